Source: an optimization exercise on an open RTL-to-GDS flow (aim: small area, a short achievable clock period and few clock cycles per item). Production flows keep margins and buffers that such runs may drop. Where RTL was checked, it was by simulation tests only, not by an equivalence proof against the original. Order is by start time. A run may have started before the one above it ended, and the first run may already hold edits. The series may have gaps, and a smaller design here may also do less where the tests do not look. No functional check of the RTL was part of runs 2 to 4. Power and IR drop assume default switching activity.

$ cat flow/design.v
`timescale 1ns/100ps
typedef logic [31:0] ADDR;
typedef logic [31:0] DATA;
typedef logic [4:0] REG_IDX;
typedef logic [$clog2(32)-1:0] ROB_IDX;
typedef logic [3:0] MEM_TAG;
typedef union packed {
    logic [7:0][7:0]  byte_level;
    logic [3:0][15:0] half_level;
    logic [1:0][31:0] word_level;
    logic      [63:0] dbbl_level;
} MEM_BLOCK;
typedef enum logic [1:0] {
    BYTE   = 2'h0,
    HALF   = 2'h1,
    WORD   = 2'h2,
    DOUBLE = 2'h3
} MEM_SIZE;
typedef enum logic [1:0] {
    MEM_NONE   = 2'h0,
    MEM_LOAD   = 2'h1,
    MEM_STORE  = 2'h2
} MEM_COMMAND;
typedef struct packed {
    logic [12-$clog2(32):0] tags;
    logic                          valid;
} ICACHE_TAG;
typedef enum logic [3:0] {
    INST_ADDR_MISALIGN  = 4'h0,
    INST_ACCESS_FAULT   = 4'h1,
    ILLEGAL_INST        = 4'h2,
    BREAKPOINT          = 4'h3,
    LOAD_ADDR_MISALIGN  = 4'h4,
    LOAD_ACCESS_FAULT   = 4'h5,
    STORE_ADDR_MISALIGN = 4'h6,
    STORE_ACCESS_FAULT  = 4'h7,
    ECALL_U_MODE        = 4'h8,
    ECALL_S_MODE        = 4'h9,
    NO_ERROR            = 4'ha,  
    ECALL_M_MODE        = 4'hb,
    INST_PAGE_FAULT     = 4'hc,
    LOAD_PAGE_FAULT     = 4'hd,
    HALTED_ON_WFI       = 4'he,  
    STORE_PAGE_FAULT    = 4'hf
} EXCEPTION_CODE;
typedef union packed {
    logic [31:0] inst;
    struct packed {
        logic [6:0] funct7;
        logic [4:0] rs2;  
        logic [4:0] rs1;  
        logic [2:0] funct3;
        logic [4:0] rd;  
        logic [6:0] opcode;
    } r;  
    struct packed {
        logic [11:0] imm;  
        logic [4:0]  rs1;  
        logic [2:0]  funct3;
        logic [4:0]  rd;   
        logic [6:0]  opcode;
    } i;  
    struct packed {
        logic [6:0] off;  
        logic [4:0] rs2;  
        logic [4:0] rs1;  
        logic [2:0] funct3;
        logic [4:0] set;  
        logic [6:0] opcode;
    } s;  
    struct packed {
        logic       of;   
        logic [5:0] s;    
        logic [4:0] rs2;  
        logic [4:0] rs1;  
        logic [2:0] funct3;
        logic [3:0] et;   
        logic       f;    
        logic [6:0] opcode;
    } b;  
    struct packed {
        logic [19:0] imm;  
        logic [4:0]  rd;  
        logic [6:0]  opcode;
    } u;  
    struct packed {
        logic       of;  
        logic [9:0] et;  
        logic       s;   
        logic [7:0] f;   
        logic [4:0] rd;  
        logic [6:0] opcode;
    } j;   
} INST;  
typedef enum logic [1:0] {
    OPA_IS_RS1  = 2'h0,
    OPA_IS_NPC  = 2'h1,
    OPA_IS_PC   = 2'h2,
    OPA_IS_ZERO = 2'h3
} ALU_OPA_SELECT;
typedef enum logic [2:0] {
    OPB_IS_RS2    = 3'h0,
    OPB_IS_I_IMM  = 3'h1,
    OPB_IS_S_IMM  = 3'h2,
    OPB_IS_B_IMM  = 3'h3,
    OPB_IS_U_IMM  = 3'h4,
    OPB_IS_J_IMM  = 3'h5
} ALU_OPB_SELECT;
typedef enum logic [3:0] {
    ALU_ADD     = 4'h0,
    ALU_SUB     = 4'h1,
    ALU_SLT     = 4'h2,
    ALU_SLTU    = 4'h3,
    ALU_AND     = 4'h4,
    ALU_OR      = 4'h5,
    ALU_XOR     = 4'h6,
    ALU_SLL     = 4'h7,
    ALU_SRL     = 4'h8,
    ALU_SRA     = 4'h9
} ALU_FUNC;
typedef enum logic [2:0] {
    M_MUL,
    M_MULH,
    M_MULHSU,
    M_MULHU
} MULT_FUNC;
function automatic logic is_older(ROB_IDX a, ROB_IDX b, ROB_IDX head);
    int dist_a, dist_b;
    if (a >= head) dist_a = a - head;
    else           dist_a = (a + 32) - head;
    if (b >= head) dist_b = b - head;
    else           dist_b = (b + 32) - head;
    return (dist_a < dist_b);
endfunction
typedef struct packed {
    INST  inst;
    ADDR  PC;
    ADDR  NPC;  
    logic valid;
} IF_ID_PACKET;
typedef struct packed {
    INST inst;
    ADDR PC;
    ADDR NPC;  
    DATA rs1_value;  
    DATA rs2_value;  
    ALU_OPA_SELECT opa_select;  
    ALU_OPB_SELECT opb_select;  
    REG_IDX  dest_reg_idx;   
    ALU_FUNC alu_func;       
    logic    mult;           
    logic    rd_mem;         
    logic    wr_mem;         
    logic    cond_branch;    
    logic    uncond_branch;  
    logic    halt;           
    logic    illegal;        
    logic    csr_op;         
    logic    valid;
} ID_EX_PACKET;
typedef struct packed {
    DATA alu_result;
    ADDR NPC;
    logic    take_branch;  
    DATA     rs2_value;
    logic    rd_mem;
    logic    wr_mem;
    REG_IDX  dest_reg_idx;
    logic    halt;
    logic    illegal;
    logic    csr_op;
    logic    rd_unsigned;  
    MEM_SIZE mem_size;
    logic    valid;
} EX_MEM_PACKET;
typedef struct packed {
    DATA    result;
    ADDR    NPC;
    REG_IDX dest_reg_idx;  
    logic   take_branch;
    logic   halt;     
    logic   illegal;  
    logic   valid;
} MEM_WB_PACKET;
typedef struct packed {
    ADDR    NPC;
    DATA    data;
    REG_IDX reg_idx;
    logic   halt;
    logic   illegal;
    logic   valid;
} COMMIT_PACKET;
typedef struct packed {
    INST inst;  
    ADDR PC;
    ADDR NPC;  
    ALU_OPA_SELECT opa_select;  
    ALU_OPB_SELECT opb_select;  
    REG_IDX  dest_reg_idx;   
    ALU_FUNC alu_func;       
    logic    mult;           
    logic    rd_mem;         
    logic    wr_mem;         
    logic    cond_branch;    
    logic    uncond_branch;  
    logic    halt;           
    logic    illegal;        
    logic    csr_op;         
    logic    [1:0]fu_type;
    logic    valid;
} DISP_PACKET;
typedef struct packed {
    logic                           valid;      
    logic [$clog2(32)-1:0]  rob_idx;
    logic [1:0]                     fu_type; 
    logic [$clog2(32)-1:0]  dest_arch_reg;  
    logic [$clog2(64)-1:0]  dest_tag;   
    logic [$clog2(64)-1:0]  src1_tag;   
    logic [$clog2(64)-1:0]  src2_tag;   
    logic                          src1_ready;  
    logic                          src2_ready;  
    DISP_PACKET                   disp_packet;  
} rs_entry_t;
typedef enum logic [1:0] {
    FU_ALU = 2'b00,
    FU_MUL = 2'b01,
    FU_LOAD = 2'b10,
    FU_BRANCH = 2'b11
} fu_type_e;
typedef struct packed {
    logic                          valid;
    logic [32-1:0]              value;
    logic [$clog2(64)-1:0] dest_prf;
    logic [32-1:0] sw_data;
    logic                          is_lw;
    logic                          is_sw;
    logic [$clog2(32)-1:0] rob_idx;
    logic                          exception;
    logic                          mispred;
    ADDR                           j_type_value;
    logic                          is_jtype;
    logic [2:0]                    funct3;
} fu_resp_t;
typedef struct packed {
    logic                         valid;       
    logic [$clog2(32)-1:0] dest_arch;   
    logic [$clog2(64)-1:0] phys_tag;    
    logic [32-1:0]              value;       
} cdb_entry_t;
typedef struct packed {
    logic [$clog2(64)-1:0] phys;   
    logic                         valid;  
} map_entry_t;
typedef struct packed {
    logic     valid;
    ADDR      addr;
    logic     addr_valid;  
    MEM_SIZE  size;
    ROB_IDX   rob_idx;
    logic     data_valid;
    MEM_BLOCK data;
    logic     issued;   
    logic [$clog2(64)-1:0]disp_rd_new_prf;
    logic [2:0] funct3;
} lq_entry_t;
typedef struct packed {
    logic     valid;
    ADDR      addr;
    logic     addr_valid;
    MEM_SIZE  size;
    ROB_IDX   rob_idx;
    logic     data_valid;
    MEM_BLOCK data;
    logic     commited; 
} sq_entry_t;  
typedef struct packed {
    logic                          valid;    
    fu_type_e                      fu_type;        
    logic [3:0]                    opcode;         
    logic [$clog2(64)-1:0] dest_tag;       
    logic [32-1:0]               src1_mux;
    logic [32-1:0]               src2_mux;
    logic                          src1_valid;       
    logic [32-1:0]               src1_val;       
    logic [32-1:0]               src2_val;       
    logic                           src2_valid;       
    logic [32-1:0]               imm;
    logic [$clog2(32)-1:0] rob_idx;        
    DISP_PACKET                    disp_packet;  
} issue_packet_t;
module mult (
    input clock, reset, start,
    input DATA rs1, rs2,
    input MULT_FUNC func,
    output DATA result,
    output done
);
    MULT_FUNC [2-2:0] internal_funcs;
    MULT_FUNC func_out;
    logic [(64*(2-1))-1:0] internal_sums, internal_mcands, internal_mpliers;
    logic [2-2:0] internal_dones;
    logic [63:0] mcand, mplier, product;
    logic [63:0] mcand_out, mplier_out;  
    mult_stage mstage [2-1:0] (
        .clock (clock),
        .reset (reset),
        .func        ({internal_funcs,   func}),
        .start       ({internal_dones,   start}),  
        .prev_sum    ({internal_sums,    64'h0}),  
        .mplier      ({internal_mpliers, mplier}),
        .mcand       ({internal_mcands,  mcand}),
        .product_sum ({product,    internal_sums}),
        .next_mplier ({mplier_out, internal_mpliers}),
        .next_mcand  ({mcand_out,  internal_mcands}),
        .next_func   ({func_out,   internal_funcs}),
        .done        ({done,       internal_dones})  
    );
    always_comb begin
        case (func)
            M_MUL, M_MULH, M_MULHSU: mcand = {{(32){rs1[31]}}, rs1};
            default:                 mcand = {32'b0, rs1};
        endcase
        case (func)
            M_MUL, M_MULH: mplier = {{(32){rs2[31]}}, rs2};
            default:       mplier = {32'b0, rs2};
        endcase
    end
    assign result = (func_out == M_MUL) ? product[31:0] : product[63:32];
endmodule  
module mult_stage (
    input clock, reset, start,
    input [63:0] prev_sum, mplier, mcand,
    input MULT_FUNC func,
    output logic [63:0] product_sum, next_mplier, next_mcand,
    output MULT_FUNC next_func,
    output logic done
);
    parameter SHIFT = 64/2;
    logic [63:0] partial_product, shifted_mplier, shifted_mcand;
    assign partial_product = mplier[SHIFT-1:0] * mcand;
    assign shifted_mplier = {SHIFT'('b0), mplier[63:SHIFT]};
    assign shifted_mcand = {mcand[63-SHIFT:0], SHIFT'('b0)};
    always_ff @(posedge clock) begin
        product_sum <= prev_sum + partial_product;
        next_mplier <= shifted_mplier;
        next_mcand  <= shifted_mcand;
        next_func   <= func;
    end
    always_ff @(posedge clock) begin
        if (reset) begin
            done <= 1'b0;
        end else begin
            done <= start;
        end
    end
endmodule  
$ cat flow/run.sh
#!/bin/bash
# synth_recipe.tcl (not shown) runs the flow's synth.tcl, then flattens the netlist and writes it again
# the make line also repeats each setting of config.mk as NAME=value (left out here)
make -C /OpenROAD-flow-scripts/flow DESIGN_CONFIG=/design/flow/config.mk WORK_HOME=/design/flow/orfs CLKGATE_MAP_FILE= SYNTH_SCRIPT=/design/flow/synth_recipe.tcl finish
$ cat flow/config.mk
export PLATFORM = sky130hd
export DESIGN_NAME = mult
export DESIGN_NICKNAME = mult
export VERILOG_FILES = /design/flow/design.v
export SDC_FILE = /design/flow/constraint.sdc
export NUM_CORES = 4
export LEC_CHECK = 0
export CAP_MARGIN = 20
export CORE_MARGIN = 2
export CORE_UTILIZATION = 40
export SLEW_MARGIN = 20
$ cat flow/constraint.sdc
create_clock -name core_clock -period 9.0 [get_ports {clock}]
set_input_delay 1.8000 -clock core_clock [delete_from_list [all_inputs] [get_ports {clock}]]
set_output_delay 1.8000 -clock core_clock [all_outputs]
set_load 0.01 [all_outputs]
==> impl_metrics.yaml, run 1 <==
route:
  drt-met1-wl_um: 50400
  drt_drc_violations_left: 0
  detailedRoute.firstIterationViolations: 1738
  drt.antenna.violating_nets: 0
  met3RoutedLength_um: 5340
  route.vias.total: 31592
  top_layer: "met5"
  routed_via_density: 4.90
  drt-wirelength-per-cell_um: 18.3
  drtPass1Iterations: 5
  wl_um: 118000
  met2WireLength_um: 58400
synthesis:
  netlist-cell-type-count: 67
  netlist_instances: 4583
  synth_area_leaders: "sky130_fd_sc_hd__fa_1, sky130_fd_sc_hd__inv_1, sky130_fd_sc_hd__dfxtp_1"
  synth_top_cell_area_share: 0.506
  synth_enable_flop_cells: 0
  ys_async_sr_fraction: 0
  postSynthRegisterBits: 169
  yosysTopAreaCell: "sky130_fd_sc_hd__fa_1"
  syn_area_per_cell_um2: 9.27
  synthesis.area_mm2: 0.0425
  post_synthesis_sequential_area_ratio: 0.0796
  synth_top_flop_cell: "sky130_fd_sc_hd__dfxtp_1"
  yosys_warnings: 2
worst_setup_path:
  cp-startpoint: "func[1]"
  r2r_start: "mstage[0].next_mplier[0]"
  reg2reg_to: "mstage[1].product_sum[62]"
  r2r_cells: 19
  worstPathRequired_ns: 9.34
  timing.reg2reg.setup_slack_ns: 3.62
  arrival_worst_endpoint_ns: 9.13
  crit_path_top_cell_by_count: "sky130_fd_sc_hd__fa_1"
  critical_path.startpoint_type: "primary input"
  cp-end-kind: "flip-flop"
  critPathSlowestCell: "sky130_fd_sc_hd__fa_2"
  cp-endpoint: "mstage[0].product_sum[63]"
  worst-path-max-fanout: 5
  max_stage_delay_on_crit_path_ns: 0.60
  critPathKind: "in2reg"
place:
  detailed_place_hpwl_um: 103000
  routabilityCongestion: 0.905
  portBuffers: 102
cts:
  clock_path_buffers: 2
  cts_tree: "done"
  root_buffer: "sky130_fd_sc_hd__clkbuf_16"
  postCtsHoldBufs: 0
  cts_buffers: 17
  clk-insertion-delay-late_ns: 0.45
  clock_sinks: 169
  cts-htree-levels: 4
  cts.reportedPaths.clkPinSlew_ns: 0.07
die:
  die_width_um: 330
  boundaryPins: 103
  placeableCoreArea_mm2: 0.105
  placement_rows: 119
  start_util: 0.404
  chipHeight_um: 330
  die-area_mm2: 0.109
global_route:
  grt_use_total: 0.223
  pin_count_of_the_biggest_net_entering_global_routing: 41
  vias_in_the_first_global_route: 34470
  number_of_antenna_violations_at_the_first_check_in_global_routing: 6
  grt_first_pass_wirelength_um: 189000
  grt_overflow_total: 0
timing:
  max_freq_ghz: 0.114
  max_slew_margin: 0.654
  timing.final.max_slew_violations: 0
  worst_clock_skew_ns: 0.0273
  finalCritPeriodShare: 0.977
  setup_viol: 0
  final_period_minus_worst_setup_slack_ns: 8.79
  hold_viol_final: 0
  worst-slew-pin-transition_ns: 0.511
min_path:
  worst_hold_path.num_cells: 0
  timing.hold.worst.class: "reg2reg"
cells_and_area:
  drive_gt1_frac: 0.150
  finish.utilization: 0.484
  syn_to_final_growth_pct: 19.9
  final_nets: 6396
  fillerInstances: 9932
run_status:
  run_status: "finished clean"
run:
  maxCapViolations: 0
-- through the flow --
| step | setup slack, ns | instance area [µm²] | TNS [ns] | hold slack (ns) | cells |
|---|---|---|---|---|---|
| global placement | -0.813 | 49300 | -16.24 | 0.311 | 6377 |
| detailed placement | -0.824 | 49300 | -15.93 | 0.312 | 6377 |
| floorplan | 0.00191 | 42500 | 0 | 0.310 | 4583 |
| finish | 0.206 | 50900 | 0 | 0.317 | 6447 |
| global route | -0.0310 | 50900 | -0.0570 | 0.330 | 6446 |
| CTS | 0.000391 | 50200 | 0 | 0.323 | 6419 |
-- synthesized netlist by cell type, drive strengths merged (3+ instances only) --
master / n
dfxtp: 169
o21ai: 54
nand2b: 14
o21bai: 14
a31oi: 11
nor2: 62
inv: 1085
o31a: 3
o41ai: 3
o211ai: 9
xor2: 67
o21a: 14
nand3b: 3
nand4: 9
a41oi: 3
xnor2: 108
nor3b: 5
a211oi: 11
mux2: 32
or4: 3
a211o: 3
nor2b: 10
nor3: 16
a21o: 46
and2: 395
a21boi: 4
nand2: 754
fa: 1074
or3: 5
and3: 8
o22ai: 5
nor4: 8
nand3: 16
clkbuf: 218
a22oi: 4
a21oi: 96
ha: 210
o31ai: 4
-- repair_timing --
item,4_1_cts,5_1_grt
gates cloned,0,6
pin swaps,39,97
setup endpoints to repair,19,24
resized for setup,77,151
buffers inserted,10,22
-- worst min path at each step --
| stage | from | endpoint | slack, ns |
|---|---|---|---|
| 6_report | mstage[0].product_sum[14] | mstage[1].product_sum[14] | 0.32 |
| 3_3_place_gp | mstage[0].product_sum[26] | mstage[1].product_sum[26] | 0.31 |
| 5_1_grt | mstage[0].product_sum[3] | mstage[1].product_sum[3] | 0.33 |
| 4_1_cts | mstage[0].product_sum[14] | mstage[1].product_sum[14] | 0.32 |
| 2_1_floorplan | mstage[0].next_func[0] | mstage[1].next_func[0] | 0.31 |
| 3_5_place_dp | mstage[0].product_sum[13] | mstage[1].product_sum[13] | 0.31 |
-- area by class of cell --
| class | instances | area (µm²) | share of cell area |
|---|---|---|---|
| clock inverter | 14 | 173 | 0.00339 |
| timing repair buffer | 660 | 6390 | 0.125 |
| sequential | 169 | 3380 | 0.0664 |
| inverter | 1085 | 4070 | 0.0800 |
| multi-input combinational | 3109 | 34700 | 0.682 |
| clock buffer | 18 | 429 | 0.00843 |
| tap | 1391 | 1740 | 0.0342 |
| antenna | 1 | 2.50 | 0.0000491 |
-- flip-flops by register name (all words and copies together) (netlist names) --
signal / cells
mstage.product_sum: 128
mstage.next_mplier: 1
mstage.done: 2
mstage.next_func: 6
mstage.next_mcand: 32
-- cell usage in the layout, fill, tap and decap left out, types with 28 or more instances in the layout --
master	netlist	routed
sky130_fd_sc_hd__mux2_2	32	32
sky130_fd_sc_hd__fa_2	0	28
sky130_fd_sc_hd__o21ai_0	54	42
sky130_fd_sc_hd__buf_12	0	75
sky130_fd_sc_hd__dfxtp_1	169	169
sky130_fd_sc_hd__xor2_1	66	64
sky130_fd_sc_hd__and2_1	395	384
sky130_fd_sc_hd__a21oi_1	96	85
sky130_fd_sc_hd__fa_1	1074	1046
sky130_fd_sc_hd__inv_1	1085	1073
sky130_fd_sc_hd__ha_1	210	192
sky130_fd_sc_hd__buf_4	0	447
sky130_fd_sc_hd__xnor2_1	108	104
sky130_fd_sc_hd__clkdlybuf4s50_1	0	58
sky130_fd_sc_hd__nand2_1	754	752
sky130_fd_sc_hd__a21o_1	46	46
sky130_fd_sc_hd__nor2_1	62	61
-- worst max-delay path: cells and delay by family --
family          cells  cell delay, ns
buf+inv             7            0.95
simple gates        6            0.77
compound gates      6            1.41
fa+ha+maj           9            4.16
-- kinds of logic after synthesis --
group / after synthesis / synth area share
AO/OA/AOI/OAI: 304 / 0.0457
XOR/XNOR: 175 / 0.0363
adder cells (fa/ha/maj): 1284 / 0.568
buffers and inverters: 1305 / 0.115
flip-flops: 169 / 0.0796
multiplexers: 32 / 0.00848
AND/OR/NAND/NOR: 1314 / 0.146
-- per-layer routing --
| metal | track usage | vias to the layer above |
|---|---|---|
| met1 | 0.298 | 16456 |
| li1 | - | 14174 |
| met2 | 0.390 | 783 |
| met3 | 0.0188 | 177 |
| met5 | 0 | - |
| met4 | 0.0620 | 2 |
Testbench counts, summed over its fixed seeds: cycles 31,457, ops 24,000.
Power of run 1 is left out: the tool's default activity adds up to more than one toggle a clock period on the data nets, which glitch-free logic cannot reach.
## Run 2: large edit since run 1, in outline
flow/design.v: 356 -> 2836 lines; modules unchanged: 0
  mult: edited, 39 -> 2546 lines, shown in part
  removed: mult_stage
==> module mult, changes in run 2, first 62 of 2572 lines <==
@@ -7,33 +7,2540 @@
 );
-    MULT_FUNC [2-2:0] internal_funcs;
-    MULT_FUNC func_out;
-    logic [(64*(2-1))-1:0] internal_sums, internal_mcands, internal_mpliers;
-    logic [2-2:0] internal_dones;
-    logic [63:0] mcand, mplier, product;
-    logic [63:0] mcand_out, mplier_out;  
-    mult_stage mstage [2-1:0] (
-        .clock (clock),
-        .reset (reset),
-        .func        ({internal_funcs,   func}),
-        .start       ({internal_dones,   start}),  
-        .prev_sum    ({internal_sums,    64'h0}),  
-        .mplier      ({internal_mpliers, mplier}),
-        .mcand       ({internal_mcands,  mcand}),
-        .product_sum ({product,    internal_sums}),
-        .next_mplier ({mplier_out, internal_mpliers}),
-        .next_mcand  ({mcand_out,  internal_mcands}),
-        .next_func   ({func_out,   internal_funcs}),
-        .done        ({done,       internal_dones})  
-    );
-    always_comb begin
-        case (func)
-            M_MUL, M_MULH, M_MULHSU: mcand = {{(32){rs1[31]}}, rs1};
-            default:                 mcand = {32'b0, rs1};
-        endcase
-        case (func)
-            M_MUL, M_MULH: mplier = {{(32){rs2[31]}}, rs2};
-            default:       mplier = {32'b0, rs2};
-        endcase
+    wire a_sign = rs1[31] & (func[1:0] != 2'd3);
+    wire b_sign = rs2[31] & ~func[1];
+    wire [33:0] aa = {a_sign, a_sign, rs1};
+    wire s1;
+    wire c2;
+    wire s3;
+    wire c4;
+    wire s5;
+    wire c6;
+    wire s7;
+    wire c8;
+    wire s9;
+    wire c10;
+    wire s11;
+    wire c12;
+    wire s13;
+    wire c14;
+    wire s15;
+    wire c16;
+    wire s17;
+    wire c18;
+    wire s19;
+    wire c20;
+    wire s21;
+    wire c22;
+    wire s23;
+    wire c24;
+    wire s25;
+    wire c26;
+    wire s27;
+    wire c28;
==> run 2 against run 1 <==
- still clean
- global-route usage rose by 9.1 points
- cell area down 20%
- synthesized area is 7.6% lower
- via count is 30% higher
- critical endpoint is now q1_43
- highest routed layer unchanged
==> impl_metrics.yaml, run 2 <==
die:
  die-area_mm2: 0.101
  chipHeight_um: 317
  boundaryPins: 103
  start_util: 0.405
  die_width_um: 317
  placeableCoreArea_mm2: 0.0970
  placement_rows: 114
route:
  drt.antenna.violating_nets: 0
  drt_drc_violations_left: 0
  route.vias.total: 41038
  routed_via_density: 6.46
  drt-wirelength-per-cell_um: 25.5
  detailedRoute.firstIterationViolations: 5473
  drtPass1Iterations: 6
  wl_um: 162000
min_path:
  worst_hold_path.num_cells: 1
  hold_path_end: "q0_0"
  timing.hold.worst.class: "in2reg"
  worst_hold_startpoint: "rs2[1]"
worst_setup_path:
  cpLargestDelayFamily: "adder cells"
  max_stage_delay_on_crit_path_ns: 0.94
  critical_path.n_buffers_inverters: 5
  critical_path_cell_sequence: "clkdlybuf4s50_1, xor2_1, and2_1, buf_4, a22oi_1, o21ai_0, fa_1, inv_1, fa_1, inv_1, fa_1, fa_1, fa_1, fa_1, inv_1, ha_1"
  critPathSlowestCell: "sky130_fd_sc_hd__and2_1"
  cp-end-kind: "flip-flop"
  worst-path-max-fanout: 17
  critPathKind: "in2reg"
  critical_path.startpoint_type: "primary input"
  worstPathRequired_ns: 9.29
  arrival_worst_endpoint_ns: 7.68
  crit_path_top_cell_by_count: "sky130_fd_sc_hd__fa_1"
synthesis:
  synth_top_cell_area_share: 0.240
  synth_area_leaders: "sky130_fd_sc_hd__fa_1, sky130_fd_sc_hd__a21oi_1, sky130_fd_sc_hd__dfxtp_1"
  ys_async_sr_fraction: 0
  synth_enable_flop_cells: 0
  yosys_warnings: 1
  synth_commonest_cells: "sky130_fd_sc_hd__a21oi_1, sky130_fd_sc_hd__clkbuf_1, sky130_fd_sc_hd__inv_1, sky130_fd_sc_hd__nand2_1, sky130_fd_sc_hd__nor2_1"
  synthesis.area_mm2: 0.0393
  netlist-cell-type-count: 82
  synth_top_flop_cell: "sky130_fd_sc_hd__dfxtp_1"
  postSynthRegisterBits: 129
  syn_area_per_cell_um2: 7.14
  post_synthesis_sequential_area_ratio: 0.0658
  synth_most_common_cell: "sky130_fd_sc_hd__a21oi_1"
  yosysTopAreaCell: "sky130_fd_sc_hd__fa_1"
  netlist_instances: 5496
power_and_ir_drop:
  vdd_drop_max_mv: 0.291
  pwr_density_cell_mw_per_mm2: 359
  leakagePower_nw: 16.2
  total_power_w: 0.0146
cts:
  cts-htree-levels: 4
  postcts_setup_bufs: 0
  clock_path_buffers: 2
  cts_tree: "done"
  cts-resized-gates: 0
  cts_buffers: 17
  clock_sinks: 129
  cts.reportedPaths.clkPinSlew_ns: 0.06
  postCtsHoldBufs: 0
  root_buffer: "sky130_fd_sc_hd__clkbuf_16"
place:
  portBuffers: 101
  placed_cell_area_mm2: 0.0402
  routabilityCongestion: 0.967
  detailed_place_hpwl_um: 118000
timing:
  finalCritPeriodShare: 0.821
  max_freq_ghz: 0.135
  timing.final.max_slew_violations: 0
  holdWs_ns: 1.80
  final_period_minus_worst_setup_slack_ns: 7.39
  hold_viol_final: 0
  worst-slew-pin-transition_ns: 1.18
  rsz_0062_raised_after_global_routing: "false"
  setup_viol: 0
  max_slew_margin: 0.209
  final_sum_of_negative_setup_slack_ns: 0
global_route:
  grt_overflow_total: 0
  vias_in_the_first_global_route: 36971
  pin_count_of_the_biggest_net_entering_global_routing: 93
  grt_use_total: 0.314
  grt_first_pass_wirelength_um: 242000
  grt_busiest_layer: "met2"
  grtUsageMet1: 0.441
  number_of_antenna_violations_at_the_first_check_in_global_routing: 8
  groute.layer.met2.usage: 0.458
  grt.met3_usage: 0.0785
run:
  maxCapViolations: 0
cells_and_area:
  syn_to_final_growth_pct: 4.00
  commonest_non_fill_non_tap_cell_in_the_layout: "sky130_fd_sc_hd__a21oi_1"
  drive_gt1_frac: 0.0552
  layout.cells.most_common_list: "sky130_fd_sc_hd__a21oi_1, sky130_fd_sc_hd__inv_1, sky130_fd_sc_hd__nand2_1"
  finish.instance_area_mm2: 0.0408
  final_nets: 5735
  finish.utilization: 0.421
run_status:
  run_status: "finished clean"
-- run 2: area by class of cell --
| cell class | instances | area (µm²) |
|---|---|---|
| Fill cell | 10028 | 56200 |
| Multi-Input combinational cell | 4156 | 32200 |
| Sequential cell | 129 | 2580 |
| Timing Repair Buffer | 256 | 1960 |
| Inverter | 504 | 1890 |
| Tap cell | 1276 | 1600 |
| Clock buffer | 18 | 429 |
| Clock inverter | 14 | 169 |
| Antenna cell | 3 | 7.51 |
-- run 2: through the flow --
stage | std cells | worst slack, ns
6_report | 6356 | 1.61
2_1_floorplan | 5496 | 2.41
3_3_place_gp | 6321 | 1.34
3_5_place_dp | 6321 | 1.33
4_1_cts | 6353 | 1.77
5_1_grt | 6354 | 1.41
-- run 2: cell families (layout without fill, tap and decap cells) --
kind of cell	after synthesis	count (layout)	synth area share
XOR/XNOR	125	125	0.0279
other	0	3	0
buffers and inverters	1211	792	0.116
AND/OR/NAND/NOR	1236	1236	0.135
multiplexers	2	2	0.000510
flip-flops	129	129	0.0658
AO/OA/AOI/OAI	2058	2058	0.339
adder cells (fa/ha/maj)	735	735	0.316
-- run 2: routing by layer --
| metal | vias to the layer above | share of wire |
|---|---|---|
| met5 | - | 0.00035 |
| li1 | 18311 | - |
| met1 | 19703 | 0.41 |
| met4 | 8 | 0.048 |
| met2 | 2599 | 0.41 |
| met3 | 417 | 0.13 |
-- run 2: how the worst max path moves through the flow --
stage               cells past startpoint    end     from  slack [ns]
global placement                       16  q1_37  rs2[20]        1.34
detailed placement                     13  q1_40  rs2[30]        1.33
finish                                 16  q1_43  rs2[24]        1.61
global route                           16  q1_37  rs2[20]        1.41
floorplan                              15  q1_33  rs2[21]        2.41
CTS                                    13  q1_40  rs2[30]        1.77
-- run 2: where the power goes --
group	switching [W]	total [W]	internal, W	leakage, nW
Clock	0.000266	0.000683	0.000417	0.291
Combinational	0.00786	0.0128	0.00493	14.8
Sequential	0.0000922	0.00117	0.00108	1.08
--- run 3: outline of the changes from run 2 ---
flow/design.v: 2836 -> 2943 lines; modules unchanged: 0
  mult: edited, 2546 -> 2653 lines, shown in part
==> module mult, changes in run 3, first 111 of 3793 lines <==
@@ -400,30 +400,30 @@
     wire c390;
-    wire s391;
-    wire c392;
-    wire s393;
-    wire c394;
-    wire s395;
-    wire c396;
-    wire s397;
-    wire c398;
-    wire s399;
-    wire c400;
-    wire s401;
-    wire c402;
-    wire s403;
-    wire c404;
-    wire s405;
-    wire c406;
-    wire s407;
-    wire c408;
-    wire s409;
-    wire c410;
-    wire s411;
-    wire c412;
-    wire s413;
-    wire c414;
-    wire s415;
-    wire c416;
-    wire s417;
-    wire c418;
+    wire k391;
+    wire s392;
+    wire c393;
+    wire s394;
+    wire c395;
+    wire s396;
+    wire c397;
+    wire s398;
+    wire c399;
+    wire s400;
+    wire c401;
+    wire s402;
+    wire c403;
+    wire s404;
+    wire c405;
+    wire s406;
+    wire c407;
+    wire s408;
+    wire c409;
+    wire s410;
+    wire c411;
+    wire s412;
+    wire c413;
+    wire s414;
+    wire c415;
+    wire s416;
+    wire c417;
+    wire k418;
     wire s419;
@@ -480,45 +480,45 @@
     wire c470;
-    wire s471;
-    wire c472;
-    wire s473;
-    wire c474;
-    wire s475;
-    wire c476;
-    wire s477;
-    wire c478;
-    wire s479;
-    wire c480;
-    wire s481;
-    wire c482;
-    wire s483;
-    wire c484;
-    wire s485;
-    wire c486;
-    wire s487;
-    wire c488;
-    wire s489;
-    wire c490;
-    wire s491;
-    wire c492;
-    wire s493;
-    wire c494;
-    wire s495;
-    wire c496;
-    wire s497;
-    wire c498;
-    wire s499;
-    wire c500;
-    wire s501;
-    wire c502;
-    wire s503;
-    wire c504;
-    wire s505;
-    wire c506;
-    wire s507;
-    wire c508;
-    wire s509;
-    wire c510;
-    wire s511;
-    wire c512;
-    wire k513;
+    wire k471;
+    wire s472;
+    wire c473;
+    wire s474;
+    wire c475;
+    wire s476;
+    wire c477;
--- a/flow/config.mk
+++ b/flow/config.mk
@@ -7,2 +7,3 @@
 export LEC_CHECK = 0
+export ABC_AREA = 1
 export CAP_MARGIN = 20
@@ -10,2 +11,3 @@
 export CORE_UTILIZATION = 40
+export SETUP_SLACK_MARGIN = 4.0
 export SLEW_MARGIN = 20
==> run 3 against run 2 <==
- still clean on timing, DRC and antenna
- first-iteration DRC count shrank 38%
- synthesized area decreased by 19%
- final cell count down 21%
- core utilization up 6.2 points
- setup slack better by 1.7 ns
- sequential share of layout area up 6.7 points
- maximum frequency rose by 31%
- critical path type is now reg2out
- highest routed layer unchanged
==> impl_metrics.yaml, run 3 <==
run_status:
  run_status: "finished clean"
timing:
  setup_viol: 0
  timing.final.max_slew_violations: 0
  hold_viol_final: 0
  worst-slew-pin-transition_ns: 1.07
  max_slew_margin: 0.286
  finalCritPeriodShare: 0.627
  rsz_0062_raised_after_global_routing: "true"
  max_freq_ghz: 0.177
  final_period_minus_worst_setup_slack_ns: 5.64
  final_sum_of_negative_setup_slack_ns: 0
synthesis:
  synthesis.area_mm2: 0.0317
  synth_top_cell_area_share: 0.305
  synth_top_flop_cell: "sky130_fd_sc_hd__dfxtp_1"
  post_synthesis_sequential_area_ratio: 0.156
  synth_most_common_cell: "sky130_fd_sc_hd__inv_1"
  synth_area_leaders: "sky130_fd_sc_hd__fa_1, sky130_fd_sc_hd__dfxtp_1, sky130_fd_sc_hd__xor2_1"
  synth_enable_flop_cells: 0
  ys_async_sr_fraction: 0
  yosys_warnings: 1
  syn_area_per_cell_um2: 8.22
  netlist-cell-type-count: 35
  postSynthRegisterBits: 246
  yosysTopAreaCell: "sky130_fd_sc_hd__fa_1"
  synth_commonest_cells: "sky130_fd_sc_hd__inv_1, sky130_fd_sc_hd__nand2_1, sky130_fd_sc_hd__xor2_1, sky130_fd_sc_hd__o22ai_1, sky130_fd_sc_hd__fa_1"
  netlist_instances: 3851
global_route:
  grt_use_total: 0.315
  number_of_antenna_violations_at_the_first_check_in_global_routing: 0
  pin_count_of_the_biggest_net_entering_global_routing: 54
  grt_first_pass_wirelength_um: 190000
  grt_overflow_total: 0
  vias_in_the_first_global_route: 29607
die:
  start_util: 0.403
  die_width_um: 285
  placeableCoreArea_mm2: 0.0786
  die-area_mm2: 0.0814
  boundaryPins: 103
  placement_rows: 103
  chipHeight_um: 285
min_path:
  timing.hold.worst.class: "in2reg"
  worst_hold_path.num_cells: 2
  hold_path_end: "q3_61"
  worst_hold_startpoint: "rs2[29]"
worst_setup_path:
  worst-path-max-fanout: 4
  arrival_worst_endpoint_ns: 3.84
  critical_path.startpoint_type: "flip-flop"
  critical_path.n_buffers_inverters: 4
  crit_path_top_cell_by_count: "sky130_fd_sc_hd__nand2_1"
  cpLargestDelayFamily: "adder cells"
  critPathSlowestCell: "sky130_fd_sc_hd__fa_2"
  timing.critical_path.depth: 20
  critical_path_cell_sequence: "fa_2, inv_2, fa_2, inv_2, fa_2, fa_2, ha_4, nand2_4, nor2_1, nand2_1, nand2_2, nand3_1, nand3_2, buf_4, nand2_1, nand2_1, nand2_1, nand2_1, o21ai_2, buf_2"
  cp-end-kind: "output port"
  max_stage_delay_on_crit_path_ns: 0.38
  worstPathRequired_ns: 7.20
  critPathKind: "reg2out"
cells_and_area:
  finish.utilization: 0.483
  commonest_non_fill_non_tap_cell_in_the_layout: "sky130_fd_sc_hd__inv_1"
  layout.cells.most_common_list: "sky130_fd_sc_hd__inv_1, sky130_fd_sc_hd__nand2_1, sky130_fd_sc_hd__xor2_1"
  regArea_mm2: 0.00493
  fillerInstances: 7450
  final_nets: 4572
  multi_input_logic_area_mm2: 0.0247
  drive_gt1_frac: 0.158
  syn_to_final_growth_pct: 19.9
cts:
  root_buffer: "sky130_fd_sc_hd__clkbuf_16"
  cts-htree-levels: 1
  cts.reportedPaths.clkPinSlew_ns: 0.07
  cts_tree: "done"
  clock_path_buffers: 3
  clock_sinks: 246
  cts_buffers: 27
  postCtsHoldBufs: 0
place:
  detailed_place_hpwl_um: 85100
  portBuffers: 101
  routabilityCongestion: 0.985
route:
  route.vias.total: 29383
  drtPass1Iterations: 12
  drt.antenna.violating_nets: 0
  wl_um: 132000
  routed_via_density: 5.87
  detailedRoute.firstIterationViolations: 3399
  drt-wirelength-per-cell_um: 26.4
  drt_drc_violations_left: 0
run:
  maxCapViolations: 0
## run 3: changes by cell type after synthesis, sizes merged, moves of 108 or more
cell,change
clkbuf,-457
inv,+154
dfxtp,+117
xor2,+475
nor2,-317
o22ai,+275
o21ai,-321
maj3,-134
a22oi,-215
a21oi,-506
a221oi,-108
a211oi,-212
nand2,+150
## run 3: worst max path at each step
stage                 endpoint  slack, ns    start
finish               result[8]       3.36     q2_2
global route         result[0]       3.22     q2_2
CTS                 result[30]       3.37     q2_2
detailed placement       q3_32       2.08  rs2[25]
global placement         q3_34       2.03  rs2[25]
floorplan                q3_32       4.00  rs2[29]
## run 3: kinds of logic after synthesis
| kind of cell | count (synthesis) | synth area share |
|---|---|---|
| xor+xnor | 538 | 0.149 |
| fa+ha+maj | 567 | 0.338 |
| buf+inv | 911 | 0.113 |
| flops | 246 | 0.156 |
| simple gates | 931 | 0.119 |
| compound gates | 658 | 0.126 |
## run 3: layout make-up
cell class              count  share of cell area
repair buffers            313              0.0899
diodes                      1           0.0000659
multi-input cells        2697               0.651
well taps                1050              0.0346
clock buffers              33              0.0194
flip-flops and latches    246               0.130
repair inverters            2            0.000429
clock inverters            15             0.00745
inverters                 648              0.0668
## run 3: metal layers
layer  vias up  part of all wire  track usage
met5         -           0.00041            0
met4         2             0.077        0.177
met3       679              0.14        0.106
met2      2263              0.42        0.477
met1     14097              0.36        0.394
li1      12342                 -            -
## run 3: through the flow
stage	setup slack (ns)	hold slack [ns]	cells	cell area (µm²)
global route	3.22	1.69	5004	38000
floorplan	4.00	1.83	3851	31700
CTS	3.37	1.75	4960	36800
finish	3.36	1.68	5005	38000
global placement	2.03	2.33	4837	33700
detailed placement	2.08	2.33	4838	33700
## run 3: repair_timing
item / 4_1_cts / 5_1_grt
setup buffers: 61 / 38
pin swaps: 86 / 62
gates resized for setup: 503 / 207
endpoints found under the setup margin: 193 / 81
cloned: 13 / 6
Power of run 3 is left out: the tool's default activity adds up to more than one toggle a clock period on the data nets, which glitch-free logic cannot reach.
## Run 4: large edit since run 3, in outline
flow/design.v: 2943 -> 2808 lines; modules unchanged: 0
  mult: edited, 2653 -> 2510 lines, shown in part
  mult_fa: new, 4 lines
  mult_ha: new, 4 lines
==> module mult, changes in run 4, first 111 of 3253 lines <==
@@ -400,30 +400,30 @@
     wire c390;
-    wire k391;
-    wire s392;
-    wire c393;
-    wire s394;
-    wire c395;
-    wire s396;
-    wire c397;
-    wire s398;
-    wire c399;
-    wire s400;
-    wire c401;
-    wire s402;
-    wire c403;
-    wire s404;
-    wire c405;
-    wire s406;
-    wire c407;
-    wire s408;
-    wire c409;
-    wire s410;
-    wire c411;
-    wire s412;
-    wire c413;
-    wire s414;
-    wire c415;
-    wire s416;
-    wire c417;
-    wire k418;
+    wire s391;
+    wire c392;
+    wire s393;
+    wire c394;
+    wire s395;
+    wire c396;
+    wire s397;
+    wire c398;
+    wire s399;
+    wire c400;
+    wire s401;
+    wire c402;
+    wire s403;
+    wire c404;
+    wire s405;
+    wire c406;
+    wire s407;
+    wire c408;
+    wire s409;
+    wire c410;
+    wire s411;
+    wire c412;
+    wire s413;
+    wire c414;
+    wire s415;
+    wire c416;
+    wire s417;
+    wire c418;
     wire s419;
@@ -480,52 +480,52 @@
     wire c470;
-    wire k471;
-    wire s472;
-    wire c473;
-    wire s474;
-    wire c475;
-    wire s476;
-    wire c477;
-    wire s478;
-    wire c479;
-    wire s480;
-    wire c481;
-    wire s482;
-    wire c483;
-    wire s484;
-    wire c485;
-    wire s486;
-    wire c487;
-    wire s488;
-    wire c489;
-    wire s490;
-    wire c491;
-    wire s492;
-    wire c493;
-    wire s494;
-    wire c495;
-    wire s496;
-    wire c497;
-    wire s498;
-    wire c499;
-    wire s500;
-    wire c501;
-    wire s502;
-    wire c503;
-    wire s504;
-    wire c505;
-    wire s506;
-    wire c507;
-    wire s508;
-    wire c509;
-    wire s510;
-    wire c511;
-    wire s512;
-    wire c513;
-    wire s514;
-    wire c515;
-    wire s516;
-    wire c517;
-    wire s518;
-    wire c519;
-    wire k520;
==> module mult_fa as of run 4 <==
module mult_fa (input a, b, c, output s, co);
    assign s = a ^ b ^ c;
    assign co = (a & b) | (a & c) | (b & c);
endmodule
==> module mult_ha as of run 4 <==
module mult_ha (input a, b, output s, co);
    assign s = a ^ b;
    assign co = a & b;
endmodule
--- a/flow/config.mk
+++ b/flow/config.mk
@@ -10,4 +10,7 @@
 export CORE_MARGIN = 2
-export CORE_UTILIZATION = 40
+export CORE_UTILIZATION = 60
+export PLACE_DENSITY = 0.7
 export SETUP_SLACK_MARGIN = 4.0
 export SLEW_MARGIN = 20
+export SYNTH_HIERARCHICAL = 1
+export TNS_END_PERCENT = 0
==> run 4 against run 3 <==
- via count decreased by 9.3%
- synthesized area decreased by 12%
- first-iteration DRC count increased by 20%
- setup slack improved by 0.37 ns
- flip-flop and latch count decreased by 57
- critical endpoint is now q2_29
==> impl_metrics.yaml, run 4 <==
run_status:
  run_status: "finished clean"
synthesis:
  syn_area_per_cell_um2: 8.95
  synthesis.area_mm2: 0.0279
  synth_enable_flop_cells: 0
  netlist_instances: 3113
  yosysTopAreaCell: "sky130_fd_sc_hd__fa_1"
  yosys_warnings: 7
  synth_most_common_cell: "sky130_fd_sc_hd__xor2_1"
  synth_commonest_cells: "sky130_fd_sc_hd__xor2_1, sky130_fd_sc_hd__o22ai_1, sky130_fd_sc_hd__fa_1, sky130_fd_sc_hd__nand2_1, sky130_fd_sc_hd__inv_1"
  post_synthesis_sequential_area_ratio: 0.136
  netlist-cell-type-count: 36
  postSynthRegisterBits: 189
  synth_top_flop_cell: "sky130_fd_sc_hd__dfxtp_1"
  synth_top_cell_area_share: 0.337
  synth_area_leaders: "sky130_fd_sc_hd__fa_1, sky130_fd_sc_hd__xor2_1, sky130_fd_sc_hd__dfxtp_1"
  ys_async_sr_fraction: 0
die:
  placeableCoreArea_mm2: 0.0456
  boundaryPins: 103
  chipHeight_um: 220
  start_util: 0.611
  placement_rows: 78
  die-area_mm2: 0.0482
  die_width_um: 220
cts:
  clock_sinks: 189
  clock_path_buffers: 2
  cts_buffers: 17
  cts_tree: "done"
  root_buffer: "sky130_fd_sc_hd__clkbuf_16"
  postCtsHoldBufs: 0
  cts-htree-levels: 4
  cts.reportedPaths.clkPinSlew_ns: 0.08
timing:
  final_period_minus_worst_setup_slack_ns: 5.27
  timing.final.ws_setup_ns: 3.73
  max_freq_ghz: 0.190
  finalCritPeriodShare: 0.586
  timing.final.max_slew_violations: 0
  final_sum_of_negative_setup_slack_ns: 0
  hold_viol_final: 0
  rsz_0062_raised_after_global_routing: "true"
  setup_viol: 0
  max_slew_margin: 0.344
  worst-slew-pin-transition_ns: 0.978
global_route:
  grt_use_total: 0.462
  grt_overflow_total: 0
  vias_in_the_first_global_route: 27447
  pin_count_of_the_biggest_net_entering_global_routing: 38
  grt_first_pass_wirelength_um: 163000
  number_of_antenna_violations_at_the_first_check_in_global_routing: 0
worst_setup_path:
  worstPathRequired_ns: 9.38
  arrival_worst_endpoint_ns: 5.66
  critPathKind: "in2reg"
  worst-path-max-fanout: 5
  critical_path.startpoint_type: "primary input"
  cp-end-kind: "flip-flop"
route:
  routed_via_density: 6.99
  drt-wirelength-per-cell_um: 28.9
  drt_drc_violations_left: 0
  drt.antenna.violating_nets: 0
  wl_um: 110000
  detailedRoute.firstIterationViolations: 4078
  drtPass1Iterations: 14
  route.vias.total: 26652
cells_and_area:
  final_nets: 3861
  syn_to_final_growth_pct: 19.8
  finish.utilization: 0.733
  layout.cells.most_common_list: "sky130_fd_sc_hd__xor2_1, sky130_fd_sc_hd__o22ai_1, sky130_fd_sc_hd__fa_1"
  commonest_non_fill_non_tap_cell_in_the_layout: "sky130_fd_sc_hd__xor2_1"
  drive_gt1_frac: 0.201
  finish.instance_area_mm2: 0.0334
place:
  portBuffers: 101
  detailed_place_hpwl_um: 68900
  placed_cell_area_mm2: 0.0294
  dp_slack_ns: 2.38
  routabilityCongestion: 0.971
min_path:
  timing.hold.worst.class: "in2reg"
run:
  maxCapViolations: 0
[run 4: cell type report]
cell class                 instances  area (µm²)
multi-input combinational       2433       23800
fill                            3242       12200
sequential                       189        3790
timing repair buffer             329        3400
inverter                         222         960
tap                              600         751
clock buffer                      19         453
clock inverter                    13         150
timing repair inverter             5        32.5
antenna                            2        5.00
[run 4: final timing paths]
kind	from	to	cells past startpoint
setup / recovery	rs2[18]	q2_29	14
hold / removal	rs2[3]	q0_2	1
[run 4: stage by stage]
| step | std cells | hold slack, ns |
|---|---|---|
| after floorplan | 3113 | 1.83 |
| after global placement | 3623 | 2.22 |
| after detailed placement | 3623 | 2.23 |
| after CTS | 3796 | 1.51 |
| after global routing | 3810 | 1.51 |
| final | 3812 | 1.54 |
[run 4: per-module statistics from Yosys (local to each module, per instance)]
module | copies in the design | cells inside
mult | 1 | 2603
mult_fa | 464 | 1
mult_ha | 46 | 1
[run 4: cells by family (layout without fill, tap and decap cells)]
| group | after synthesis | in the layout | share of synthesized area |
|---|---|---|---|
| AOI/OAI and AO/OA | 692 | 695 | 0.150 |
| DFF | 189 | 189 | 0.136 |
| buffers and inverters | 499 | 588 | 0.0695 |
| other | 0 | 2 | 0 |
| and+or+nand+nor | 639 | 644 | 0.0947 |
| xor gates and xnor gates | 500 | 500 | 0.157 |
| adders and majority gates | 594 | 594 | 0.393 |
[run 4: metal layers]
| metal | vias to the layer above | wire length [µm] | track usage |
|---|---|---|---|
| li1 | 10575 | - | - |
| met1 | 12736 | 37200 | 0.551 |
| met2 | 2507 | 45900 | 0.676 |
| met3 | 832 | 17400 | 0.209 |
| met4 | 2 | 9590 | 0.294 |
| met5 | - | 135 | 0 |
[run 4: repair_timing]
item | CTS | global route
pin swaps | 80 | 34
setup buffers | 125 | 9
resized for setup | 446 | 92
cloned | 16 | 5
endpoints found under the setup margin | 157 | 100
[run 4: worst max-delay path: stages]
cell and delay (ns):
sky130_fd_sc_hd__dlygate4sd2_1 0.30, sky130_fd_sc_hd__nand2_2 0.10, sky130_fd_sc_hd__inv_1 0.07, sky130_fd_sc_hd__nor2_4 0.13
sky130_fd_sc_hd__clkinvlp_4 0.29, sky130_fd_sc_hd__buf_6 0.23, sky130_fd_sc_hd__o22ai_1 0.16, sky130_fd_sc_hd__xor2_1 0.33
sky130_fd_sc_hd__fa_1 0.50, sky130_fd_sc_hd__fa_1 0.48, sky130_fd_sc_hd__fa_2 0.38, sky130_fd_sc_hd__fa_1 0.42
sky130_fd_sc_hd__ha_1 0.20, sky130_fd_sc_hd__ha_1 0.27
Power of run 4 is not shown: the default activity estimate is doubtful for this run.
## Run 5: large edit since run 4, in outline
flow/design.v: 2808 -> 2760 lines; modules unchanged: 2
  mult: edited, 2510 -> 2462 lines, shown in part
==> module mult, changes in run 5, first 92 of 1842 lines <==
@@ -938,547 +938,686 @@
     wire c928;
+    wire s929;
+    wire c930;
+    wire s931;
+    wire c932;
+    wire s933;
+    wire c934;
+    wire s935;
+    wire c936;
+    wire s937;
+    wire c938;
+    wire s939;
+    wire c940;
+    wire s941;
+    wire c942;
+    wire s943;
+    wire c944;
+    wire s945;
+    wire c946;
+    wire s947;
+    wire c948;
+    wire s949;
+    wire c950;
+    wire s951;
+    wire c952;
+    wire s953;
+    wire c954;
+    wire s955;
+    wire c956;
+    wire s957;
+    wire c958;
+    wire s959;
+    wire c960;
+    wire s961;
+    wire c962;
+    wire s963;
+    wire c964;
+    wire s965;
+    wire c966;
+    wire s967;
+    wire c968;
+    wire s969;
+    wire c970;
+    wire s971;
+    wire c972;
+    wire s973;
+    wire c974;
+    wire s975;
+    wire c976;
+    wire s977;
+    wire c978;
+    wire s979;
+    wire c980;
+    wire s981;
+    wire c982;
+    wire s983;
+    wire c984;
+    wire s985;
+    wire c986;
+    wire s987;
+    wire c988;
+    wire s989;
+    wire c990;
+    wire s991;
+    wire c992;
+    wire s993;
+    wire c994;
+    wire s995;
+    wire c996;
+    wire s997;
+    wire c998;
+    wire s999;
+    wire c1000;
+    wire s1001;
+    wire c1002;
+    wire s1003;
+    wire c1004;
+    wire s1005;
+    wire c1006;
+    wire s1007;
+    wire c1008;
+    wire s1009;
+    wire c1010;
     wire bo0 = rs2[0] ^ 1'b0;
     wire bt0 = (rs2[1] & ~rs2[0] & ~1'b0) | (~rs2[1] & rs2[0] & 1'b0);
-    wire bn0 = rs2[1];
-    wire [33:0] pp0 = (({34{bo0}} & aa) | ({34{bt0}} & {aa[32:0], 1'b0})) ^ {34{bn0}};
+    wire [34:0] ax0 = {aa, 1'b0} ^ {35{rs2[1]}};
+    wire [33:0] pp0 = ({34{bo0}} & ax0[34:1]) | ({34{bt0}} & ax0[33:0]);
+    wire bn0 = rs2[1] & ~(rs2[0] & 1'b0);
     wire bo1 = rs2[2] ^ rs2[1];
==> run 5 against run 4 <==
- routed wire length is 8.4% lower
- clock-buffer cell count is 2 higher
- global-route usage is 2.8 points lower
- core utilization is 3.3 points lower
- die area is 3.6% lower
- setup slack worse by 0.099 ns
- maximum frequency is 1.8% lower
- final cell count is 7.3% lower
- sequential share of layout area is 2.5 points lower
- non-clock buffer count is 95 lower
- synthesized area is 3.6% lower
- via count is 8.7% lower
==> impl_metrics.yaml, run 5 <==
cells_and_area:
  commonest_non_fill_non_tap_cell_in_the_layout: "sky130_fd_sc_hd__xnor2_1"
  layout.cells.most_common_list: "sky130_fd_sc_hd__xnor2_1, sky130_fd_sc_hd__fa_1, sky130_fd_sc_hd__o22ai_1"
  antenna_cell_count: 0
  final_nets: 3606
  finish.utilization: 0.699
  layout.cells.non_filler: 3532
  syn_to_final_growth_pct: 15.2
  drive_gt1_frac: 0.165
synthesis:
  synthesis.area_mm2: 0.0268
  post_synthesis_sequential_area_ratio: 0.101
  netlist-cell-type-count: 42
  synth_enable_flop_cells: 0
  synth_top_cell_area_share: 0.357
  postSynthRegisterBits: 136
  ys_async_sr_fraction: 0
  yosys_warnings: 7
  syn_area_per_cell_um2: 9.25
  synth_top_flop_cell: "sky130_fd_sc_hd__dfxtp_1"
  netlist_instances: 2903
  synth_most_common_cell: "sky130_fd_sc_hd__xnor2_1"
  yosysTopAreaCell: "sky130_fd_sc_hd__fa_1"
  synth_area_leaders: "sky130_fd_sc_hd__fa_1, sky130_fd_sc_hd__xnor2_1, sky130_fd_sc_hd__o22ai_1"
  synth_commonest_cells: "sky130_fd_sc_hd__xnor2_1, sky130_fd_sc_hd__fa_1, sky130_fd_sc_hd__o22ai_1, sky130_fd_sc_hd__nand2_1, sky130_fd_sc_hd__inv_1"
place:
  detailed_place_hpwl_um: 71100
  routabilityCongestion: 0.996
  dp.cells: 3410
  portBuffers: 101
timing:
  final_period_minus_worst_setup_slack_ns: 5.37
  rsz_0062_raised_after_global_routing: "true"
  final_sum_of_negative_setup_slack_ns: 0
  max_freq_ghz: 0.186
  finalCritPeriodShare: 0.597
  hold_viol_final: 0
  holdWs_ns: 1.84
  setup_viol: 0
  timing.final.max_slew_violations: 0
  worst-slew-pin-transition_ns: 0.966
  max_slew_margin: 0.356
global_route:
  grt_busiest_layer: "met2"
  grt_use_total: 0.433
  grt.met3_usage: 0.128
  grt_first_pass_wirelength_um: 149000
  grtUsageMet1: 0.536
  number_of_antenna_violations_at_the_first_check_in_global_routing: 1
  vias_in_the_first_global_route: 25042
  groute.layer.met2.usage: 0.657
  pin_count_of_the_biggest_net_entering_global_routing: 39
  grt_overflow_total: 0
route:
  drtPass1Iterations: 7
  drt_drc_violations_left: 0
  wl_um: 101000
  routed_via_density: 6.89
  drt-wirelength-per-cell_um: 28.6
  route.vias.total: 24331
  drt.antenna.violating_nets: 0
  detailedRoute.firstIterationViolations: 3209
worst_setup_path:
  critical_path_cell_sequence: "clkdlybuf4s50_1, ha_1, inv_8, o21ai_0, fa_1, fa_1, fa_1, fa_1, fa_1, ha_1"
  critPathSlowestCell: "sky130_fd_sc_hd__clkdlybuf4s50_1"
  max_stage_delay_on_crit_path_ns: 0.52
  cp-end-kind: "flip-flop"
  worstPathRequired_ns: 9.36
  cpLargestDelayFamily: "adder cells"
  worst-path-max-fanout: 33
  crit_path_top_cell_by_count: "sky130_fd_sc_hd__fa_1"
  critPathKind: "in2reg"
  critical_path.n_buffers_inverters: 2
  critical_path.startpoint_type: "primary input"
  arrival_worst_endpoint_ns: 5.74
die:
  placeableCoreArea_mm2: 0.0442
  start_util: 0.607
  chipHeight_um: 216
  die-area_mm2: 0.0465
  placement_rows: 77
  boundaryPins: 103
  die_width_um: 216
cts:
  clock_path_buffers: 2
  postCtsHoldBufs: 0
  root_buffer: "sky130_fd_sc_hd__clkbuf_16"
  clock_sinks: 136
  cts-htree-levels: 4
  cts.reportedPaths.clkPinSlew_ns: 0.06
  cts_tree: "done"
  cts_buffers: 17
min_path:
  timing.hold.worst.class: "in2reg"
  hold_path_end: "done_q"
  worst_hold_path.num_cells: 3
  worst_hold_startpoint: "start"
run_status:
  run_status: "finished clean"
run:
  maxCapViolations: 0
power_and_ir_drop:
  leakagePower_nw: 12.4
  vdd_drop_max_mv: 0.305
  pwr_density_cell_mw_per_mm2: 403
[run 5: report_power, final]
group	switching [W]	internal (W)	total, W	leakage (nW)
Sequential	0.000155	0.00106	0.00121	1.14
Clock	0.000315	0.000400	0.000715	0.268
Combinational	0.00611	0.00441	0.0105	10.9
Total	0.00658	0.00587	0.0124	12.4
[run 5: metal layers]
metal | vias to the layer above | part of all wire
met3 | 553 | 0.13
met5 | - | 0.00070
met4 | 2 | 0.078
li1 | 9867 | -
met1 | 11919 | 0.35
met2 | 1990 | 0.44
[run 5: layout make-up]
cell class	count	area, µm²
multi-input cells	2326	23400
flip-flops and latches	136	2720
repair inverters	11	83.8
inverters	202	1030
fillers	3337	13300
clock inverters	10	96.3
repair buffers	234	2350
well taps	592	741
clock buffers	21	470
[run 5: worst max-delay path by stage]
stage | from | endpoint | cells past startpoint
floorplan | rs1[9] | q2_35 | 9
global placement | rs2[0] | q0_24 | 11
detailed placement | rs2[0] | q0_24 | 11
CTS | rs2[26] | q0_27 | 9
global route | q1_30 | result[6] | 14
finish | rs2[26] | q2_31 | 10
[run 5: per-stage QoR]
step	setup WS (ns)	total power (W)	area (µm²)
2_1_floorplan	3.97	0.00736	27800
3_3_place_gp	2.22	0.0102	28100
3_5_place_dp	2.12	0.0104	28100
4_1_cts	3.74	0.0120	30400
5_1_grt	3.56	0.0134	30900
6_report	3.63	0.0124	30900
[run 5: worst min-delay path, stage by stage]
cell                              delay, ns
sky130_fd_sc_hd__clkdlybuf4s50_1       0.40
sky130_fd_sc_hd__inv_1                 0.05
sky130_fd_sc_hd__nor2_1                0.03
[run 5: timing repair]
action | CTS | global route
endpoints found under the setup margin | 154 | 116
buffers inserted | 61 | 14
gates cloned | 13 | 3
pin swaps | 27 | 13
gates resized for setup | 312 | 93
[run 5: kinds of logic after synthesis]
| family | Yosys count | share of synthesized area |
|---|---|---|
| AOI/OAI and AO/OA | 659 | 0.153 |
| xor gates and xnor gates | 518 | 0.169 |
| adders and majority gates | 608 | 0.417 |
| buffers and inverters | 443 | 0.0706 |
| DFF | 136 | 0.101 |
| and+or+nand+nor | 539 | 0.0884 |
[run 5: per-module statistics from Yosys, one instance, submodules excluded]
| module | times used | area [µm²] | cells |
|---|---|---|---|
| mult | 1 | 16700 | 2379 |
| mult_ha | 48 | 12.5 | 1 |
| mult_fa | 476 | 20.0 | 1 |
Testbench counts for the RTL of run 5, summed over its fixed seeds: cycles 24,000, ops 24,000.
==> run 6: changes to the inputs <==
==> flow/flow/run.sh (new file) <==
#!/bin/bash
# The standard layout (standard.sh: ORFS synthesis through finish), except
# that the port buffers buffer_ports inserts are plain buf_2 cells rather than the
# delay cells it picks by default. Make's full output goes to flow_make.log.
set -euo pipefail
bash standard.sh BUFFER_PORTS_ARGS="-buffer_cell sky130_fd_sc_hd__buf_2" finish > flow_make.log 2>&1
==> flow/standard.sh (new file) <==
#!/bin/bash
# synth_recipe.tcl (not shown) runs the flow's synth.tcl, then flattens the netlist and writes it again
# the make line also repeats each setting of config.mk as NAME=value (left out here)
make -C /OpenROAD-flow-scripts/flow DESIGN_CONFIG=/design/flow/config.mk WORK_HOME=/design/flow/orfs CLKGATE_MAP_FILE= SYNTH_SCRIPT=/design/flow/synth_recipe.tcl "${@:-finish}"
removed: flow/run.sh
==> run 6 against run 5 <==
- still clean
- flip-flop and latch count did not move
- sequential share of layout area barely moved
- final cell count down 0.31%
- core utilization decreased by 0.057 points
- die area stayed put
- hold slack got worse by 0.37 ns
- maximum frequency grew 3.3%
- combinational power hardly changed
- critical endpoint is now q1_32
==> impl_metrics.yaml, run 6 <==
run_status:
  run_status: "finished clean"
worst_setup_path:
  cp-end-kind: "flip-flop"
  worst-path-max-fanout: 18
  critical_path.startpoint_type: "primary input"
  cp-startpoint: "rs1[11]"
  worstPathRequired_ns: 9.35
  arrival_worst_endpoint_ns: 5.55
  critPathKind: "in2reg"
route:
  routed_via_density: 6.99
  drtPass1Iterations: 8
  detailedRoute.firstIterationViolations: 3030
  drt_drc_violations_left: 0
  drt-wirelength-per-cell_um: 30.0
  drt.antenna.violating_nets: 0
  route.vias.total: 24606
  wl_um: 106000
cts:
  cts_tree: "done"
  clock_sinks: 136
  cts.reportedPaths.clkPinSlew_ns: 0.07
  postCtsHoldBufs: 0
  clock_path_buffers: 2
  cts-htree-levels: 4
  cts_buffers: 17
  root_buffer: "sky130_fd_sc_hd__clkbuf_16"
timing:
  hold_viol_final: 0
  final_sum_of_negative_setup_slack_ns: 0
  max_freq_ghz: 0.192
  setup_viol: 0
  timing.final.max_slew_violations: 0
  finalCritPeriodShare: 0.578
  max_slew_margin: 0.343
  holdWs_ns: 1.47
  final_period_minus_worst_setup_slack_ns: 5.20
  rsz_0062_raised_after_global_routing: "true"
  worst-slew-pin-transition_ns: 0.986
die:
  boundaryPins: 103
  placement_rows: 77
  start_util: 0.607
  die-area_mm2: 0.0465
  chipHeight_um: 216
  die_width_um: 216
  placeableCoreArea_mm2: 0.0442
synthesis:
  netlist_instances: 2903
  synth_enable_flop_cells: 0
  synth_top_cell_area_share: 0.357
  ys_async_sr_fraction: 0
  synth_area_leaders: "sky130_fd_sc_hd__fa_1, sky130_fd_sc_hd__xnor2_1, sky130_fd_sc_hd__o22ai_1"
  netlist-cell-type-count: 42
  yosysTopAreaCell: "sky130_fd_sc_hd__fa_1"
  synth_commonest_cells: "sky130_fd_sc_hd__xnor2_1, sky130_fd_sc_hd__fa_1, sky130_fd_sc_hd__o22ai_1, sky130_fd_sc_hd__nand2_1, sky130_fd_sc_hd__inv_1"
  yosys_warnings: 7
  postSynthRegisterBits: 136
  syn_area_per_cell_um2: 9.25
  post_synthesis_sequential_area_ratio: 0.101
  synth_top_flop_cell: "sky130_fd_sc_hd__dfxtp_1"
  synth_most_common_cell: "sky130_fd_sc_hd__xnor2_1"
  synthesis.area_mm2: 0.0268
min_path:
  worst_hold_startpoint: "reset"
  timing.hold.worst.class: "in2reg"
place:
  placed_cell_area_mm2: 0.0275
  routabilityCongestion: 0.986
  dp.cells: 3385
  portBuffers: 101
  detailed_place_hpwl_um: 71700
cells_and_area:
  final_nets: 3594
  layout.cells.most_common_list: "sky130_fd_sc_hd__xnor2_1, sky130_fd_sc_hd__fa_1, sky130_fd_sc_hd__o22ai_1"
  antenna_cell_count: 0
  commonest_non_fill_non_tap_cell_in_the_layout: "sky130_fd_sc_hd__xnor2_1"
  finish.instance_area_mm2: 0.0309
  layout.cells.non_filler: 3521
  finish.utilization: 0.699
  syn_to_final_growth_pct: 15.1
  drive_gt1_frac: 0.194
global_route:
  number_of_antenna_violations_at_the_first_check_in_global_routing: 0
  grt_use_total: 0.440
  vias_in_the_first_global_route: 25162
  grt_overflow_total: 0
  grt_first_pass_wirelength_um: 151000
  pin_count_of_the_biggest_net_entering_global_routing: 37
power_and_ir_drop:
  total_switching_power_w: 0.00669
  netSwitchingFraction: 0.537
  vdd_drop_max_mv: 0.290
  internal_power_w: 0.00577
  pwr-share-clk: 0.058
  comb_power_share: 0.845
  seq_power_share: 0.097
  leakagePower_nw: 12.4
  pwr_density_cell_mw_per_mm2: 403
run:
  maxCapViolations: 0
==> run 6: cell counts after synthesis <==
Identical to the previous run, type by type.
==> run 6: critical path, stage by stage <==
cell                      delay, ns
sky130_fd_sc_hd__buf_2         0.71
sky130_fd_sc_hd__xnor2_1       0.25
sky130_fd_sc_hd__o22ai_1       0.28
sky130_fd_sc_hd__fa_2          0.51
sky130_fd_sc_hd__fa_1          0.45
sky130_fd_sc_hd__fa_1          0.48
sky130_fd_sc_hd__fa_1          0.63
sky130_fd_sc_hd__fa_1          0.43
==> run 6: path summary, 6_finish.rpt <==
check	to	slack, ns	cells past startpoint
min	done_q	1.47	2
max	q1_32	3.80	8
==> run 6: Yosys stat by module, one instance, submodules excluded <==
module	copies in the design	cells inside	cell area, µm²	flops+latches
mult_ha	48	1	12.5	0
mult	1	2379	16700	136
mult_fa	476	1	20.0	0
==> run 6: logic make-up (layout without fill, tap and decap cells) <==
family | Yosys count | in the layout | share of synthesized area
and+or+nand+nor | 539 | 541 | 0.0884
adders and majority gates | 608 | 608 | 0.417
DFF | 136 | 136 | 0.101
AOI/OAI and AO/OA | 659 | 659 | 0.153
xor gates and xnor gates | 518 | 518 | 0.169
buffers and inverters | 443 | 467 | 0.0706
==> run 6: cell type report <==
class / count / area (µm²)
sequential: 136 / 2730
multi-input combinational: 2326 / 23500
timing repair inverter: 14 / 123
inverter: 202 / 1100
tap: 592 / 741
clock inverter: 13 / 120
timing repair buffer: 219 / 2120
fill: 3318 / 13300
clock buffer: 19 / 453
==> run 6: per-stage QoR <==
stage          setup WS [ns]  power [W]
3_5_place_dp            2.38     0.0102
2_1_floorplan           3.97    0.00736
4_1_cts                 3.93     0.0116
5_1_grt                 3.80     0.0134
3_3_place_gp            2.42    0.00995
6_report                3.80     0.0125
==> run 6: timing repair <==
| action | in CTS | in global routing |
|---|---|---|
| pin swaps | 17 | 36 |
| resized for setup | 255 | 141 |
| setup endpoints to repair | 149 | 92 |
| gates cloned | 17 | 11 |
| setup buffers | 48 | 28 |
==> run 6: power by group through the flow <==
stage          sequential (W)  combinational (W)  clock, W
3_5_place_dp          0.00122            0.00897         0
4_1_cts               0.00121            0.00965  0.000720
5_1_grt               0.00123             0.0114  0.000741
6_report              0.00121             0.0105  0.000717
3_3_place_gp          0.00121            0.00874         0
2_1_floorplan         0.00117            0.00619         0
==> run 6: routing by layer <==
metal | vias up | part of all wire | GRT usage
li1 | 9868 | - | -
met3 | 648 | 0.14 | 0.149
met2 | 2186 | 0.43 | 0.668
met4 | 0 | 0.081 | 0.276
met1 | 11904 | 0.35 | 0.540
met5 | - | 0 | 0
==> run 7: changes to the inputs <==
--- a/flow/design.v
+++ b/flow/design.v
@@ -1310,81 +1310,81 @@
     wire c1010;
-    wire bo0 = rs2[0] ^ 1'b0;
-    wire bt0 = (rs2[1] & ~rs2[0] & ~1'b0) | (~rs2[1] & rs2[0] & 1'b0);
-    wire [34:0] ax0 = {aa, 1'b0} ^ {35{rs2[1]}};
-    wire [33:0] pp0 = ({34{bo0}} & ax0[34:1]) | ({34{bt0}} & ax0[33:0]);
+    wire bo0_n, bt0_n;
+    mult_benc u_benc0 (.x2(rs2[1]), .x1(rs2[0]), .x0(1'b0), .one_n(bo0_n), .two_n(bt0_n));
+    wire [34:0] ax0_n = ~({aa, 1'b0} ^ {35{rs2[1]}});
+    wire [33:0] pp0 = ~(({34{bo0_n}} | ax0_n[34:1]) & ({34{bt0_n}} | ax0_n[33:0]));
     wire bn0 = rs2[1] & ~(rs2[0] & 1'b0);
-    wire bo1 = rs2[2] ^ rs2[1];
-    wire bt1 = (rs2[3] & ~rs2[2] & ~rs2[1]) | (~rs2[3] & rs2[2] & rs2[1]);
-    wire [34:0] ax1 = {aa, 1'b0} ^ {35{rs2[3]}};
-    wire [33:0] pp1 = ({34{bo1}} & ax1[34:1]) | ({34{bt1}} & ax1[33:0]);
+    wire bo1_n, bt1_n;
+    mult_benc u_benc1 (.x2(rs2[3]), .x1(rs2[2]), .x0(rs2[1]), .one_n(bo1_n), .two_n(bt1_n));
+    wire [34:0] ax1_n = ~({aa, 1'b0} ^ {35{rs2[3]}});
+    wire [33:0] pp1 = ~(({34{bo1_n}} | ax1_n[34:1]) & ({34{bt1_n}} | ax1_n[33:0]));
     wire bn1 = rs2[3] & ~(rs2[2] & rs2[1]);
-    wire bo2 = rs2[4] ^ rs2[3];
-    wire bt2 = (rs2[5] & ~rs2[4] & ~rs2[3]) | (~rs2[5] & rs2[4] & rs2[3]);
-    wire [34:0] ax2 = {aa, 1'b0} ^ {35{rs2[5]}};
-    wire [33:0] pp2 = ({34{bo2}} & ax2[34:1]) | ({34{bt2}} & ax2[33:0]);
+    wire bo2_n, bt2_n;
+    mult_benc u_benc2 (.x2(rs2[5]), .x1(rs2[4]), .x0(rs2[3]), .one_n(bo2_n), .two_n(bt2_n));
+    wire [34:0] ax2_n = ~({aa, 1'b0} ^ {35{rs2[5]}});
+    wire [33:0] pp2 = ~(({34{bo2_n}} | ax2_n[34:1]) & ({34{bt2_n}} | ax2_n[33:0]));
     wire bn2 = rs2[5] & ~(rs2[4] & rs2[3]);
-    wire bo3 = rs2[6] ^ rs2[5];
-    wire bt3 = (rs2[7] & ~rs2[6] & ~rs2[5]) | (~rs2[7] & rs2[6] & rs2[5]);
-    wire [34:0] ax3 = {aa, 1'b0} ^ {35{rs2[7]}};
-    wire [33:0] pp3 = ({34{bo3}} & ax3[34:1]) | ({34{bt3}} & ax3[33:0]);
+    wire bo3_n, bt3_n;
+    mult_benc u_benc3 (.x2(rs2[7]), .x1(rs2[6]), .x0(rs2[5]), .one_n(bo3_n), .two_n(bt3_n));
+    wire [34:0] ax3_n = ~({aa, 1'b0} ^ {35{rs2[7]}});
+    wire [33:0] pp3 = ~(({34{bo3_n}} | ax3_n[34:1]) & ({34{bt3_n}} | ax3_n[33:0]));
     wire bn3 = rs2[7] & ~(rs2[6] & rs2[5]);
-    wire bo4 = rs2[8] ^ rs2[7];
-    wire bt4 = (rs2[9] & ~rs2[8] & ~rs2[7]) | (~rs2[9] & rs2[8] & rs2[7]);
-    wire [34:0] ax4 = {aa, 1'b0} ^ {35{rs2[9]}};
-    wire [33:0] pp4 = ({34{bo4}} & ax4[34:1]) | ({34{bt4}} & ax4[33:0]);
+    wire bo4_n, bt4_n;
+    mult_benc u_benc4 (.x2(rs2[9]), .x1(rs2[8]), .x0(rs2[7]), .one_n(bo4_n), .two_n(bt4_n));
+    wire [34:0] ax4_n = ~({aa, 1'b0} ^ {35{rs2[9]}});
+    wire [33:0] pp4 = ~(({34{bo4_n}} | ax4_n[34:1]) & ({34{bt4_n}} | ax4_n[33:0]));
     wire bn4 = rs2[9] & ~(rs2[8] & rs2[7]);
-    wire bo5 = rs2[10] ^ rs2[9];
-    wire bt5 = (rs2[11] & ~rs2[10] & ~rs2[9]) | (~rs2[11] & rs2[10] & rs2[9]);
-    wire [34:0] ax5 = {aa, 1'b0} ^ {35{rs2[11]}};
-    wire [33:0] pp5 = ({34{bo5}} & ax5[34:1]) | ({34{bt5}} & ax5[33:0]);
+    wire bo5_n, bt5_n;
+    mult_benc u_benc5 (.x2(rs2[11]), .x1(rs2[10]), .x0(rs2[9]), .one_n(bo5_n), .two_n(bt5_n));
+    wire [34:0] ax5_n = ~({aa, 1'b0} ^ {35{rs2[11]}});
+    wire [33:0] pp5 = ~(({34{bo5_n}} | ax5_n[34:1]) & ({34{bt5_n}} | ax5_n[33:0]));
     wire bn5 = rs2[11] & ~(rs2[10] & rs2[9]);
-    wire bo6 = rs2[12] ^ rs2[11];
-    wire bt6 = (rs2[13] & ~rs2[12] & ~rs2[11]) | (~rs2[13] & rs2[12] & rs2[11]);
-    wire [34:0] ax6 = {aa, 1'b0} ^ {35{rs2[13]}};
-    wire [33:0] pp6 = ({34{bo6}} & ax6[34:1]) | ({34{bt6}} & ax6[33:0]);
+    wire bo6_n, bt6_n;
+    mult_benc u_benc6 (.x2(rs2[13]), .x1(rs2[12]), .x0(rs2[11]), .one_n(bo6_n), .two_n(bt6_n));
+    wire [34:0] ax6_n = ~({aa, 1'b0} ^ {35{rs2[13]}});
+    wire [33:0] pp6 = ~(({34{bo6_n}} | ax6_n[34:1]) & ({34{bt6_n}} | ax6_n[33:0]));
     wire bn6 = rs2[13] & ~(rs2[12] & rs2[11]);
-    wire bo7 = rs2[14] ^ rs2[13];
-    wire bt7 = (rs2[15] & ~rs2[14] & ~rs2[13]) | (~rs2[15] & rs2[14] & rs2[13]);
-    wire [34:0] ax7 = {aa, 1'b0} ^ {35{rs2[15]}};
-    wire [33:0] pp7 = ({34{bo7}} & ax7[34:1]) | ({34{bt7}} & ax7[33:0]);
+    wire bo7_n, bt7_n;
+    mult_benc u_benc7 (.x2(rs2[15]), .x1(rs2[14]), .x0(rs2[13]), .one_n(bo7_n), .two_n(bt7_n));
+    wire [34:0] ax7_n = ~({aa, 1'b0} ^ {35{rs2[15]}});
+    wire [33:0] pp7 = ~(({34{bo7_n}} | ax7_n[34:1]) & ({34{bt7_n}} | ax7_n[33:0]));
     wire bn7 = rs2[15] & ~(rs2[14] & rs2[13]);
-    wire bo8 = rs2[16] ^ rs2[15];
-    wire bt8 = (rs2[17] & ~rs2[16] & ~rs2[15]) | (~rs2[17] & rs2[16] & rs2[15]);
-    wire [34:0] ax8 = {aa, 1'b0} ^ {35{rs2[17]}};
-    wire [33:0] pp8 = ({34{bo8}} & ax8[34:1]) | ({34{bt8}} & ax8[33:0]);
+    wire bo8_n, bt8_n;
+    mult_benc u_benc8 (.x2(rs2[17]), .x1(rs2[16]), .x0(rs2[15]), .one_n(bo8_n), .two_n(bt8_n));
+    wire [34:0] ax8_n = ~({aa, 1'b0} ^ {35{rs2[17]}});
+    wire [33:0] pp8 = ~(({34{bo8_n}} | ax8_n[34:1]) & ({34{bt8_n}} | ax8_n[33:0]));
     wire bn8 = rs2[17] & ~(rs2[16] & rs2[15]);
-    wire bo9 = rs2[18] ^ rs2[17];
-    wire bt9 = (rs2[19] & ~rs2[18] & ~rs2[17]) | (~rs2[19] & rs2[18] & rs2[17]);
-    wire [34:0] ax9 = {aa, 1'b0} ^ {35{rs2[19]}};
-    wire [33:0] pp9 = ({34{bo9}} & ax9[34:1]) | ({34{bt9}} & ax9[33:0]);
+    wire bo9_n, bt9_n;
+    mult_benc u_benc9 (.x2(rs2[19]), .x1(rs2[18]), .x0(rs2[17]), .one_n(bo9_n), .two_n(bt9_n));
+    wire [34:0] ax9_n = ~({aa, 1'b0} ^ {35{rs2[19]}});
+    wire [33:0] pp9 = ~(({34{bo9_n}} | ax9_n[34:1]) & ({34{bt9_n}} | ax9_n[33:0]));
     wire bn9 = rs2[19] & ~(rs2[18] & rs2[17]);
-    wire bo10 = rs2[20] ^ rs2[19];
-    wire bt10 = (rs2[21] & ~rs2[20] & ~rs2[19]) | (~rs2[21] & rs2[20] & rs2[19]);
-    wire [34:0] ax10 = {aa, 1'b0} ^ {35{rs2[21]}};
-    wire [33:0] pp10 = ({34{bo10}} & ax10[34:1]) | ({34{bt10}} & ax10[33:0]);
+    wire bo10_n, bt10_n;
+    mult_benc u_benc10 (.x2(rs2[21]), .x1(rs2[20]), .x0(rs2[19]), .one_n(bo10_n), .two_n(bt10_n));
+    wire [34:0] ax10_n = ~({aa, 1'b0} ^ {35{rs2[21]}});
+    wire [33:0] pp10 = ~(({34{bo10_n}} | ax10_n[34:1]) & ({34{bt10_n}} | ax10_n[33:0]));
     wire bn10 = rs2[21] & ~(rs2[20] & rs2[19]);
-    wire bo11 = rs2[22] ^ rs2[21];
-    wire bt11 = (rs2[23] & ~rs2[22] & ~rs2[21]) | (~rs2[23] & rs2[22] & rs2[21]);
-    wire [34:0] ax11 = {aa, 1'b0} ^ {35{rs2[23]}};
-    wire [33:0] pp11 = ({34{bo11}} & ax11[34:1]) | ({34{bt11}} & ax11[33:0]);
+    wire bo11_n, bt11_n;
+    mult_benc u_benc11 (.x2(rs2[23]), .x1(rs2[22]), .x0(rs2[21]), .one_n(bo11_n), .two_n(bt11_n));
+    wire [34:0] ax11_n = ~({aa, 1'b0} ^ {35{rs2[23]}});
+    wire [33:0] pp11 = ~(({34{bo11_n}} | ax11_n[34:1]) & ({34{bt11_n}} | ax11_n[33:0]));
     wire bn11 = rs2[23] & ~(rs2[22] & rs2[21]);
-    wire bo12 = rs2[24] ^ rs2[23];
-    wire bt12 = (rs2[25] & ~rs2[24] & ~rs2[23]) | (~rs2[25] & rs2[24] & rs2[23]);
-    wire [34:0] ax12 = {aa, 1'b0} ^ {35{rs2[25]}};
-    wire [33:0] pp12 = ({34{bo12}} & ax12[34:1]) | ({34{bt12}} & ax12[33:0]);
+    wire bo12_n, bt12_n;
+    mult_benc u_benc12 (.x2(rs2[25]), .x1(rs2[24]), .x0(rs2[23]), .one_n(bo12_n), .two_n(bt12_n));
+    wire [34:0] ax12_n = ~({aa, 1'b0} ^ {35{rs2[25]}});
+    wire [33:0] pp12 = ~(({34{bo12_n}} | ax12_n[34:1]) & ({34{bt12_n}} | ax12_n[33:0]));
     wire bn12 = rs2[25] & ~(rs2[24] & rs2[23]);
-    wire bo13 = rs2[26] ^ rs2[25];
-    wire bt13 = (rs2[27] & ~rs2[26] & ~rs2[25]) | (~rs2[27] & rs2[26] & rs2[25]);
-    wire [34:0] ax13 = {aa, 1'b0} ^ {35{rs2[27]}};
-    wire [33:0] pp13 = ({34{bo13}} & ax13[34:1]) | ({34{bt13}} & ax13[33:0]);
+    wire bo13_n, bt13_n;
+    mult_benc u_benc13 (.x2(rs2[27]), .x1(rs2[26]), .x0(rs2[25]), .one_n(bo13_n), .two_n(bt13_n));
+    wire [34:0] ax13_n = ~({aa, 1'b0} ^ {35{rs2[27]}});
+    wire [33:0] pp13 = ~(({34{bo13_n}} | ax13_n[34:1]) & ({34{bt13_n}} | ax13_n[33:0]));
     wire bn13 = rs2[27] & ~(rs2[26] & rs2[25]);
-    wire bo14 = rs2[28] ^ rs2[27];
-    wire bt14 = (rs2[29] & ~rs2[28] & ~rs2[27]) | (~rs2[29] & rs2[28] & rs2[27]);
-    wire [34:0] ax14 = {aa, 1'b0} ^ {35{rs2[29]}};
-    wire [33:0] pp14 = ({34{bo14}} & ax14[34:1]) | ({34{bt14}} & ax14[33:0]);
+    wire bo14_n, bt14_n;
+    mult_benc u_benc14 (.x2(rs2[29]), .x1(rs2[28]), .x0(rs2[27]), .one_n(bo14_n), .two_n(bt14_n));
+    wire [34:0] ax14_n = ~({aa, 1'b0} ^ {35{rs2[29]}});
+    wire [33:0] pp14 = ~(({34{bo14_n}} | ax14_n[34:1]) & ({34{bt14_n}} | ax14_n[33:0]));
     wire bn14 = rs2[29] & ~(rs2[28] & rs2[27]);
-    wire bo15 = rs2[30] ^ rs2[29];
-    wire bt15 = (rs2[31] & ~rs2[30] & ~rs2[29]) | (~rs2[31] & rs2[30] & rs2[29]);
-    wire [34:0] ax15 = {aa, 1'b0} ^ {35{rs2[31]}};
-    wire [33:0] pp15 = ({34{bo15}} & ax15[34:1]) | ({34{bt15}} & ax15[33:0]);
+    wire bo15_n, bt15_n;
+    mult_benc u_benc15 (.x2(rs2[31]), .x1(rs2[30]), .x0(rs2[29]), .one_n(bo15_n), .two_n(bt15_n));
+    wire [34:0] ax15_n = ~({aa, 1'b0} ^ {35{rs2[31]}});
+    wire [33:0] pp15 = ~(({34{bo15_n}} | ax15_n[34:1]) & ({34{bt15_n}} | ax15_n[33:0]));
     wire bn15 = rs2[31] & ~(rs2[30] & rs2[29]);
@@ -2756,2 +2756,6 @@
 endmodule
+module mult_benc (input x2, x1, x0, output one_n, two_n);
+    assign one_n = ~(x1 ^ x0);
+    assign two_n = ~((x2 ^ x1) & ~(x1 ^ x0));
+endmodule
 module mult_ha (input a, b, output s, co);
==> run 7 against run 6 <==
- still clean
- sequential share of layout area is 0.065 points lower
- first-iteration DRC count is 34% higher
- routed wire length is 1.2% higher
- maximum frequency is 2.5% higher
- via count is 0.50% higher
- die area is 0.42% lower
- final cell count is 0.74% higher
- setup slack better by 0.13 ns
- critical path type unchanged
==> impl_metrics.yaml, run 7 <==
place:
  routabilityCongestion: 1.02
  detailed_place_hpwl_um: 69300
  portBuffers: 101
synthesis:
  syn_area_per_cell_um2: 9.13
  synth_area_leaders: "sky130_fd_sc_hd__fa_1, sky130_fd_sc_hd__xnor2_1, sky130_fd_sc_hd__o22ai_1"
  synth_commonest_cells: "sky130_fd_sc_hd__xnor2_1, sky130_fd_sc_hd__o22ai_1, sky130_fd_sc_hd__fa_1, sky130_fd_sc_hd__nand2_1, sky130_fd_sc_hd__inv_1"
  yosysTopAreaCell: "sky130_fd_sc_hd__fa_1"
  synth_top_cell_area_share: 0.359
  ys_async_sr_fraction: 0
  post_synthesis_sequential_area_ratio: 0.102
  postSynthRegisterBits: 136
  yosys_warnings: 7
  synthesis.area_mm2: 0.0267
  synth_top_flop_cell: "sky130_fd_sc_hd__dfxtp_1"
  synth_enable_flop_cells: 0
  netlist-cell-type-count: 40
  synth_most_common_cell: "sky130_fd_sc_hd__xnor2_1"
  netlist_instances: 2928
route:
  route.vias.total: 24730
  drt_drc_violations_left: 0
  drt-wirelength-per-cell_um: 30.1
  wl_um: 107000
  detailedRoute.firstIterationViolations: 4070
  drtPass1Iterations: 8
  drt.antenna.violating_nets: 0
  routed_via_density: 6.97
worst_setup_path:
  critical_path.startpoint_type: "primary input"
  arrival_worst_endpoint_ns: 5.36
  cp-end-kind: "flip-flop"
  worstPathRequired_ns: 9.28
  worst-path-max-fanout: 18
  critPathKind: "in2reg"
min_path:
  worst_hold_path.num_cells: 2
  worst_hold_startpoint: "func[0]"
  timing.hold.worst.class: "in2reg"
  hold_path_end: "is_mul_q"
global_route:
  number_of_antenna_violations_at_the_first_check_in_global_routing: 1
  grt_first_pass_wirelength_um: 148000
  grt_overflow_total: 0
  pin_count_of_the_biggest_net_entering_global_routing: 39
  vias_in_the_first_global_route: 23807
  grt_use_total: 0.433
timing:
  worst-slew-pin-transition_ns: 0.807
  final_sum_of_negative_setup_slack_ns: 0
  setup_viol: 0
  max_slew_margin: 0.456
  rsz_0062_raised_after_global_routing: "true"
  timing.final.max_slew_violations: 0
  final_period_minus_worst_setup_slack_ns: 5.07
  finalCritPeriodShare: 0.564
  max_freq_ghz: 0.197
  hold_viol_final: 0
cts:
  cts_buffers: 17
  cts.reportedPaths.clkPinSlew_ns: 0.09
  postCtsHoldBufs: 0
  cts-htree-levels: 4
  clock_sinks: 136
  cts_tree: "done"
  clock_path_buffers: 2
  root_buffer: "sky130_fd_sc_hd__clkbuf_16"
cells_and_area:
  multi_input_logic_area_mm2: 0.0235
  regArea_mm2: 0.00273
  fillerInstances: 3375
  syn_to_final_growth_pct: 16.4
  commonest_non_fill_non_tap_cell_in_the_layout: "sky130_fd_sc_hd__xnor2_1"
  layout.cells.most_common_list: "sky130_fd_sc_hd__xnor2_1, sky130_fd_sc_hd__o22ai_1, sky130_fd_sc_hd__fa_1"
  final_nets: 3606
  drive_gt1_frac: 0.176
die:
  placement_rows: 77
  boundaryPins: 103
  chipHeight_um: 215
  start_util: 0.606
  die-area_mm2: 0.0463
  placeableCoreArea_mm2: 0.0441
  die_width_um: 215
run:
  maxCapViolations: 0
run_status:
  run_status: "finished clean"
==> run 7: kinds of logic after synthesis <==
family,after synthesis,share of synthesized area
xor gates and xnor gates,547,0.179
buffers and inverters,484,0.0737
other,1,0.000140
DFF,136,0.102
AOI/OAI and AO/OA,665,0.153
adders and majority gates,593,0.412
and+or+nand+nor,502,0.0800
==> run 7: repair_timing <==
item,4_1_cts,5_1_grt
cloned,13,20
pin swaps,13,52
gates resized for setup,149,262
endpoints found under the hold margin,0,0
setup buffers,16,60
endpoints found under the setup margin,145,89
==> run 7: worst max path at each step <==
stage,slack [ns],start,to
final,3.93,rs2[29],q0_49
after global routing,3.87,q2_29,result[1]
after global placement,2.53,rs2[25],q0_49
after detailed placement,2.44,rs2[29],q0_46
after floorplan,3.99,rs2[29],q0_49
after CTS,3.86,q0_29,result[3]
==> run 7: per-module statistics from Yosys, one instance, submodules excluded <==
module	flops+latches	times used	cells inside
mult	136	1	2308
mult_fa	0	476	1
mult_benc	0	16	6
mult_ha	0	48	1
==> run 7: cell type report <==
cell class / instances / share of cell area
antenna: 1 / 0.0000804
clock buffer: 20 / 0.0147
clock inverter: 10 / 0.00466
inverter: 214 / 0.0259
multi-input combinational: 2324 / 0.755
sequential: 136 / 0.0876
tap: 592 / 0.0238
timing repair buffer: 250 / 0.0887
==> run 7: metrics by stage <==
| step | setup WS (ns) | hold slack [ns] | utilization | instances | cell area (µm²) |
|---|---|---|---|---|---|
| 6_report | 3.93 | 1.51 | 0.705 | 3547 | 31100 |
| 5_1_grt | 3.87 | 1.51 | 0.705 | 3546 | 31100 |
| 4_1_cts | 3.86 | 1.50 | 0.659 | 3466 | 29100 |
| 3_5_place_dp | 2.44 | 1.96 | 0.623 | 3407 | 27500 |
| 3_3_place_gp | 2.53 | 1.96 | 0.623 | 3407 | 27500 |
| 2_1_floorplan | 3.99 | 1.87 | - | 2930 | 27500 |
==> run 7: worst max-delay path, cell delays in order <==
cell	delay [ns]
sky130_fd_sc_hd__clkbuf_4	0.17
sky130_fd_sc_hd__buf_12	0.17
sky130_fd_sc_hd__o21ai_4	0.27
sky130_fd_sc_hd__nand2_4	0.18
sky130_fd_sc_hd__buf_8	0.21
sky130_fd_sc_hd__o22ai_1	0.20
sky130_fd_sc_hd__fa_1	0.47
sky130_fd_sc_hd__fa_1	0.39
sky130_fd_sc_hd__fa_1	0.43
sky130_fd_sc_hd__fa_1	0.55
sky130_fd_sc_hd__fa_2	0.50
==> run 7: layer usage <==
| metal | track usage | share of wire | vias up |
|---|---|---|---|
| met4 | 0.210 | 0.069 | 4 |
| li1 | - | - | 9964 |
| met1 | 0.586 | 0.36 | 11900 |
| met2 | 0.601 | 0.39 | 2375 |
| met5 | 0.0115 | 0.00088 | - |
| met3 | 0.174 | 0.17 | 487 |
Testbench counts for the RTL of run 7, summed over its fixed seeds: cycles 24,000, ops 24,000.
Power of run 7 is not shown: the default activity estimate is doubtful for this run.
==> run 8: changes to the inputs <==
--- a/flow/design.v
+++ b/flow/design.v
@@ -1310,80 +1310,80 @@
     wire c1010;
+    wire [34:0] ax0_n = ~({aa, 1'b0} ^ {35{rs2[1]}});
     wire bo0_n, bt0_n;
     mult_benc u_benc0 (.x2(rs2[1]), .x1(rs2[0]), .x0(1'b0), .one_n(bo0_n), .two_n(bt0_n));
-    wire [34:0] ax0_n = ~({aa, 1'b0} ^ {35{rs2[1]}});
     wire [33:0] pp0 = ~(({34{bo0_n}} | ax0_n[34:1]) & ({34{bt0_n}} | ax0_n[33:0]));
     wire bn0 = rs2[1] & ~(rs2[0] & 1'b0);
+    wire [34:0] ax1_n = ~({aa, 1'b0} ^ {35{rs2[3]}});
     wire bo1_n, bt1_n;
     mult_benc u_benc1 (.x2(rs2[3]), .x1(rs2[2]), .x0(rs2[1]), .one_n(bo1_n), .two_n(bt1_n));
-    wire [34:0] ax1_n = ~({aa, 1'b0} ^ {35{rs2[3]}});
     wire [33:0] pp1 = ~(({34{bo1_n}} | ax1_n[34:1]) & ({34{bt1_n}} | ax1_n[33:0]));
     wire bn1 = rs2[3] & ~(rs2[2] & rs2[1]);
+    wire [34:0] ax2_n = ~({aa, 1'b0} ^ {35{rs2[5]}});
     wire bo2_n, bt2_n;
     mult_benc u_benc2 (.x2(rs2[5]), .x1(rs2[4]), .x0(rs2[3]), .one_n(bo2_n), .two_n(bt2_n));
-    wire [34:0] ax2_n = ~({aa, 1'b0} ^ {35{rs2[5]}});
     wire [33:0] pp2 = ~(({34{bo2_n}} | ax2_n[34:1]) & ({34{bt2_n}} | ax2_n[33:0]));
     wire bn2 = rs2[5] & ~(rs2[4] & rs2[3]);
+    wire [34:0] ax3_n = ~({aa, 1'b0} ^ {35{rs2[7]}});
     wire bo3_n, bt3_n;
     mult_benc u_benc3 (.x2(rs2[7]), .x1(rs2[6]), .x0(rs2[5]), .one_n(bo3_n), .two_n(bt3_n));
-    wire [34:0] ax3_n = ~({aa, 1'b0} ^ {35{rs2[7]}});
     wire [33:0] pp3 = ~(({34{bo3_n}} | ax3_n[34:1]) & ({34{bt3_n}} | ax3_n[33:0]));
     wire bn3 = rs2[7] & ~(rs2[6] & rs2[5]);
+    wire [34:0] ax4_n = ~({aa, 1'b0} ^ {35{rs2[9]}});
     wire bo4_n, bt4_n;
     mult_benc u_benc4 (.x2(rs2[9]), .x1(rs2[8]), .x0(rs2[7]), .one_n(bo4_n), .two_n(bt4_n));
-    wire [34:0] ax4_n = ~({aa, 1'b0} ^ {35{rs2[9]}});
     wire [33:0] pp4 = ~(({34{bo4_n}} | ax4_n[34:1]) & ({34{bt4_n}} | ax4_n[33:0]));
     wire bn4 = rs2[9] & ~(rs2[8] & rs2[7]);
+    wire [34:0] ax5_n = ~({aa, 1'b0} ^ {35{rs2[11]}});
     wire bo5_n, bt5_n;
     mult_benc u_benc5 (.x2(rs2[11]), .x1(rs2[10]), .x0(rs2[9]), .one_n(bo5_n), .two_n(bt5_n));
-    wire [34:0] ax5_n = ~({aa, 1'b0} ^ {35{rs2[11]}});
     wire [33:0] pp5 = ~(({34{bo5_n}} | ax5_n[34:1]) & ({34{bt5_n}} | ax5_n[33:0]));
     wire bn5 = rs2[11] & ~(rs2[10] & rs2[9]);
+    wire [34:0] ax6_n = ~({aa, 1'b0} ^ {35{rs2[13]}});
     wire bo6_n, bt6_n;
     mult_benc u_benc6 (.x2(rs2[13]), .x1(rs2[12]), .x0(rs2[11]), .one_n(bo6_n), .two_n(bt6_n));
-    wire [34:0] ax6_n = ~({aa, 1'b0} ^ {35{rs2[13]}});
     wire [33:0] pp6 = ~(({34{bo6_n}} | ax6_n[34:1]) & ({34{bt6_n}} | ax6_n[33:0]));
     wire bn6 = rs2[13] & ~(rs2[12] & rs2[11]);
+    wire [34:0] ax7_n = ~({aa, 1'b0} ^ {35{rs2[15]}});
     wire bo7_n, bt7_n;
     mult_benc u_benc7 (.x2(rs2[15]), .x1(rs2[14]), .x0(rs2[13]), .one_n(bo7_n), .two_n(bt7_n));
-    wire [34:0] ax7_n = ~({aa, 1'b0} ^ {35{rs2[15]}});
     wire [33:0] pp7 = ~(({34{bo7_n}} | ax7_n[34:1]) & ({34{bt7_n}} | ax7_n[33:0]));
     wire bn7 = rs2[15] & ~(rs2[14] & rs2[13]);
+    wire [34:0] ax8_n = ~({aa, 1'b0} ^ {35{rs2[17]}});
     wire bo8_n, bt8_n;
     mult_benc u_benc8 (.x2(rs2[17]), .x1(rs2[16]), .x0(rs2[15]), .one_n(bo8_n), .two_n(bt8_n));
-    wire [34:0] ax8_n = ~({aa, 1'b0} ^ {35{rs2[17]}});
     wire [33:0] pp8 = ~(({34{bo8_n}} | ax8_n[34:1]) & ({34{bt8_n}} | ax8_n[33:0]));
     wire bn8 = rs2[17] & ~(rs2[16] & rs2[15]);
+    wire [34:0] ax9_n = ~({aa, 1'b0} ^ {35{rs2[19]}});
     wire bo9_n, bt9_n;
     mult_benc u_benc9 (.x2(rs2[19]), .x1(rs2[18]), .x0(rs2[17]), .one_n(bo9_n), .two_n(bt9_n));
-    wire [34:0] ax9_n = ~({aa, 1'b0} ^ {35{rs2[19]}});
     wire [33:0] pp9 = ~(({34{bo9_n}} | ax9_n[34:1]) & ({34{bt9_n}} | ax9_n[33:0]));
     wire bn9 = rs2[19] & ~(rs2[18] & rs2[17]);
+    wire [34:0] ax10_n = ~({aa, 1'b0} ^ {35{rs2[21]}});
     wire bo10_n, bt10_n;
     mult_benc u_benc10 (.x2(rs2[21]), .x1(rs2[20]), .x0(rs2[19]), .one_n(bo10_n), .two_n(bt10_n));
-    wire [34:0] ax10_n = ~({aa, 1'b0} ^ {35{rs2[21]}});
     wire [33:0] pp10 = ~(({34{bo10_n}} | ax10_n[34:1]) & ({34{bt10_n}} | ax10_n[33:0]));
     wire bn10 = rs2[21] & ~(rs2[20] & rs2[19]);
+    wire [34:0] ax11_n = ~({aa, 1'b0} ^ {35{rs2[23]}});
     wire bo11_n, bt11_n;
     mult_benc u_benc11 (.x2(rs2[23]), .x1(rs2[22]), .x0(rs2[21]), .one_n(bo11_n), .two_n(bt11_n));
-    wire [34:0] ax11_n = ~({aa, 1'b0} ^ {35{rs2[23]}});
     wire [33:0] pp11 = ~(({34{bo11_n}} | ax11_n[34:1]) & ({34{bt11_n}} | ax11_n[33:0]));
     wire bn11 = rs2[23] & ~(rs2[22] & rs2[21]);
+    wire [34:0] ax12_n = ~({aa, 1'b0} ^ {35{rs2[25]}});
     wire bo12_n, bt12_n;
     mult_benc u_benc12 (.x2(rs2[25]), .x1(rs2[24]), .x0(rs2[23]), .one_n(bo12_n), .two_n(bt12_n));
-    wire [34:0] ax12_n = ~({aa, 1'b0} ^ {35{rs2[25]}});
     wire [33:0] pp12 = ~(({34{bo12_n}} | ax12_n[34:1]) & ({34{bt12_n}} | ax12_n[33:0]));
     wire bn12 = rs2[25] & ~(rs2[24] & rs2[23]);
+    wire [34:0] ax13_n = ~({aa, 1'b0} ^ {35{rs2[27]}});
     wire bo13_n, bt13_n;
     mult_benc u_benc13 (.x2(rs2[27]), .x1(rs2[26]), .x0(rs2[25]), .one_n(bo13_n), .two_n(bt13_n));
-    wire [34:0] ax13_n = ~({aa, 1'b0} ^ {35{rs2[27]}});
     wire [33:0] pp13 = ~(({34{bo13_n}} | ax13_n[34:1]) & ({34{bt13_n}} | ax13_n[33:0]));
     wire bn13 = rs2[27] & ~(rs2[26] & rs2[25]);
+    wire [34:0] ax14_n = ~({aa, 1'b0} ^ {35{rs2[29]}});
     wire bo14_n, bt14_n;
     mult_benc u_benc14 (.x2(rs2[29]), .x1(rs2[28]), .x0(rs2[27]), .one_n(bo14_n), .two_n(bt14_n));
-    wire [34:0] ax14_n = ~({aa, 1'b0} ^ {35{rs2[29]}});
     wire [33:0] pp14 = ~(({34{bo14_n}} | ax14_n[34:1]) & ({34{bt14_n}} | ax14_n[33:0]));
     wire bn14 = rs2[29] & ~(rs2[28] & rs2[27]);
+    wire [34:0] ax15_n = ~({aa, 1'b0} ^ {35{rs2[31]}});
     wire bo15_n, bt15_n;
     mult_benc u_benc15 (.x2(rs2[31]), .x1(rs2[30]), .x0(rs2[29]), .one_n(bo15_n), .two_n(bt15_n));
-    wire [34:0] ax15_n = ~({aa, 1'b0} ^ {35{rs2[31]}});
     wire [33:0] pp15 = ~(({34{bo15_n}} | ax15_n[34:1]) & ({34{bt15_n}} | ax15_n[33:0]));
@@ -1455,3 +1455,3 @@
     mult_fa u_fa64 (.a(pp8[0]), .b(c108), .c(c110), .s(s127), .co(c128));
-    mult_fa u_fa65 (.a(s121), .b(s123), .c(s125), .s(s129), .co(c130));
+    mult_fa u_fa65 (.a(s123), .b(s121), .c(s125), .s(s129), .co(c130));
     mult_fa u_fa66 (.a(c112), .b(c114), .c(s127), .s(s131), .co(c132));
@@ -1461,3 +1461,3 @@
     mult_fa u_fa70 (.a(pp6[5]), .b(pp7[3]), .c(pp8[1]), .s(s139), .co(c140));
-    mult_fa u_fa71 (.a(c122), .b(c124), .c(c126), .s(s141), .co(c142));
+    mult_fa u_fa71 (.a(c124), .b(c122), .c(c126), .s(s141), .co(c142));
     mult_fa u_fa72 (.a(s135), .b(s137), .c(s139), .s(s143), .co(c144));
@@ -1470,6 +1470,6 @@
     mult_fa u_fa79 (.a(pp8[2]), .b(pp9[0]), .c(c136), .s(s157), .co(c158));
-    mult_fa u_fa80 (.a(c138), .b(c140), .c(s151), .s(s159), .co(c160));
-    mult_fa u_fa81 (.a(s153), .b(s155), .c(c142), .s(s161), .co(c162));
+    mult_fa u_fa80 (.a(c138), .b(c140), .c(s153), .s(s159), .co(c160));
+    mult_fa u_fa81 (.a(s151), .b(s155), .c(c142), .s(s161), .co(c162));
     mult_fa u_fa82 (.a(c144), .b(s157), .c(s159), .s(s163), .co(c164));
-    mult_fa u_fa83 (.a(s161), .b(c146), .c(s163), .s(s165), .co(c166));
+    mult_fa u_fa83 (.a(c146), .b(s161), .c(s163), .s(s165), .co(c166));
     mult_fa u_fa84 (.a(pp0[19]), .b(pp1[17]), .c(pp2[15]), .s(s167), .co(c168));
@@ -1477,3 +1477,3 @@
     mult_fa u_fa86 (.a(pp6[7]), .b(pp7[5]), .c(pp8[3]), .s(s171), .co(c172));
-    mult_fa u_fa87 (.a(pp9[1]), .b(c152), .c(c154), .s(s173), .co(c174));
+    mult_fa u_fa87 (.a(pp9[1]), .b(c154), .c(c152), .s(s173), .co(c174));
     mult_fa u_fa88 (.a(c156), .b(s167), .c(s169), .s(s175), .co(c176));
@@ -1483,8 +1483,8 @@
     mult_fa u_fa92 (.a(s181), .b(s179), .c(c166), .s(s183), .co(c184));
-    mult_fa u_fa93 (.a(bn10), .b(pp0[20]), .c(pp10[0]), .s(s185), .co(c186));
-    mult_fa u_fa94 (.a(pp1[18]), .b(pp2[16]), .c(pp3[14]), .s(s187), .co(c188));
-    mult_fa u_fa95 (.a(pp4[12]), .b(pp5[10]), .c(pp6[8]), .s(s189), .co(c190));
-    mult_fa u_fa96 (.a(pp7[6]), .b(pp8[4]), .c(pp9[2]), .s(s191), .co(c192));
+    mult_fa u_fa93 (.a(bn10), .b(pp0[20]), .c(pp1[18]), .s(s185), .co(c186));
+    mult_fa u_fa94 (.a(pp2[16]), .b(pp3[14]), .c(pp4[12]), .s(s187), .co(c188));
+    mult_fa u_fa95 (.a(pp5[10]), .b(pp6[8]), .c(pp7[6]), .s(s189), .co(c190));
+    mult_fa u_fa96 (.a(pp8[4]), .b(pp9[2]), .c(pp10[0]), .s(s191), .co(c192));
     mult_fa u_fa97 (.a(c168), .b(c170), .c(c172), .s(s193), .co(c194));
-    mult_fa u_fa98 (.a(s185), .b(s187), .c(s189), .s(s195), .co(c196));
+    mult_fa u_fa98 (.a(s187), .b(s185), .c(s189), .s(s195), .co(c196));
     mult_fa u_fa99 (.a(s191), .b(c174), .c(c176), .s(s197), .co(c198));
@@ -1492,41 +1492,41 @@
     mult_fa u_fa101 (.a(s197), .b(c182), .c(c180), .s(s201), .co(c202));
-    mult_fa u_fa102 (.a(pp0[21]), .b(pp10[1]), .c(pp1[19]), .s(s203), .co(c204));
-    mult_fa u_fa103 (.a(pp2[17]), .b(pp3[15]), .c(pp4[13]), .s(s205), .co(c206));
-    mult_fa u_fa104 (.a(pp5[11]), .b(pp6[9]), .c(pp7[7]), .s(s207), .co(c208));
-    mult_fa u_fa105 (.a(pp8[5]), .b(pp9[3]), .c(c186), .s(s209), .co(c210));
-    mult_fa u_fa106 (.a(c188), .b(c190), .c(c192), .s(s211), .co(c212));
+    mult_fa u_fa102 (.a(pp0[21]), .b(pp1[19]), .c(pp2[17]), .s(s203), .co(c204));
+    mult_fa u_fa103 (.a(pp3[15]), .b(pp4[13]), .c(pp5[11]), .s(s205), .co(c206));
+    mult_fa u_fa104 (.a(pp6[9]), .b(pp7[7]), .c(pp8[5]), .s(s207), .co(c208));
+    mult_fa u_fa105 (.a(pp9[3]), .b(pp10[1]), .c(c188), .s(s209), .co(c210));
+    mult_fa u_fa106 (.a(c186), .b(c190), .c(c192), .s(s211), .co(c212));
     mult_fa u_fa107 (.a(s203), .b(s205), .c(s207), .s(s213), .co(c214));
-    mult_fa u_fa108 (.a(c194), .b(c196), .c(s209), .s(s215), .co(c216));
-    mult_fa u_fa109 (.a(s211), .b(s213), .c(c198), .s(s217), .co(c218));
+    mult_fa u_fa108 (.a(c194), .b(c196), .c(s211), .s(s215), .co(c216));
+    mult_fa u_fa109 (.a(s209), .b(s213), .c(c198), .s(s217), .co(c218));
     mult_ha u_ha110 (.a(s215), .b(c200), .s(s219), .co(c220));
     mult_fa u_fa111 (.a(s217), .b(s219), .c(c202), .s(s221), .co(c222));
-    mult_fa u_fa112 (.a(bn11), .b(pp0[22]), .c(pp10[2]), .s(s223), .co(c224));
-    mult_fa u_fa113 (.a(pp11[0]), .b(pp1[20]), .c(pp2[18]), .s(s225), .co(c226));
-    mult_fa u_fa114 (.a(pp3[16]), .b(pp4[14]), .c(pp5[12]), .s(s227), .co(c228));
-    mult_fa u_fa115 (.a(pp6[10]), .b(pp7[8]), .c(pp8[6]), .s(s229), .co(c230));
-    mult_fa u_fa116 (.a(pp9[4]), .b(c204), .c(c206), .s(s231), .co(c232));
-    mult_fa u_fa117 (.a(c208), .b(s223), .c(s225), .s(s233), .co(c234));
-    mult_fa u_fa118 (.a(s227), .b(s229), .c(c210), .s(s235), .co(c236));
-    mult_fa u_fa119 (.a(c212), .b(c214), .c(s231), .s(s237), .co(c238));
-    mult_fa u_fa120 (.a(s233), .b(s235), .c(c216), .s(s239), .co(c240));
+    mult_fa u_fa112 (.a(bn11), .b(pp0[22]), .c(pp1[20]), .s(s223), .co(c224));
+    mult_fa u_fa113 (.a(pp2[18]), .b(pp3[16]), .c(pp4[14]), .s(s225), .co(c226));
+    mult_fa u_fa114 (.a(pp5[12]), .b(pp6[10]), .c(pp7[8]), .s(s227), .co(c228));
+    mult_fa u_fa115 (.a(pp8[6]), .b(pp9[4]), .c(pp10[2]), .s(s229), .co(c230));
+    mult_fa u_fa116 (.a(pp11[0]), .b(c204), .c(c206), .s(s231), .co(c232));
+    mult_fa u_fa117 (.a(c208), .b(s225), .c(s223), .s(s233), .co(c234));
+    mult_fa u_fa118 (.a(s227), .b(s229), .c(c212), .s(s235), .co(c236));
+    mult_fa u_fa119 (.a(c210), .b(c214), .c(s231), .s(s237), .co(c238));
+    mult_fa u_fa120 (.a(s233), .b(c216), .c(s235), .s(s239), .co(c240));
     mult_fa u_fa121 (.a(s237), .b(c218), .c(s239), .s(s241), .co(c242));
-    mult_fa u_fa122 (.a(pp0[23]), .b(pp10[3]), .c(pp11[1]), .s(s243), .co(c244));
-    mult_fa u_fa123 (.a(pp1[21]), .b(pp2[19]), .c(pp3[17]), .s(s245), .co(c246));
-    mult_fa u_fa124 (.a(pp4[15]), .b(pp5[13]), .c(pp6[11]), .s(s247), .co(c248));
-    mult_fa u_fa125 (.a(pp7[9]), .b(pp8[7]), .c(pp9[5]), .s(s249), .co(c250));
-    mult_fa u_fa126 (.a(c224), .b(c226), .c(c228), .s(s251), .co(c252));
+    mult_fa u_fa122 (.a(pp0[23]), .b(pp1[21]), .c(pp2[19]), .s(s243), .co(c244));
+    mult_fa u_fa123 (.a(pp3[17]), .b(pp4[15]), .c(pp5[13]), .s(s245), .co(c246));
+    mult_fa u_fa124 (.a(pp6[11]), .b(pp7[9]), .c(pp8[7]), .s(s247), .co(c248));
+    mult_fa u_fa125 (.a(pp9[5]), .b(pp10[3]), .c(pp11[1]), .s(s249), .co(c250));
+    mult_fa u_fa126 (.a(c226), .b(c224), .c(c228), .s(s251), .co(c252));
     mult_fa u_fa127 (.a(c230), .b(s243), .c(s245), .s(s253), .co(c254));
     mult_fa u_fa128 (.a(s247), .b(s249), .c(c232), .s(s255), .co(c256));
-    mult_fa u_fa129 (.a(c234), .b(s251), .c(s253), .s(s257), .co(c258));
-    mult_fa u_fa130 (.a(c236), .b(s255), .c(c238), .s(s259), .co(c260));
+    mult_fa u_fa129 (.a(s251), .b(c234), .c(s253), .s(s257), .co(c258));
+    mult_fa u_fa130 (.a(c236), .b(c238), .c(s255), .s(s259), .co(c260));
     mult_ha u_ha131 (.a(s257), .b(c240), .s(s261), .co(c262));
-    mult_fa u_fa132 (.a(bn12), .b(pp0[24]), .c(pp10[4]), .s(s263), .co(c264));
-    mult_fa u_fa133 (.a(pp11[2]), .b(pp12[0]), .c(pp1[22]), .s(s265), .co(c266));
-    mult_fa u_fa134 (.a(pp2[20]), .b(pp3[18]), .c(pp4[16]), .s(s267), .co(c268));
-    mult_fa u_fa135 (.a(pp5[14]), .b(pp6[12]), .c(pp7[10]), .s(s269), .co(c270));
-    mult_fa u_fa136 (.a(pp8[8]), .b(pp9[6]), .c(c244), .s(s271), .co(c272));
+    mult_fa u_fa132 (.a(bn12), .b(pp0[24]), .c(pp1[22]), .s(s263), .co(c264));
+    mult_fa u_fa133 (.a(pp2[20]), .b(pp3[18]), .c(pp4[16]), .s(s265), .co(c266));
+    mult_fa u_fa134 (.a(pp5[14]), .b(pp6[12]), .c(pp7[10]), .s(s267), .co(c268));
+    mult_fa u_fa135 (.a(pp8[8]), .b(pp9[6]), .c(pp10[4]), .s(s269), .co(c270));
+    mult_fa u_fa136 (.a(pp11[2]), .b(pp12[0]), .c(c244), .s(s271), .co(c272));
     mult_fa u_fa137 (.a(c246), .b(c248), .c(c250), .s(s273), .co(c274));
-    mult_fa u_fa138 (.a(s263), .b(s265), .c(s267), .s(s275), .co(c276));
+    mult_fa u_fa138 (.a(s265), .b(s263), .c(s267), .s(s275), .co(c276));
     mult_fa u_fa139 (.a(s269), .b(c252), .c(c254), .s(s277), .co(c278));
-    mult_fa u_fa140 (.a(s271), .b(s273), .c(s275), .s(s279), .co(c280));
+    mult_fa u_fa140 (.a(s273), .b(s271), .c(s275), .s(s279), .co(c280));
     mult_fa u_fa141 (.a(c256), .b(c258), .c(s277), .s(s281), .co(c282));
@@ -1534,10 +1534,10 @@
     mult_fa u_fa143 (.a(s281), .b(c262), .c(s283), .s(s285), .co(c286));
-    mult_fa u_fa144 (.a(pp0[25]), .b(pp10[5]), .c(pp11[3]), .s(s287), .co(c288));
-    mult_fa u_fa145 (.a(pp12[1]), .b(pp1[23]), .c(pp2[21]), .s(s289), .co(c290));
-    mult_fa u_fa146 (.a(pp3[19]), .b(pp4[17]), .c(pp5[15]), .s(s291), .co(c292));
-    mult_fa u_fa147 (.a(pp6[13]), .b(pp7[11]), .c(pp8[9]), .s(s293), .co(c294));
-    mult_fa u_fa148 (.a(pp9[7]), .b(c264), .c(c266), .s(s295), .co(c296));
+    mult_fa u_fa144 (.a(pp0[25]), .b(pp1[23]), .c(pp2[21]), .s(s287), .co(c288));
+    mult_fa u_fa145 (.a(pp3[19]), .b(pp4[17]), .c(pp5[15]), .s(s289), .co(c290));
+    mult_fa u_fa146 (.a(pp6[13]), .b(pp7[11]), .c(pp8[9]), .s(s291), .co(c292));
+    mult_fa u_fa147 (.a(pp9[7]), .b(pp10[5]), .c(pp11[3]), .s(s293), .co(c294));
+    mult_fa u_fa148 (.a(pp12[1]), .b(c266), .c(c264), .s(s295), .co(c296));
     mult_fa u_fa149 (.a(c268), .b(c270), .c(s287), .s(s297), .co(c298));
     mult_fa u_fa150 (.a(s289), .b(s291), .c(s293), .s(s299), .co(c300));
-    mult_fa u_fa151 (.a(c272), .b(c274), .c(c276), .s(s301), .co(c302));
+    mult_fa u_fa151 (.a(c274), .b(c272), .c(c276), .s(s301), .co(c302));
     mult_fa u_fa152 (.a(s295), .b(s297), .c(s299), .s(s303), .co(c304));
@@ -1545,87 +1545,87 @@
     mult_fa u_fa154 (.a(s303), .b(c282), .c(s305), .s(s307), .co(c308));
-    mult_fa u_fa155 (.a(bn13), .b(pp0[26]), .c(pp10[6]), .s(s309), .co(c310));
-    mult_fa u_fa156 (.a(pp11[4]), .b(pp12[2]), .c(pp13[0]), .s(s311), .co(c312));
-    mult_fa u_fa157 (.a(pp1[24]), .b(pp2[22]), .c(pp3[20]), .s(s313), .co(c314));
-    mult_fa u_fa158 (.a(pp4[18]), .b(pp5[16]), .c(pp6[14]), .s(s315), .co(c316));
-    mult_fa u_fa159 (.a(pp7[12]), .b(pp8[10]), .c(pp9[8]), .s(s317), .co(c318));
+    mult_fa u_fa155 (.a(bn13), .b(pp0[26]), .c(pp1[24]), .s(s309), .co(c310));
+    mult_fa u_fa156 (.a(pp2[22]), .b(pp3[20]), .c(pp4[18]), .s(s311), .co(c312));
+    mult_fa u_fa157 (.a(pp5[16]), .b(pp6[14]), .c(pp7[12]), .s(s313), .co(c314));
+    mult_fa u_fa158 (.a(pp8[10]), .b(pp9[8]), .c(pp10[6]), .s(s315), .co(c316));
+    mult_fa u_fa159 (.a(pp11[4]), .b(pp12[2]), .c(pp13[0]), .s(s317), .co(c318));
     mult_fa u_fa160 (.a(c288), .b(c290), .c(c292), .s(s319), .co(c320));
-    mult_fa u_fa161 (.a(c294), .b(s309), .c(s311), .s(s321), .co(c322));
+    mult_fa u_fa161 (.a(c294), .b(s311), .c(s309), .s(s321), .co(c322));
     mult_fa u_fa162 (.a(s313), .b(s315), .c(s317), .s(s323), .co(c324));
-    mult_fa u_fa163 (.a(c296), .b(c298), .c(c300), .s(s325), .co(c326));
-    mult_fa u_fa164 (.a(s319), .b(s321), .c(s323), .s(s327), .co(c328));
-    mult_fa u_fa165 (.a(c302), .b(c304), .c(s325), .s(s329), .co(c330));
+    mult_fa u_fa163 (.a(c296), .b(s319), .c(c298), .s(s325), .co(c326));
+    mult_fa u_fa164 (.a(c300), .b(s321), .c(s323), .s(s327), .co(c328));
+    mult_fa u_fa165 (.a(c302), .b(s325), .c(c304), .s(s329), .co(c330));
     mult_ha u_ha166 (.a(s327), .b(c306), .s(s331), .co(c332));
-    mult_fa u_fa167 (.a(pp0[27]), .b(pp10[7]), .c(pp11[5]), .s(s333), .co(c334));
-    mult_fa u_fa168 (.a(pp12[3]), .b(pp13[1]), .c(pp1[25]), .s(s335), .co(c336));
-    mult_fa u_fa169 (.a(pp2[23]), .b(pp3[21]), .c(pp4[19]), .s(s337), .co(c338));
-    mult_fa u_fa170 (.a(pp5[17]), .b(pp6[15]), .c(pp7[13]), .s(s339), .co(c340));
-    mult_fa u_fa171 (.a(pp8[11]), .b(pp9[9]), .c(c310), .s(s341), .co(c342));
-    mult_fa u_fa172 (.a(c312), .b(c314), .c(c316), .s(s343), .co(c344));
+    mult_fa u_fa167 (.a(pp0[27]), .b(pp1[25]), .c(pp2[23]), .s(s333), .co(c334));
+    mult_fa u_fa168 (.a(pp3[21]), .b(pp4[19]), .c(pp5[17]), .s(s335), .co(c336));
+    mult_fa u_fa169 (.a(pp6[15]), .b(pp7[13]), .c(pp8[11]), .s(s337), .co(c338));
+    mult_fa u_fa170 (.a(pp9[9]), .b(pp10[7]), .c(pp11[5]), .s(s339), .co(c340));
+    mult_fa u_fa171 (.a(pp12[3]), .b(pp13[1]), .c(c312), .s(s341), .co(c342));
+    mult_fa u_fa172 (.a(c310), .b(c314), .c(c316), .s(s343), .co(c344));
     mult_fa u_fa173 (.a(c318), .b(s333), .c(s335), .s(s345), .co(c346));
     mult_fa u_fa174 (.a(s337), .b(s339), .c(c320), .s(s347), .co(c348));
-    mult_fa u_fa175 (.a(c322), .b(c324), .c(s341), .s(s349), .co(c350));
-    mult_fa u_fa176 (.a(s343), .b(s345), .c(s347), .s(s351), .co(c352));
-    mult_fa u_fa177 (.a(c326), .b(c328), .c(s349), .s(s353), .co(c354));
-    mult_ha u_ha178 (.a(s351), .b(c330), .s(s355), .co(c356));
+    mult_fa u_fa175 (.a(c322), .b(s343), .c(c324), .s(s349), .co(c350));
+    mult_fa u_fa176 (.a(s341), .b(s345), .c(c326), .s(s351), .co(c352));
+    mult_fa u_fa177 (.a(s347), .b(s349), .c(c328), .s(s353), .co(c354));
+    mult_ha u_ha178 (.a(c330), .b(s351), .s(s355), .co(c356));
     mult_fa u_fa179 (.a(s353), .b(c332), .c(s355), .s(s357), .co(c358));
-    mult_fa u_fa180 (.a(bn14), .b(pp0[28]), .c(pp10[8]), .s(s359), .co(c360));
-    mult_fa u_fa181 (.a(pp11[6]), .b(pp12[4]), .c(pp13[2]), .s(s361), .co(c362));
-    mult_fa u_fa182 (.a(pp14[0]), .b(pp1[26]), .c(pp2[24]), .s(s363), .co(c364));
-    mult_fa u_fa183 (.a(pp3[22]), .b(pp4[20]), .c(pp5[18]), .s(s365), .co(c366));
-    mult_fa u_fa184 (.a(pp6[16]), .b(pp7[14]), .c(pp8[12]), .s(s367), .co(c368));
-    mult_fa u_fa185 (.a(pp9[10]), .b(c334), .c(c336), .s(s369), .co(c370));
-    mult_fa u_fa186 (.a(c338), .b(c340), .c(s359), .s(s371), .co(c372));
-    mult_fa u_fa187 (.a(s361), .b(s363), .c(s365), .s(s373), .co(c374));
-    mult_fa u_fa188 (.a(s367), .b(c342), .c(c344), .s(s375), .co(c376));
+    mult_fa u_fa180 (.a(bn14), .b(pp0[28]), .c(pp1[26]), .s(s359), .co(c360));
+    mult_fa u_fa181 (.a(pp2[24]), .b(pp3[22]), .c(pp4[20]), .s(s361), .co(c362));
+    mult_fa u_fa182 (.a(pp5[18]), .b(pp6[16]), .c(pp7[14]), .s(s363), .co(c364));
+    mult_fa u_fa183 (.a(pp8[12]), .b(pp9[10]), .c(pp10[8]), .s(s365), .co(c366));
+    mult_fa u_fa184 (.a(pp11[6]), .b(pp12[4]), .c(pp13[2]), .s(s367), .co(c368));
+    mult_fa u_fa185 (.a(pp14[0]), .b(c334), .c(c336), .s(s369), .co(c370));
+    mult_fa u_fa186 (.a(c338), .b(c340), .c(s361), .s(s371), .co(c372));
+    mult_fa u_fa187 (.a(s359), .b(s363), .c(s365), .s(s373), .co(c374));
+    mult_fa u_fa188 (.a(s367), .b(c344), .c(c342), .s(s375), .co(c376));
     mult_fa u_fa189 (.a(c346), .b(s369), .c(s371), .s(s377), .co(c378));
-    mult_fa u_fa190 (.a(s373), .b(c348), .c(s375), .s(s379), .co(c380));
-    mult_fa u_fa191 (.a(c350), .b(s377), .c(c352), .s(s381), .co(c382));
+    mult_fa u_fa190 (.a(s373), .b(c348), .c(c350), .s(s379), .co(c380));
+    mult_fa u_fa191 (.a(s375), .b(s377), .c(c352), .s(s381), .co(c382));
     mult_fa u_fa192 (.a(s379), .b(c354), .c(c356), .s(s383), .co(c384));
-    mult_fa u_fa193 (.a(pp0[29]), .b(pp10[9]), .c(pp11[7]), .s(s385), .co(c386));
-    mult_fa u_fa194 (.a(pp12[5]), .b(pp13[3]), .c(pp14[1]), .s(s387), .co(c388));
-    mult_fa u_fa195 (.a(pp1[27]), .b(pp2[25]), .c(pp3[23]), .s(s389), .co(c390));
-    mult_fa u_fa196 (.a(pp4[21]), .b(pp5[19]), .c(pp6[17]), .s(s391), .co(c392));
-    mult_fa u_fa197 (.a(pp7[15]), .b(pp8[13]), .c(pp9[11]), .s(s393), .co(c394));
-    mult_fa u_fa198 (.a(c360), .b(c362), .c(c364), .s(s395), .co(c396));
+    mult_fa u_fa193 (.a(pp0[29]), .b(pp1[27]), .c(pp2[25]), .s(s385), .co(c386));
+    mult_fa u_fa194 (.a(pp3[23]), .b(pp4[21]), .c(pp5[19]), .s(s387), .co(c388));
+    mult_fa u_fa195 (.a(pp6[17]), .b(pp7[15]), .c(pp8[13]), .s(s389), .co(c390));
+    mult_fa u_fa196 (.a(pp9[11]), .b(pp10[9]), .c(pp11[7]), .s(s391), .co(c392));
+    mult_fa u_fa197 (.a(pp12[5]), .b(pp13[3]), .c(pp14[1]), .s(s393), .co(c394));
+    mult_fa u_fa198 (.a(c362), .b(c360), .c(c364), .s(s395), .co(c396));
     mult_fa u_fa199 (.a(c366), .b(c368), .c(s385), .s(s397), .co(c398));
     mult_fa u_fa200 (.a(s387), .b(s389), .c(s391), .s(s399), .co(c400));
-    mult_fa u_fa201 (.a(s393), .b(c370), .c(c372), .s(s401), .co(c402));
-    mult_fa u_fa202 (.a(c374), .b(s395), .c(s397), .s(s403), .co(c404));
-    mult_fa u_fa203 (.a(s399), .b(c376), .c(c378), .s(s405), .co(c406));
+    mult_fa u_fa201 (.a(s393), .b(c370), .c(s395), .s(s401), .co(c402));
+    mult_fa u_fa202 (.a(c372), .b(c374), .c(s399), .s(s403), .co(c404));
+    mult_fa u_fa203 (.a(s397), .b(c376), .c(c378), .s(s405), .co(c406));
     mult_fa u_fa204 (.a(s401), .b(s403), .c(c380), .s(s407), .co(c408));
     mult_ha u_ha205 (.a(s405), .b(c382), .s(s409), .co(c410));
-    mult_fa u_fa206 (.a(bn15), .b(pp0[30]), .c(pp10[10]), .s(s411), .co(c412));
-    mult_fa u_fa207 (.a(pp11[8]), .b(pp12[6]), .c(pp13[4]), .s(s413), .co(c414));
-    mult_fa u_fa208 (.a(pp14[2]), .b(pp15[0]), .c(pp1[28]), .s(s415), .co(c416));
-    mult_fa u_fa209 (.a(pp2[26]), .b(pp3[24]), .c(pp4[22]), .s(s417), .co(c418));
-    mult_fa u_fa210 (.a(pp5[20]), .b(pp6[18]), .c(pp7[16]), .s(s419), .co(c420));
-    mult_fa u_fa211 (.a(pp8[14]), .b(pp9[12]), .c(c386), .s(s421), .co(c422));
+    mult_fa u_fa206 (.a(bn15), .b(pp0[30]), .c(pp1[28]), .s(s411), .co(c412));
+    mult_fa u_fa207 (.a(pp2[26]), .b(pp3[24]), .c(pp4[22]), .s(s413), .co(c414));
+    mult_fa u_fa208 (.a(pp5[20]), .b(pp6[18]), .c(pp7[16]), .s(s415), .co(c416));
+    mult_fa u_fa209 (.a(pp8[14]), .b(pp9[12]), .c(pp10[10]), .s(s417), .co(c418));
+    mult_fa u_fa210 (.a(pp11[8]), .b(pp12[6]), .c(pp13[4]), .s(s419), .co(c420));
+    mult_fa u_fa211 (.a(pp14[2]), .b(pp15[0]), .c(c386), .s(s421), .co(c422));
     mult_fa u_fa212 (.a(c388), .b(c390), .c(c392), .s(s423), .co(c424));
-    mult_fa u_fa213 (.a(c394), .b(s411), .c(s413), .s(s425), .co(c426));
+    mult_fa u_fa213 (.a(c394), .b(s413), .c(s411), .s(s425), .co(c426));
     mult_fa u_fa214 (.a(s415), .b(s417), .c(s419), .s(s427), .co(c428));
-    mult_fa u_fa215 (.a(c396), .b(c398), .c(c400), .s(s429), .co(c430));
-    mult_fa u_fa216 (.a(s421), .b(s423), .c(s425), .s(s431), .co(c432));
-    mult_fa u_fa217 (.a(s427), .b(c402), .c(c404), .s(s433), .co(c434));
-    mult_fa u_fa218 (.a(s429), .b(s431), .c(c406), .s(s435), .co(c436));
+    mult_fa u_fa215 (.a(c396), .b(c400), .c(s423), .s(s429), .co(c430));
+    mult_fa u_fa216 (.a(c398), .b(s421), .c(s425), .s(s431), .co(c432));
+    mult_fa u_fa217 (.a(s427), .b(c402), .c(s429), .s(s433), .co(c434));
+    mult_fa u_fa218 (.a(c404), .b(s431), .c(c406), .s(s435), .co(c436));
     mult_ha u_ha219 (.a(s433), .b(c408), .s(s437), .co(c438));
-    mult_fa u_fa220 (.a(pp0[31]), .b(pp10[11]), .c(pp11[9]), .s(s439), .co(c440));
-    mult_fa u_fa221 (.a(pp12[7]), .b(pp13[5]), .c(pp14[3]), .s(s441), .co(c442));
-    mult_fa u_fa222 (.a(pp15[1]), .b(pp1[29]), .c(pp2[27]), .s(s443), .co(c444));
-    mult_fa u_fa223 (.a(pp3[25]), .b(pp4[23]), .c(pp5[21]), .s(s445), .co(c446));
-    mult_fa u_fa224 (.a(pp6[19]), .b(pp7[17]), .c(pp8[15]), .s(s447), .co(c448));
-    mult_fa u_fa225 (.a(pp9[13]), .b(c412), .c(c414), .s(s449), .co(c450));
+    mult_fa u_fa220 (.a(pp0[31]), .b(pp1[29]), .c(pp2[27]), .s(s439), .co(c440));
+    mult_fa u_fa221 (.a(pp3[25]), .b(pp4[23]), .c(pp5[21]), .s(s441), .co(c442));
+    mult_fa u_fa222 (.a(pp6[19]), .b(pp7[17]), .c(pp8[15]), .s(s443), .co(c444));
+    mult_fa u_fa223 (.a(pp9[13]), .b(pp10[11]), .c(pp11[9]), .s(s445), .co(c446));
+    mult_fa u_fa224 (.a(pp12[7]), .b(pp13[5]), .c(pp14[3]), .s(s447), .co(c448));
+    mult_fa u_fa225 (.a(pp15[1]), .b(c414), .c(c412), .s(s449), .co(c450));
     mult_fa u_fa226 (.a(c416), .b(c418), .c(c420), .s(s451), .co(c452));
     mult_fa u_fa227 (.a(s439), .b(s441), .c(s443), .s(s453), .co(c454));
-    mult_fa u_fa228 (.a(s445), .b(s447), .c(c422), .s(s455), .co(c456));
-    mult_fa u_fa229 (.a(c424), .b(c426), .c(c428), .s(s457), .co(c458));
-    mult_fa u_fa230 (.a(s449), .b(s451), .c(s453), .s(s459), .co(c460));
-    mult_fa u_fa231 (.a(s455), .b(c430), .c(c432), .s(s461), .co(c462));
+    mult_fa u_fa228 (.a(s445), .b(s447), .c(c424), .s(s455), .co(c456));
+    mult_fa u_fa229 (.a(c422), .b(c426), .c(s449), .s(s457), .co(c458));
+    mult_fa u_fa230 (.a(c428), .b(s451), .c(s453), .s(s459), .co(c460));
+    mult_fa u_fa231 (.a(c430), .b(s455), .c(c432), .s(s461), .co(c462));
     mult_fa u_fa232 (.a(s457), .b(s459), .c(c434), .s(s463), .co(c464));
     mult_ha u_ha233 (.a(s461), .b(c436), .s(s465), .co(c466));
-    mult_fa u_fa234 (.a(pp0[32]), .b(pp10[12]), .c(pp11[10]), .s(s467), .co(c468));
-    mult_fa u_fa235 (.a(pp12[8]), .b(pp13[6]), .c(pp14[4]), .s(s469), .co(c470));
-    mult_fa u_fa236 (.a(pp15[2]), .b(pp16[0]), .c(pp1[30]), .s(s471), .co(c472));
-    mult_fa u_fa237 (.a(pp2[28]), .b(pp3[26]), .c(pp4[24]), .s(s473), .co(c474));
-    mult_fa u_fa238 (.a(pp5[22]), .b(pp6[20]), .c(pp7[18]), .s(s475), .co(c476));
-    mult_fa u_fa239 (.a(pp8[16]), .b(pp9[14]), .c(c440), .s(s477), .co(c478));
+    mult_fa u_fa234 (.a(pp0[32]), .b(pp1[30]), .c(pp2[28]), .s(s467), .co(c468));
+    mult_fa u_fa235 (.a(pp3[26]), .b(pp4[24]), .c(pp5[22]), .s(s469), .co(c470));
+    mult_fa u_fa236 (.a(pp6[20]), .b(pp7[18]), .c(pp8[16]), .s(s471), .co(c472));
+    mult_fa u_fa237 (.a(pp9[14]), .b(pp10[12]), .c(pp11[10]), .s(s473), .co(c474));
+    mult_fa u_fa238 (.a(pp12[8]), .b(pp13[6]), .c(pp14[4]), .s(s475), .co(c476));
+    mult_fa u_fa239 (.a(pp15[2]), .b(pp16[0]), .c(c440), .s(s477), .co(c478));
     mult_fa u_fa240 (.a(c442), .b(c444), .c(c446), .s(s479), .co(c480));
@@ -1634,13 +1634,13 @@
     mult_fa u_fa243 (.a(c450), .b(c452), .c(c454), .s(s485), .co(c486));
-    mult_fa u_fa244 (.a(s477), .b(s479), .c(s481), .s(s487), .co(c488));
+    mult_fa u_fa244 (.a(s479), .b(s477), .c(s481), .s(s487), .co(c488));
     mult_fa u_fa245 (.a(s483), .b(c456), .c(c458), .s(s489), .co(c490));
-    mult_fa u_fa246 (.a(c460), .b(s485), .c(s487), .s(s491), .co(c492));
+    mult_fa u_fa246 (.a(s485), .b(c460), .c(s487), .s(s491), .co(c492));
     mult_fa u_fa247 (.a(c462), .b(s489), .c(s491), .s(s493), .co(c494));
-    assign s495 = ~(pp10[13] ^ pp11[11]);
-    assign c496 = pp10[13] | pp11[11];
-    mult_fa u_fa248 (.a(pp12[9]), .b(pp13[7]), .c(pp14[5]), .s(s497), .co(c498));
-    mult_fa u_fa249 (.a(pp15[3]), .b(pp16[1]), .c(pp1[31]), .s(s499), .co(c500));
-    mult_fa u_fa250 (.a(pp2[29]), .b(pp3[27]), .c(pp4[25]), .s(s501), .co(c502));
-    mult_fa u_fa251 (.a(pp5[23]), .b(pp6[21]), .c(pp7[19]), .s(s503), .co(c504));
-    mult_fa u_fa252 (.a(pp8[17]), .b(pp9[15]), .c(~pp0[33]), .s(s505), .co(c506));
+    assign s495 = ~(~pp0[33] ^ pp1[31]);
+    assign c496 = ~pp0[33] | pp1[31];
+    mult_fa u_fa248 (.a(pp2[29]), .b(pp3[27]), .c(pp4[25]), .s(s497), .co(c498));
+    mult_fa u_fa249 (.a(pp5[23]), .b(pp6[21]), .c(pp7[19]), .s(s499), .co(c500));
+    mult_fa u_fa250 (.a(pp8[17]), .b(pp9[15]), .c(pp10[13]), .s(s501), .co(c502));
+    mult_fa u_fa251 (.a(pp11[11]), .b(pp12[9]), .c(pp13[7]), .s(s503), .co(c504));
+    mult_fa u_fa252 (.a(pp14[5]), .b(pp15[3]), .c(pp16[1]), .s(s505), .co(c506));
     mult_fa u_fa253 (.a(s495), .b(c468), .c(c470), .s(s507), .co(c508));
@@ -1648,15 +1648,15 @@
     mult_fa u_fa255 (.a(s497), .b(s499), .c(s501), .s(s511), .co(c512));
-    mult_fa u_fa256 (.a(s503), .b(s505), .c(c478), .s(s513), .co(c514));
-    mult_fa u_fa257 (.a(c480), .b(c482), .c(c484), .s(s515), .co(c516));
-    mult_fa u_fa258 (.a(s507), .b(s509), .c(s511), .s(s517), .co(c518));
-    mult_fa u_fa259 (.a(s513), .b(c486), .c(c488), .s(s519), .co(c520));
-    mult_fa u_fa260 (.a(s515), .b(s517), .c(c490), .s(s521), .co(c522));
+    mult_fa u_fa256 (.a(s503), .b(s505), .c(c480), .s(s513), .co(c514));
+    mult_fa u_fa257 (.a(c478), .b(s507), .c(c482), .s(s515), .co(c516));
+    mult_fa u_fa258 (.a(c484), .b(s509), .c(s511), .s(s517), .co(c518));
+    mult_fa u_fa259 (.a(c486), .b(s513), .c(s515), .s(s519), .co(c520));
+    mult_fa u_fa260 (.a(c488), .b(s517), .c(c490), .s(s521), .co(c522));
     mult_ha u_ha261 (.a(c492), .b(s519), .s(s523), .co(c524));
-    assign s525 = ~(pp10[14] ^ pp11[12]);
-    assign c526 = pp10[14] | pp11[12];
-    mult_fa u_fa262 (.a(pp12[10]), .b(pp13[8]), .c(pp14[6]), .s(s527), .co(c528));
-    mult_fa u_fa263 (.a(pp15[4]), .b(pp16[2]), .c(pp1[32]), .s(s529), .co(c530));
-    mult_fa u_fa264 (.a(pp2[30]), .b(pp3[28]), .c(pp4[26]), .s(s531), .co(c532));
-    mult_fa u_fa265 (.a(pp5[24]), .b(pp6[22]), .c(pp7[20]), .s(s533), .co(c534));
-    mult_fa u_fa266 (.a(pp8[18]), .b(pp9[16]), .c(c496), .s(s535), .co(c536));
+    assign s525 = ~(pp1[32] ^ pp2[30]);
+    assign c526 = pp1[32] | pp2[30];
+    mult_fa u_fa262 (.a(pp3[28]), .b(pp4[26]), .c(pp5[24]), .s(s527), .co(c528));
+    mult_fa u_fa263 (.a(pp6[22]), .b(pp7[20]), .c(pp8[18]), .s(s529), .co(c530));
+    mult_fa u_fa264 (.a(pp9[16]), .b(pp10[14]), .c(pp11[12]), .s(s531), .co(c532));
+    mult_fa u_fa265 (.a(pp12[10]), .b(pp13[8]), .c(pp14[6]), .s(s533), .co(c534));
+    mult_fa u_fa266 (.a(pp15[4]), .b(pp16[2]), .c(c496), .s(s535), .co(c536));
     mult_fa u_fa267 (.a(s525), .b(c498), .c(c500), .s(s537), .co(c538));
@@ -1665,13 +1665,13 @@
     mult_fa u_fa270 (.a(s533), .b(s535), .c(c508), .s(s543), .co(c544));
-    mult_fa u_fa271 (.a(c510), .b(c512), .c(s537), .s(s545), .co(c546));
+    mult_fa u_fa271 (.a(c510), .b(s537), .c(c512), .s(s545), .co(c546));
     mult_fa u_fa272 (.a(s539), .b(s541), .c(c514), .s(s547), .co(c548));
-    mult_fa u_fa273 (.a(s543), .b(c516), .c(c518), .s(s549), .co(c550));
-    mult_fa u_fa274 (.a(s545), .b(s547), .c(c520), .s(s551), .co(c552));
+    mult_fa u_fa273 (.a(c516), .b(s543), .c(s545), .s(s549), .co(c550));
+    mult_fa u_fa274 (.a(c518), .b(s547), .c(c520), .s(s551), .co(c552));
     mult_ha u_ha275 (.a(s549), .b(c524), .s(s553), .co(c554));
-    mult_fa u_fa276 (.a(pp10[15]), .b(pp11[13]), .c(pp12[11]), .s(s555), .co(c556));
-    mult_fa u_fa277 (.a(pp13[9]), .b(pp14[7]), .c(pp15[5]), .s(s557), .co(c558));
-    mult_fa u_fa278 (.a(pp16[3]), .b(pp2[31]), .c(pp3[29]), .s(s559), .co(c560));
-    mult_fa u_fa279 (.a(pp4[27]), .b(pp5[25]), .c(pp6[23]), .s(s561), .co(c562));
-    mult_fa u_fa280 (.a(pp7[21]), .b(pp8[19]), .c(pp9[17]), .s(s563), .co(c564));
-    mult_fa u_fa281 (.a(~pp1[33]), .b(c526), .c(c528), .s(s565), .co(c566));
+    mult_fa u_fa276 (.a(~pp1[33]), .b(pp2[31]), .c(pp3[29]), .s(s555), .co(c556));
+    mult_fa u_fa277 (.a(pp4[27]), .b(pp5[25]), .c(pp6[23]), .s(s557), .co(c558));
+    mult_fa u_fa278 (.a(pp7[21]), .b(pp8[19]), .c(pp9[17]), .s(s559), .co(c560));
+    mult_fa u_fa279 (.a(pp10[15]), .b(pp11[13]), .c(pp12[11]), .s(s561), .co(c562));
+    mult_fa u_fa280 (.a(pp13[9]), .b(pp14[7]), .c(pp15[5]), .s(s563), .co(c564));
+    mult_fa u_fa281 (.a(pp16[3]), .b(c526), .c(c528), .s(s565), .co(c566));
     mult_fa u_fa282 (.a(c530), .b(c532), .c(c534), .s(s567), .co(c568));
@@ -1684,9 +1684,9 @@
     mult_fa u_fa289 (.a(c550), .b(s577), .c(s579), .s(s581), .co(c582));
-    assign s583 = ~(pp10[16] ^ pp11[14]);
-    assign c584 = pp10[16] | pp11[14];
-    mult_fa u_fa290 (.a(pp12[12]), .b(pp13[10]), .c(pp14[8]), .s(s585), .co(c586));
-    mult_fa u_fa291 (.a(pp15[6]), .b(pp16[4]), .c(pp2[32]), .s(s587), .co(c588));
-    mult_fa u_fa292 (.a(pp3[30]), .b(pp4[28]), .c(pp5[26]), .s(s589), .co(c590));
-    mult_fa u_fa293 (.a(pp6[24]), .b(pp7[22]), .c(pp8[20]), .s(s591), .co(c592));
-    mult_fa u_fa294 (.a(pp9[18]), .b(s583), .c(c556), .s(s593), .co(c594));
+    assign s583 = ~(pp2[32] ^ pp3[30]);
+    assign c584 = pp2[32] | pp3[30];
+    mult_fa u_fa290 (.a(pp4[28]), .b(pp5[26]), .c(pp6[24]), .s(s585), .co(c586));
+    mult_fa u_fa291 (.a(pp7[22]), .b(pp8[20]), .c(pp9[18]), .s(s587), .co(c588));
+    mult_fa u_fa292 (.a(pp10[16]), .b(pp11[14]), .c(pp12[12]), .s(s589), .co(c590));
+    mult_fa u_fa293 (.a(pp13[10]), .b(pp14[8]), .c(pp15[6]), .s(s591), .co(c592));
+    mult_fa u_fa294 (.a(pp16[4]), .b(s583), .c(c556), .s(s593), .co(c594));
     mult_fa u_fa295 (.a(c558), .b(c560), .c(c562), .s(s595), .co(c596));
@@ -1694,12 +1694,12 @@
     mult_fa u_fa297 (.a(s589), .b(s591), .c(c566), .s(s599), .co(c600));
-    mult_fa u_fa298 (.a(c568), .b(c570), .c(s593), .s(s601), .co(c602));
-    mult_fa u_fa299 (.a(s595), .b(s597), .c(c572), .s(s603), .co(c604));
-    mult_fa u_fa300 (.a(s599), .b(c574), .c(c576), .s(s605), .co(c606));
-    mult_fa u_fa301 (.a(s601), .b(s603), .c(c578), .s(s607), .co(c608));
+    mult_fa u_fa298 (.a(c568), .b(c570), .c(s595), .s(s601), .co(c602));
+    mult_fa u_fa299 (.a(s593), .b(s597), .c(c572), .s(s603), .co(c604));
+    mult_fa u_fa300 (.a(c574), .b(s599), .c(s601), .s(s605), .co(c606));
+    mult_fa u_fa301 (.a(c576), .b(s603), .c(c578), .s(s607), .co(c608));
     mult_ha u_ha302 (.a(s605), .b(c580), .s(s609), .co(c610));
-    mult_fa u_fa303 (.a(pp10[17]), .b(pp11[15]), .c(pp12[13]), .s(s611), .co(c612));
-    mult_fa u_fa304 (.a(pp13[11]), .b(pp14[9]), .c(pp15[7]), .s(s613), .co(c614));
-    mult_fa u_fa305 (.a(pp16[5]), .b(pp3[31]), .c(pp4[29]), .s(s615), .co(c616));
-    mult_fa u_fa306 (.a(pp5[27]), .b(pp6[25]), .c(pp7[23]), .s(s617), .co(c618));
-    mult_fa u_fa307 (.a(pp8[21]), .b(pp9[19]), .c(~pp2[33]), .s(s619), .co(c620));
+    mult_fa u_fa303 (.a(~pp2[33]), .b(pp3[31]), .c(pp4[29]), .s(s611), .co(c612));
+    mult_fa u_fa304 (.a(pp5[27]), .b(pp6[25]), .c(pp7[23]), .s(s613), .co(c614));
+    mult_fa u_fa305 (.a(pp8[21]), .b(pp9[19]), .c(pp10[17]), .s(s615), .co(c616));
+    mult_fa u_fa306 (.a(pp11[15]), .b(pp12[13]), .c(pp13[11]), .s(s617), .co(c618));
+    mult_fa u_fa307 (.a(pp14[9]), .b(pp15[7]), .c(pp16[5]), .s(s619), .co(c620));
     mult_fa u_fa308 (.a(c584), .b(c586), .c(c588), .s(s621), .co(c622));
@@ -1707,13 +1707,13 @@
     mult_fa u_fa310 (.a(s613), .b(s615), .c(s617), .s(s625), .co(c626));
-    mult_fa u_fa311 (.a(s619), .b(c594), .c(c596), .s(s627), .co(c628));
-    mult_fa u_fa312 (.a(c598), .b(s621), .c(s623), .s(s629), .co(c630));
-    mult_fa u_fa313 (.a(s625), .b(c600), .c(s627), .s(s631), .co(c632));
-    mult_fa u_fa314 (.a(c602), .b(s629), .c(c604), .s(s633), .co(c634));
-    mult_fa u_fa315 (.a(s631), .b(c606), .c(s633), .s(s635), .co(c636));
-    assign s637 = ~(pp10[18] ^ pp11[16]);
-    assign c638 = pp10[18] | pp11[16];
-    mult_fa u_fa316 (.a(pp12[14]), .b(pp13[12]), .c(pp14[10]), .s(s639), .co(c640));
-    mult_fa u_fa317 (.a(pp15[8]), .b(pp16[6]), .c(pp3[32]), .s(s641), .co(c642));
-    mult_fa u_fa318 (.a(pp4[30]), .b(pp5[28]), .c(pp6[26]), .s(s643), .co(c644));
-    mult_fa u_fa319 (.a(pp7[24]), .b(pp8[22]), .c(pp9[20]), .s(s645), .co(c646));
+    mult_fa u_fa311 (.a(s619), .b(c596), .c(c594), .s(s627), .co(c628));
+    mult_fa u_fa312 (.a(s621), .b(c598), .c(s625), .s(s629), .co(c630));
+    mult_fa u_fa313 (.a(s623), .b(c600), .c(c602), .s(s631), .co(c632));
+    mult_fa u_fa314 (.a(s627), .b(s629), .c(c604), .s(s633), .co(c634));
+    mult_fa u_fa315 (.a(c606), .b(s631), .c(s633), .s(s635), .co(c636));
+    assign s637 = ~(pp3[32] ^ pp4[30]);
+    assign c638 = pp3[32] | pp4[30];
+    mult_fa u_fa316 (.a(pp5[28]), .b(pp6[26]), .c(pp7[24]), .s(s639), .co(c640));
+    mult_fa u_fa317 (.a(pp8[22]), .b(pp9[20]), .c(pp10[18]), .s(s641), .co(c642));
+    mult_fa u_fa318 (.a(pp11[16]), .b(pp12[14]), .c(pp13[12]), .s(s643), .co(c644));
+    mult_fa u_fa319 (.a(pp14[10]), .b(pp15[8]), .c(pp16[6]), .s(s645), .co(c646));
     mult_fa u_fa320 (.a(s637), .b(c612), .c(c614), .s(s647), .co(c648));
@@ -1721,4 +1721,4 @@
     mult_fa u_fa322 (.a(s639), .b(s641), .c(s643), .s(s651), .co(c652));
-    mult_fa u_fa323 (.a(s645), .b(c622), .c(c624), .s(s653), .co(c654));
-    mult_fa u_fa324 (.a(c626), .b(s647), .c(s649), .s(s655), .co(c656));
+    mult_fa u_fa323 (.a(s645), .b(c622), .c(s647), .s(s653), .co(c654));
+    mult_fa u_fa324 (.a(c626), .b(c624), .c(s649), .s(s655), .co(c656));
     mult_fa u_fa325 (.a(s651), .b(c628), .c(c630), .s(s657), .co(c658));
@@ -1726,7 +1726,7 @@
     mult_ha u_ha327 (.a(s657), .b(c634), .s(s661), .co(c662));
-    mult_fa u_fa328 (.a(pp10[19]), .b(pp11[17]), .c(pp12[15]), .s(s663), .co(c664));
-    mult_fa u_fa329 (.a(pp13[13]), .b(pp14[11]), .c(pp15[9]), .s(s665), .co(c666));
-    mult_fa u_fa330 (.a(pp16[7]), .b(pp4[31]), .c(pp5[29]), .s(s667), .co(c668));
-    mult_fa u_fa331 (.a(pp6[27]), .b(pp7[25]), .c(pp8[23]), .s(s669), .co(c670));
-    mult_fa u_fa332 (.a(pp9[21]), .b(~pp3[33]), .c(c638), .s(s671), .co(c672));
+    mult_fa u_fa328 (.a(~pp3[33]), .b(pp4[31]), .c(pp5[29]), .s(s663), .co(c664));
+    mult_fa u_fa329 (.a(pp6[27]), .b(pp7[25]), .c(pp8[23]), .s(s665), .co(c666));
+    mult_fa u_fa330 (.a(pp9[21]), .b(pp10[19]), .c(pp11[17]), .s(s667), .co(c668));
+    mult_fa u_fa331 (.a(pp12[15]), .b(pp13[13]), .c(pp14[11]), .s(s669), .co(c670));
+    mult_fa u_fa332 (.a(pp15[9]), .b(pp16[7]), .c(c638), .s(s671), .co(c672));
     mult_fa u_fa333 (.a(c640), .b(c642), .c(c644), .s(s673), .co(c674));
@@ -1738,8 +1738,8 @@
     mult_fa u_fa339 (.a(s681), .b(c658), .c(s683), .s(s685), .co(c686));
-    assign s687 = ~(pp10[20] ^ pp11[18]);
-    assign c688 = pp10[20] | pp11[18];
-    mult_fa u_fa340 (.a(pp12[16]), .b(pp13[14]), .c(pp14[12]), .s(s689), .co(c690));
-    mult_fa u_fa341 (.a(pp15[10]), .b(pp16[8]), .c(pp4[32]), .s(s691), .co(c692));
-    mult_fa u_fa342 (.a(pp5[30]), .b(pp6[28]), .c(pp7[26]), .s(s693), .co(c694));
-    mult_fa u_fa343 (.a(pp8[24]), .b(pp9[22]), .c(s687), .s(s695), .co(c696));
+    assign s687 = ~(pp4[32] ^ pp5[30]);
+    assign c688 = pp4[32] | pp5[30];
+    mult_fa u_fa340 (.a(pp6[28]), .b(pp7[26]), .c(pp8[24]), .s(s689), .co(c690));
+    mult_fa u_fa341 (.a(pp9[22]), .b(pp10[20]), .c(pp11[18]), .s(s691), .co(c692));
+    mult_fa u_fa342 (.a(pp12[16]), .b(pp13[14]), .c(pp14[12]), .s(s693), .co(c694));
+    mult_fa u_fa343 (.a(pp15[10]), .b(pp16[8]), .c(s687), .s(s695), .co(c696));
     mult_fa u_fa344 (.a(c664), .b(c666), .c(c668), .s(s697), .co(c698));
@@ -1747,3 +1747,3 @@
     mult_fa u_fa346 (.a(s693), .b(c672), .c(s695), .s(s701), .co(c702));
-    mult_fa u_fa347 (.a(c674), .b(c676), .c(s697), .s(s703), .co(c704));
+    mult_fa u_fa347 (.a(c674), .b(s697), .c(c676), .s(s703), .co(c704));
     mult_fa u_fa348 (.a(s699), .b(c678), .c(s701), .s(s705), .co(c706));
@@ -1751,7 +1751,7 @@
     mult_ha u_ha350 (.a(s705), .b(c684), .s(s709), .co(c710));
-    mult_fa u_fa351 (.a(pp10[21]), .b(pp11[19]), .c(pp12[17]), .s(s711), .co(c712));
-    mult_fa u_fa352 (.a(pp13[15]), .b(pp14[13]), .c(pp15[11]), .s(s713), .co(c714));
-    mult_fa u_fa353 (.a(pp16[9]), .b(pp5[31]), .c(pp6[29]), .s(s715), .co(c716));
-    mult_fa u_fa354 (.a(pp7[27]), .b(pp8[25]), .c(pp9[23]), .s(s717), .co(c718));
-    mult_fa u_fa355 (.a(~pp4[33]), .b(c688), .c(c690), .s(s719), .co(c720));
+    mult_fa u_fa351 (.a(~pp4[33]), .b(pp5[31]), .c(pp6[29]), .s(s711), .co(c712));
+    mult_fa u_fa352 (.a(pp7[27]), .b(pp8[25]), .c(pp9[23]), .s(s713), .co(c714));
+    mult_fa u_fa353 (.a(pp10[21]), .b(pp11[19]), .c(pp12[17]), .s(s715), .co(c716));
+    mult_fa u_fa354 (.a(pp13[15]), .b(pp14[13]), .c(pp15[11]), .s(s717), .co(c718));
+    mult_fa u_fa355 (.a(pp16[9]), .b(c688), .c(c690), .s(s719), .co(c720));
     mult_fa u_fa356 (.a(c692), .b(c694), .c(s711), .s(s721), .co(c722));
@@ -1762,18 +1762,18 @@
     mult_fa u_fa361 (.a(s727), .b(c706), .c(s729), .s(s731), .co(c732));
-    assign s733 = ~(pp10[22] ^ pp11[20]);
-    assign c734 = pp10[22] | pp11[20];
-    mult_fa u_fa362 (.a(pp12[18]), .b(pp13[16]), .c(pp14[14]), .s(s735), .co(c736));
-    mult_fa u_fa363 (.a(pp15[12]), .b(pp16[10]), .c(pp5[32]), .s(s737), .co(c738));
-    mult_fa u_fa364 (.a(pp6[30]), .b(pp7[28]), .c(pp8[26]), .s(s739), .co(c740));
-    mult_fa u_fa365 (.a(pp9[24]), .b(s733), .c(c712), .s(s741), .co(c742));
+    assign s733 = ~(pp5[32] ^ pp6[30]);
+    assign c734 = pp5[32] | pp6[30];
+    mult_fa u_fa362 (.a(pp7[28]), .b(pp8[26]), .c(pp9[24]), .s(s735), .co(c736));
+    mult_fa u_fa363 (.a(pp10[22]), .b(pp11[20]), .c(pp12[18]), .s(s737), .co(c738));
+    mult_fa u_fa364 (.a(pp13[16]), .b(pp14[14]), .c(pp15[12]), .s(s739), .co(c740));
+    mult_fa u_fa365 (.a(pp16[10]), .b(s733), .c(c712), .s(s741), .co(c742));
     mult_fa u_fa366 (.a(c714), .b(c716), .c(c718), .s(s743), .co(c744));
     mult_fa u_fa367 (.a(s735), .b(s737), .c(s739), .s(s745), .co(c746));
-    mult_fa u_fa368 (.a(c720), .b(c722), .c(c724), .s(s747), .co(c748));
-    mult_fa u_fa369 (.a(s741), .b(s743), .c(s745), .s(s749), .co(c750));
-    mult_fa u_fa370 (.a(c726), .b(c728), .c(s747), .s(s751), .co(c752));
+    mult_fa u_fa368 (.a(c720), .b(c722), .c(s741), .s(s747), .co(c748));
+    mult_fa u_fa369 (.a(c724), .b(s743), .c(s745), .s(s749), .co(c750));
+    mult_fa u_fa370 (.a(c726), .b(s747), .c(c728), .s(s751), .co(c752));
     mult_ha u_ha371 (.a(s749), .b(c730), .s(s753), .co(c754));
-    mult_fa u_fa372 (.a(pp10[23]), .b(pp11[21]), .c(pp12[19]), .s(s755), .co(c756));
-    mult_fa u_fa373 (.a(pp13[17]), .b(pp14[15]), .c(pp15[13]), .s(s757), .co(c758));
-    mult_fa u_fa374 (.a(pp16[11]), .b(pp6[31]), .c(pp7[29]), .s(s759), .co(c760));
-    mult_fa u_fa375 (.a(pp8[27]), .b(pp9[25]), .c(~pp5[33]), .s(s761), .co(c762));
+    mult_fa u_fa372 (.a(~pp5[33]), .b(pp6[31]), .c(pp7[29]), .s(s755), .co(c756));
+    mult_fa u_fa373 (.a(pp8[27]), .b(pp9[25]), .c(pp10[23]), .s(s757), .co(c758));
+    mult_fa u_fa374 (.a(pp11[21]), .b(pp12[19]), .c(pp13[17]), .s(s759), .co(c760));
+    mult_fa u_fa375 (.a(pp14[15]), .b(pp15[13]), .c(pp16[11]), .s(s761), .co(c762));
     mult_fa u_fa376 (.a(c734), .b(c736), .c(c738), .s(s763), .co(c764));
@@ -1781,10 +1781,10 @@
     mult_fa u_fa378 (.a(s759), .b(s761), .c(c742), .s(s767), .co(c768));
-    mult_fa u_fa379 (.a(c744), .b(c746), .c(s763), .s(s769), .co(c770));
-    mult_fa u_fa380 (.a(s765), .b(s767), .c(c748), .s(s771), .co(c772));
-    mult_fa u_fa381 (.a(c750), .b(s769), .c(c752), .s(s773), .co(c774));
-    assign s775 = ~(pp10[24] ^ pp11[22]);
-    assign c776 = pp10[24] | pp11[22];
-    mult_fa u_fa382 (.a(pp12[20]), .b(pp13[18]), .c(pp14[16]), .s(s777), .co(c778));
-    mult_fa u_fa383 (.a(pp15[14]), .b(pp16[12]), .c(pp6[32]), .s(s779), .co(c780));
-    mult_fa u_fa384 (.a(pp7[30]), .b(pp8[28]), .c(pp9[26]), .s(s781), .co(c782));
+    mult_fa u_fa379 (.a(c744), .b(s763), .c(c746), .s(s769), .co(c770));
+    mult_fa u_fa380 (.a(s765), .b(c748), .c(s767), .s(s771), .co(c772));
+    mult_fa u_fa381 (.a(s769), .b(c750), .c(c752), .s(s773), .co(c774));
+    assign s775 = ~(pp6[32] ^ pp7[30]);
+    assign c776 = pp6[32] | pp7[30];
+    mult_fa u_fa382 (.a(pp8[28]), .b(pp9[26]), .c(pp10[24]), .s(s777), .co(c778));
+    mult_fa u_fa383 (.a(pp11[22]), .b(pp12[20]), .c(pp13[18]), .s(s779), .co(c780));
+    mult_fa u_fa384 (.a(pp14[16]), .b(pp15[14]), .c(pp16[12]), .s(s781), .co(c782));
     mult_fa u_fa385 (.a(s775), .b(c756), .c(c758), .s(s783), .co(c784));
@@ -1792,9 +1792,9 @@
     mult_fa u_fa387 (.a(s779), .b(s781), .c(c764), .s(s787), .co(c788));
-    mult_fa u_fa388 (.a(c766), .b(s783), .c(s785), .s(s789), .co(c790));
-    mult_fa u_fa389 (.a(c768), .b(s787), .c(c770), .s(s791), .co(c792));
+    mult_fa u_fa388 (.a(s783), .b(c766), .c(s785), .s(s789), .co(c790));
+    mult_fa u_fa389 (.a(c768), .b(c770), .c(s787), .s(s791), .co(c792));
     mult_ha u_ha390 (.a(s789), .b(c772), .s(s793), .co(c794));
-    mult_fa u_fa391 (.a(pp10[25]), .b(pp11[23]), .c(pp12[21]), .s(s795), .co(c796));
-    mult_fa u_fa392 (.a(pp13[19]), .b(pp14[17]), .c(pp15[15]), .s(s797), .co(c798));
-    mult_fa u_fa393 (.a(pp16[13]), .b(pp7[31]), .c(pp8[29]), .s(s799), .co(c800));
-    mult_fa u_fa394 (.a(pp9[27]), .b(~pp6[33]), .c(c776), .s(s801), .co(c802));
+    mult_fa u_fa391 (.a(~pp6[33]), .b(pp7[31]), .c(pp8[29]), .s(s795), .co(c796));
+    mult_fa u_fa392 (.a(pp9[27]), .b(pp10[25]), .c(pp11[23]), .s(s797), .co(c798));
+    mult_fa u_fa393 (.a(pp12[21]), .b(pp13[19]), .c(pp14[17]), .s(s799), .co(c800));
+    mult_fa u_fa394 (.a(pp15[15]), .b(pp16[13]), .c(c776), .s(s801), .co(c802));
     mult_fa u_fa395 (.a(c778), .b(c780), .c(c782), .s(s803), .co(c804));
@@ -1804,7 +1804,7 @@
     mult_fa u_fa399 (.a(c790), .b(s807), .c(s809), .s(s811), .co(c812));
-    assign s813 = ~(pp10[26] ^ pp11[24]);
-    assign c814 = pp10[26] | pp11[24];
-    mult_fa u_fa400 (.a(pp12[22]), .b(pp13[20]), .c(pp14[18]), .s(s815), .co(c816));
-    mult_fa u_fa401 (.a(pp15[16]), .b(pp16[14]), .c(pp7[32]), .s(s817), .co(c818));
-    mult_fa u_fa402 (.a(pp8[30]), .b(pp9[28]), .c(s813), .s(s819), .co(c820));
+    assign s813 = ~(pp7[32] ^ pp8[30]);
+    assign c814 = pp7[32] | pp8[30];
+    mult_fa u_fa400 (.a(pp9[28]), .b(pp10[26]), .c(pp11[24]), .s(s815), .co(c816));
+    mult_fa u_fa401 (.a(pp12[22]), .b(pp13[20]), .c(pp14[18]), .s(s817), .co(c818));
+    mult_fa u_fa402 (.a(pp15[16]), .b(pp16[14]), .c(s813), .s(s819), .co(c820));
     mult_fa u_fa403 (.a(c796), .b(c798), .c(c800), .s(s821), .co(c822));
@@ -1815,6 +1815,6 @@
     mult_fa u_fa408 (.a(s827), .b(s829), .c(c812), .s(s831), .co(c832));
-    mult_fa u_fa409 (.a(pp10[27]), .b(pp11[25]), .c(pp12[23]), .s(s833), .co(c834));
-    mult_fa u_fa410 (.a(pp13[21]), .b(pp14[19]), .c(pp15[17]), .s(s835), .co(c836));
-    mult_fa u_fa411 (.a(pp16[15]), .b(pp8[31]), .c(pp9[29]), .s(s837), .co(c838));
-    mult_fa u_fa412 (.a(~pp7[33]), .b(c814), .c(c816), .s(s839), .co(c840));
+    mult_fa u_fa409 (.a(~pp7[33]), .b(pp8[31]), .c(pp9[29]), .s(s833), .co(c834));
+    mult_fa u_fa410 (.a(pp10[27]), .b(pp11[25]), .c(pp12[23]), .s(s835), .co(c836));
+    mult_fa u_fa411 (.a(pp13[21]), .b(pp14[19]), .c(pp15[17]), .s(s837), .co(c838));
+    mult_fa u_fa412 (.a(pp16[15]), .b(c814), .c(c816), .s(s839), .co(c840));
     mult_fa u_fa413 (.a(c818), .b(s833), .c(s835), .s(s841), .co(c842));
@@ -1822,9 +1822,9 @@
     mult_fa u_fa415 (.a(s839), .b(s841), .c(c824), .s(s845), .co(c846));
-    mult_fa u_fa416 (.a(s843), .b(c826), .c(s845), .s(s847), .co(c848));
+    mult_fa u_fa416 (.a(c826), .b(s843), .c(s845), .s(s847), .co(c848));
     mult_ha u_ha417 (.a(c828), .b(c830), .s(s849), .co(c850));
-    assign s851 = ~(pp10[28] ^ pp11[26]);
-    assign c852 = pp10[28] | pp11[26];
-    mult_fa u_fa418 (.a(pp12[24]), .b(pp13[22]), .c(pp14[20]), .s(s853), .co(c854));
-    mult_fa u_fa419 (.a(pp15[18]), .b(pp16[16]), .c(pp8[32]), .s(s855), .co(c856));
-    mult_fa u_fa420 (.a(pp9[30]), .b(s851), .c(c834), .s(s857), .co(c858));
+    assign s851 = ~(pp8[32] ^ pp9[30]);
+    assign c852 = pp8[32] | pp9[30];
+    mult_fa u_fa418 (.a(pp10[28]), .b(pp11[26]), .c(pp12[24]), .s(s853), .co(c854));
+    mult_fa u_fa419 (.a(pp13[22]), .b(pp14[20]), .c(pp15[18]), .s(s855), .co(c856));
+    mult_fa u_fa420 (.a(pp16[16]), .b(s851), .c(c834), .s(s857), .co(c858));
     mult_fa u_fa421 (.a(c836), .b(c838), .c(s853), .s(s859), .co(c860));
@@ -1833,25 +1833,25 @@
     mult_fa u_fa424 (.a(s861), .b(c846), .c(s863), .s(s865), .co(c866));
-    mult_fa u_fa425 (.a(pp10[29]), .b(pp11[27]), .c(pp12[25]), .s(s867), .co(c868));
-    mult_fa u_fa426 (.a(pp13[23]), .b(pp14[21]), .c(pp15[19]), .s(s869), .co(c870));
-    mult_fa u_fa427 (.a(pp16[17]), .b(pp9[31]), .c(~pp8[33]), .s(s871), .co(c872));
+    mult_fa u_fa425 (.a(~pp8[33]), .b(pp9[31]), .c(pp10[29]), .s(s867), .co(c868));
+    mult_fa u_fa426 (.a(pp11[27]), .b(pp12[25]), .c(pp13[23]), .s(s869), .co(c870));
+    mult_fa u_fa427 (.a(pp14[21]), .b(pp15[19]), .c(pp16[17]), .s(s871), .co(c872));
     mult_fa u_fa428 (.a(c852), .b(c854), .c(c856), .s(s873), .co(c874));
     mult_fa u_fa429 (.a(s867), .b(s869), .c(s871), .s(s875), .co(c876));
-    mult_fa u_fa430 (.a(c858), .b(c860), .c(s873), .s(s877), .co(c878));
+    mult_fa u_fa430 (.a(c858), .b(s873), .c(c860), .s(s877), .co(c878));
     mult_fa u_fa431 (.a(s875), .b(c862), .c(s877), .s(s879), .co(c880));
     mult_fa u_fa432 (.a(c864), .b(s879), .c(c866), .s(s881), .co(c882));
-    assign s883 = ~(pp10[30] ^ pp11[28]);
-    assign c884 = pp10[30] | pp11[28];
-    mult_fa u_fa433 (.a(pp12[26]), .b(pp13[24]), .c(pp14[22]), .s(s885), .co(c886));
-    mult_fa u_fa434 (.a(pp15[20]), .b(pp16[18]), .c(pp9[32]), .s(s887), .co(c888));
+    assign s883 = ~(pp9[32] ^ pp10[30]);
+    assign c884 = pp9[32] | pp10[30];
+    mult_fa u_fa433 (.a(pp11[28]), .b(pp12[26]), .c(pp13[24]), .s(s885), .co(c886));
+    mult_fa u_fa434 (.a(pp14[22]), .b(pp15[20]), .c(pp16[18]), .s(s887), .co(c888));
     mult_fa u_fa435 (.a(s883), .b(c868), .c(c870), .s(s889), .co(c890));
     mult_fa u_fa436 (.a(c872), .b(s885), .c(s887), .s(s891), .co(c892));
-    mult_fa u_fa437 (.a(c874), .b(c876), .c(s889), .s(s893), .co(c894));
+    mult_fa u_fa437 (.a(c874), .b(s889), .c(c876), .s(s893), .co(c894));
     mult_fa u_fa438 (.a(s891), .b(c878), .c(s893), .s(s895), .co(c896));
-    mult_fa u_fa439 (.a(pp10[31]), .b(pp11[29]), .c(pp12[27]), .s(s897), .co(c898));
-    mult_fa u_fa440 (.a(pp13[25]), .b(pp14[23]), .c(pp15[21]), .s(s899), .co(c900));
-    mult_fa u_fa441 (.a(pp16[19]), .b(~pp9[33]), .c(c884), .s(s901), .co(c902));
+    mult_fa u_fa439 (.a(~pp9[33]), .b(pp10[31]), .c(pp11[29]), .s(s897), .co(c898));
+    mult_fa u_fa440 (.a(pp12[27]), .b(pp13[25]), .c(pp14[23]), .s(s899), .co(c900));
+    mult_fa u_fa441 (.a(pp15[21]), .b(pp16[19]), .c(c884), .s(s901), .co(c902));
     mult_fa u_fa442 (.a(c886), .b(c888), .c(s897), .s(s903), .co(c904));
     mult_fa u_fa443 (.a(s899), .b(s901), .c(c890), .s(s905), .co(c906));
-    mult_fa u_fa444 (.a(c892), .b(s903), .c(s905), .s(s907), .co(c908));
-    mult_fa u_fa445 (.a(c894), .b(s907), .c(c896), .s(s909), .co(c910));
+    mult_fa u_fa444 (.a(c892), .b(s903), .c(c894), .s(s907), .co(c908));
+    mult_fa u_fa445 (.a(s905), .b(c896), .c(s907), .s(s909), .co(c910));
     assign s911 = ~(pp10[32] ^ pp11[30]);
@@ -1863,5 +1863,5 @@
     mult_fa u_fa450 (.a(s917), .b(c906), .c(s919), .s(s921), .co(c922));
-    mult_fa u_fa451 (.a(pp11[31]), .b(pp12[29]), .c(pp13[27]), .s(s923), .co(c924));
-    mult_fa u_fa452 (.a(pp14[25]), .b(pp15[23]), .c(pp16[21]), .s(s925), .co(c926));
-    mult_fa u_fa453 (.a(~pp10[33]), .b(c912), .c(c914), .s(s927), .co(c928));
+    mult_fa u_fa451 (.a(~pp10[33]), .b(pp11[31]), .c(pp12[29]), .s(s923), .co(c924));
+    mult_fa u_fa452 (.a(pp13[27]), .b(pp14[25]), .c(pp15[23]), .s(s925), .co(c926));
+    mult_fa u_fa453 (.a(pp16[21]), .b(c912), .c(c914), .s(s927), .co(c928));
     mult_fa u_fa454 (.a(s923), .b(s925), .c(c916), .s(s929), .co(c930));
@@ -1875,4 +1875,4 @@
     mult_fa u_fa460 (.a(s939), .b(c930), .c(s941), .s(s943), .co(c944));
-    mult_fa u_fa461 (.a(pp12[31]), .b(pp13[29]), .c(pp14[27]), .s(s945), .co(c946));
-    mult_fa u_fa462 (.a(pp15[25]), .b(pp16[23]), .c(~pp11[33]), .s(s947), .co(c948));
+    mult_fa u_fa461 (.a(~pp11[33]), .b(pp12[31]), .c(pp13[29]), .s(s945), .co(c946));
+    mult_fa u_fa462 (.a(pp14[27]), .b(pp15[25]), .c(pp16[23]), .s(s947), .co(c948));
     mult_fa u_fa463 (.a(c936), .b(c938), .c(s945), .s(s949), .co(c950));
@@ -1886,4 +1886,4 @@
     mult_fa u_fa469 (.a(c952), .b(s961), .c(c954), .s(s963), .co(c964));
-    mult_fa u_fa470 (.a(pp13[31]), .b(pp14[29]), .c(pp15[27]), .s(s965), .co(c966));
-    mult_fa u_fa471 (.a(pp16[25]), .b(~pp12[33]), .c(c956), .s(s967), .co(c968));
+    mult_fa u_fa470 (.a(~pp12[33]), .b(pp13[31]), .c(pp14[29]), .s(s965), .co(c966));
+    mult_fa u_fa471 (.a(pp15[27]), .b(pp16[25]), .c(c956), .s(s967), .co(c968));
     mult_fa u_fa472 (.a(c958), .b(s965), .c(s967), .s(s969), .co(c970));
@@ -1895,4 +1895,4 @@
     mult_fa u_fa476 (.a(c970), .b(s977), .c(c972), .s(s979), .co(c980));
-    mult_fa u_fa477 (.a(pp14[31]), .b(pp15[29]), .c(pp16[27]), .s(s981), .co(c982));
-    mult_fa u_fa478 (.a(~pp13[33]), .b(c974), .c(s981), .s(s983), .co(c984));
+    mult_fa u_fa477 (.a(~pp13[33]), .b(pp14[31]), .c(pp15[29]), .s(s981), .co(c982));
+    mult_fa u_fa478 (.a(pp16[27]), .b(c974), .c(s981), .s(s983), .co(c984));
     mult_ha u_ha479 (.a(c976), .b(s983), .s(s985), .co(c986));
@@ -1903,3 +1903,3 @@
     mult_ha u_ha482 (.a(c984), .b(s991), .s(s993), .co(c994));
-    mult_fa u_fa483 (.a(pp15[31]), .b(pp16[29]), .c(~pp14[33]), .s(s995), .co(c996));
+    mult_fa u_fa483 (.a(~pp14[33]), .b(pp15[31]), .c(pp16[29]), .s(s995), .co(c996));
     mult_ha u_ha484 (.a(c990), .b(s995), .s(s997), .co(c998));
@@ -1910,3 +1910,3 @@
     mult_fa u_fa487 (.a(s1003), .b(c998), .c(c1000), .s(s1005), .co(c1006));
-    mult_fa u_fa488 (.a(pp16[31]), .b(~pp15[33]), .c(c1002), .s(s1007), .co(c1008));
+    mult_fa u_fa488 (.a(~pp15[33]), .b(pp16[31]), .c(c1002), .s(s1007), .co(c1008));
     mult_fa u_fa489 (.a(c1004), .b(s1007), .c(c1006), .s(s1009), .co(c1010));
==> run 8 against run 7 <==
- critical path type unchanged
- maximum frequency shrank 0.95%
- still clean on timing, DRC and antenna
- critical path depth is the same
- largest cell class unchanged
- synthesized cell count barely moved
- cell area down 4.2%
- sequential share of layout area increased by 0.37 points
- first-iteration DRC count is 27% lower
- hold slack got worse by 0.035 ns
- synthesized area increased by 0.34%
- non-clock buffer count is 50 lower
- global-route usage down 2.9 points
==> impl_metrics.yaml, run 8 <==
run_status:
  run_status: "finished clean"
synthesis:
  synth_enable_flop_cells: 0
  synth_area_leaders: "sky130_fd_sc_hd__fa_1, sky130_fd_sc_hd__xnor2_1, sky130_fd_sc_hd__o22ai_1"
  post_synthesis_sequential_area_ratio: 0.101
  syn_area_per_cell_um2: 9.16
  yosysTopAreaCell: "sky130_fd_sc_hd__fa_1"
  postSynthRegisterBits: 136
  ys_async_sr_fraction: 0
  synth_most_common_cell: "sky130_fd_sc_hd__xnor2_1"
  synthesis.area_mm2: 0.0268
  synth_top_flop_cell: "sky130_fd_sc_hd__dfxtp_1"
  netlist_instances: 2930
  netlist-cell-type-count: 43
  synth_commonest_cells: "sky130_fd_sc_hd__xnor2_1, sky130_fd_sc_hd__o22ai_1, sky130_fd_sc_hd__fa_1, sky130_fd_sc_hd__nand2_1, sky130_fd_sc_hd__inv_1"
  yosys_warnings: 7
  synth_top_cell_area_share: 0.357
die:
  die_width_um: 215
  boundaryPins: 103
  placeableCoreArea_mm2: 0.0442
  start_util: 0.607
  placement_rows: 77
  chipHeight_um: 215
  die-area_mm2: 0.0464
global_route:
  grt_use_total: 0.404
  grt_first_pass_wirelength_um: 141000
  pin_count_of_the_biggest_net_entering_global_routing: 41
  number_of_antenna_violations_at_the_first_check_in_global_routing: 3
  grt_overflow_total: 0
  vias_in_the_first_global_route: 23809
worst_setup_path:
  worstPathRequired_ns: 9.34
  worst-path-max-fanout: 10
  critPathKind: "in2reg"
  critical_path.startpoint_type: "primary input"
  cp-end-kind: "flip-flop"
  arrival_worst_endpoint_ns: 5.46
min_path:
  timing.hold.worst.class: "in2reg"
  worst_hold_path.num_cells: 2
  worst_hold_startpoint: "reset"
  hold_path_end: "done_q"
route:
  drt.antenna.violating_nets: 0
  drt-wirelength-per-cell_um: 27.7
  routed_via_density: 6.71
  detailedRoute.firstIterationViolations: 2960
  drtPass1Iterations: 8
  wl_um: 96800
  route.vias.total: 23468
  drt_drc_violations_left: 0
cts:
  clock_sinks: 136
  cts_buffers: 17
  cts-htree-levels: 4
  cts_tree: "done"
  root_buffer: "sky130_fd_sc_hd__clkbuf_16"
  cts.reportedPaths.clkPinSlew_ns: 0.07
  clock_path_buffers: 2
timing:
  final_period_minus_worst_setup_slack_ns: 5.12
  setup_viol: 0
  rsz_0062_raised_after_global_routing: "true"
  hold_viol_final: 0
  max_freq_ghz: 0.195
  max_slew_margin: 0.431
  final_sum_of_negative_setup_slack_ns: 0
  timing.final.max_slew_violations: 0
  finalCritPeriodShare: 0.569
  timing.final.ws_setup_ns: 3.88
  worst-slew-pin-transition_ns: 0.854
cells_and_area:
  final_nets: 3552
  syn_to_final_growth_pct: 11.2
  drive_gt1_frac: 0.137
  finish.instance_area_mm2: 0.0298
  commonest_non_fill_non_tap_cell_in_the_layout: "sky130_fd_sc_hd__o22ai_1"
  layout.cells.most_common_list: "sky130_fd_sc_hd__o22ai_1, sky130_fd_sc_hd__xnor2_1, sky130_fd_sc_hd__fa_1"
  fillerInstances: 3478
place:
  portBuffers: 101
  placed_cell_area_mm2: 0.0276
  detailed_place_hpwl_um: 70500
  dp_slack_ns: 2.35
  routabilityCongestion: 0.992
run:
  maxCapViolations: 0
==> run 8: area by class of cell <==
type	count	area (µm²)	share of cell area
Multi-Input combinational cell	2318	23000	0.771
Inverter	216	816	0.0274
Tap cell	592	741	0.0248
Clock inverter	13	108	0.00361
Clock buffer	19	453	0.0152
Sequential cell	136	2720	0.0913
Timing Repair Buffer	200	1990	0.0666
Antenna cell	2	5.00	0.000168
==> run 8: per-layer routing <==
layer / routed length, µm / track usage / share of wire
met1: 35500 / 0.505 / 0.37
met2: 42900 / 0.636 / 0.44
met3: 11900 / 0.111 / 0.12
met4: 6530 / 0.226 / 0.067
met5: 40 / 0.00625 / 0.00041
==> run 8: through the flow <==
stage,hold WS (ns),std cells,utilization
final,1.47,3496,0.674
after CTS,1.46,3462,0.651
after detailed placement,1.96,3409,0.623
after global placement,1.96,3408,0.623
after global routing,1.47,3496,0.674
after floorplan,1.87,2932,-
==> run 8: repair_timing <==
action | CTS | global route
resized for setup | 113 | 128
hold buffers | 0 | 0
cloned | 3 | 14
endpoints found under the setup margin | 153 | 93
pin swaps | 16 | 17
setup buffers | 18 | 18
==> run 8: logic make-up after synthesis <==
group           synth area share
xor+xnor                   0.179
compound gates             0.152
buf+inv                   0.0743
simple gates              0.0830
flops                      0.101
fa+ha+maj                  0.411
other cells             0.000140
==> run 8: worst max-delay path, cell delays in order <==
cell and delay [ns]:
sky130_fd_sc_hd__clkbuf_4 0.21, sky130_fd_sc_hd__buf_12 0.21, sky130_fd_sc_hd__nand2_1 0.11, sky130_fd_sc_hd__nand2_4 0.21, sky130_fd_sc_hd__nand2_4 0.19, sky130_fd_sc_hd__o22ai_1 0.28, sky130_fd_sc_hd__fa_1 0.51, sky130_fd_sc_hd__fa_1 0.53
sky130_fd_sc_hd__fa_1 0.44, sky130_fd_sc_hd__fa_1 0.55, sky130_fd_sc_hd__fa_1 0.41
==> run 8: worst max path at each step <==
stage | from | to
floorplan | rs2[1] | q0_15
global placement | rs2[23] | q0_56
detailed placement | rs2[23] | q0_49
CTS | q2_31 | result[5]
global route | q0_34 | result[19]
finish | rs2[17] | q2_35
==> run 8: per-module statistics from Yosys (local to each module, per instance) <==
module,copies in the design,cells inside,flip-flops and latches,cell area [µm²]
mult,1,2310,136,16200
mult_benc,16,6,0,28.8
mult_fa,476,1,0,20.0
mult_ha,48,1,0,12.5
Testbench counts for the RTL of run 8, summed over its fixed seeds: cycles 24,000, ops 24,000.
Power of run 8 is not shown: the default activity estimate is doubtful for this run.
==> run 9: too many edits to list; what changed since run 8 <==
flow/design.v: 2764 -> 2779 lines; modules unchanged: 3
  mult: edited, 2462 -> 2477 lines, shown in part
==> module mult, changes in run 9, first 41 of 1352 lines <==
@@ -1002,20 +1002,2 @@
     wire c992;
-    wire s993;
-    wire c994;
-    wire s995;
-    wire c996;
-    wire s997;
-    wire c998;
-    wire s999;
-    wire c1000;
-    wire s1001;
-    wire c1002;
-    wire s1003;
-    wire c1004;
-    wire s1005;
-    wire c1006;
-    wire s1007;
-    wire c1008;
-    wire s1009;
-    wire c1010;
     wire [34:0] ax0_n = ~({aa, 1'b0} ^ {35{rs2[1]}});
@@ -1160,10 +1142,10 @@
     mult_fa u_fa59 (.a(s113), .b(c102), .c(s115), .s(s117), .co(c118));
-    mult_fa u_fa60 (.a(c104), .b(s117), .c(c106), .s(s119), .co(c120));
-    mult_fa u_fa61 (.a(bn8), .b(pp0[16]), .c(pp1[14]), .s(s121), .co(c122));
-    mult_fa u_fa62 (.a(pp2[12]), .b(pp3[10]), .c(pp4[8]), .s(s123), .co(c124));
-    mult_fa u_fa63 (.a(pp5[6]), .b(pp6[4]), .c(pp7[2]), .s(s125), .co(c126));
-    mult_fa u_fa64 (.a(pp8[0]), .b(c108), .c(c110), .s(s127), .co(c128));
-    mult_fa u_fa65 (.a(s123), .b(s121), .c(s125), .s(s129), .co(c130));
-    mult_fa u_fa66 (.a(c112), .b(c114), .c(s127), .s(s131), .co(c132));
-    mult_fa u_fa67 (.a(s129), .b(c116), .c(s131), .s(s133), .co(c134));
+    mult_fa u_fa60 (.a(bn8), .b(pp0[16]), .c(pp1[14]), .s(s119), .co(c120));
+    mult_fa u_fa61 (.a(pp2[12]), .b(pp3[10]), .c(pp4[8]), .s(s121), .co(c122));
+    mult_fa u_fa62 (.a(pp5[6]), .b(pp6[4]), .c(pp7[2]), .s(s123), .co(c124));
+    mult_fa u_fa63 (.a(pp8[0]), .b(c108), .c(c110), .s(s125), .co(c126));
+    mult_fa u_fa64 (.a(s119), .b(s121), .c(s123), .s(s127), .co(c128));
+    mult_fa u_fa65 (.a(c112), .b(c114), .c(s125), .s(s129), .co(c130));
+    mult_ha u_ha66 (.a(s127), .b(c116), .s(s131), .co(c132));
+    mult_fa u_fa67 (.a(s129), .b(s131), .c(c118), .s(s133), .co(c134));
     mult_fa u_fa68 (.a(pp0[17]), .b(pp1[15]), .c(pp2[13]), .s(s135), .co(c136));
@@ -1171,15 +1153,15 @@
==> run 9 against run 8 <==
- clock-buffer cell count is 5 higher
- critical endpoint is now result[14]
- sequential share of layout area increased by 0.89 points
- first-iteration DRC count rose by 1.7%
- still clean
- synthesized cell count is 0.72% higher
- critical path type is now reg2out
- synthesized area up 0.47%
- non-clock buffer count decreased by 11
- final cell count is 0.11% higher
- routed wire length increased by 0.24%
- core utilization is 0.55 points lower
- global-route usage rose by 1.3 points
- maximum frequency shrank 1.5%
- flip-flop and latch count rose by 12
==> impl_metrics.yaml, run 9 <==
run_status:
  run_status: "finished clean"
cts:
  cts_tree: "done"
  clock_sinks: 148
  root_buffer: "sky130_fd_sc_hd__clkbuf_16"
  cts.reportedPaths.clkPinSlew_ns: 0.06
  clock_path_buffers: 2
  cts_buffers: 17
  cts-htree-levels: 4
cells_and_area:
  drive_gt1_frac: 0.128
  syn_to_final_growth_pct: 10.0
  final_nets: 3557
  fillerInstances: 3494
  commonest_non_fill_non_tap_cell_in_the_layout: "sky130_fd_sc_hd__o22ai_1"
  antenna_cell_count: 0
  layout.cells.most_common_list: "sky130_fd_sc_hd__o22ai_1, sky130_fd_sc_hd__xnor2_1, sky130_fd_sc_hd__fa_1"
die:
  placeableCoreArea_mm2: 0.0443
  placement_rows: 77
  die-area_mm2: 0.0466
  die_width_um: 216
  start_util: 0.608
  boundaryPins: 103
  chipHeight_um: 216
timing:
  setup_viol: 0
  worst-slew-pin-transition_ns: 0.944
  max_slew_margin: 0.371
  holdWs_ns: 1.48
  max_freq_ghz: 0.192
  final_sum_of_negative_setup_slack_ns: 0
  timing.final.max_slew_violations: 0
  hold_viol_final: 0
  finalCritPeriodShare: 0.578
  rsz_0062_raised_after_global_routing: "true"
  final_period_minus_worst_setup_slack_ns: 5.20
route:
  detailedRoute.firstIterationViolations: 3009
  routed_via_density: 6.83
  drt_drc_violations_left: 0
  wl_um: 97100
  route.vias.total: 23904
  drt-wirelength-per-cell_um: 27.7
  drt.antenna.violating_nets: 0
  drtPass1Iterations: 7
min_path:
  timing.hold.worst.class: "in2reg"
  worst_hold_path.num_cells: 2
worst_setup_path:
  arrival_worst_endpoint_ns: 3.40
  cp-end-kind: "output port"
  worst-path-max-fanout: 6
  worstPathRequired_ns: 7.20
  critical_path.startpoint_type: "flip-flop"
  critPathKind: "reg2out"
global_route:
  grt_first_pass_wirelength_um: 145000
  grt_use_total: 0.417
  pin_count_of_the_biggest_net_entering_global_routing: 41
  vias_in_the_first_global_route: 25209
  grt_overflow_total: 0
  number_of_antenna_violations_at_the_first_check_in_global_routing: 0
place:
  portBuffers: 101
  routabilityCongestion: 0.948
  detailed_place_hpwl_um: 66400
synthesis:
  synth_area_leaders: "sky130_fd_sc_hd__fa_1, sky130_fd_sc_hd__xnor2_1, sky130_fd_sc_hd__o22ai_1"
  synth_most_common_cell: "sky130_fd_sc_hd__xnor2_1"
  synthesis.area_mm2: 0.0270
  netlist_instances: 2951
  yosysTopAreaCell: "sky130_fd_sc_hd__fa_1"
  yosys_warnings: 7
  ys_async_sr_fraction: 0
  netlist-cell-type-count: 41
  synth_enable_flop_cells: 0
  synth_top_cell_area_share: 0.354
  synth_commonest_cells: "sky130_fd_sc_hd__xnor2_1, sky130_fd_sc_hd__o22ai_1, sky130_fd_sc_hd__fa_1, sky130_fd_sc_hd__nand2_1, sky130_fd_sc_hd__inv_1"
  postSynthRegisterBits: 148
  syn_area_per_cell_um2: 9.13
  post_synthesis_sequential_area_ratio: 0.110
  synth_top_flop_cell: "sky130_fd_sc_hd__dfxtp_1"
run:
  maxCapViolations: 0
## run 9: cell types whose count changed in the layout (fill, tap and decap cells not counted), sizes merged, moves of 3 or more
cell / before / now
buf: 177 / 180
o21bai: 5 / 1
fa: 479 / 476
dfxtp: 136 / 148
a21oi: 70 / 77
clkbuf: 42 / 32
nand3: 77 / 71
nand4: 6 / 9
## run 9: path summary, 6_finish.rpt
path | from | to
setup / recovery | q1_31 | result[14]
hold / removal | reset | done_q
## run 9: layout make-up
type	instances	area, µm²	area share
clock buffer	24	492	0.0166
multi-input combinational	2316	22800	0.771
clock inverter	8	98.8	0.00333
sequential	148	2970	0.100
tap	592	741	0.0250
inverter	223	840	0.0283
timing repair buffer	189	1660	0.0559
## run 9: critical path: stages (launching register included)
cell,delay [ns]
sky130_fd_sc_hd__dfxtp_2,0.33
sky130_fd_sc_hd__fa_2,0.68
sky130_fd_sc_hd__ha_4,0.25
sky130_fd_sc_hd__nand2_4,0.09
sky130_fd_sc_hd__nor2_4,0.04
sky130_fd_sc_hd__buf_6,0.11
sky130_fd_sc_hd__a21oi_4,0.17
sky130_fd_sc_hd__nand3_4,0.28
sky130_fd_sc_hd__buf_4,0.25
sky130_fd_sc_hd__nand2_2,0.07
sky130_fd_sc_hd__nand3_1,0.26
sky130_fd_sc_hd__o21ai_2,0.21
sky130_fd_sc_hd__buf_2,0.18
## run 9: Yosys stat by module, one instance, submodules excluded
module | cells | flops+latches | cell area (µm²) | copies in the design
mult | 2334 | 148 | 16400 | 1
mult_benc | 6 | 0 | 28.8 | 16
mult_fa | 1 | 0 | 20.0 | 473
mult_ha | 1 | 0 | 12.5 | 48
## run 9: cell families after synthesis
family,share of synthesized area
AO/OA/AOI/OAI,0.151
adder cells (fa/ha/maj),0.407
XOR/XNOR,0.178
AND/OR/NAND/NOR,0.0787
buffers and inverters,0.0742
flip-flops,0.110
other,0.000139
## run 9: what timing repair did
action                     CTS  global route
pin swaps                   38            26
setup endpoints to repair  148            77
cloned                       6             3
hold buffers                 0             0
buffers inserted            29             6
gates resized for setup    188            62
## run 9: metrics by stage
stage	std cells	setup WS [ns]	util	instance area (µm²)
after global placement	3424	2.72	0.621	27500
after global routing	3500	3.80	0.669	29600
after detailed placement	3424	2.68	0.621	27500
after CTS	3491	3.90	0.660	29200
final	3500	3.80	0.669	29600
after floorplan	2953	3.96	-	27200
## run 9: layer usage
| metal | part of all wire | track usage | wire, µm |
|---|---|---|---|
| met5 | 0 | 0 | 0 |
| met4 | 0.079 | 0.284 | 7660 |
| met3 | 0.13 | 0.134 | 12800 |
| met2 | 0.44 | 0.636 | 42300 |
| met1 | 0.35 | 0.505 | 34400 |
Testbench counts for the RTL of run 9, summed over its fixed seeds: cycles 24,000, ops 24,000.
Power of run 9 is not shown: the default activity estimate is doubtful for this run.
## Run 10: large edit since run 9, in outline
flow/design.v: 2779 -> 2764 lines; modules unchanged: 3
  mult: edited, 2477 -> 2462 lines, shown in part
==> module mult, changes in run 10, first 41 of 1352 lines <==
@@ -1002,2 +1002,20 @@
     wire c992;
+    wire s993;
+    wire c994;
+    wire s995;
+    wire c996;
+    wire s997;
+    wire c998;
+    wire s999;
+    wire c1000;
+    wire s1001;
+    wire c1002;
+    wire s1003;
+    wire c1004;
+    wire s1005;
+    wire c1006;
+    wire s1007;
+    wire c1008;
+    wire s1009;
+    wire c1010;
     wire [34:0] ax0_n = ~({aa, 1'b0} ^ {35{rs2[1]}});
@@ -1142,10 +1160,10 @@
     mult_fa u_fa59 (.a(s113), .b(c102), .c(s115), .s(s117), .co(c118));
-    mult_fa u_fa60 (.a(bn8), .b(pp0[16]), .c(pp1[14]), .s(s119), .co(c120));
-    mult_fa u_fa61 (.a(pp2[12]), .b(pp3[10]), .c(pp4[8]), .s(s121), .co(c122));
-    mult_fa u_fa62 (.a(pp5[6]), .b(pp6[4]), .c(pp7[2]), .s(s123), .co(c124));
-    mult_fa u_fa63 (.a(pp8[0]), .b(c108), .c(c110), .s(s125), .co(c126));
-    mult_fa u_fa64 (.a(s119), .b(s121), .c(s123), .s(s127), .co(c128));
-    mult_fa u_fa65 (.a(c112), .b(c114), .c(s125), .s(s129), .co(c130));
-    mult_ha u_ha66 (.a(s127), .b(c116), .s(s131), .co(c132));
-    mult_fa u_fa67 (.a(s129), .b(s131), .c(c118), .s(s133), .co(c134));
+    mult_fa u_fa60 (.a(c104), .b(s117), .c(c106), .s(s119), .co(c120));
+    mult_fa u_fa61 (.a(bn8), .b(pp0[16]), .c(pp1[14]), .s(s121), .co(c122));
+    mult_fa u_fa62 (.a(pp2[12]), .b(pp3[10]), .c(pp4[8]), .s(s123), .co(c124));
+    mult_fa u_fa63 (.a(pp5[6]), .b(pp6[4]), .c(pp7[2]), .s(s125), .co(c126));
+    mult_fa u_fa64 (.a(pp8[0]), .b(c108), .c(c110), .s(s127), .co(c128));
+    mult_fa u_fa65 (.a(s123), .b(s121), .c(s125), .s(s129), .co(c130));
+    mult_fa u_fa66 (.a(c112), .b(c114), .c(s127), .s(s131), .co(c132));
+    mult_fa u_fa67 (.a(s129), .b(c116), .c(s131), .s(s133), .co(c134));
     mult_fa u_fa68 (.a(pp0[17]), .b(pp1[15]), .c(pp2[13]), .s(s135), .co(c136));
@@ -1153,15 +1171,15 @@
==> run 10 against run 9 <==
- still clean
- non-clock buffer count increased by 34
- die area shrank 0.55%
- first-iteration DRC count grew 8.1%
- core utilization increased by 3.5 points
- critical endpoint is now q2_35
- highest routed layer unchanged
==> impl_metrics.yaml, run 10 <==
run_status:
  run_status: "finished clean"
timing:
  worst-slew-pin-transition_ns: 1.13
  timing.final.max_slew_violations: 0
  setup_viol: 0
  max_slew_margin: 0.245
  final_period_minus_worst_setup_slack_ns: 5.06
  max_freq_ghz: 0.198
  final_sum_of_negative_setup_slack_ns: 0
  hold_viol_final: 0
  finalCritPeriodShare: 0.562
  rsz_0062_raised_after_global_routing: "true"
place:
  routabilityCongestion: 1.01
  detailed_place_hpwl_um: 70700
  portBuffers: 101
global_route:
  vias_in_the_first_global_route: 25078
  number_of_antenna_violations_at_the_first_check_in_global_routing: 0
  grt_overflow_total: 0
  pin_count_of_the_biggest_net_entering_global_routing: 41
  grt_use_total: 0.455
  grt_first_pass_wirelength_um: 154000
die:
  placeableCoreArea_mm2: 0.0441
  die-area_mm2: 0.0464
  start_util: 0.607
  chipHeight_um: 215
  die_width_um: 215
  placement_rows: 77
  boundaryPins: 103
cts:
  clock_path_buffers: 2
  cts.reportedPaths.clkPinSlew_ns: 0.06
  root_buffer: "sky130_fd_sc_hd__clkbuf_16"
  clock_sinks: 136
  postCtsHoldBufs: 0
  cts_buffers: 17
  cts_tree: "done"
  cts-htree-levels: 4
cells_and_area:
  finish.utilization: 0.704
  commonest_non_fill_non_tap_cell_in_the_layout: "sky130_fd_sc_hd__o22ai_1"
  syn_to_final_growth_pct: 16.0
  final_nets: 3574
  layout.cells.most_common_list: "sky130_fd_sc_hd__o22ai_1, sky130_fd_sc_hd__xnor2_1, sky130_fd_sc_hd__fa_1"
  fillerInstances: 3353
  drive_gt1_frac: 0.169
synthesis:
  synth_most_common_cell: "sky130_fd_sc_hd__xnor2_1"
  synth_enable_flop_cells: 0
  yosys_warnings: 7
  synth_top_flop_cell: "sky130_fd_sc_hd__dfxtp_1"
  yosysTopAreaCell: "sky130_fd_sc_hd__fa_1"
  synth_top_cell_area_share: 0.358
  synth_area_leaders: "sky130_fd_sc_hd__fa_1, sky130_fd_sc_hd__xnor2_1, sky130_fd_sc_hd__o22ai_1"
  synth_commonest_cells: "sky130_fd_sc_hd__xnor2_1, sky130_fd_sc_hd__o22ai_1, sky130_fd_sc_hd__fa_1, sky130_fd_sc_hd__nand2_1, sky130_fd_sc_hd__inv_1"
  synthesis.area_mm2: 0.0268
  post_synthesis_sequential_area_ratio: 0.102
  netlist_instances: 2924
  ys_async_sr_fraction: 0
  postSynthRegisterBits: 136
  netlist-cell-type-count: 41
  syn_area_per_cell_um2: 9.17
route:
  drt_drc_violations_left: 0
  detailedRoute.firstIterationViolations: 3254
  wl_um: 108000
  drt.antenna.violating_nets: 0
  routed_via_density: 7.02
  route.vias.total: 24699
  drtPass1Iterations: 8
  drt-wirelength-per-cell_um: 30.6
worst_setup_path:
  worstPathRequired_ns: 9.37
  worst-path-max-fanout: 13
  cp-endpoint: "q2_35"
  cp-startpoint: "rs2[25]"
  arrival_worst_endpoint_ns: 5.43
  critical_path.startpoint_type: "primary input"
  cp-end-kind: "flip-flop"
  critPathKind: "in2reg"
min_path:
  timing.hold.worst.class: "in2reg"
run:
  maxCapViolations: 0
run 10: worst min-delay path by stage:
stage | endpoint | slack [ns] | from | cells after the start
final | done_q | 1.46 | reset | 2
after global placement | done_q | 1.96 | reset | 2
after CTS | done_q | 1.42 | reset | 2
after detailed placement | done_q | 1.96 | reset | 2
after global routing | done_q | 1.45 | reset | 2
after floorplan | is_mul_q | 1.87 | func[0] | 1
run 10: logic make-up (layout without fill, tap and decap cells):
logic type,Yosys count,in the layout,synth area share
other cells,1,4,0.000140
simple gates,499,512,0.0827
xor+xnor,546,546,0.178
compound gates,668,668,0.154
flops,136,136,0.102
buf+inv,481,466,0.0726
fa+ha+maj,593,593,0.411
run 10: metrics by stage:
stage	setup slack, ns	cell area, µm²	hold slack [ns]	instances
floorplan	3.98	27700	1.87	2926
global placement	2.31	27600	1.96	3399
detailed placement	2.23	27600	1.96	3399
CTS	3.95	29800	1.42	3475
global route	3.88	31100	1.45	3516
finish	3.94	31100	1.46	3517
run 10: modules after synthesis (local to each module, per instance):
module     cell area, µm²  flip-flops and latches
mult                16200                     136
mult_benc            28.8                       0
mult_fa              20.0                       0
mult_ha              12.5                       0
run 10: final cells by class:
cell class	instances	area (µm²)	share of cell area
multi-input cells	2322	23600	0.760
inverters	211	795	0.0256
flip-flops and latches	136	2730	0.0877
repair buffers	223	2570	0.0827
clock buffers	18	439	0.0141
diodes	1	2.50	0.0000805
well taps	592	741	0.0238
clock inverters	14	189	0.00608
run 10: repair_timing:
item	4_1_cts	5_1_grt
gates resized for setup	200	172
hold endpoints to repair	0	0
setup buffers	21	29
pin swaps	20	35
cloned	23	12
setup endpoints to repair	145	71
run 10: per-layer routing:
metal  up-vias  GRT usage  share of wire
met3       669      0.188           0.15
li1       9898          -              -
met1     11848      0.539           0.34
met5         -    0.00208              0
met2      2284      0.680           0.42
met4         0      0.303          0.084
run 10: worst max-delay path, stage by stage:
cell,delay [ns]
sky130_fd_sc_hd__buf_2,0.19
sky130_fd_sc_hd__buf_12,0.19
sky130_fd_sc_hd__nand2_1,0.06
sky130_fd_sc_hd__nand2_1,0.16
sky130_fd_sc_hd__nand2_4,0.15
sky130_fd_sc_hd__buf_4,0.23
sky130_fd_sc_hd__o22ai_1,0.25
sky130_fd_sc_hd__fa_1,0.49
sky130_fd_sc_hd__fa_1,0.44
sky130_fd_sc_hd__fa_1,0.51
sky130_fd_sc_hd__fa_1,0.54
sky130_fd_sc_hd__fa_1,0.40
Testbench counts for the RTL of run 10, summed over its fixed seeds: cycles 24,000, ops 24,000.
Power of run 10 is not shown: the default activity estimate is doubtful for this run.
==> run 11: changes to the inputs <==
==> flow/design.v: back to that of run 9 <==
--- a/flow/config.mk
+++ b/flow/config.mk
@@ -11,2 +11,3 @@
 export CORE_UTILIZATION = 60
+export CTS_BUF_LIST = sky130_fd_sc_hd__clkbuf_8
 export PLACE_DENSITY = 0.7
==> run 11 against run 10 <==
- setup slack got worse by 0.13 ns
- die area increased by 0.55%
- synthesized area increased by 0.56%
- still clean on timing, DRC and antenna
==> impl_metrics.yaml, run 11 <==
synthesis:
  synth_most_common_cell: "sky130_fd_sc_hd__xnor2_1"
  synth-simple-area-share: 0.0787
  synth_mux_area_frac: 0
  netlist_instances: 2951
  yosys.area_share.xor_xnor: 0.178
  synth_top_flop_cell: "sky130_fd_sc_hd__dfxtp_1"
  synth_top_family_by_area: "adder cells"
  synth_area_in_adders: 0.407
  synth-compound-area-share: 0.151
  yosys_warnings: 7
  netlist-cell-type-count: 41
  synth_top_cell_area_share: 0.354
  postSynthRegisterBits: 148
  syn_area_per_cell_um2: 9.13
  yosysTopAreaCell: "sky130_fd_sc_hd__fa_1"
  synth_enable_flop_cells: 0
  ys_async_sr_fraction: 0
  synth_commonest_cells: "sky130_fd_sc_hd__xnor2_1, sky130_fd_sc_hd__o22ai_1, sky130_fd_sc_hd__fa_1, sky130_fd_sc_hd__nand2_1, sky130_fd_sc_hd__inv_1"
  synth_area_leaders: "sky130_fd_sc_hd__fa_1, sky130_fd_sc_hd__xnor2_1, sky130_fd_sc_hd__o22ai_1"
  post_synthesis_sequential_area_ratio: 0.110
  synthesis.area_mm2: 0.0270
die:
  die-area_mm2: 0.0466
  die_width_um: 216
  chipHeight_um: 216
  start_util: 0.608
  boundaryPins: 103
  placeableCoreArea_mm2: 0.0443
  placement_rows: 77
cells_and_area:
  drive_gt1_frac: 0.132
  layout.cells.most_common_list: "sky130_fd_sc_hd__o22ai_1, sky130_fd_sc_hd__xnor2_1, sky130_fd_sc_hd__fa_1"
  commonest_non_fill_non_tap_cell_in_the_layout: "sky130_fd_sc_hd__o22ai_1"
  antenna_cell_count: 0
  syn_to_final_growth_pct: 9.18
  final_nets: 3557
  fillerInstances: 3526
cts:
  root_buffer: "sky130_fd_sc_hd__clkbuf_8"
  cts_buffers: 17
  clock_sinks: 148
  postCtsHoldBufs: 0
  cts.reportedPaths.clkPinSlew_ns: 0.08
  cts-htree-levels: 4
  cts_tree: "done"
  clock_path_buffers: 2
worst_setup_path:
  arrival_worst_endpoint_ns: 3.39
  critical_path_cell_sequence: "fa_2, ha_4, nand2_4, nor2_4, buf_4, buf_6, a21oi_4, nand3_4, buf_12, inv_6, fa_2, o21ai_1, buf_2"
  cp-startpoint: "q2_31"
  critPathKind: "reg2out"
  cpLargestDelayFamily: "adder cells"
  cp-end-kind: "output port"
  crit_path_top_cell_by_count: "sky130_fd_sc_hd__fa_2"
  max_stage_delay_on_crit_path_ns: 0.66
  worst-path-max-fanout: 6
  critical_path.startpoint_type: "flip-flop"
  critPathSlowestCell: "sky130_fd_sc_hd__fa_2"
  worstPathRequired_ns: 7.20
  critical_path.n_buffers_inverters: 5
place:
  detailed_place_hpwl_um: 66400
  routabilityCongestion: 0.948
  portBuffers: 101
timing:
  timing.final.max_slew_violations: 0
  final_sum_of_negative_setup_slack_ns: 0
  max_freq_ghz: 0.193
  finalCritPeriodShare: 0.577
  setup_viol: 0
  final_period_minus_worst_setup_slack_ns: 5.19
  rsz_0062_raised_after_global_routing: "true"
  hold_viol_final: 0
  worst-slew-pin-transition_ns: 0.909
  max_slew_margin: 0.394
global_route:
  vias_in_the_first_global_route: 24896
  pin_count_of_the_biggest_net_entering_global_routing: 41
  grt_overflow_total: 0
  grt_first_pass_wirelength_um: 143000
  number_of_antenna_violations_at_the_first_check_in_global_routing: 1
  grt_use_total: 0.411
route:
  drtPass1Iterations: 8
  route.vias.total: 23711
  wl_um: 95700
  detailedRoute.firstIterationViolations: 2684
  drt.antenna.violating_nets: 0
  drt-wirelength-per-cell_um: 27.3
  drt_drc_violations_left: 0
  routed_via_density: 6.77
min_path:
  timing.hold.worst.class: "in2reg"
  worst_hold_startpoint: "reset"
  worst_hold_path.num_cells: 2
  hold_path_end: "done_q"
run:
  maxCapViolations: 0
run_status:
  run_status: "finished clean"
run 11: cell types whose count changed after synthesis, sizes merged, moves of 6 or more:
cell    delta
buf       +10
dfxtp     +12
nor2       -6
clkbuf     -9
nand2     +11
inv       +12
run 11: cells by family after synthesis:
group | Yosys count
compound gates | 666
fa+ha+maj | 592
xor+xnor | 548
simple gates | 502
buf+inv | 494
flops | 148
other cells | 1
run 11: cell type report:
class	instances	area, µm²	share of cell area
Sequential cell	148	2970	0.101
Clock buffer	21	289	0.00982
Tap cell	592	741	0.0252
Inverter	223	842	0.0286
Multi-Input combinational cell	2316	23000	0.781
Clock inverter	11	110	0.00374
Timing Repair Buffer	189	1500	0.0509
run 11: per-stage QoR:
| stage | instance area (µm²) | worst slack (ns) | hold WS (ns) | util | cells |
|---|---|---|---|---|---|
| 2_1_floorplan | 27200 | 3.96 | 1.87 | - | 2953 |
| 3_3_place_gp | 27500 | 2.72 | 1.96 | 0.621 | 3424 |
| 3_5_place_dp | 27500 | 2.68 | 1.96 | 0.621 | 3424 |
| 4_1_cts | 28800 | 3.82 | 1.37 | 0.650 | 3484 |
| 5_1_grt | 29400 | 3.71 | 1.39 | 0.664 | 3500 |
| 6_report | 29400 | 3.81 | 1.41 | 0.664 | 3500 |
run 11: timing repair:
item                                    in CTS  in global routing
endpoints found under the setup margin     145                 97
pin swaps                                   35                 30
gates resized for setup                    145                107
cloned                                       4                  1
setup buffers                               24                 15
run 11: how the worst max path moves through the flow:
stage                      end  slack [ns]  depth (start not counted)
finish               result[0]        3.81                         13
global route        result[16]        3.71                         14
CTS                  result[1]        3.82                         13
detailed placement       q0_18        2.68                         12
global placement         q0_18        2.72                         12
floorplan                q2_37        3.96                          9
run 11: per-module statistics from Yosys (local to each module, per instance):
module | area, µm² | copies in the design | cells
mult | 16400 | 1 | 2334
mult_benc | 28.8 | 16 | 6
mult_fa | 20.0 | 473 | 1
mult_ha | 12.5 | 48 | 1
run 11: routing by layer:
layer | share of wire | global-route usage | wire length [µm] | up-vias
met4 | 0.073 | 0.274 | 7000 | 2
met2 | 0.44 | 0.630 | 42200 | 1840
met5 | 0.00010 | 0 | 10 | -
met1 | 0.35 | 0.496 | 33900 | 11511
li1 | - | - | - | 9803
met3 | 0.13 | 0.135 | 12700 | 555
Testbench counts for the RTL of run 11, summed over its fixed seeds: cycles 24,000, ops 24,000.
Power of run 11 is not shown: the default activity estimate is doubtful for this run.
==> run 12: changes to the inputs <==
==> flow/flow/run.sh (replaced) <==
#!/bin/bash
# The standard layout (standard.sh: ORFS synthesis through finish), except
# that the port buffers buffer_ports inserts are plain buf_2 cells rather than the
# delay cells it picks by default, and that the timing repair after global routing
# aims at a slightly smaller setup margin than the repair after clock tree synthesis
# (config.mk's SETUP_SLACK_MARGIN), so that it spends less area.
# Make's full output goes to flow_make_cts.log and flow_make_finish.log.
set -euo pipefail
PORTS='BUFFER_PORTS_ARGS=-buffer_cell sky130_fd_sc_hd__buf_2'
bash standard.sh "$PORTS" cts > flow_make_cts.log 2>&1
bash standard.sh "$PORTS" SETUP_SLACK_MARGIN=3.8 finish > flow_make_finish.log 2>&1
--- a/flow/config.mk
+++ b/flow/config.mk
@@ -11,3 +11,2 @@
 export CORE_UTILIZATION = 60
-export CTS_BUF_LIST = sky130_fd_sc_hd__clkbuf_8
 export PLACE_DENSITY = 0.7
==> run 12 against run 11 <==
- die area is the same
- core utilization fell by 0.26 points
- non-clock buffer count fell by 8
- synthesized cell count stayed put
- maximum frequency down 0.53%
- first-iteration DRC count rose by 3.1%
- setup slack worse by 0.028 ns
- via count down 0.11%
- highest routed layer unchanged
- clock-buffer cell count increased by 3
- hold slack better by 0.067 ns
- routed wire length barely moved
- synthesized area unchanged
==> impl_metrics.yaml, run 12 <==
global_route:
  grt.met3_usage: 0.134
  vias_in_the_first_global_route: 25209
  groute.layer.met2.usage: 0.636
  number_of_antenna_violations_at_the_first_check_in_global_routing: 1
  pin_count_of_the_biggest_net_entering_global_routing: 41
  grt_first_pass_wirelength_um: 145000
  grt_busiest_layer: "met2"
  grt_use_total: 0.417
  grtUsageMet1: 0.505
  grt_overflow_total: 0
route:
  drtPass1Iterations: 9
  routed_via_density: 6.78
  drt.antenna.violating_nets: 0
  route.vias.total: 23685
  detailedRoute.firstIterationViolations: 2767
  drt-wirelength-per-cell_um: 27.4
  drt_drc_violations_left: 0
  wl_um: 95800
synthesis:
  synth-simple-area-share: 0.0787
  yosys_warnings: 7
  synth_mux_area_frac: 0
  netlist_instances: 2951
  ys_async_sr_fraction: 0
  synth_top_cell_area_share: 0.354
  post_synthesis_sequential_area_ratio: 0.110
  yosys.area_share.xor_xnor: 0.178
  postSynthRegisterBits: 148
  synth_top_flop_cell: "sky130_fd_sc_hd__dfxtp_1"
  synth_enable_flop_cells: 0
  synth_top_family_by_area: "adder cells"
  netlist-cell-type-count: 41
  synth_area_leaders: "sky130_fd_sc_hd__fa_1, sky130_fd_sc_hd__xnor2_1, sky130_fd_sc_hd__o22ai_1"
  synth_area_in_adders: 0.407
  synth_commonest_cells: "sky130_fd_sc_hd__xnor2_1, sky130_fd_sc_hd__o22ai_1, sky130_fd_sc_hd__fa_1, sky130_fd_sc_hd__nand2_1, sky130_fd_sc_hd__inv_1"
  syn_area_per_cell_um2: 9.13
  synth_most_common_cell: "sky130_fd_sc_hd__xnor2_1"
  synth-compound-area-share: 0.151
  synthesis.area_mm2: 0.0270
  yosysTopAreaCell: "sky130_fd_sc_hd__fa_1"
cells_and_area:
  syn_to_final_growth_pct: 8.75
  finish.utilization: 0.661
  commonest_non_fill_non_tap_cell_in_the_layout: "sky130_fd_sc_hd__o22ai_1"
  layout.cells.most_common_list: "sky130_fd_sc_hd__o22ai_1, sky130_fd_sc_hd__xnor2_1, sky130_fd_sc_hd__fa_1"
  final_nets: 3549
  multi_input_logic_area_mm2: 0.0227
  antenna_cell_count: 0
  fillerInstances: 3549
  drive_gt1_frac: 0.117
  regArea_mm2: 0.00297
cts:
  cts_tree: "done"
  clock_sinks: 148
  cts-htree-levels: 4
  root_buffer: "sky130_fd_sc_hd__clkbuf_16"
  cts.reportedPaths.clkPinSlew_ns: 0.06
  clock_path_buffers: 2
  cts_buffers: 17
  postCtsHoldBufs: 0
timing:
  setup_viol: 0
  max_slew_margin: 0.380
  worst-slew-pin-transition_ns: 0.931
  final_sum_of_negative_setup_slack_ns: 0
  rsz_0062_raised_after_global_routing: "true"
  final_period_minus_worst_setup_slack_ns: 5.22
  max_freq_ghz: 0.192
  finalCritPeriodShare: 0.580
  hold_viol_final: 0
  timing.final.max_slew_violations: 0
place:
  detailed_place_hpwl_um: 66400
  routabilityCongestion: 0.948
  portBuffers: 101
die:
  boundaryPins: 103
  placeableCoreArea_mm2: 0.0443
  start_util: 0.608
  placement_rows: 77
  die_width_um: 216
  chipHeight_um: 216
  die-area_mm2: 0.0466
min_path:
  timing.hold.worst.class: "in2reg"
  worst_hold_startpoint: "reset"
worst_setup_path:
  worst-path-max-fanout: 40
  critical_path.startpoint_type: "primary input"
  cp-startpoint: "rs2[13]"
  worstPathRequired_ns: 9.35
  critPathKind: "in2reg"
  cp-end-kind: "flip-flop"
  arrival_worst_endpoint_ns: 5.57
run:
  maxCapViolations: 0
run_status:
  run_status: "finished clean"
[run 12: cell counts after synthesis]
Identical to the previous run, type by type.
[run 12: area by class of cell]
class,instances,area share
inverters,223,0.0286
well taps,592,0.0253
flip-flops and latches,148,0.101
clock buffers,24,0.0168
repair buffers,181,0.0502
clock inverters,8,0.00337
multi-input cells,2316,0.774
[run 12: repair_timing]
item | CTS | global route
gates cloned | 6 | 0
setup endpoints to repair | 148 | 41
hold endpoints to repair | 0 | 0
pin swaps | 38 | 6
setup buffers | 29 | 1
gates resized for setup | 188 | 10
[run 12: layer usage]
layer  share of wire  wire [µm]
met1            0.35      33600
met2            0.44      42100
met3            0.13      12700
met4           0.076       7320
met5         0.00014         13
[run 12: logic make-up (layout without fill, tap and decap cells)]
family	Yosys count	count (layout)
other cells	1	3
xor+xnor	548	548
flops	148	148
simple gates	502	507
fa+ha+maj	592	592
compound gates	666	666
buf+inv	494	436
[run 12: per-stage QoR]
step	area (µm²)	instances	setup slack, ns	hold slack (ns)
final	29300	3492	3.78	1.48
after global routing	29300	3492	3.73	1.47
after global placement	27500	3424	2.72	1.96
after floorplan	27200	2953	3.96	1.87
after CTS	29200	3491	3.90	1.45
after detailed placement	27500	3424	2.68	1.96
[run 12: critical path, stage by stage]
cell and delay (ns):
sky130_fd_sc_hd__buf_2 0.09, sky130_fd_sc_hd__buf_8 0.35, sky130_fd_sc_hd__nand2_1 0.09, sky130_fd_sc_hd__nand2_1 0.37, sky130_fd_sc_hd__nand2_4 0.33, sky130_fd_sc_hd__o22ai_1 0.30, sky130_fd_sc_hd__fa_1 0.47, sky130_fd_sc_hd__fa_1 0.40
sky130_fd_sc_hd__fa_1 0.49, sky130_fd_sc_hd__fa_1 0.41, sky130_fd_sc_hd__fa_1 0.43
[run 12: final timing paths]
| kind | slack (ns) | end | depth (start not counted) |
|---|---|---|---|
| min | 1.48 | done_q | 2 |
| max | 3.78 | q0_18 | 11 |
[run 12: modules after synthesis, one instance, submodules excluded]
| module | copies in the design | cells inside | cell area (µm²) |
|---|---|---|---|
| mult_benc | 16 | 6 | 28.8 |
| mult | 1 | 2334 | 16400 |
| mult_ha | 48 | 1 | 12.5 |
| mult_fa | 473 | 1 | 20.0 |
Power of run 12 is not shown: the default activity estimate is doubtful for this run.
==> run 13: changes to the inputs <==
==> flow/flow/run.sh (replaced) <==
#!/bin/bash
# The standard layout (standard.sh: ORFS synthesis through finish), except
# that the port buffers buffer_ports inserts are plain buf_2 cells rather than the
# delay cells it picks by default. Make's full output goes to flow_make.log.
set -euo pipefail
bash standard.sh BUFFER_PORTS_ARGS="-buffer_cell sky130_fd_sc_hd__buf_2" finish > flow_make.log 2>&1
--- a/flow/config.mk
+++ b/flow/config.mk
@@ -10,4 +10,4 @@
 export CORE_MARGIN = 2
-export CORE_UTILIZATION = 60
-export PLACE_DENSITY = 0.7
+export CORE_UTILIZATION = 50
+export PLACE_DENSITY = 0.6
 export SETUP_SLACK_MARGIN = 4.0
==> run 13 against run 12 <==
- final cell count increased by 3.4%
- core utilization fell by 10 points
- first-iteration DRC count decreased by 11%
- non-clock buffer count up 19
- critical endpoint is now q1_32
- clock-buffer cell count shrank 3
- critical path depth is 1 lower
- cell area rose by 2.2%
- critical path type unchanged
- die area up 20%
- synthesized area unchanged
==> impl_metrics.yaml, run 13 <==
run_status:
  run_status: "finished clean"
cts:
  cts_buffers: 17
  clock_sinks: 148
  root_buffer: "sky130_fd_sc_hd__clkbuf_16"
  cts.reportedPaths.clkPinSlew_ns: 0.06
  postCtsHoldBufs: 0
  cts-htree-levels: 4
  clock_path_buffers: 2
  cts_tree: "done"
worst_setup_path:
  critical_path_cell_sequence: "buf_8, buf_12, xnor2_2, buf_4, o22ai_1, fa_1, fa_1, fa_1, fa_1, fa_1"
  max_stage_delay_on_crit_path_ns: 0.58
  crit_path_top_cell_by_count: "sky130_fd_sc_hd__fa_1"
  arrival_worst_endpoint_ns: 5.47
  cp-end-kind: "flip-flop"
  critPathSlowestCell: "sky130_fd_sc_hd__fa_1"
  critical_path.startpoint_type: "primary input"
  critical_path.n_buffers_inverters: 3
  worst-path-max-fanout: 34
  cpLargestDelayFamily: "adder cells"
  critPathKind: "in2reg"
  worstPathRequired_ns: 9.37
synthesis:
  synth_top_family_by_area: "adder cells"
  postSynthRegisterBits: 148
  netlist_instances: 2951
  synth_commonest_cells: "sky130_fd_sc_hd__xnor2_1, sky130_fd_sc_hd__o22ai_1, sky130_fd_sc_hd__fa_1, sky130_fd_sc_hd__nand2_1, sky130_fd_sc_hd__inv_1"
  netlist-cell-type-count: 41
  synth_enable_flop_cells: 0
  synth_top_cell_area_share: 0.354
  synthesis.area_mm2: 0.0270
  synth-simple-area-share: 0.0787
  syn_area_per_cell_um2: 9.13
  synth_area_leaders: "sky130_fd_sc_hd__fa_1, sky130_fd_sc_hd__xnor2_1, sky130_fd_sc_hd__o22ai_1"
  post_synthesis_sequential_area_ratio: 0.110
  synth_top_flop_cell: "sky130_fd_sc_hd__dfxtp_1"
  synth-compound-area-share: 0.151
  synth_area_in_adders: 0.407
  yosys.area_share.xor_xnor: 0.178
  ys_async_sr_fraction: 0
  synth_most_common_cell: "sky130_fd_sc_hd__xnor2_1"
  yosysTopAreaCell: "sky130_fd_sc_hd__fa_1"
  yosys_warnings: 7
  synth_mux_area_frac: 0
die:
  chipHeight_um: 236
  start_util: 0.503
  placement_rows: 85
  die_width_um: 236
  boundaryPins: 103
  die-area_mm2: 0.0558
  placeableCoreArea_mm2: 0.0536
global_route:
  grt_use_total: 0.336
  vias_in_the_first_global_route: 24385
  pin_count_of_the_biggest_net_entering_global_routing: 42
  grt_first_pass_wirelength_um: 141000
  grt_overflow_total: 0
  number_of_antenna_violations_at_the_first_check_in_global_routing: 0
cells_and_area:
  multi_input_logic_area_mm2: 0.0229
  antenna_cell_count: 0
  final_nets: 3566
  fillerInstances: 4774
  drive_gt1_frac: 0.135
  commonest_non_fill_non_tap_cell_in_the_layout: "sky130_fd_sc_hd__o22ai_1"
  layout.cells.most_common_list: "sky130_fd_sc_hd__o22ai_1, sky130_fd_sc_hd__xnor2_1, sky130_fd_sc_hd__fa_1"
  regArea_mm2: 0.00297
  syn_to_final_growth_pct: 11.2
timing:
  final_period_minus_worst_setup_slack_ns: 5.10
  worst-slew-pin-transition_ns: 0.958
  max_freq_ghz: 0.196
  max_slew_margin: 0.361
  setup_viol: 0
  timing.final.max_slew_violations: 0
  finalCritPeriodShare: 0.567
  rsz_0062_raised_after_global_routing: "true"
  final_sum_of_negative_setup_slack_ns: 0
  hold_viol_final: 0
run:
  maxCapViolations: 0
route:
  drt_drc_violations_left: 0
  drt-wirelength-per-cell_um: 26.2
  drtPass1Iterations: 6
  routed_via_density: 6.47
  wl_um: 94500
  route.vias.total: 23360
  detailedRoute.firstIterationViolations: 2454
  drt.antenna.violating_nets: 0
min_path:
  timing.hold.worst.class: "in2reg"
place:
  detailed_place_hpwl_um: 67400
  portBuffers: 101
  routabilityCongestion: 0.917
## run 13: worst paths after layout
path                  cells after the start     from  endpoint
worst max-delay path                     10  rs2[27]     q1_32
worst min-delay path                      2    reset    done_q
## run 13: modules after synthesis (local to each module, per instance)
module,cells,cell area (µm²)
mult_benc,6,28.8
mult_fa,1,20.0
mult,2334,16400
mult_ha,1,12.5
## run 13: timing repair
| action | 4_1_cts | 5_1_grt |
|---|---|---|
| endpoints found under the setup margin | 150 | 76 |
| cloned | 4 | 7 |
| pin swaps | 30 | 34 |
| resized for setup | 176 | 94 |
| setup buffers | 26 | 12 |
## run 13: final cells by class
| type | count | share of cell area |
|---|---|---|
| Timing Repair Buffer | 200 | 0.0616 |
| Inverter | 223 | 0.0281 |
| Clock buffer | 21 | 0.0157 |
| Tap cell | 696 | 0.0291 |
| Clock inverter | 8 | 0.00263 |
| Multi-Input combinational cell | 2314 | 0.764 |
| Sequential cell | 148 | 0.0991 |
## run 13: metal layers
metal	global-route usage	vias to the layer above	part of all wire
met5	0	-	0
met4	0.184	0	0.058
met3	0.0783	374	0.10
met2	0.541	1516	0.46
met1	0.420	11600	0.38
li1	-	9870	-
## run 13: per-stage QoR
step           hold slack [ns]  setup slack [ns]  cells  utilization  cell area, µm²
6_report                  1.45              3.90   3610        0.559           30000
5_1_grt                   1.45              3.85   3610        0.559           30000
4_1_cts                   1.42              3.91   3591        0.547           29300
3_5_place_dp              1.97              2.45   3532        0.517           27700
3_3_place_gp              1.96              2.48   3532        0.517           27700
2_1_floorplan             1.87              3.96   2953            -           27200
## run 13: cell families after synthesis
logic type | Yosys count
xor gates and xnor gates | 548
and+or+nand+nor | 502
DFF | 148
AOI/OAI and AO/OA | 666
buffers and inverters | 494
other | 1
adders and majority gates | 592
Power of run 13 is not shown: the default activity estimate is doubtful for this run.

[what the ideal ports hide]
The results above use ideal ports. As a check the final layouts listed here were re-extracted and re-timed, cells and wires unchanged.
Step 1: set_driving_cell puts a clkbuf_16 on clock and a buf_2 on each other input, an assumption about the parent block.
Step 2 also shifts input and output timing later by t, the mid clock arrival at the registers, as if the neighbouring blocks saw the same clock.
a / b / c = no drivers / after step 1 / after step 2; a / b = the first two.
run | t (ns) | slack for setup (ns) | hold slack, ns | worst setup path after step 2 | worst data-port slew with drivers (ns)
run 1 | 0.470 | 0.206 / 0.146 / -0.323 | 0.317 / 0.317 / 0.317 | input to register | 0.14
run 2 | 0.466 | 1.614 / 1.625 / 1.159 | 1.795 / 1.764 / 2.230 | input to register | 0.14
run 3 | 0.622 | 3.359 / 3.292 / 3.455 | 1.683 / 1.642 / 2.264 | input to register | 0.05
run 4 | 0.565 | 3.726 / 3.738 / 3.174 | 1.539 / 1.514 / 2.079 | input to register | 0.07
run 5 | 0.540 | 3.627 / 3.570 / 3.126 | 1.838 / 1.796 / 2.336 | input to register | 0.08
run 6 | 0.533 | 3.797 / 3.803 / 3.293 | 1.472 / 1.430 / 1.963 | input to register | 0.16
run 7 | 0.506 | 3.926 / 3.861 / 3.355 | 1.507 / 1.469 / 1.975 | input to register | 0.20
run 8 | 0.522 | 3.877 / 3.856 / 3.334 | 1.472 / 1.435 / 1.957 | input to register | 0.12
run 9 | 0.526 | 3.799 / 3.738 / 3.365 | 1.477 / 1.438 / 1.963 | input to register | 0.06
run 10 | 0.542 | 3.939 / 3.925 / 3.411 | 1.461 / 1.428 / 1.971 | input to register | 0.07
run 11 | 0.583 | 3.810 / 3.752 / 3.268 | 1.408 / 1.373 / 1.955 | input to register | 0.06
run 12 | 0.525 | 3.782 / 3.756 / 3.291 | 1.476 / 1.436 / 1.961 | input to register | 0.06
run 13 | 0.558 | 3.897 / 3.841 / 3.358 | 1.454 / 1.408 / 1.967 | input to register | 0.08
Met with ideal ports but missed after step 2: setup timing in run 1. For run 7, which loses most, drivers alone change the setup slack by -0.065 ns; drivers and shift together by -0.571 ns.
